Background: an optimization exercise with open tools, aiming at small area. Do not read the settings as production practice. The RTL was checked by simulation tests, not by an equivalence proof against the original design. Runs are listed by start time; runs that overlapped did not see each other's results, and the first one shown may already differ from the original design. Not every run is shown, and edits may drop behaviour that the tests do not exercise.

File: design/flow/run.sh
#!/bin/bash
# synth_recipe.tcl (not shown) runs the flow's synth.tcl, then flattens the netlist and writes it again
# the make line also repeats each setting of config.mk as NAME=value (left out here)
make -C /OpenROAD-flow-scripts/flow DESIGN_CONFIG=/design/flow/config.mk WORK_HOME=/design/flow/orfs CLKGATE_MAP_FILE= SYNTH_SCRIPT=/design/flow/synth_recipe.tcl finish
File: design/flow/config.mk
export PLATFORM = sky130hd
export DESIGN_NAME = main
export DESIGN_NICKNAME = main
export VERILOG_FILES = /design/flow/design.v
export SDC_FILE = /design/flow/constraint.sdc
export NUM_CORES = 4
export LEC_CHECK = 0
export CAP_MARGIN = 20
export CORE_MARGIN = 2
export CORE_UTILIZATION = 40
export SLEW_MARGIN = 20
File: design/flow/constraint.sdc
create_clock -name core_clock -period 10.0 [get_ports {clk}]
set_input_delay 2.0000 -clock core_clock [delete_from_list [all_inputs] [get_ports {clk}]]
set_output_delay 2.0000 -clock core_clock [all_outputs]
set_load 0.01 [all_outputs]
File: design/flow/design.v
module  clkgen   
    #(parameter DIVWIDTH = 16) 
     (
    clk, rst, en, div, clkdiv, rise
);
input clk, rst, en;
input wire [DIVWIDTH-1:0] div;
output reg clkdiv;
output wire rise;
reg [DIVWIDTH-1:0] divct;
assign rise = en && (divct == div) && !clkdiv;
always @(posedge clk or negedge rst)
begin
    if(!rst)
    begin
       divct <= 1'b0;
       clkdiv <= 1'b0;
    end 
    else if(en) begin
       divct <= divct + 1'b1;
       if(divct == div) begin
           divct <= 1'b0;
           clkdiv <= !clkdiv;
       end 
    end    
end
endmodule
module siggen (
    clk, en, rst, npl, zero, runup, start, startRise
);
input clk, en, rst;
output wire startRise;
input wire [9:0] npl;
output reg runup;
output reg zero;
output reg start;
reg [9:0] nplDiv;
reg [2:0] status;
reg [4:0] tmpct;
parameter            IDLE   = 3'd0 ;
parameter            RUNUP   = 3'd1 ;
parameter            RUNDOWN  = 3'd2 ;
parameter            ZEROS  = 3'd3 ;
assign startRise = en && (status == IDLE) && !start;
always @(posedge clk or negedge rst)
begin
    if(!rst)
    begin
       zero <= 1'b0;
       runup <= 1'b0;
       status <= IDLE;
       tmpct <= 5'd0;
       start <= 1'b0;
    end 
    else if(en) begin
        case(status)
        IDLE:
            begin
                status <= RUNUP;
                tmpct <= 5'd0;
                nplDiv <= 10'b0;
                start <= 1'b1;
            end
        RUNUP:
            begin
                start <= 1'b0;
                tmpct <= tmpct + 5'd1;
                if(tmpct == 5'd19) 
                begin
                    tmpct <= 5'd0;
                    nplDiv <= nplDiv + 10'd1;
                end
                if(nplDiv == npl) begin
                    nplDiv <= 10'b0;
                    runup <= 1'd0;
                    status <= RUNDOWN;
                end
                else
                    runup <= 1'd1;
            end
        RUNDOWN:
            begin
                status <= ZEROS;
                zero <= 1'b1;
                tmpct <= 5'd0;
            end
        ZEROS:
            begin
                tmpct <= tmpct + 5'd1;
                if(tmpct == 5'd4) 
                begin
                    tmpct <= 5'd0;
                    status <= IDLE;
                    zero <= 1'b0;
                end
            end
        endcase
    end    
end
endmodule
module pwmgen 
#(parameter PERIOD = 10'd259) 
(
    clk, rst, start, reload, enable, mode, pwm, modeA, modeB
);
input clk,reload, enable, mode, rst, start;
output reg pwm;
output reg [31:0] modeA;
output reg [31:0] modeB;
reg [9:0] count;
reg [9:0] startct;
reg [9:0] finishct;
reg modest;
always @(posedge clk or negedge rst)
begin
	if(!rst) begin
		count <= 10'b0;
	end
	else begin
		if(enable) begin
			if(count == PERIOD) begin
				count <= 10'b0;
			end
			else begin
				count <= count + 10'd1;
			end
		end
		else begin
			count <= 10'b0;
		end
	 end
end
always @(posedge clk or negedge rst)
begin
	if(!rst) begin
		startct <= 10'b0;
		finishct <= 10'b0;
		modest <= 1'b0;
	end
	else begin
		if(count == 10'b0) begin
			modest <= mode;
			if(mode) begin
				startct <=  10'd2;
				finishct <= PERIOD-10'd2;
			end
			else begin
				startct <=  (PERIOD>>1) - 10'd2;
				finishct <= (PERIOD>>1) + 10'd2;
			end	
		end
		else begin
			startct <= startct;
			finishct <= finishct;
			modest <= modest;
		end
	 end
end
always @(posedge clk or negedge rst)
begin
	if(!rst) begin
		pwm <= 1'b0; 
	end
	else begin
		if(enable) begin
			if(count == startct) begin
				pwm <= 1'b1;
			end
			else if(count == finishct) begin
				pwm <= 1'b0;
			end	
		end
		else begin
			pwm <= pwm;
		end
	 end
end
always @(posedge clk or negedge rst)
begin
	 if(!rst) begin
		modeA <= 32'b0;
		modeB <= 32'b0;
	 end
	 else  begin
		if(start) begin
			modeA <= 32'b0;
			modeB <= 32'b0;
		 end
		 else if(count == 10'b1) begin
			if(modest) begin
				modeB <= modeB+32'b1;
			end
			else begin
				modeA <= modeA+32'b1;
			end
		 end
		 else begin
			 modeB <= modeB;
			 modeA <= modeA;
		 end
	 end
end
endmodule
module spi (
    stpwmNA,stpwmNB,stpwmPA,stpwmPB,strundown,stN64,stP8,stN1,sck,cs,miso,mosi,error,msclk,nplc,rst
);
    input wire [31:0] stpwmNA;
    input wire [31:0] stpwmNB;
    input wire [31:0] stpwmPA;
    input wire [31:0] stpwmPB;
    input wire [11:0] strundown;
    input wire [7:0]  stN64;
    input wire [7:0]  stP8;
    input wire [7:0]  stN1;
    input wire [2:0]  error;
    input wire sck;
    input wire cs;
    input wire msclk;
    input wire rst;
    output reg miso;
    output reg [9:0] nplc;
    input wire mosi;
    reg sck1,sck2, cs1, cs2;
    wire sckPosedge;
    wire csLow;
    wire csEdge;
    reg [2:0] status;
    reg [4:0] counter;
    reg [31:0] tmp;
    parameter            IDLE   = 3'd0 ;
    parameter            NA   = 3'd1 ;
    parameter            NB  = 3'd2 ;
    parameter            PA  = 3'd3 ;
    parameter            PB  = 3'd4 ;
    parameter            RD  = 3'd5 ;
    parameter            OTHER  = 3'd6 ;
    assign sckPosedge = ((sck1 == 1'b1)  && (sck2 == 1'b0));
    assign csEdge = ((cs1 == 1'b0) && (cs2 == 1'b1));
    always @(posedge msclk) begin
        sck1 <= sck;
        sck2 <= sck1;
        cs1 <= cs;
        cs2 <= cs1;
        if(!rst) begin
            nplc <= 10'd2;
            counter <= 5'b0;
            status <= IDLE;
            tmp <= stpwmNA;
            miso <= 1'b0;
        end
        else begin 
            if(cs) begin
                counter <= 5'b0;
                status <= IDLE;
                tmp <= stpwmNA;
                miso <= 1'b0;
            end
            else begin
                if(csEdge) begin
                    status <= NA;
                    tmp <= stpwmNA;
                    miso <= 1'b0;
                end
                else if (sckPosedge) begin
                    counter <= counter + 5'b1;
                    miso <= tmp[31];
                    case(status)
                        NA:
                        begin
                            if(counter == 5'd31) begin
                                status <= NB;
                                tmp <= stpwmNB;
                            end
                            else begin
                                tmp <= {tmp[30:0],mosi};
                                if((counter == 5'd16) && (tmp[15:10] == 6'b101010)) begin
                                    nplc <= tmp[9:0];
                                end
                            end
                        end
                        NB:
                        begin
                            if(counter == 5'd31) begin
                                status <= PA;
                                tmp <= stpwmPA;
                            end
                            else begin
                                tmp <= {tmp[30:0],1'b0};
                            end
                        end
                        PA:
                        begin
                            if(counter == 5'd31) begin
                                status <= PB;
                                tmp <= stpwmPB;
                            end
                            else begin
                                tmp <= {tmp[30:0],1'b0};
                            end
                        end
                        PB:
                        begin
                            if(counter == 5'd31) begin
                                status <= RD;
                                tmp <= {1'b0,error,strundown,stN64,stP8};
                            end
                            else begin
                                tmp <= {tmp[30:0],1'b0};
                            end
                        end
                        RD:
                        begin
                            if(counter == 5'd31) begin
                                status <= OTHER;
                                tmp <= {stN1,24'b0};
                            end
                            else begin
                                tmp <= {tmp[30:0],1'b0};
                            end
                        end
                        OTHER:
                        begin
                            if(counter == 5'd31) begin
                                status <= NA;
                                tmp <= stpwmNA;
                            end
                            else begin
                                tmp <= {tmp[30:0],1'b0};
                            end
                        end
                        default:
                        begin
                            counter <= 5'b0;
                            status <= NA;
                            tmp <= stpwmNA;
                            miso <= 1'b0;
                        end
                    endcase
                end
            end
        end
    end
endmodule
module main (clk, rst, zeroLevel, mediaLevel, highLevel ,sp512, sn512, sn64, sp8, sn1, sinput, szero,sck,cs,miso,mosi);
    input clk, rst, zeroLevel, mediaLevel, highLevel;
    output wire sp512, sn512, sinput, szero;
    output reg sn64,sp8, sn1;
    input wire sck;
    input wire cs;
    output wire miso;
    input wire mosi;
    parameter            IDLE   = 3'd0 ;
    parameter            RUNUP   = 3'd1 ;
    parameter            RUNDOWN  = 3'd2 ;
    parameter            N64  = 3'd3 ;
    parameter            P8  = 3'd4 ;
    parameter            N1  = 3'd5 ;
    parameter            ERROR  = 3'd6 ;
    wire ms;
    wire clk100k;
    reg [2:0] status;
    reg rundownreg;
    wire start;
    wire isrunup;
    wire modeN;
    wire modeP;
    wire runupw;
    reg preSinput;
    wire [31:0] wpwmNA;
    wire [31:0] wpwmNB;
    wire [31:0] wpwmPA;
    wire [31:0] wpwmPB;
    reg [31:0] stpwmNA;
    reg [31:0] stpwmNB;
    reg [31:0] stpwmPA;
    reg [31:0] stpwmPB;
    reg [11:0] strundown;
    reg [7:0]  stN64;
    reg [7:0]  stP8;
    reg [7:0]  stN1;
    reg [11:0] trundown;
    reg [7:0]  tN64;
    reg [7:0]  tP8;
    reg [7:0]  tN1;
    reg [2:0]  error;
    wire [9:0]  nplc;
    wire sgrundown;
    wire sgstart;
    wire rise100k;
    wire risems;
    wire startRise;
    assign modeN = mediaLevel ? 1'b0: 1'b1;
    assign modeP = highLevel ? 1'b1: 1'b0;
    assign isrunup = (status == RUNUP);
    assign sp512 = isrunup? runupw: rundownreg;
    assign sgrundown = (preSinput == 1'b1 && sinput == 1'b0);
    clkgen #(.DIVWIDTH(9)) c100k(clk,rst,1'b1,9'd124, clk100k, rise100k);
    clkgen #(.DIVWIDTH(9)) cms(clk,rst,rise100k,9'd49,ms,risems);
    siggen gen(.clk(clk),.en(risems),.rst(rst),.npl(nplc),.zero(szero),.runup(sinput),.start(start),.startRise(startRise));
    pwmgen #(.PERIOD(249)) pwmN(.clk(clk), .rst(rst),.start(start), .reload(clk100k), .enable(sinput), .mode(modeN), .pwm(sn512), .modeA(wpwmNA), .modeB(wpwmNB));
    pwmgen #(.PERIOD(249)) pwmP(.clk(clk), .rst(rst),.start(start), .reload(clk100k), .enable(sinput), .mode(modeP), .pwm(runupw), .modeA(wpwmPA), .modeB(wpwmPB)); 
    spi aaa(.stpwmNA(32'd1), .stpwmNB(stpwmNB), .stpwmPA(stpwmPA), .stpwmPB(stpwmPB), .strundown(strundown), 
            .stN64(stN64), .stP8(stP8), .stN1(stN1), .sck(sck), .cs(cs),.mosi(mosi), .miso(miso), .error(error), .nplc(nplc), .msclk(clk), .rst(rst));
    always @(posedge clk or negedge rst)
    begin
        if(!rst) begin
            strundown <= 12'b0;
            stN64 <= 8'b0;
            stP8 <= 8'b0;
            stN1 <= 8'b0;
            stpwmNA <= 32'b0;
            stpwmNB <= 32'b0;
            stpwmPA <= 32'b0;
            stpwmPB <= 32'b0;
        end
        else if(startRise) begin
            stpwmNA <= wpwmNA;
            stpwmNB <= wpwmNB;
            stpwmPA <= wpwmPA;
            stpwmPB <= wpwmPB;
            strundown <= trundown;
            stN64 <= tN64;
            stP8 <= tP8;
            stN1 <= tN1;
        end
	 end
    always @(posedge clk or negedge rst)
    begin
        if(!rst) begin
            status <= IDLE;
            sn64 <= 1'b0;
            rundownreg <= 1'b0;
            sp8 <= 1'b0;
            sn1 <= 1'b0;
            preSinput <= 1'b0;
            rundownreg  <= 1'b1;
            trundown <= 12'b0;
            tN64 <= 8'b0;
            tP8 <= 8'b0;
            tN1 <= 8'b0;
            error <= 3'b0;
        end
        else begin
            preSinput <= sinput;
            if(szero) begin
                sn1 <= 1'b0;
                sp8 <= 1'b0;
                sn64 <= 1'b0;
                rundownreg <= 1'b0;
                status <= IDLE;
            end
            else begin  
                case(status)
                    IDLE:
                    begin
                        if(start) begin
                            status <= RUNUP; 
                        end
                    end
                    RUNUP:
                    begin
                        if(sgrundown) begin
                            rundownreg  <= 1'b1;
                            trundown <= 12'b1;
                            tN64 <= 8'b0;
                            tP8 <= 8'b0;
                            tN1 <= 8'b0;
                            if(zeroLevel) begin
                                error <= 3'd0;
                                status <= RUNDOWN;
                            end
                            else begin
                                error <= 3'd1;
                                status <= IDLE;
                            end
                        end
                    end
                    RUNDOWN:
                        begin
                            if(zeroLevel) begin
                                if(trundown == 12'd4095) begin
                                    error <= 3'd2;
                                    status <= IDLE;
                                end
                                else begin
                                    trundown <= trundown + 12'b1;
                                end
                            end
                            else begin
                                rundownreg  <= 1'b0;
                                status <= N64;
                                sn64 <= 1'b1;
                                tN64 <= 8'b1;
                            end
                        end
                    N64:
                        begin
                            if(!zeroLevel) begin
                                if(trundown == 8'd255) begin
                                    error <= 3'd3;
                                    status <= IDLE;
                                end
                                else begin
                                    tN64 <= tN64 + 8'b1;
                                end
                            end
                            else begin
                                sn64  <= 1'b0;
                                status <= P8;
                                sp8 <= 1'b1;
                                tP8 <= 8'b1;
                            end
                        end
                    P8:
                        begin
                            if(zeroLevel) begin
                                if(trundown == 8'd255) begin
                                    error <= 3'd4;
                                    status <= IDLE;
                                end
                                else begin
                                    tP8 <= tP8 + 8'b1;
                                end
                            end
                            else begin
                                sp8  <= 1'b0;
                                status <= N1;
                                sn1 <= 1'b1;
                                tN1 <= 8'b1;
                            end 
                        end
                    N1:
                        begin
                            if(!zeroLevel) begin
                                if(trundown == 8'd255) begin
                                    error <= 3'd5;
                                    status <= IDLE;
                                end
                                else begin
                                    tN1 <= tN1 + 8'b1;
                                end
                            end
                            else begin
                                sn1  <= 1'b0;
                                status <= IDLE;
                            end 
                        end
                endcase
            end
        end
    end
endmodule
==> reports/metrics.yaml, run 1 <==
cp_top_family: "flip-flops"
synthDominantCellAreaShare: 0.427
final.setup_skew_ns: 0.0170
yosysSeqAreaShare: 0.500
dr_total_vias: 14619
hold_buffers: 0
rrSetupSlack_ns: 6.05
cts_root_buf: "clkbuf_16"
worstMarginPinSlew_ns: 1.08
synth.area.top_cells: "dfrtp_1, mux2_2, dfxtp_1"
critPathSlowestCell: "dfrtp_1"
dp.cells: 2455
reg2reg_to: "stpwmPB[23]"
synth.area.mux_share: 0.0834
setup_viol: 0
grt_antenna_before_repair: 0
cts_buffers: 45
crit_chain: "nand2b_1 > nor2_1 > mux2_2 > clkdlybuf4s50_1"
dr.pass1.iters: 7
synth_top_family_by_area: "simple AND/OR/NAND/NOR gates"
hold_viol_final: 0
syn-cell-area_um2: 19500
period_share: 0.449
maxCapViolCount: 0
synth-edff-count: 10
num_antenna_cells: 0
fmax_mhz: 223
routedWlPerCell_um: 18.9
cts.sinks: 398
synth_top_cells_by_count: "dfrtp_1, nor2_1, nand2_1, o21ai_0, mux2_2"
wl_mm: 47.8
async_flop_share: 0.837
path_clk_slew_ns: 0.06
cp_num_buf_inv: 1
max_stage_delay_ns: 0.75
nNetsFinal: 1923
status: "no timing/DRC/antenna violations"
rsz0062_at_grt: "false"
cts_tree: "built"
seqCellArea_um2: 9740
synthAdderAreaFrac: 0.0180
die_h_um: 225
reg2reg_depth: 7
core_region_area_um2: 47800
cts_setup_buffers: 0
pin_count: 16
layout_min_cycle_time_ns: 4.49
drt_iter0_markers: 1431
syn_inst: 1917
reg2reg_from: "cms.divct[3]"
hpwl_mm: 32.6
dieArea_um2: 50400
drc: 0
setup.worst_path.class: "flop to primary output"
start_kind: "flop"
finalSetupTns_ns: 0
yosys.cell_count.top_type: "dfrtp_1"
rows: 80
syn_area_per_cell_um2: 10.1
drive_gt1_frac: 0.119
initial_core_util: 0.407
finalNonFillerCells: 2535
grt_overflow: 0
clk_latency_ns: 0.57
synth_warnings: 5
maxSlewHeadroom: 0.278
ys_types: 76
hold_path.class: "flop to flop"
synth_fp_nets: 1953
cts_buffer_depth: 3
ys_seq_elements: 398
grt_usage: 0.192
htreeDepth: 2
worstSetupEndpointType: "primary output"
nFillCells: 4445
via_per_inst: 5.77
synth-compound-area-share: 0.126
synth-simple-area-share: 0.186
synth_top_flop_cell: "dfrtp_1"
gp_congestion: 0.824
path_max_fanout: 21
grt_pass1_vias: 14034
die_w_um: 225
required_ns: 8.00
grt_pass1_wl_mm: 77.9
synth_xor_area_frac: 0.0536
grt_start_max_net_pins: 151
hold_path_depth: 0
synth_largest_area_cell: "dfrtp_1"
io_buffers: 15
post_cts_resized: 0
multi_input_area_um2: 9120
whs_endpoint: "aaa.cs2"
worstPathArrival_ns: 2.49
syn2layout_area_growth_pct: 11.5
antenna_left: 0
worstHoldStart: "aaa.cs1"
slew_violations: 0
==> placed cells by master, fill, tap and decap left out, types with 24 or more instances in the layout <==
master / synthesis / layout
nor2_1: 180 / 179
nand4_1: 43 / 43
xor2_1: 37 / 37
a221oi_1: 26 / 26
xnor2_1: 82 / 82
dfxtp_1: 55 / 55
and3_1: 33 / 33
o21ai_0: 127 / 127
nand3_1: 73 / 73
nor4_1: 39 / 39
mux2_2: 105 / 105
nor3_1: 33 / 32
buf_4: 7 / 24
nand2_1: 136 / 136
a21oi_1: 64 / 64
mux2_1: 24 / 24
or3_1: 29 / 29
inv_1: 41 / 41
ha_1: 28 / 28
a222oi_1: 28 / 28
clkbuf_16: 0 / 45
nor2b_1: 24 / 24
dfrtp_1: 332 / 331
==> through the flow <==
stage          utilization  cell area [um^2]  setup slack, ns  hold slack (ns)
6_report             0.454             21700             5.51            0.355
5_1_grt              0.454             21700             5.37            0.363
4_1_cts              0.454             21700             5.47            0.359
3_5_place_dp         0.421             20100             5.57            0.349
3_3_place_gp         0.421             20100             5.63            0.340
2_1_floorplan            -             19500             6.60            0.331
==> kinds of logic (layout without fill, tap and decap cells) <==
kind of cell / Yosys count / after routing
AO/OA/AOI/OAI: 369 / 369
XOR/XNOR: 119 / 119
flip-flops: 398 / 398
buffers and inverters: 160 / 163
adder cells (fa/ha/maj): 28 / 28
AND/OR/NAND/NOR: 697 / 697
multiplexers: 146 / 146
==> sequential cells by signal (all words and copies together) (netlist names), 9 cells and up <==
name         flops
stpwmPB         32
pwmN.modeB      32
aaa.tmp         32
strundown       12
gen.nplDiv      10
pwmN.count      10
pwmP.count      10
c100k.divct      9
aaa.nplc        10
pwmP.modeA      32
stpwmNB         32
pwmP.modeB      32
stpwmPA         32
trundown        12
cms.divct        9
==> worst max path at each step <==
stage / end / start / slack (ns) / cells past startpoint
2_1_floorplan: trundown[9] / zeroLevel / 6.60 / 7
3_3_place_gp: trundown[11] / zeroLevel / 5.63 / 7
3_5_place_dp: trundown[11] / zeroLevel / 5.57 / 7
4_1_cts: sp512 / status[0] / 5.47 / 4
5_1_grt: sp512 / status[0] / 5.37 / 4
6_report: sp512 / status[0] / 5.51 / 4
==> worst reg2reg max path: stages, from the launching register on <==
cell and delay (ns):
dfrtp_1 0.44, or4_1 0.54, nor4b_2 0.78, nand4_1 0.17
buf_4 0.25, nand2b_4 0.53, buf_4 0.62, mux2_1 0.51
==> cell type report <==
type	count	share of cell area
clock buffer	60	0.0577
clock inverter	20	0.0140
inverter	42	0.00726
tap	615	0.0355
sequential	398	0.449
timing repair buffer	41	0.0166
multi-input combinational	1359	0.420
==> metal layers <==
metal / vias to the layer above / GRT usage / routed length [um]
met5: - / 0 / 0
met4: 0 / 0.0562 / 1080
met1: 7284 / 0.281 / 22500
met2: 346 / 0.297 / 21600
li1: 6911 / - / -
met3: 78 / 0.0251 / 2640
Power of run 1 is not shown: the default activity estimate is doubtful for this run.
==> run 2, diff against run 1 <==
==> design/flow/design.v (replaced) <==
module clkgen (clk, rst, ph, tick);
    input clk, rst;
    output reg [7:0] ph;
    output wire tick;
    reg [6:0] ms;
    wire r100k = (ph == 8'd249);
    assign tick = r100k && (ms == 7'd49);
    always @(posedge clk or negedge rst)
    begin
        if(!rst) begin
            ph <= 8'd125;
            ms <= 7'd0;
        end
        else begin
            ph <= r100k ? 8'd0 : ph + 8'd1;
            if(r100k)
                ms <= (ms == 7'd99) ? 7'd0 : ms + 7'd1;
        end
    end
endmodule
module siggen (clk, en, rst, npl, zero, runup, start, startRise);
    input clk, en, rst;
    input wire [2:0] npl;
    output reg zero;
    output reg runup;
    output reg start;
    output wire startRise;
    reg rd;
    reg [4:0] tmpct;
    reg [2:0] nplDiv;
    wire idle = !start && !runup && !rd && !zero;
    wire last = (nplDiv == npl);
    assign startRise = en && idle;
    always @(posedge clk or negedge rst)
    begin
        if(!rst) begin
            zero <= 1'b0;
            runup <= 1'b0;
            start <= 1'b0;
            rd <= 1'b0;
        end
        else if(en) begin
            start <= idle;
            runup <= (start || runup) && !last;
            rd <= (start || runup) && last;
            zero <= rd || (zero && tmpct != 5'd4);
        end
    end
    always @(posedge clk)
    begin
        if(en) begin
            if(idle || rd) begin
                tmpct <= 5'd0;
                nplDiv <= 3'd0;
            end
            else if(tmpct == 5'd19) begin
                tmpct <= 5'd0;
                nplDiv <= nplDiv + 3'd1;
            end
            else
                tmpct <= tmpct + 5'd1;
        end
    end
endmodule
module pwmgen (clk, rst, enable, mode, ph, pwm, modest);
    input clk, rst, enable, mode;
    input wire [7:0] ph;
    output reg pwm;
    output reg modest;
    always @(posedge clk or negedge rst)
    begin
        if(!rst) begin
            pwm <= 1'b0;
            modest <= 1'b0;
        end
        else begin
            if(!enable || ph == 8'd0)
                modest <= mode;
            if(enable) begin
                if(modest ? (ph == 8'd2) : (ph == 8'd122))
                    pwm <= 1'b1;
                else if(modest ? (ph == 8'd247) : (ph == 8'd126))
                    pwm <= 1'b0;
            end
        end
    end
endmodule
module spi (
    stpwmNB,stpwmPA,stpwmPB,strundown,stN64,stP8,stN1,sck,cs,miso,mosi,error,msclk,nplc,rst
);
    parameter W = 14;
    input wire [W-1:0] stpwmNB;
    input wire [W-1:0] stpwmPA;
    input wire [W-1:0] stpwmPB;
    input wire [11:0] strundown;
    input wire [7:0]  stN64;
    input wire [7:0]  stP8;
    input wire [7:0]  stN1;
    input wire [2:0]  error;
    input wire sck;
    input wire cs;
    input wire msclk;
    input wire rst;
    output reg miso;
    output reg [2:0] nplc;
    input wire mosi;
    reg sck1,sck2, cs1, cs2;
    wire sckPosedge;
    wire csEdge;
    reg [2:0] status;
    reg [4:0] counter;
    reg [31:0] tmp;
    parameter            IDLE   = 3'd0 ;
    parameter            NA   = 3'd1 ;
    parameter            NB  = 3'd2 ;
    parameter            PA  = 3'd3 ;
    parameter            PB  = 3'd4 ;
    parameter            RD  = 3'd5 ;
    parameter            OTHER  = 3'd6 ;
    assign sckPosedge = sck1 && !sck2;
    assign csEdge = !cs1 && cs2;
    always @(posedge msclk) begin
        sck1 <= sck;
        sck2 <= sck1;
        cs1 <= cs;
        cs2 <= cs1;
        if(!rst) begin
            nplc <= 3'd2;
            counter <= 5'b0;
            status <= IDLE;
            tmp <= 32'd1;
            miso <= 1'b0;
        end
        else begin
            if(cs) begin
                counter <= 5'b0;
                status <= IDLE;
                tmp <= 32'd1;
                miso <= 1'b0;
            end
            else begin
                if(csEdge) begin
                    status <= NA;
                    tmp <= 32'd1;
                    miso <= 1'b0;
                end
                else if (sckPosedge) begin
                    counter <= counter + 5'b1;
                    miso <= tmp[31];
                    tmp <= {tmp[30:0],mosi};
                    if((status == NA) && (counter == 5'd16) && tmp[15] && !tmp[10])
                        nplc <= tmp[2:0];
                    if(counter == 5'd31) begin
                        case(status)
                            NA: begin status <= NB; tmp <= stpwmNB; end
                            NB: begin status <= PA; tmp <= stpwmPA; end
                            PA: begin status <= PB; tmp <= stpwmPB; end
                            PB: begin status <= RD; tmp <= {1'b0,error,strundown,stN64,stP8}; end
                            RD: begin status <= OTHER; tmp <= {stN1,24'b0}; end
                            default: begin status <= NA; tmp <= 32'd1; end
                        endcase
                    end
                    if(status == IDLE) begin
                        counter <= 5'b0;
                        status <= NA;
                        tmp <= 32'd1;
                        miso <= 1'b0;
                    end
                end
            end
        end
    end
endmodule
module main (clk, rst, zeroLevel, mediaLevel, highLevel ,sp512, sn512, sn64, sp8, sn1, sinput, szero,sck,cs,miso,mosi);
    input clk, rst, zeroLevel, mediaLevel, highLevel;
    output wire sp512, sn512, sinput, szero;
    output reg sn64,sp8, sn1;
    input wire sck;
    input wire cs;
    output wire miso;
    input wire mosi;
    localparam W = 14;
    parameter            IDLE   = 3'd0 ;
    parameter            RUNUP   = 3'd1 ;
    parameter            RUNDOWN  = 3'd2 ;
    parameter            N64  = 3'd3 ;
    parameter            P8  = 3'd4 ;
    parameter            N1  = 3'd5 ;
    wire [7:0] ph;
    wire tick;
    reg [2:0] status;
    reg rundownreg;
    wire start;
    wire isrunup;
    wire runupw;
    wire modestN, modestP;
    reg preSinput;
    reg [W-1:0] pwmNB, pwmPA, pwmPB;
    reg [W-1:0] stpwmNB, stpwmPA, stpwmPB;
    reg [11:0] strundown;
    reg [7:0]  stN64;
    reg [7:0]  stP8;
    reg [7:0]  stN1;
    reg [11:0] trundown;
    reg [7:0]  tN64;
    reg [7:0]  tP8;
    reg [7:0]  tN1;
    reg [2:0]  error;
    wire [2:0] nplc;
    wire sgrundown;
    wire startRise;
    assign isrunup = (status == RUNUP);
    assign sp512 = isrunup? runupw: rundownreg;
    assign sgrundown = preSinput && !sinput;
    clkgen tb0(.clk(clk), .rst(rst), .ph(ph), .tick(tick));
    siggen gen(.clk(clk),.en(tick),.rst(rst),.npl(nplc),.zero(szero),.runup(sinput),.start(start),.startRise(startRise));
    pwmgen pwmN(.clk(clk), .rst(rst), .enable(sinput), .mode(!mediaLevel), .ph(ph), .pwm(sn512), .modest(modestN));
    pwmgen pwmP(.clk(clk), .rst(rst), .enable(sinput), .mode(highLevel), .ph(ph), .pwm(runupw), .modest(modestP));
    spi aaa(.stpwmNB(stpwmNB), .stpwmPA(stpwmPA), .stpwmPB(stpwmPB), .strundown(strundown),
            .stN64(stN64), .stP8(stP8), .stN1(stN1), .sck(sck), .cs(cs),.mosi(mosi), .miso(miso), .error(error), .nplc(nplc), .msclk(clk), .rst(rst));
    always @(posedge clk or negedge rst)
    begin
        if(!rst) begin
            pwmNB <= {W{1'b0}};
            pwmPA <= {W{1'b0}};
            pwmPB <= {W{1'b0}};
        end
        else if(start) begin
            pwmNB <= {W{1'b0}};
            pwmPA <= {W{1'b0}};
            pwmPB <= {W{1'b0}};
        end
        else if(sinput && ph == 8'd1) begin
            if(modestN)
                pwmNB <= pwmNB + 1'b1;
            if(modestP)
                pwmPB <= pwmPB + 1'b1;
            else
                pwmPA <= pwmPA + 1'b1;
        end
    end
    always @(posedge clk or negedge rst)
    begin
        if(!rst) begin
            strundown <= 12'b0;
            stN64 <= 8'b0;
            stP8 <= 8'b0;
            stN1 <= 8'b0;
            stpwmNB <= {W{1'b0}};
            stpwmPA <= {W{1'b0}};
            stpwmPB <= {W{1'b0}};
        end
        else if(startRise) begin
            stpwmNB <= pwmNB;
            stpwmPA <= pwmPA;
            stpwmPB <= pwmPB;
            strundown <= trundown;
            stN64 <= tN64;
            stP8 <= tP8;
            stN1 <= tN1;
        end
    end
    always @(posedge clk or negedge rst)
    begin
        if(!rst) begin
            status <= IDLE;
            sn64 <= 1'b0;
            sp8 <= 1'b0;
            sn1 <= 1'b0;
            preSinput <= 1'b0;
            rundownreg  <= 1'b1;
            trundown <= 12'b0;
            tN64 <= 8'b0;
            tP8 <= 8'b0;
            tN1 <= 8'b0;
            error <= 3'b0;
        end
        else begin
            preSinput <= sinput;
            if(szero) begin
                sn1 <= 1'b0;
                sp8 <= 1'b0;
                sn64 <= 1'b0;
                rundownreg <= 1'b0;
                status <= IDLE;
            end
            else begin
                case(status)
                    IDLE:
                        if(start)
                            status <= RUNUP;
                    RUNUP:
                        if(sgrundown) begin
                            rundownreg  <= 1'b1;
                            trundown <= 12'b1;
                            tN64 <= 8'b0;
                            tP8 <= 8'b0;
                            tN1 <= 8'b0;
                            if(zeroLevel) begin
                                error <= 3'd0;
                                status <= RUNDOWN;
                            end
                            else begin
                                error <= 3'd1;
                                status <= IDLE;
                            end
                        end
                    RUNDOWN:
                        if(zeroLevel) begin
                            if(trundown == 12'd4095) begin
                                error <= 3'd2;
                                status <= IDLE;
                            end
                            else
                                trundown <= trundown + 12'b1;
                        end
                        else begin
                            rundownreg  <= 1'b0;
                            status <= N64;
                            sn64 <= 1'b1;
                            tN64 <= 8'b1;
                        end
                    N64:
                        if(!zeroLevel) begin
                            if(trundown == 12'd255) begin
                                error <= 3'd3;
                                status <= IDLE;
                            end
                            else
                                tN64 <= tN64 + 8'b1;
                        end
                        else begin
                            sn64  <= 1'b0;
                            status <= P8;
                            sp8 <= 1'b1;
                            tP8 <= 8'b1;
                        end
                    P8:
                        if(zeroLevel) begin
                            if(trundown == 12'd255) begin
                                error <= 3'd4;
                                status <= IDLE;
                            end
                            else
                                tP8 <= tP8 + 8'b1;
                        end
                        else begin
                            sp8  <= 1'b0;
                            status <= N1;
                            sn1 <= 1'b1;
                            tN1 <= 8'b1;
                        end
                    N1:
                        if(!zeroLevel) begin
                            if(trundown == 12'd255) begin
                                error <= 3'd5;
                                status <= IDLE;
                            end
                            else
                                tN1 <= tN1 + 8'b1;
                        end
                        else begin
                            sn1  <= 1'b0;
                            status <= IDLE;
                        end
                    default: ;
                endcase
            end
        end
    end
endmodule
==> run 2 against run 1 <==
  * Flip-flop and latch count shrank 152
  * Largest cell class unchanged
  * Cell count shrank 39%
  * Critical path depth is the same
  * Synthesized cell count shrank 40%
  * Critical endpoint unchanged
  * Design area shrank 38%
  * Global-route usage shrank 2.0 points
  * Die area shrank 38%
  * Clock skew shrank 0.0069 ns
  * Hold slack lost 0.0086 ns
  * Register-to-register slack gained 0.85 ns
==> reports/metrics.yaml, run 2 <==
rows: 63
async_flop_share: 0.772
synth-edff-count: 8
core_region_area_um2: 29600
grt_usage: 0.172
io_buffers: 15
die_h_um: 177
dr_total_vias: 8610
synth_top_flop_cell: "dfrtp_1"
cts_buffer_depth: 3
yosysSeqAreaShare: 0.499
cts.sinks: 246
yosys.cell_count.top_type: "dfrtp_1"
synth_xor_area_frac: 0.0447
period_share: 0.461
dr.pass1.iters: 5
synth_fp_nets: 1177
worstHoldStart: "aaa.cs1"
synth-compound-area-share: 0.126
pin_count: 16
maxCapViolCount: 0
synth_largest_area_cell: "dfrtp_1"
syn-cell-area_um2: 12000
path_max_fanout: 23
cts_tree: "built"
ys_seq_elements: 246
max_stage_delay_ns: 0.85
gp_congestion: 0.812
syn_area_per_cell_um2: 10.4
rrSetupSlack_ns: 6.90
post_cts_resized: 0
path_clk_slew_ns: 0.06
cts_setup_buffers: 0
rsz0062_at_grt: "false"
nFillCells: 2783
reg2reg_from: "tb0.ph[0]"
final_cell_mix: "dfrtp_1, nor2_1, mux2_2"
synth_top_cells_by_count: "dfrtp_1, nor2_1, mux2_2, nand2_1, dfxtp_1"
synth.area.top_cells: "dfrtp_1, dfxtp_1, mux2_2"
grt_antenna_before_repair: 0
initial_core_util: 0.405
hpwl_mm: 17.4
num_antenna_cells: 0
grt_pass1_wl_mm: 44.0
synthAdderAreaFrac: 0.0199
dieArea_um2: 31300
drive_gt1_frac: 0.145
worstSetupEndpointType: "primary output"
slew_violations: 0
maxSlewHeadroom: 0.299
grt_overflow: 0
via_per_inst: 5.54
grt_pass1_vias: 8238
final.setup_skew_ns: 0.0100
fmax_mhz: 217
hold_viol_final: 0
critPathSlowestCell: "dfrtp_1"
top_register: "aaa.tmp"
syn_inst: 1150
clk_latency_ns: 0.54
synth.area.mux_share: 0.108
hold_path.class: "flop to flop"
cts_root_buf: "clkbuf_16"
final_common_cell: "dfrtp_1"
wl_mm: 26.4
setup_viol: 0
reg2reg_to: "strundown[10]"
synth_warnings: 5
drc: 0
nNetsFinal: 1168
hold_buffers: 0
syn2layout_area_growth_pct: 12.4
finalSetupTns_ns: 0
cp_top_family: "flip-flops"
synth-simple-area-share: 0.169
whs_endpoint: "aaa.cs2"
synthDominantCellAreaShare: 0.383
routedWlPerCell_um: 17.0
status: "no timing/DRC/antenna violations"
crit_chain: "nand2b_1 > nor2_1 > mux2_2 > clkdlybuf4s50_1"
ys_types: 72
cp_num_buf_inv: 1
worstPathArrival_ns: 2.61
htreeDepth: 1
start_kind: "flop"
setup.worst_path.class: "flop to primary output"
worstMarginPinSlew_ns: 1.05
grt_start_max_net_pins: 80
antenna_left: 0
drt_iter0_markers: 657
layout_min_cycle_time_ns: 4.61
largest_reg_flops: 32
cts_buffers: 28
seqCellArea_um2: 5960
die_w_um: 177
hold_path_depth: 0
required_ns: 8.00
synth_top_family_by_area: "simple AND/OR/NAND/NOR gates"
reg2reg_depth: 8
multi_input_area_um2: 5600
fin_worst_hold_slack_ns: 0.347
## run 2: cell count changes after synthesis, sizes merged, moves of 24 or more
cell    change
clkbuf     -52
nor2       -47
mux2       -42
nand2      -72
dfrtp     -149
o21ai      -94
xnor2      -48
nand3      -37
a221oi     -24
## run 2: final cells by class
cell class | instances | area share
clock inverter | 14 | 0.0169
multi-input combinational | 806 | 0.417
timing repair buffer | 25 | 0.0170
sequential | 246 | 0.444
inverter | 34 | 0.00959
clock buffer | 38 | 0.0595
tap | 390 | 0.0363
## run 2: worst max-delay path by stage
stage,slack (ns),cells after the start,endpoint,from
after floorplan,6.57,7,tN64[7],zeroLevel
after global placement,5.55,6,tN1[7],zeroLevel
after CTS,5.39,4,sp512,status[0]
after global routing,5.24,4,sp512,status[0]
after detailed placement,5.48,6,tN1[5],zeroLevel
final,5.39,4,sp512,status[0]
## run 2: per-stage QoR
step,util,setup WS (ns),cells,instance area (um^2)
floorplan,-,6.57,1150,12000
global placement,0.420,5.55,1501,12400
detailed placement,0.420,5.48,1501,12400
CTS,0.454,5.39,1553,13400
global route,0.455,5.24,1553,13400
finish,0.455,5.39,1553,13400
## run 2: routing by layer
| metal | track usage | routed length [um] | vias to the layer above |
|---|---|---|---|
| li1 | - | - | 4175 |
| met1 | 0.243 | 12500 | 4264 |
| met2 | 0.280 | 12400 | 132 |
| met3 | 0.0221 | 833 | 39 |
| met4 | 0.0417 | 595 | 0 |
| met5 | 0 | 0 | - |
## run 2: logic make-up after synthesis
kind of cell / after synthesis
DFF: 246
buffers and inverters: 98
adders and majority gates: 19
xor gates and xnor gates: 61
AOI/OAI and AO/OA: 216
and+or+nand+nor: 395
muxes: 115
Power of run 2 is not shown: the default activity estimate is doubtful for this run.
==> run 3, diff against run 2 <==
--- a/design/flow/design.v
+++ b/design/flow/design.v
@@ -20,3 +20,3 @@
 endmodule
-module siggen (clk, en, rst, npl, zero, runup, start, startRise);
+module siggen (clk, en, rst, npl, zero, runup, start, startRise, nrun);
     input clk, en, rst;
@@ -27,2 +27,3 @@
     output wire startRise;
+    output wire [2:0] nrun;
     reg rd;
@@ -33,2 +34,3 @@
     assign startRise = en && idle;
+    assign nrun = nplDiv;
     always @(posedge clk or negedge rst)
@@ -51,3 +53,3 @@
         if(en) begin
-            if(idle || rd) begin
+            if(idle) begin
                 tmpct <= 5'd0;
@@ -55,2 +57,4 @@
             end
+            else if(rd)
+                tmpct <= 5'd0;
             else if(tmpct == 5'd19) begin
@@ -71,20 +75,19 @@
     begin
-        if(!rst) begin
+        if(!rst)
             pwm <= 1'b0;
-            modest <= 1'b0;
-        end
-        else begin
-            if(!enable || ph == 8'd0)
-                modest <= mode;
-            if(enable) begin
-                if(modest ? (ph == 8'd2) : (ph == 8'd122))
-                    pwm <= 1'b1;
-                else if(modest ? (ph == 8'd247) : (ph == 8'd126))
-                    pwm <= 1'b0;
-            end
+        else if(enable) begin
+            if(modest ? (ph == 8'd2) : (ph == 8'd122))
+                pwm <= 1'b1;
+            else if(modest ? (ph == 8'd247) : (ph == 8'd126))
+                pwm <= 1'b0;
         end
     end
+    always @(posedge clk)
+    begin
+        if(!enable || ph == 8'd0)
+            modest <= mode;
+    end
 endmodule
 module spi (
-    stpwmNB,stpwmPA,stpwmPB,strundown,stN64,stP8,stN1,sck,cs,miso,mosi,error,msclk,nplc,rst
+    stpwmNB,stpwmPA,stpwmPB,strundown,stN64,stP8,stN1,valid,sck,cs,miso,mosi,error,msclk,nplc,rst
 );
@@ -98,2 +101,3 @@
     input wire [7:0]  stN1;
+    input wire valid;        
     input wire [2:0]  error;
@@ -121,2 +125,16 @@
     assign csEdge = !cs1 && cs2;
+    wire selNB = (status == NA) && valid;
+    wire selPA = (status == NB) && valid;
+    wire selPB = (status == PA) && valid;
+    wire selE  = (status == PB);
+    wire selRD = selE && valid;
+    wire selOT = (status == RD) && valid;
+    wire selNA = (status == OTHER) || (status == 3'd7);
+    wire [31:0] nextw = ({32{selNB}} & {{(32-W){1'b0}}, stpwmNB})
+                      | ({32{selPA}} & {{(32-W){1'b0}}, stpwmPA})
+                      | ({32{selPB}} & {{(32-W){1'b0}}, stpwmPB})
+                      | ({32{selE}}  & {1'b0, error, 28'b0})
+                      | ({32{selRD}} & {4'b0, strundown, stN64, stP8})
+                      | ({32{selOT}} & {stN1, 24'b0})
+                      | {31'b0, selNA};
     always @(posedge msclk) begin
@@ -153,10 +171,4 @@
                     if(counter == 5'd31) begin
-                        case(status)
-                            NA: begin status <= NB; tmp <= stpwmNB; end
-                            NB: begin status <= PA; tmp <= stpwmPA; end
-                            PA: begin status <= PB; tmp <= stpwmPB; end
-                            PB: begin status <= RD; tmp <= {1'b0,error,strundown,stN64,stP8}; end
-                            RD: begin status <= OTHER; tmp <= {stN1,24'b0}; end
-                            default: begin status <= NA; tmp <= 32'd1; end
-                        endcase
+                        status <= (status == OTHER) ? NA : status + 3'd1;
+                        tmp <= nextw;
                     end
@@ -197,4 +209,6 @@
     reg preSinput;
-    reg [W-1:0] pwmNB, pwmPA, pwmPB;
-    reg [W-1:0] stpwmNB, stpwmPA, stpwmPB;
+    reg [W-1:0] pwmNB, pwmPB;
+    wire [2:0] nrun;
+    reg [2:0] stNrun;
+    reg [W-1:0] stpwmNB, stpwmPB;
     reg [11:0] strundown;
@@ -211,2 +225,5 @@
     wire startRise;
+    reg [1:0] vcnt;
+    wire valid = vcnt[1];
+    wire [W-1:0] stpwmPA = stNrun * 14'd2000 - stpwmPB;
     assign isrunup = (status == RUNUP);
@@ -215,3 +232,3 @@
     clkgen tb0(.clk(clk), .rst(rst), .ph(ph), .tick(tick));
-    siggen gen(.clk(clk),.en(tick),.rst(rst),.npl(nplc),.zero(szero),.runup(sinput),.start(start),.startRise(startRise));
+    siggen gen(.clk(clk),.en(tick),.rst(rst),.npl(nplc),.zero(szero),.runup(sinput),.start(start),.startRise(startRise),.nrun(nrun));
     pwmgen pwmN(.clk(clk), .rst(rst), .enable(sinput), .mode(!mediaLevel), .ph(ph), .pwm(sn512), .modest(modestN));
@@ -219,13 +236,14 @@
     spi aaa(.stpwmNB(stpwmNB), .stpwmPA(stpwmPA), .stpwmPB(stpwmPB), .strundown(strundown),
-            .stN64(stN64), .stP8(stP8), .stN1(stN1), .sck(sck), .cs(cs),.mosi(mosi), .miso(miso), .error(error), .nplc(nplc), .msclk(clk), .rst(rst));
+            .stN64(stN64), .stP8(stP8), .stN1(stN1), .valid(valid), .sck(sck), .cs(cs),.mosi(mosi), .miso(miso), .error(error), .nplc(nplc), .msclk(clk), .rst(rst));
     always @(posedge clk or negedge rst)
     begin
-        if(!rst) begin
-            pwmNB <= {W{1'b0}};
-            pwmPA <= {W{1'b0}};
-            pwmPB <= {W{1'b0}};
-        end
-        else if(start) begin
+        if(!rst)
+            vcnt <= 2'b0;
+        else if(startRise)
+            vcnt <= {vcnt[1] | vcnt[0], 1'b1};
+    end
+    always @(posedge clk)
+    begin
+        if(start) begin
             pwmNB <= {W{1'b0}};
-            pwmPA <= {W{1'b0}};
             pwmPB <= {W{1'b0}};
@@ -237,21 +255,10 @@
                 pwmPB <= pwmPB + 1'b1;
-            else
-                pwmPA <= pwmPA + 1'b1;
         end
     end
-    always @(posedge clk or negedge rst)
+    always @(posedge clk)
     begin
-        if(!rst) begin
-            strundown <= 12'b0;
-            stN64 <= 8'b0;
-            stP8 <= 8'b0;
-            stN1 <= 8'b0;
-            stpwmNB <= {W{1'b0}};
-            stpwmPA <= {W{1'b0}};
-            stpwmPB <= {W{1'b0}};
-        end
-        else if(startRise) begin
+        if(startRise) begin
             stpwmNB <= pwmNB;
-            stpwmPA <= pwmPA;
             stpwmPB <= pwmPB;
+            stNrun <= nrun;
             strundown <= trundown;
@@ -262,2 +269,37 @@
     end
+    wire live = !szero;
+    wire goRD     = live && (status == RUNUP) && sgrundown;
+    wire rdCount  = live && (status == RUNDOWN) && zeroLevel && (trundown != 12'd4095);
+    wire n64Enter = live && (status == RUNDOWN) && !zeroLevel;
+    wire n64Count = live && (status == N64) && !zeroLevel && (trundown != 12'd255);
+    wire p8Enter  = live && (status == N64) && zeroLevel;
+    wire p8Count  = live && (status == P8) && zeroLevel && (trundown != 12'd255);
+    wire n1Enter  = live && (status == P8) && !zeroLevel;
+    wire n1Count  = live && (status == N1) && !zeroLevel && (trundown != 12'd255);
+    always @(posedge clk)
+    begin
+        preSinput <= sinput;
+        if(goRD) begin
+            trundown <= 12'b1;
+            tN64 <= 8'b0;
+            tP8 <= 8'b0;
+            tN1 <= 8'b0;
+        end
+        else begin
+            if(rdCount)
+                trundown <= trundown + 12'b1;
+            if(n64Enter)
+                tN64 <= 8'b1;
+            else if(n64Count)
+                tN64 <= tN64 + 8'b1;
+            if(p8Enter)
+                tP8 <= 8'b1;
+            else if(p8Count)
+                tP8 <= tP8 + 8'b1;
+            if(n1Enter)
+                tN1 <= 8'b1;
+            else if(n1Count)
+                tN1 <= tN1 + 8'b1;
+        end
+    end
     always @(posedge clk or negedge rst)
@@ -269,8 +311,3 @@
             sn1 <= 1'b0;
-            preSinput <= 1'b0;
             rundownreg  <= 1'b1;
-            trundown <= 12'b0;
-            tN64 <= 8'b0;
-            tP8 <= 8'b0;
-            tN1 <= 8'b0;
             error <= 3'b0;
@@ -278,3 +315,2 @@
         else begin
-            preSinput <= sinput;
             if(szero) begin
@@ -294,6 +330,2 @@
                             rundownreg  <= 1'b1;
-                            trundown <= 12'b1;
-                            tN64 <= 8'b0;
-                            tP8 <= 8'b0;
-                            tN1 <= 8'b0;
                             if(zeroLevel) begin
@@ -313,4 +345,2 @@
                             end
-                            else
-                                trundown <= trundown + 12'b1;
                         end
@@ -320,3 +350,2 @@
                             sn64 <= 1'b1;
-                            tN64 <= 8'b1;
                         end
@@ -328,4 +357,2 @@
                             end
-                            else
-                                tN64 <= tN64 + 8'b1;
                         end
@@ -335,3 +362,2 @@
                             sp8 <= 1'b1;
-                            tP8 <= 8'b1;
                         end
@@ -343,4 +369,2 @@
                             end
-                            else
-                                tP8 <= tP8 + 8'b1;
                         end
@@ -350,3 +374,2 @@
                             sn1 <= 1'b1;
-                            tN1 <= 8'b1;
                         end
@@ -358,4 +381,2 @@
                             end
-                            else
-                                tN1 <= tN1 + 8'b1;
                         end
==> run 3 against run 2 <==
  * Still clean
  * Wire length fell by 14%
  * Synthesized area fell by 11%
  * Design area fell by 11%
  * Critical path depth did not move
  * Non-clock buffer count fell by 1
  * Fmax rose by 9.4%
  * Utilization rose by 0.25 points
  * Worst setup slack improved by 0.40 ns
  * Clock skew barely moved
  * Flip-flop and latch count fell by 23
  * Critical endpoint unchanged
  * Hold slack improved by 0.017 ns
==> reports/metrics.yaml, run 3 <==
status: "no timing/DRC/antenna violations"
maxCapViolCount: 0
max_stage_delay_ns: 0.55
io_buffers: 15
syn_inst: 1096
die_w_um: 167
pin_count: 16
setup_slack_ns: 5.79
dr.pass1.iters: 15
rows: 59
final_common_cell: "nor2_1"
wl_met3_um: 999
worstPathArrival_ns: 2.21
synth_largest_area_cell: "edfxtp_1"
core_region_area_um2: 26100
cts_root_buf: "clkbuf_16"
gp_congestion: 0.820
ys_seq_elements: 223
top_register: "aaa.tmp"
grt_start_max_net_pins: 71
synth_fp_nets: 1146
hold_viol_final: 0
cp_num_buf_inv: 1
period_share: 0.421
dieArea_um2: 28000
synth_top_cells_by_count: "nor2_1, dfxtp_1, nand2_1, edfxtp_1"
slew_violations: 0
path_clk_slew_ns: 0.06
path_max_fanout: 12
worstSetupEndpointType: "primary output"
synth_top_flop_cell: "dfxtp_1"
setup.worst_path.class: "flop to primary output"
cts_buffers: 24
cts_buffer_depth: 3
htreeDepth: 1
ys_types: 66
syn-cell-area_um2: 10700
yosys.cell_count.top_type: "nor2_1"
maxSlewHeadroom: 0.416
finalNonFillerCells: 1454
num_antenna_cells: 0
fmax_mhz: 237
postLayoutCoreUtil: 0.457
wl_met2_mm: 9.87
dr_total_vias: 7690
largest_reg_flops: 32
clk_latency_ns: 0.51
rsz0062_at_grt: "false"
crit_chain: "nor2_1 > nand2_1 > mux2_2 > clkdlybuf4s50_1"
synthDominantCellAreaShare: 0.217
critPathSlowestCell: "clkdlybuf4s50_1"
via_per_inst: 5.29
hold_buffers: 0
cp_top_family: "buffers and inverters"
worstMarginPinSlew_ns: 0.876
yosysSeqAreaShare: 0.507
dp.cells: 1410
grt_pass1_wl_mm: 38.2
drive_gt1_frac: 0.0742
dp_slack_ns: 5.69
routedWlPerCell_um: 15.6
wl_mm: 22.7
die_h_um: 167
grt_usage: 0.165
hold_path.class: "flop to flop"
syn2layout_area_growth_pct: 12.0
grt_antenna_before_repair: 0
finalSetupTns_ns: 0
synth-edff-count: 77
routed.top_layer: "met4"
final.setup_skew_ns: 0.0103
synth.area.top_cells: "edfxtp_1, dfxtp_1, dfrtp_1"
antenna_left: 0
syn_area_per_cell_um2: 9.73
grt_pass1_vias: 7252
cts_setup_buffers: 0
synth_warnings: 5
hpwl_mm: 15.5
post_cts_resized: 0
final_cell_mix: "nor2_1, dfxtp_1, nand2_1"
required_ns: 8.00
m1WireLength_mm: 11.5
layout_min_cycle_time_ns: 4.21
drt_iter0_markers: 476
cts_tree: "built"
start_kind: "flop"
async_flop_share: 0.148
cts.sinks: 223
nNetsFinal: 1151
grt_overflow: 0
drc: 0
initial_core_util: 0.408
nFillCells: 2511
setup_viol: 0
[run 3: kinds of logic (layout without fill, tap and decap cells)]
logic type	Yosys count	count (layout)	share of synthesized area
and+or+nand+nor	435	435	0.203
adders and majority gates	42	42	0.0521
xor gates and xnor gates	80	80	0.0657
DFF	223	223	0.507
buffers and inverters	101	124	0.0358
AOI/OAI and AO/OA	199	199	0.120
muxes	16	16	0.0157
[run 3: worst paths after layout]
kind	startpoint	end	slack (ns)	cells after the start
min in group asynchronous	rst	sn64	1.54	2
max in group asynchronous	rst	rundownreg	8.09	2
max reg2reg	stNrun[0]	aaa.tmp[13]	6.25	12
min	aaa.cs1	aaa.cs2	0.36	0
max	status[1]	sp512	5.79	4
min reg2reg	aaa.cs1	aaa.cs2	0.36	0
[run 3: cell type report]
cell class,instances,area [um^2],area share
clock inverter,10,82.6,0.00691
multi-input combinational,772,4900,0.410
inverter,56,210,0.0176
clock buffer,34,709,0.0594
timing repair buffer,24,213,0.0178
tap,335,419,0.0351
sequential,223,5410,0.453
[run 3: through the flow]
| stage | hold WS [ns] | cell area [um^2] |
|---|---|---|
| 3_3_place_gp | 0.351 | 11200 |
| 6_report | 0.364 | 11900 |
| 3_5_place_dp | 0.358 | 11200 |
| 2_1_floorplan | 0.344 | 10700 |
| 4_1_cts | 0.364 | 11900 |
| 5_1_grt | 0.368 | 11900 |
[run 3: metal layers]
layer  up-vias  global-route usage
li1       3898                   -
met4         0              0.0378
met2       145               0.253
met1      3622               0.248
met3        25              0.0225
met5         -                   0
Power of run 3 is not shown: the default activity estimate is doubtful for this run.
==> run 4, diff against run 3 <==
--- a/design/flow/design.v
+++ b/design/flow/design.v
@@ -1,8 +1,25 @@
-module clkgen (clk, rst, ph, tick);
+module clkgen (clk, rst, tick, p0, p1, p2, p122, p126, p247);
     input clk, rst;
-    output reg [7:0] ph;
     output wire tick;
+    output wire p0, p1, p2, p122, p126, p247;
+    reg [7:0] ph;
     reg [6:0] ms;
-    wire r100k = (ph == 8'd249);
-    assign tick = r100k && (ms == 7'd49);
+    function [7:0] phnext;
+        input [7:0] s;
+        phnext = {s[6:0], s[7] ^ s[5] ^ s[4] ^ s[3]};
+    endfunction
+    function [6:0] msnext;
+        input [6:0] s;
+        msnext = {s[5:0], s[6] ^ s[5]};
+    endfunction
+    localparam [7:0] PH0 = 8'h01;
+    localparam [6:0] MS0 = 7'h01;
+    wire r100k = (ph == PH(249));
+    assign tick = r100k && (ms == MS(49));
+    assign p0 = (ph == PH(0));
+    assign p1 = (ph == PH(1));
+    assign p2 = (ph == PH(2));
+    assign p122 = (ph == PH(122));
+    assign p126 = (ph == PH(126));
+    assign p247 = (ph == PH(247));
     always @(posedge clk or negedge rst)
@@ -10,11 +27,29 @@
         if(!rst) begin
-            ph <= 8'd125;
-            ms <= 7'd0;
+            ph <= PH(125);
+            ms <= MS0;
         end
         else begin
-            ph <= r100k ? 8'd0 : ph + 8'd1;
+            ph <= r100k ? PH0 : phnext(ph);
             if(r100k)
-                ms <= (ms == 7'd99) ? 7'd0 : ms + 7'd1;
+                ms <= (ms == MS(99)) ? MS0 : msnext(ms);
         end
     end
+    function [7:0] PH;
+        input integer k;
+        integer i;
+        begin
+            PH = PH0;
+            for(i = 0; i < k; i = i + 1)
+                PH = phnext(PH);
+        end
+    endfunction
+    function [6:0] MS;
+        input integer k;
+        integer i;
+        begin
+            MS = MS0;
+            for(i = 0; i < k; i = i + 1)
+                MS = msnext(MS);
+        end
+    endfunction
 endmodule
@@ -29,3 +64,3 @@
     reg rd;
-    reg [4:0] tmpct;
+    reg [4:0] tmpct;      
     reg [2:0] nplDiv;
@@ -33,2 +68,16 @@
     wire last = (nplDiv == npl);
+    function [4:0] tnext;
+        input [4:0] s;
+        tnext = {s[3:0], s[4] ^ s[2]};
+    endfunction
+    localparam [4:0] T0 = 5'h01;
+    function [4:0] T;
+        input integer k;
+        integer i;
+        begin
+            T = T0;
+            for(i = 0; i < k; i = i + 1)
+                T = tnext(T);
+        end
+    endfunction
     assign startRise = en && idle;
@@ -47,3 +96,3 @@
             rd <= (start || runup) && last;
-            zero <= rd || (zero && tmpct != 5'd4);
+            zero <= rd || (zero && tmpct != T(4));
         end
@@ -54,3 +103,3 @@
             if(idle) begin
-                tmpct <= 5'd0;
+                tmpct <= T0;
                 nplDiv <= 3'd0;
@@ -58,5 +107,5 @@
             else if(rd)
-                tmpct <= 5'd0;
-            else if(tmpct == 5'd19) begin
-                tmpct <= 5'd0;
+                tmpct <= T0;
+            else if(tmpct == T(19)) begin
+                tmpct <= T0;
                 nplDiv <= nplDiv + 3'd1;
@@ -64,3 +113,3 @@
             else
-                tmpct <= tmpct + 5'd1;
+                tmpct <= tnext(tmpct);
         end
@@ -68,5 +117,5 @@
 endmodule
-module pwmgen (clk, rst, enable, mode, ph, pwm, modest);
+module pwmgen (clk, rst, enable, mode, p0, p2, p122, p126, p247, pwm, modest);
     input clk, rst, enable, mode;
-    input wire [7:0] ph;
+    input wire p0, p2, p122, p126, p247;   
     output reg pwm;
@@ -78,5 +127,5 @@
         else if(enable) begin
-            if(modest ? (ph == 8'd2) : (ph == 8'd122))
+            if(modest ? p2 : p122)
                 pwm <= 1'b1;
-            else if(modest ? (ph == 8'd247) : (ph == 8'd126))
+            else if(modest ? p247 : p126)
                 pwm <= 1'b0;
@@ -86,3 +135,3 @@
     begin
-        if(!enable || ph == 8'd0)
+        if(!enable || p0)
             modest <= mode;
@@ -115,3 +164,3 @@
     reg [4:0] counter;
-    reg [31:0] tmp;
+    reg [31:0] tmp;      
     parameter            IDLE   = 3'd0 ;
@@ -125,9 +174,10 @@
     assign csEdge = !cs1 && cs2;
-    wire selNB = (status == NA) && valid;
-    wire selPA = (status == NB) && valid;
-    wire selPB = (status == PA) && valid;
-    wire selE  = (status == PB);
+    wire isNA = (status == NA);
+    wire wend = (counter == 5'd31);
+    wire selNB = wend && isNA && valid;
+    wire selPA = wend && (status == NB) && valid;
+    wire selPB = wend && (status == PA) && valid;
+    wire selE  = wend && (status == PB);
     wire selRD = selE && valid;
-    wire selOT = (status == RD) && valid;
-    wire selNA = (status == OTHER) || (status == 3'd7);
+    wire selOT = wend && (status == RD) && valid;
     wire [31:0] nextw = ({32{selNB}} & {{(32-W){1'b0}}, stpwmNB})
@@ -137,4 +187,8 @@
                       | ({32{selRD}} & {4'b0, strundown, stN64, stP8})
-                      | ({32{selOT}} & {stN1, 24'b0})
-                      | {31'b0, selNA};
+                      | ({32{selOT}} & {stN1, 24'b0});
+    wire [31:0] shifted = {tmp[30:0], mosi && isNA} & {32{!(isNA && wend)}};
+    always @(posedge msclk) begin
+        if(sckPosedge)
+            tmp <= shifted | nextw;
+    end
     always @(posedge msclk) begin
@@ -148,3 +202,2 @@
             status <= IDLE;
-            tmp <= 32'd1;
             miso <= 1'b0;
@@ -155,3 +208,2 @@
                 status <= IDLE;
-                tmp <= 32'd1;
                 miso <= 1'b0;
@@ -161,3 +213,2 @@
                     status <= NA;
-                    tmp <= 32'd1;
                     miso <= 1'b0;
@@ -166,10 +217,7 @@
                     counter <= counter + 5'b1;
-                    miso <= tmp[31];
-                    tmp <= {tmp[30:0],mosi};
-                    if((status == NA) && (counter == 5'd16) && tmp[15] && !tmp[10])
+                    miso <= isNA ? wend : tmp[31];
+                    if(isNA && (counter == 5'd16) && tmp[15] && !tmp[10])
                         nplc <= tmp[2:0];
-                    if(counter == 5'd31) begin
+                    if(wend)
                         status <= (status == OTHER) ? NA : status + 3'd1;
-                        tmp <= nextw;
-                    end
                     if(status == IDLE) begin
@@ -177,3 +225,2 @@
                         status <= NA;
-                        tmp <= 32'd1;
                         miso <= 1'b0;
@@ -200,3 +247,3 @@
     parameter            N1  = 3'd5 ;
-    wire [7:0] ph;
+    wire p0, p1, p2, p122, p126, p247;
     wire tick;
@@ -231,6 +278,6 @@
     assign sgrundown = preSinput && !sinput;
-    clkgen tb0(.clk(clk), .rst(rst), .ph(ph), .tick(tick));
+    clkgen tb0(.clk(clk), .rst(rst), .tick(tick), .p0(p0), .p1(p1), .p2(p2), .p122(p122), .p126(p126), .p247(p247));
     siggen gen(.clk(clk),.en(tick),.rst(rst),.npl(nplc),.zero(szero),.runup(sinput),.start(start),.startRise(startRise),.nrun(nrun));
-    pwmgen pwmN(.clk(clk), .rst(rst), .enable(sinput), .mode(!mediaLevel), .ph(ph), .pwm(sn512), .modest(modestN));
-    pwmgen pwmP(.clk(clk), .rst(rst), .enable(sinput), .mode(highLevel), .ph(ph), .pwm(runupw), .modest(modestP));
+    pwmgen pwmN(.clk(clk), .rst(rst), .enable(sinput), .mode(!mediaLevel), .p0(p0), .p2(p2), .p122(p122), .p126(p126), .p247(p247), .pwm(sn512), .modest(modestN));
+    pwmgen pwmP(.clk(clk), .rst(rst), .enable(sinput), .mode(highLevel), .p0(p0), .p2(p2), .p122(p122), .p126(p126), .p247(p247), .pwm(runupw), .modest(modestP));
     spi aaa(.stpwmNB(stpwmNB), .stpwmPA(stpwmPA), .stpwmPB(stpwmPB), .strundown(strundown),
@@ -250,3 +297,3 @@
         end
-        else if(sinput && ph == 8'd1) begin
+        else if(sinput && p1) begin
             if(modestN)
--- a/design/flow/config.mk
+++ b/design/flow/config.mk
@@ -9,3 +9,6 @@
 export CORE_MARGIN = 2
-export CORE_UTILIZATION = 40
+export CORE_UTILIZATION = 60
+export CTS_BUF_LIST = sky130_fd_sc_hd__clkbuf_16
+export CTS_CLUSTER_DIAMETER = 100
+export CTS_CLUSTER_SIZE = 30
 export SLEW_MARGIN = 20
==> run 4 against run 3 <==
  * Global-route usage grew 6.6 points
  * Register-to-register slack got worse by 0.46 ns
  * Critical path type unchanged
  * Synthesized cell count down 16%
  * Largest cell class unchanged
  * Synthesized area decreased by 5.1%
  * Sequential share of layout area grew 8.0 points
  * Non-clock buffer count decreased by 3
  * First-iteration DRC count up 31%
  * Critical endpoint unchanged
  * Highest routed layer unchanged
==> reports/metrics.yaml, run 4 <==
status: "no timing/DRC/antenna violations"
worstSetupEndpointType: "primary output"
gp_congestion: 0.930
syn-cell-area_um2: 10100
cts_setup_buffers: 0
drt_iter0_markers: 625
hold_buffers: 0
synth_largest_area_cell: "edfxtp_1"
num_antenna_cells: 0
yosys.cell_count.top_type: "edfxtp_1"
dr_total_vias: 6815
via_per_inst: 6.02
rrSetupSlack_ns: 5.79
hold_path.class: "flop to flop"
startpoint: "status[1]"
clk_latency_ns: 0.47
post_cts_resized: 0
drive_gt1_frac: 0.0570
syn_inst: 916
yosysSeqAreaShare: 0.566
top_register: "aaa.tmp"
cts_tree: "built"
maxSlewHeadroom: 0.223
maxCapViolCount: 0
synth.area.mux_share: 0.0166
hold_viol_final: 0
synth-simple-area-share: 0.170
io_buffers: 15
wl_mm: 20.4
ys_seq_elements: 223
nNetsFinal: 949
initial_core_util: 0.612
synth_xor_area_frac: 0.0641
start_kind: "flop"
synth_top_family_by_area: "simple AND/OR/NAND/NOR gates"
synthDominantCellAreaShare: 0.323
dieArea_um2: 17900
pin_count: 16
routedWlPerCell_um: 18.0
largest_reg_flops: 32
cts_buffers: 11
worstPathArrival_ns: 2.23
drc: 0
synth_top_cells_by_count: "edfxtp_1, nor2_1, dfxtp_1, nand2_1, inv_1"
cts_root_buf: "clkbuf_16"
grt_pass1_wl_mm: 33.6
period_share: 0.423
synth.area.top_cells: "edfxtp_1, dfxtp_1, dfrtp_1"
setup_viol: 0
synth_warnings: 5
reg2reg_depth: 12
path_clk_slew_ns: 0.11
async_flop_share: 0.148
fmax_mhz: 237
synthAdderAreaFrac: 0.0448
rsz0062_at_grt: "false"
synth-edff-count: 109
htreeDepth: 1
hold_path_depth: 0
cts.sinks: 223
synth_fp_nets: 957
hpwl_mm: 14.4
final_cell_mix: "edfxtp_1, nor2_1, dfxtp_1"
reg2reg_from: "stNrun[0]"
synth_top_flop_cell: "edfxtp_1"
final_common_cell: "edfxtp_1"
dr.pass1.iters: 8
seqCellArea_um2: 5730
grt_pass1_vias: 6548
synth-compound-area-share: 0.103
grt_usage: 0.231
final.setup_skew_ns: 0.0141
grt_start_max_net_pins: 68
slew_violations: 0
worstHoldStart: "aaa.cs1"
core_region_area_um2: 16500
die_w_um: 134
ys_types: 66
reg2reg_to: "aaa.tmp[13]"
worstMarginPinSlew_ns: 1.15
layout_min_cycle_time_ns: 4.23
finalSetupTns_ns: 0
path_max_fanout: 15
setup.worst_path.class: "flop to primary output"
grt_overflow: 0
whs_endpoint: "aaa.cs2"
nFillCells: 1292
antenna_left: 0
multi_input_area_um2: 4050
cts_buffer_depth: 3
syn_area_per_cell_um2: 11.0
rows: 47
die_h_um: 134
syn2layout_area_growth_pct: 6.17
grt_antenna_before_repair: 0
required_ns: 8.00
-- run 4: cell types whose count changed in the layout (fill, tap and decap cells not counted), moves of 16 or more --
cell	before	now
a222oi_1	0	20
a22oi_1	28	2
dfxtp_1	113	81
edfxtp_1	77	109
nand2_1	101	64
nand3_1	46	30
nor2_1	135	93
o21ai_0	56	27
-- run 4: area by class of cell --
type / instances / area share
sequential: 223 / 0.533
multi-input combinational: 606 / 0.377
clock buffer: 11 / 0.0256
tap: 220 / 0.0256
timing repair buffer: 21 / 0.0177
inverter: 45 / 0.0157
clock inverter: 6 / 0.00536
-- run 4: worst max path at each step --
stage	cells after the start	endpoint
after global routing	12	aaa.tmp[13]
after floorplan	12	aaa.tmp[13]
after CTS	4	sp512
final	4	sp512
after global placement	6	tN64[3]
after detailed placement	6	tN64[3]
-- run 4: routing by layer --
metal | track usage | vias to the layer above | wire length, um
li1 | - | 3304 | -
met4 | 0.0674 | 0 | 473
met2 | 0.356 | 177 | 9180
met5 | 0 | - | 0
met1 | 0.345 | 3304 | 9790
met3 | 0.0317 | 30 | 952
-- run 4: cell families after synthesis --
| kind of cell | after synthesis |
|---|---|
| adder cells (fa/ha/maj) | 34 |
| flip-flops | 223 |
| XOR/XNOR | 74 |
| buffers and inverters | 87 |
| AND/OR/NAND/NOR | 331 |
| AO/OA/AOI/OAI | 151 |
| multiplexers | 16 |
-- run 4: critical path: stages (launching register included) --
cell	delay, ns
dfrtp_1	0.64
nor2_1	0.14
nand2_1	0.14
mux2_2	0.36
clkdlybuf4s50_1	0.48
-- run 4: per-stage QoR --
stage               cell area (um^2)  setup slack, ns  cells   util  hold WS [ns]
global route                   10700             5.62   1132  0.650         0.368
global placement               10400             5.82   1115  0.630         0.333
finish                         10700             5.77   1132  0.650         0.353
CTS                            10700             5.77   1132  0.650         0.357
detailed placement             10400             5.67   1115  0.630         0.336
floorplan                      10100             6.08    916      -         0.323
Power of run 4 is not shown: the default activity estimate is doubtful for this run.
==> run 5, diff against run 4 <==
--- a/design/flow/design.v
+++ b/design/flow/design.v
@@ -55,3 +55,3 @@
 endmodule
-module siggen (clk, en, rst, npl, zero, runup, start, startRise, nrun);
+module siggen (clk, en, rst, npl, zero, runup, start, startRise, nrun, rdown);
     input clk, en, rst;
@@ -63,2 +63,3 @@
     output wire [2:0] nrun;
+    output wire rdown;       
     reg rd;
@@ -84,2 +85,3 @@
     assign nrun = nplDiv;
+    assign rdown = rd;
     always @(posedge clk or negedge rst)
@@ -255,3 +257,3 @@
     wire modestN, modestP;
-    reg preSinput;
+    wire rdown;
     reg [W-1:0] pwmNB, pwmPB;
@@ -274,8 +276,18 @@
     wire valid = vcnt[1];
-    wire [W-1:0] stpwmPA = stNrun * 14'd2000 - stpwmPB;
+    wire [W-1:0] stpwmPA;
+    wire [W-1:0] nruns = stNrun * 14'd2000;
+    genvar gi;
+    wire [W:0] brw;
+    assign brw[0] = 1'b0;
+    generate
+        for(gi = 0; gi < W; gi = gi + 1) begin : sub
+            assign stpwmPA[gi] = nruns[gi] ^ stpwmPB[gi] ^ brw[gi];
+            assign brw[gi+1] = (!nruns[gi] && (stpwmPB[gi] || brw[gi])) || (stpwmPB[gi] && brw[gi]);
+        end
+    endgenerate
     assign isrunup = (status == RUNUP);
     assign sp512 = isrunup? runupw: rundownreg;
-    assign sgrundown = preSinput && !sinput;
+    assign sgrundown = rdown && (nrun != 3'd0);
     clkgen tb0(.clk(clk), .rst(rst), .tick(tick), .p0(p0), .p1(p1), .p2(p2), .p122(p122), .p126(p126), .p247(p247));
-    siggen gen(.clk(clk),.en(tick),.rst(rst),.npl(nplc),.zero(szero),.runup(sinput),.start(start),.startRise(startRise),.nrun(nrun));
+    siggen gen(.clk(clk),.en(tick),.rst(rst),.npl(nplc),.zero(szero),.runup(sinput),.start(start),.startRise(startRise),.nrun(nrun),.rdown(rdown));
     pwmgen pwmN(.clk(clk), .rst(rst), .enable(sinput), .mode(!mediaLevel), .p0(p0), .p2(p2), .p122(p122), .p126(p126), .p247(p247), .pwm(sn512), .modest(modestN));
@@ -327,3 +339,2 @@
     begin
-        preSinput <= sinput;
         if(goRD) begin
==> design/flow/flow/run.sh (new file) <==
#!/bin/bash
# Layout: the standard flow (standard.sh, standard synthesis unchanged)
# with two settings of its own, passed to ORFS through the environment:
#  - clock tree synthesis: no dummy loads, clkbuf_16 leaf buffers, small
#    root and tree buffers (the design has large timing slack)
#  - port buffering: every input and output port still gets a buffer, a buf_1
# The make output goes to standard.log here; ORFS keeps its per-step logs
# under orfs/logs.
set -euo pipefail
export CTS_ARGS="-sink_clustering_enable -repair_clock_nets -dont_use_dummy_load -sink_clustering_size 30 -sink_clustering_max_diameter 100 -buf_list sky130_fd_sc_hd__clkbuf_16 -root_buf sky130_fd_sc_hd__clkbuf_2 -tree_buf sky130_fd_sc_hd__clkbuf_2"
export BUFFER_PORTS_ARGS="-buffer_cell sky130_fd_sc_hd__buf_1"
bash standard.sh > standard.log 2>&1
==> design/flow/standard.sh (new file) <==
#!/bin/bash
# synth_recipe.tcl (not shown) runs the flow's synth.tcl, then flattens the netlist and writes it again
# the make line also repeats each setting of config.mk as NAME=value (left out here)
make -C /OpenROAD-flow-scripts/flow DESIGN_CONFIG=/design/flow/config.mk WORK_HOME=/design/flow/orfs CLKGATE_MAP_FILE= SYNTH_SCRIPT=/design/flow/synth_recipe.tcl "${@:-finish}"
--- a/design/flow/config.mk
+++ b/design/flow/config.mk
@@ -10,5 +10,2 @@
 export CORE_UTILIZATION = 60
-export CTS_BUF_LIST = sky130_fd_sc_hd__clkbuf_16
-export CTS_CLUSTER_DIAMETER = 100
-export CTS_CLUSTER_SIZE = 30
 export SLEW_MARGIN = 20
removed: design/flow/run.sh
==> run 5 against run 4 <==
  * Hold slack gained 0.0085 ns
  * Synthesized cell count shrank 4.8%
  * Critical path type is now flop to flop
  * Largest cell class unchanged
  * Critical path depth grew 15
  * Die area shrank 2.3%
  * Worst setup slack lost 0.69 ns
  * Via count shrank 6.7%
  * Fmax shrank 14%
  * Global-route usage shrank 1.4 points
  * Wire length shrank 8.9%
==> reports/metrics.yaml, run 5 <==
hpwl_mm: 13.2
final.setup_skew_ns: 0.0564
synthDominantCellAreaShare: 0.332
start_kind: "flop"
worstSetupEndpointType: "flop"
die_w_um: 132
yosysSeqAreaShare: 0.578
nNetsFinal: 915
yosys.cell_count.top_type: "edfxtp_1"
largest_reg_flops: 32
drt_iter0_markers: 429
gp_congestion: 0.847
ys_seq_elements: 222
setup_slack_ns: 5.08
cts_buffer_depth: 3
dr.pass1.iters: 5
cts.sinks: 222
synth_top_cells_by_count: "edfxtp_1, nor2_1, dfxtp_1, nand2_1, inv_1"
drc: 0
fmax_mhz: 203
drive_gt1_frac: 0.0518
syn_area_per_cell_um2: 11.3
setup.worst_path.class: "flop to flop"
synth-edff-count: 109
grt_pass1_vias: 6240
die_h_um: 132
async_flop_share: 0.149
synth_warnings: 5
grt_usage: 0.217
slew_violations: 0
routedWlPerCell_um: 17.1
finalSetupTns_ns: 0
synth_fp_nets: 916
post_cts_resized: 0
status: "no timing/DRC/antenna violations"
required_ns: 10.41
clk_latency_ns: 0.66
path_max_fanout: 2
postLayoutCoreUtil: 0.646
final_cell_mix: "edfxtp_1, nor2_1, dfxtp_1"
maxCapViolCount: 0
worstMarginPinSlew_ns: 1.08
cts_buffers: 11
dr_total_vias: 6355
grt_pass1_wl_mm: 31.2
antenna_left: 0
io_buffers: 15
grt_start_max_net_pins: 60
hold_path.class: "flop to flop"
maxSlewHeadroom: 0.271
cts_setup_buffers: 0
rsz0062_at_grt: "false"
grt_antenna_before_repair: 1
synth_largest_area_cell: "edfxtp_1"
syn2layout_area_growth_pct: 4.61
worstPathArrival_ns: 5.32
dieArea_um2: 17500
grt_overflow: 0
nFillCells: 1320
synth.area.top_cells: "edfxtp_1, dfxtp_1, dfrtp_1"
syn_inst: 872
initial_core_util: 0.617
setup_viol: 0
ys_types: 63
path_clk_slew_ns: 0.11
syn-cell-area_um2: 9870
hold_viol_final: 0
top_register: "aaa.tmp"
wl_mm: 18.6
hold_buffers: 0
synth_top_flop_cell: "edfxtp_1"
layout_min_cycle_time_ns: 4.92
core_region_area_um2: 16000
period_share: 0.492
dp_slack_ns: 5.07
cts_root_buf: "clkbuf_2"
rows: 46
pin_count: 16
cts_tree: "built"
htreeDepth: 1
via_per_inst: 5.85
final_common_cell: "edfxtp_1"
==> run 5: changes by cell type after synthesis, moves of 5 or more <==
cell      delta
a21oi_1      -8
a222oi_1     -5
a22oi_1     +19
a31oi_1      -5
clkbuf_1     -7
fa_1         +9
ha_1         -6
inv_1        +6
nand2_1      +6
nand4_1     -11
nor3_1       -7
o211ai_1    -10
xnor2_1     -11
==> run 5: worst paths after layout <==
path | cells past startpoint | slack (ns) | end | start
setup reg to reg | 19 | 5.08 | aaa.tmp[12] | stpwmPB[0]
max in group asynchronous | 2 | 8.22 | gen.start | rst
hold reg to reg | 0 | 0.36 | aaa.cs2 | aaa.cs1
setup / recovery | 19 | 5.08 | aaa.tmp[12] | stpwmPB[0]
hold / removal | 0 | 0.36 | aaa.cs2 | aaa.cs1
min in group asynchronous | 2 | 1.38 | error[0] | rst
==> run 5: cell type report <==
cell class	count	area [um^2]	share of cell area
Sequential cell	222	5710	0.553
Multi-Input combinational cell	565	3840	0.372
Tap cell	216	270	0.0262
Clock buffer	11	215	0.0208
Inverter	50	188	0.0182
Timing Repair Buffer	21	103	0.00993
Antenna cell	1	2.50	0.000242
==> run 5: worst max-delay path, cell delays in order (launching register included) <==
cell and delay (ns):
edfxtp_1 0.41, inv_1 0.07, ha_1 0.13, ha_1 0.13, ha_1 0.13, inv_1 0.05
fa_1 0.35, inv_1 0.08, fa_1 0.16, inv_1 0.05, fa_1 0.38, fa_1 0.40
fa_1 0.39, fa_1 0.39, fa_1 0.39, fa_1 0.37, inv_1 0.08, fa_1 0.41
a222oi_1 0.23, nand2_1 0.08
==> run 5: through the flow <==
step / instance area [um^2] / std cells / hold slack (ns)
after floorplan: 9870 / 872 / 0.323
after global placement: 10100 / 1074 / 0.334
after detailed placement: 10100 / 1074 / 0.342
after CTS: 10300 / 1085 / 0.362
after global routing: 10300 / 1086 / 0.367
final: 10300 / 1086 / 0.362
==> run 5: cells by family (layout without fill, tap and decap cells) <==
logic type,Yosys count,after routing,synth area share
AOI/OAI and AO/OA,139,139,0.0977
buffers and inverters,85,82,0.0341
other,0,1,0
muxes,15,15,0.0157
xor gates and xnor gates,61,61,0.0541
DFF,222,222,0.578
adders and majority gates,36,36,0.0555
and+or+nand+nor,314,314,0.165
==> run 5: metal layers <==
metal / part of all wire / track usage / wire length [um] / vias up
met3: 0.036 / 0.0208 / 674 / 18
met2: 0.49 / 0.364 / 9140 / 112
met5: 0 / 0 / 0 / -
li1: - / - / - / 3112
met1: 0.46 / 0.311 / 8490 / 3113
met4: 0.014 / 0.0484 / 257 / 0
Power of run 5 is not shown: the default activity estimate is doubtful for this run.
==> run 6, diff against run 5 <==
--- a/design/flow/design.v
+++ b/design/flow/design.v
@@ -303,2 +303,3 @@
     end
+    wire pev = sinput && p1;
     always @(posedge clk)
@@ -309,7 +310,5 @@
         end
-        else if(sinput && p1) begin
-            if(modestN)
-                pwmNB <= pwmNB + 1'b1;
-            if(modestP)
-                pwmPB <= pwmPB + 1'b1;
+        else begin
+            pwmNB <= pwmNB + (pev && modestN);
+            pwmPB <= pwmPB + (pev && modestP);
         end
@@ -346,16 +345,6 @@
         else begin
-            if(rdCount)
-                trundown <= trundown + 12'b1;
-            if(n64Enter)
-                tN64 <= 8'b1;
-            else if(n64Count)
-                tN64 <= tN64 + 8'b1;
-            if(p8Enter)
-                tP8 <= 8'b1;
-            else if(p8Count)
-                tP8 <= tP8 + 8'b1;
-            if(n1Enter)
-                tN1 <= 8'b1;
-            else if(n1Count)
-                tN1 <= tN1 + 8'b1;
+            trundown <= trundown + rdCount;
+            tN64 <= tN64 + (n64Enter || n64Count);
+            tP8 <= tP8 + (p8Enter || p8Count);
+            tN1 <= tN1 + (n1Enter || n1Count);
         end
==> run 6 against run 5 <==
  * Non-clock buffer count unchanged
  * Register-to-register slack lost 0.098 ns
  * Still clean
  * Largest cell class unchanged
  * Hold slack got worse by 0.0097 ns
==> reports/metrics.yaml, run 6 <==
required_ns: 10.46
setup_viol: 0
syn_inst: 820
maxSlewHeadroom: 0.357
largest_reg_flops: 32
dp.cells: 1022
path_clk_slew_ns: 0.11
reg2reg_from: "stpwmPB[0]"
period_share: 0.502
grt_pass1_wl_mm: 29.1
initial_core_util: 0.608
via_per_inst: 5.81
setup.worst_path.class: "flop to flop"
htreeDepth: 1
layout_min_cycle_time_ns: 5.02
synth.area.top_cells: "edfxtp_1, dfxtp_1, dfrtp_1"
cts.sinks: 222
rrSetupSlack_ns: 4.98
routedWlPerCell_um: 17.0
synth_top_cells_by_count: "edfxtp_1, dfxtp_1, nor2_1, nand2_1, inv_1"
cp_num_buf_inv: 5
finalSetupTns_ns: 0
final_cell_mix: "edfxtp_1, dfxtp_1, nor2_1"
worstSetupEndpointType: "flop"
synthDominantCellAreaShare: 0.341
grt_overflow: 0
status: "no timing/DRC/antenna violations"
start_kind: "flop"
whs_endpoint: "aaa.cs2"
synth_largest_area_cell: "edfxtp_1"
ys_seq_elements: 222
syn2layout_area_growth_pct: 4.92
syn-cell-area_um2: 9590
hold_viol_final: 0
cpMostUsedCell: "fa_1"
die_h_um: 130
maxCapViolCount: 0
cts_buffer_depth: 3
grt_usage: 0.217
slew_violations: 0
drive_gt1_frac: 0.0453
grt_pass1_vias: 5812
worstPathArrival_ns: 5.47
drc: 0
rows: 46
yosysSeqAreaShare: 0.595
hpwl_mm: 12.2
cts_buffers: 11
rsz0062_at_grt: "false"
wl_mm: 17.6
nNetsFinal: 869
syn_area_per_cell_um2: 11.7
synth_fp_nets: 870
path_max_fanout: 2
dr_total_vias: 6008
ys_types: 58
worstMarginPinSlew_ns: 0.965
async_flop_share: 0.149
io_buffers: 15
reg2reg_depth: 19
drt_iter0_markers: 537
antenna_left: 0
synth_warnings: 5
gp_congestion: 0.867
synth-edff-count: 109
synth_top_flop_cell: "edfxtp_1"
post_cts_resized: 0
yosys.cell_count.top_type: "edfxtp_1"
cts_setup_buffers: 0
crit_chain: "inv_1 > ha_1 > ha_1 > ha_1 > inv_1 > fa_1 > inv_1 > fa_1 > inv_1 > fa_1 > fa_1 > fa_1 > fa_1 > fa_1 > fa_1 > inv_1 > fa_1 > a222oi_1 > nand2_1"
cts_root_buf: "clkbuf_2"
critPathSlowestCell: "fa_1"
dr.pass1.iters: 6
grt_antenna_before_repair: 1
reg2reg_to: "aaa.tmp[12]"
worstHoldStart: "aaa.cs1"
finalNonFillerCells: 1034
hold_path.class: "flop to flop"
final.setup_skew_ns: 0.0740
cp_top_family: "adder cells"
hold_path_depth: 0
top_register: "aaa.tmp"
hold_buffers: 0
die_w_um: 130
core_region_area_um2: 15800
pin_count: 16
grt_start_max_net_pins: 61
clk_latency_ns: 0.71
dieArea_um2: 17000
fmax_mhz: 199
max_stage_delay_ns: 0.43
final_common_cell: "edfxtp_1"
cts_tree: "built"
## run 6: changes by cell type after synthesis, sizes merged, moves of 6 or more
cell | before | now
a221o | 0 | 7
a222oi | 15 | 8
ha | 23 | 29
inv | 50 | 40
mux2i | 11 | 5
nand2 | 70 | 48
nand4 | 17 | 11
nor2 | 91 | 78
nor2b | 9 | 19
or3 | 10 | 4
## run 6: cells by family after synthesis
| group | share of synthesized area |
|---|---|
| and+or+nand+nor | 0.146 |
| DFF | 0.595 |
| AOI/OAI and AO/OA | 0.0994 |
| buffers and inverters | 0.0303 |
| xor gates and xnor gates | 0.0566 |
| adders and majority gates | 0.0650 |
| muxes | 0.00757 |
## run 6: worst max path at each step
stage | startpoint | to | cells after the start
final | stpwmPB[0] | aaa.tmp[12] | 19
after global routing | stpwmPB[0] | aaa.tmp[12] | 19
after CTS | stpwmPB[0] | aaa.tmp[12] | 19
after detailed placement | stpwmPB[0] | aaa.tmp[12] | 19
after global placement | stpwmPB[1] | aaa.tmp[12] | 19
after floorplan | stpwmPB[1] | aaa.tmp[12] | 19
## run 6: final cells by class
class | count | area (um^2)
Sequential cell | 222 | 5710
Tap cell | 216 | 270
Inverter | 40 | 150
Antenna cell | 1 | 2.50
Clock buffer | 11 | 215
Multi-Input combinational cell | 523 | 3610
Fill cell | 1279 | 5710
Timing Repair Buffer | 21 | 103
## run 6: metrics by stage
step	hold slack [ns]	setup WS (ns)	util	instance area, um^2
6_report	0.352	4.98	0.638	10100
5_1_grt	0.363	4.74	0.638	10100
4_1_cts	0.355	4.97	0.638	10100
3_5_place_dp	0.333	4.98	0.624	9840
3_3_place_gp	0.327	5.07	0.624	9840
2_1_floorplan	0.323	5.23	-	9590
## run 6: layer usage
layer,global-route usage,share of wire,up-vias
li1,-,-,2927
met4,0.0532,0.021,0
met2,0.364,0.48,112
met1,0.304,0.46,2940
met5,0,0,-
met3,0.0285,0.036,29
Power of run 6 is not shown: the default activity estimate is doubtful for this run.
==> run 7, diff against run 6 <==
--- a/design/flow/flow/run.sh
+++ b/design/flow/flow/run.sh
@@ -6,2 +6,4 @@
 #  - port buffering: every input and output port still gets a buffer, a buf_1
+#  - power recovery after global routing (ORFS's RECOVER_POWER): gates off
+#    the critical paths are downsized
 # The make output goes to standard.log here; ORFS keeps its per-step logs
@@ -11,2 +13,3 @@
 export BUFFER_PORTS_ARGS="-buffer_cell sky130_fd_sc_hd__buf_1"
+export RECOVER_POWER=100
 bash standard.sh > standard.log 2>&1
==> run 7 against run 6 <==
  * The layout now fails its checks (capacitance limit, slew limit)
  * Register-to-register slack worse by 1.6 ns
  * Clock-buffer cell count stayed put
  * Cell count stayed put
  * Synthesized cell count stayed put
  * Flip-flop and latch count stayed put
  * First-iteration DRC count is 3.0% lower
  * Fmax is 24% lower
  * Design area is 0.35% lower
  * Die area stayed put
  * Sequential share of layout area is 0.19 points higher
  * Critical path depth is 13 lower
  * Largest cell class unchanged
==> reports/metrics.yaml, run 7 <==
hold_buffers: 0
yosysSeqAreaShare: 0.595
reg2reg_to: "stpwmNB[5]"
synth_top_flop_cell: "edfxtp_1"
core_region_area_um2: 15800
final_common_cell: "edfxtp_1"
io_buffers: 15
ys_types: 58
die_w_um: 130
dr.pass1.iters: 5
htreeDepth: 1
required_ns: 10.17
grt_pass1_vias: 5812
yosys.cell_count.top_type: "edfxtp_1"
slew_violations: 152
setup.worst_path.class: "flop to flop"
nFillCells: 1287
synth_fp_nets: 870
worstPathArrival_ns: 6.74
syn_inst: 820
rrSetupSlack_ns: 3.43
syn_area_per_cell_um2: 11.7
dieArea_um2: 17000
die_h_um: 130
final.setup_skew_ns: 0.0731
rsz0062_at_grt: "false"
grt_start_max_net_pins: 61
path_clk_slew_ns: 0.10
synth_top_cells_by_count: "edfxtp_1, dfxtp_1, nor2_1, nand2_1, inv_1"
hold_path_depth: 0
worstHoldStart: "aaa.cs1"
via_per_inst: 5.81
dp_slack_ns: 4.98
rows: 46
gp_congestion: 0.867
whs_endpoint: "aaa.cs2"
setup_viol: 0
layout_min_cycle_time_ns: 6.57
top_register: "aaa.tmp"
finalSetupTns_ns: 0
cts_buffer_depth: 3
drive_gt1_frac: 0.0330
synth_warnings: 5
drt_iter0_markers: 521
cts_tree: "built"
setup_slack_ns: 3.43
grt_antenna_before_repair: 1
hold_viol_final: 0
synth.area.top_cells: "edfxtp_1, dfxtp_1, dfrtp_1"
fin_worst_hold_slack_ns: 0.352
final_cell_mix: "edfxtp_1, dfxtp_1, nor2_1"
syn2layout_area_growth_pct: 4.55
fmax_mhz: 152
drc: 0
maxSlewHeadroom: -1.23
largest_reg_flops: 32
hpwl_mm: 12.2
cts_buffers: 11
reg2reg_from: "tb0.ph[7]"
routedWlPerCell_um: 17.0
grt_usage: 0.217
period_share: 0.657
reg2reg_depth: 6
worstMarginPinSlew_ns: 3.35
post_cts_resized: 0
status: "failed layout checks"
path_max_fanout: 60
async_flop_share: 0.149
synth-edff-count: 109
start_kind: "flop"
wl_mm: 17.6
initial_core_util: 0.608
synthDominantCellAreaShare: 0.341
ys_seq_elements: 222
worstSetupEndpointType: "flop"
cts_setup_buffers: 0
dr_total_vias: 6010
antenna_left: 0
clk_latency_ns: 0.70
hold_path.class: "flop to flop"
syn-cell-area_um2: 9590
nNetsFinal: 869
synth_largest_area_cell: "edfxtp_1"
grt_overflow: 0
cts.sinks: 222
pin_count: 16
maxCapViolCount: 4
violations: "capacitance limit, slew limit"
grt_pass1_wl_mm: 29.1
cts_root_buf: "clkbuf_2"
run 7: cell counts after synthesis:
No cell type changed its count.
run 7: through the flow:
stage | instances | instance area (um^2) | util
global placement | 1022 | 9840 | 0.624
CTS | 1033 | 10100 | 0.638
floorplan | 820 | 9590 | -
global route | 1034 | 10000 | 0.636
finish | 1034 | 10000 | 0.636
detailed placement | 1022 | 9840 | 0.624
run 7: kinds of logic after synthesis:
group | share of synthesized area
simple gates | 0.146
flops | 0.595
compound gates | 0.0994
buf+inv | 0.0303
xor+xnor | 0.0566
fa+ha+maj | 0.0650
mux | 0.00757
run 7: critical path: stages (launching register included):
cell      delay, ns
dfrtp_1        0.44
or4b_1         0.52
or4b_1         0.72
nor3b_1        1.33
nand2_1        0.24
inv_1          0.39
clkbuf_1       2.40
run 7: routing by layer:
| metal | wire length [um] | GRT usage | vias to the layer above |
|---|---|---|---|
| li1 | - | - | 2927 |
| met3 | 716 | 0.0285 | 28 |
| met1 | 8110 | 0.304 | 2939 |
| met4 | 367 | 0.0532 | 0 |
| met5 | 0 | 0 | - |
| met2 | 8390 | 0.364 | 116 |
run 7: layout make-up:
cell class / count / area [um^2] / share of cell area
clock buffer: 11 / 215 / 0.0215
antenna: 1 / 2.50 / 0.000250
inverter: 40 / 150 / 0.0150
multi-input combinational: 523 / 3590 / 0.358
sequential: 222 / 5710 / 0.569
timing repair buffer: 21 / 90.1 / 0.00899
tap: 216 / 270 / 0.0270
run 7: how the worst max path moves through the flow:
stage | from | end | depth (start not counted)
finish | tb0.ph[7] | stpwmNB[5] | 6
global route | tb0.ph[7] | stpwmNB[5] | 6
CTS | stpwmPB[0] | aaa.tmp[12] | 19
detailed placement | stpwmPB[0] | aaa.tmp[12] | 19
global placement | stpwmPB[1] | aaa.tmp[12] | 19
floorplan | stpwmPB[1] | aaa.tmp[12] | 19
Power of run 7 is not shown: the default activity estimate is doubtful for this run.
==> run 8, diff against run 7 <==
--- a/design/flow/design.v
+++ b/design/flow/design.v
@@ -277,3 +277,18 @@
     wire [W-1:0] stpwmPA;
-    wire [W-1:0] nruns = stNrun * 14'd2000;
+    function [W-1:0] tfun;
+        input [2:0] n;
+        integer i, j;
+        reg [W-1:0] t;
+        begin
+            for(i = 0; i < W; i = i + 1) begin
+                tfun[i] = 1'b0;
+                for(j = 0; j < 8; j = j + 1) begin
+                    t = j * 2000;
+                    if(t[i] && n == j)
+                        tfun[i] = 1'b1;
+                end
+            end
+        end
+    endfunction
+    wire [W-1:0] nruns = tfun(stNrun);
     genvar gi;
--- a/design/flow/flow/run.sh
+++ b/design/flow/flow/run.sh
@@ -2,3 +2,3 @@
 # Layout: the standard flow (standard.sh, standard synthesis unchanged)
-# with two settings of its own, passed to ORFS through the environment:
+# with settings of its own, passed to ORFS through the environment:
 #  - clock tree synthesis: no dummy loads, clkbuf_16 leaf buffers, small
==> run 8 against run 7 <==
  * Critical path depth is 1 higher
  * Synthesized cell count down 0.24%
  * Cell count decreased by 0.19%
  * Still fails the layout checks on capacitance limit, slew limit
  * Die area down 0.80%
  * Wire length down 0.84%
  * Highest routed layer unchanged
  * Utilization fell by 0.54 points
==> reports/metrics.yaml, run 8 <==
path_max_fanout: 67
whs_endpoint: "aaa.cs2"
cp_top_family: "buffers and inverters"
final.setup_skew_ns: 0.0471
initial_core_util: 0.605
drive_gt1_frac: 0.0380
crit_chain: "or4b_1 > nor4_1 > nand3_4 > clkinvlp_2 > nand2_1 > clkinv_1 > clkbuf_1"
nNetsFinal: 856
dr.pass1.iters: 6
top_register: "aaa.tmp"
synthDominantCellAreaShare: 0.344
fin_worst_hold_slack_ns: 0.355
reg2reg_from: "tb0.ph[1]"
grt_overflow: 0
cts_setup_buffers: 0
ys_types: 67
hold_path_depth: 0
worstHoldStart: "aaa.cs1"
wl_mm: 17.4
drc: 0
rows: 46
yosys.cell_count.top_type: "edfxtp_1"
cts_tree: "built"
pin_count: 16
status: "failed layout checks"
fmax_mhz: 170
hold_path.class: "flop to flop"
hold_viol_final: 0
setup.worst_path.class: "flop to flop"
synth-edff-count: 109
cts_buffers: 11
rrSetupSlack_ns: 4.12
start_kind: "flop"
yosysSeqAreaShare: 0.600
worstMarginPinSlew_ns: 3.78
htreeDepth: 1
hpwl_mm: 11.8
finalSetupTns_ns: 0
rsz0062_at_grt: "false"
io_buffers: 15
via_per_inst: 5.81
dr_total_vias: 5991
setup_viol: 0
grt_usage: 0.210
dieArea_um2: 16900
async_flop_share: 0.149
worstSetupEndpointType: "flop"
cts.sinks: 222
synth_fp_nets: 856
syn2layout_area_growth_pct: 4.14
critPathSlowestCell: "clkbuf_1"
synth.area.top_cells: "edfxtp_1, dfxtp_1, dfrtp_1"
num_antenna_cells: 0
grt_antenna_before_repair: 0
max_stage_delay_ns: 2.65
routed.top_layer: "met4"
wl_met2_mm: 7.99
synth_top_flop_cell: "edfxtp_1"
layout_min_cycle_time_ns: 5.88
maxCapViolCount: 2
grt_start_max_net_pins: 68
syn-cell-area_um2: 9510
antenna_left: 0
wl_met3_um: 624
slew_violations: 88
drt_iter0_markers: 566
ys_seq_elements: 222
clk_latency_ns: 0.70
hold_buffers: 0
worstPathArrival_ns: 6.06
synth_warnings: 5
gp_congestion: 0.844
violations: "capacitance limit, slew limit"
cp_num_buf_inv: 3
die_w_um: 130
die_h_um: 130
final_cell_mix: "edfxtp_1, nor2_1, dfxtp_1"
cts_buffer_depth: 3
required_ns: 10.18
syn_area_per_cell_um2: 11.6
reg2reg_to: "strundown[11]"
path_clk_slew_ns: 0.11
largest_reg_flops: 32
routedWlPerCell_um: 16.9
cts_root_buf: "clkbuf_2"
period_share: 0.588
synth_top_cells_by_count: "edfxtp_1, nor2_1, dfxtp_1, nand2_1, inv_1"
synth_largest_area_cell: "edfxtp_1"
syn_inst: 818
grt_pass1_wl_mm: 28.0
final_common_cell: "edfxtp_1"
grt_pass1_vias: 5436
m1WireLength_mm: 8.47
post_cts_resized: 0
maxSlewHeadroom: -1.52
reg2reg_depth: 7
core_region_area_um2: 15700
-- run 8: cell types whose count changed after synthesis, sizes merged, moves of 8 or more --
| cell | before | now |
|---|---|---|
| nor2 | 78 | 86 |
| o21ai | 31 | 22 |
| a21oi | 29 | 20 |
| a222oi | 8 | 20 |
| nand2 | 48 | 64 |
| ha | 29 | 21 |
| a22oi | 20 | 11 |
-- run 8: routing by layer --
layer | global-route usage | vias up
met5 | 0 | -
met4 | 0.0531 | 0
met3 | 0.0221 | 19
met2 | 0.328 | 130
met1 | 0.317 | 2926
li1 | - | 2916
-- run 8: worst reg2reg max path, delay by kind of cell (launching register included) --
| kind | cells | cell delay, ns |
|---|---|---|
| buffers and inverters | 3 | 3.09 |
| AND/OR/NAND/NOR | 4 | 1.83 |
| flip-flops | 1 | 0.44 |
-- run 8: cell type report --
cell class / instances / area (um^2)
Clock buffer: 11 / 215
Fill cell: 1278 / 5810
Inverter: 42 / 159
Multi-Input combinational cell: 519 / 3460
Sequential cell: 222 / 5710
Tap cell: 216 / 270
Timing Repair Buffer: 22 / 90.1
-- run 8: cell families after synthesis --
family          count (synthesis)  synth area share
simple gates                  300             0.162
xor+xnor                       64            0.0589
fa+ha+maj                      31            0.0476
buf+inv                        77            0.0332
mux                            10            0.0113
compound gates                114            0.0866
flops                         222             0.600
-- run 8: worst max path at each step --
stage,depth (start not counted),start,to
final,7,tb0.ph[1],strundown[11]
after global routing,7,tb0.ph[1],strundown[10]
after CTS,23,stpwmPB[1],aaa.tmp[12]
after detailed placement,23,stpwmPB[1],aaa.tmp[12]
after global placement,23,stpwmPB[1],aaa.tmp[12]
after floorplan,23,stpwmPB[1],aaa.tmp[12]
-- run 8: metrics by stage --
stage,std cells,instance area [um^2],utilization,setup slack (ns)
after floorplan,818,9510,-,5.44
after global placement,1018,9730,0.619,5.27
after detailed placement,1018,9730,0.619,5.22
after CTS,1029,9950,0.633,5.23
after global routing,1032,9900,0.630,3.54
final,1032,9900,0.630,4.12
Power of run 8 is not shown: the default activity estimate is doubtful for this run.
==> run 9, diff against run 8 <==
--- a/design/flow/flow/run.sh
+++ b/design/flow/flow/run.sh
@@ -6,4 +6,2 @@
 #  - port buffering: every input and output port still gets a buffer, a buf_1
-#  - power recovery after global routing (ORFS's RECOVER_POWER): gates off
-#    the critical paths are downsized
 # The make output goes to standard.log here; ORFS keeps its per-step logs
@@ -13,3 +11,2 @@
 export BUFFER_PORTS_ARGS="-buffer_cell sky130_fd_sc_hd__buf_1"
-export RECOVER_POWER=100
 bash standard.sh > standard.log 2>&1
==> run 9 against run 8 <==
  * First-iteration DRC count is 1.2% lower
  * Via count is 0.22% higher
  * Flip-flop and latch count stayed put
  * Critical path depth is 16 higher
  * Critical endpoint is now aaa.tmp[12]
  * The run now finishes clean
  * Synthesized area stayed put
  * Die area stayed put
  * Largest cell class unchanged
==> reports/metrics.yaml, run 9 <==
status: "no timing/DRC/antenna violations"
dr_total_vias: 6004
cts_root_buf: "clkbuf_2"
synthDominantCellAreaShare: 0.344
antenna_left: 0
largest_reg_flops: 32
via_per_inst: 5.82
cts_buffer_depth: 3
yosysSeqAreaShare: 0.600
crit_chain: "inv_1 > ha_1 > ha_1 > ha_1 > inv_1 > fa_1 > inv_1 > fa_1 > inv_1 > fa_1 > inv_1 > fa_1 > inv_1 > fa_1 > inv_1 > fa_1 > inv_1 > fa_1 > fa_1 > inv_1 > fa_1 > a22oi_1 > nand2_1"
async_flop_share: 0.149
worstMarginPinSlew_ns: 1.04
design_area_um2: 10000
grt_pass1_vias: 5436
synth-compound-area-share: 0.0866
syn_area_per_cell_um2: 11.6
hpwl_mm: 11.8
synth.area.mux_share: 0.0113
required_ns: 10.45
start_kind: "flop"
cts_buffers: 11
synth_xor_area_frac: 0.0589
nNetsFinal: 856
syn2layout_area_growth_pct: 5.26
dieArea_um2: 16900
finalSetupTns_ns: 0
clk_latency_ns: 0.69
grt_antenna_before_repair: 0
routedWlPerCell_um: 16.8
top_register: "aaa.tmp"
maxSlewHeadroom: 0.301
multi_input_area_um2: 3500
path_max_fanout: 2
post_cts_resized: 0
synth_warnings: 5
critPathSlowestCell: "fa_1"
rsz0062_at_grt: "false"
maxCapViolCount: 0
ys_seq_elements: 222
num_antenna_cells: 0
rrSetupSlack_ns: 5.27
synthAdderAreaFrac: 0.0476
synth-edff-count: 109
layout_min_cycle_time_ns: 4.73
slew_violations: 0
synth_largest_area_cell: "edfxtp_1"
grt_overflow: 0
syn-cell-area_um2: 9510
cts_tree: "built"
final.setup_skew_ns: 0.0481
final_common_cell: "edfxtp_1"
hold_path.class: "flop to flop"
drive_gt1_frac: 0.0588
grt_usage: 0.210
setup.worst_path.class: "flop to flop"
die_h_um: 130
htreeDepth: 1
gp_congestion: 0.844
detailed_place.area_um2: 9730
cts_setup_buffers: 0
grt_pass1_wl_mm: 28.0
synth-simple-area-share: 0.162
wl_mm: 17.4
syn_inst: 818
worstPathArrival_ns: 5.18
synth_top_flop_cell: "edfxtp_1"
period_share: 0.473
cts.sinks: 222
drc: 0
hold_buffers: 0
pin_count: 16
io_buffers: 15
rows: 46
ys_types: 67
final_cell_mix: "edfxtp_1, nor2_1, dfxtp_1"
nFillCells: 1263
synth_top_cells_by_count: "edfxtp_1, nor2_1, dfxtp_1, nand2_1, inv_1"
drt_iter0_markers: 559
yosys.cell_count.top_type: "edfxtp_1"
path_clk_slew_ns: 0.11
synth_fp_nets: 856
fmax_mhz: 211
dr.pass1.iters: 5
core_region_area_um2: 15700
max_stage_delay_ns: 0.41
seqCellArea_um2: 5710
grt_start_max_net_pins: 68
setup_viol: 0
synth.area.top_cells: "edfxtp_1, dfxtp_1, dfrtp_1"
hold_viol_final: 0
die_w_um: 130
worstSetupEndpointType: "flop"
initial_core_util: 0.605
synth_top_family_by_area: "simple AND/OR/NAND/NOR gates"
fin_worst_hold_slack_ns: 0.355
run 9: final timing paths:
path / startpoint / to / cells after the start
worst max-delay path: stpwmPB[1] / aaa.tmp[12] / 23
worst min-delay path: aaa.cs1 / aaa.cs2 / 0
worst max register to register: stpwmPB[1] / aaa.tmp[12] / 23
worst min register to register: aaa.cs1 / aaa.cs2 / 0
max in group asynchronous: rst / tb0.ms[0] / 2
min in group asynchronous: rst / vcnt[0] / 1
run 9: cell families after synthesis:
| kind of cell | after synthesis |
|---|---|
| AND/OR/NAND/NOR | 300 |
| flip-flops | 222 |
| AO/OA/AOI/OAI | 114 |
| buffers and inverters | 77 |
| XOR/XNOR | 64 |
| adder cells (fa/ha/maj) | 31 |
| multiplexers | 10 |
run 9: final cells by class:
type	instances	area share
timing repair buffer	22	0.0150
inverter	42	0.0163
clock buffer	11	0.0215
sequential	222	0.570
tap	216	0.0270
multi-input combinational	519	0.350
run 9: stage by stage:
stage	setup slack, ns	utilization	std cells
6_report	5.27	0.637	1032
2_1_floorplan	5.44	-	818
3_5_place_dp	5.22	0.619	1018
3_3_place_gp	5.27	0.619	1018
4_1_cts	5.23	0.633	1029
5_1_grt	4.93	0.637	1032
run 9: worst max-delay path: cells and delay by family (launching register included):
kind                       cells  cell delay (ns)
AOI/OAI and AO/OA              1             0.16
DFF                            1             0.40
buffers and inverters          9             0.59
adders and majority gates     12             3.30
and+or+nand+nor                1             0.07
run 9: metal layers:
metal	vias up	track usage	share of wire
li1	2916	-	-
met2	156	0.328	0.46
met1	2913	0.317	0.48
met3	19	0.0221	0.042
met4	0	0.0531	0.020
met5	-	0	0
Power of run 9 is not shown: the default activity estimate is doubtful for this run.
==> run 10, diff against run 9 <==
--- a/design/flow/design.v
+++ b/design/flow/design.v
@@ -223,3 +223,10 @@
                     if(wend)
-                        status <= (status == OTHER) ? NA : status + 3'd1;
+                        case(status)
+                            NA: status <= NB;
+                            NB: status <= PA;
+                            PA: status <= PB;
+                            PB: status <= RD;
+                            RD: status <= OTHER;
+                            default: status <= NA;
+                        endcase
                     if(status == IDLE) begin
==> run 10 against run 9 <==
  * Worst setup slack got worse by 0.011 ns
  * Global-route usage is 0.27 points higher
  * Register-to-register slack about the same
  * Die area shrank 0.28%
  * Design area shrank 0.70%
==> reports/metrics.yaml, run 10 <==
slew_violations: 0
drt_iter0_markers: 427
routedWlPerCell_um: 16.7
initial_core_util: 0.619
dr.pass1.iters: 5
die_w_um: 130
crit_chain: "inv_1 > ha_1 > ha_1 > ha_1 > inv_1 > fa_1 > inv_1 > fa_1 > inv_1 > fa_1 > fa_1 > fa_1 > inv_1 > fa_1 > fa_1 > fa_1 > inv_1 > fa_1 > xor2_1 > nor2_1 > xnor2_1 > o21ai_0"
fmax_mhz: 211
maxSlewHeadroom: 0.295
synth_top_flop_cell: "edfxtp_1"
hold_path.class: "flop to flop"
synthDominantCellAreaShare: 0.345
synth.area.top_cells: "edfxtp_1, dfxtp_1, dfrtp_1"
ys_seq_elements: 222
layout_min_cycle_time_ns: 4.74
hold_buffers: 0
nNetsFinal: 853
worstMarginPinSlew_ns: 1.06
rsz0062_at_grt: "false"
largest_reg_flops: 32
top_register: "aaa.tmp"
pin_count: 16
drc: 0
post_cts_resized: 0
htreeDepth: 1
wl_mm: 17.1
cpMostUsedCell: "fa_1"
path_clk_slew_ns: 0.11
async_flop_share: 0.149
synth-edff-count: 109
grt_pass1_vias: 5646
via_per_inst: 5.83
final.setup_skew_ns: 0.0443
seqCellArea_um2: 5710
gp_congestion: 0.852
rrSetupSlack_ns: 5.26
worstSetupEndpointType: "flop"
die_h_um: 130
cts_setup_buffers: 0
dr_total_vias: 5980
reg2reg_depth: 22
core_region_area_um2: 15300
final_common_cell: "edfxtp_1"
cts_buffers: 11
grt_pass1_wl_mm: 28.5
critPathSlowestCell: "fa_1"
period_share: 0.474
hold_viol_final: 0
cts_buffer_depth: 3
setup_viol: 0
syn_inst: 816
multi_input_area_um2: 3490
synth_fp_nets: 853
status: "no timing/DRC/antenna violations"
hold_path_depth: 0
cts_root_buf: "clkbuf_2"
grt_antenna_before_repair: 1
cts_tree: "built"
finalSetupTns_ns: 0
maxCapViolCount: 0
grt_usage: 0.212
path_max_fanout: 2
required_ns: 10.41
cts.sinks: 222
hpwl_mm: 11.8
grt_start_max_net_pins: 68
yosysSeqAreaShare: 0.602
syn_area_per_cell_um2: 11.6
ys_types: 57
synth_largest_area_cell: "edfxtp_1"
start_kind: "flop"
synth_warnings: 5
rows: 45
yosys.cell_count.top_type: "edfxtp_1"
final_cell_mix: "edfxtp_1, dfxtp_1, nor2_1"
grt_overflow: 0
setup.worst_path.class: "flop to flop"
worstPathArrival_ns: 5.15
nFillCells: 1216
drive_gt1_frac: 0.0627
syn-cell-area_um2: 9480
synth_top_cells_by_count: "edfxtp_1, dfxtp_1, nor2_1, nand2_1, inv_1"
clk_latency_ns: 0.67
dieArea_um2: 16800
max_stage_delay_ns: 0.45
syn2layout_area_growth_pct: 4.83
io_buffers: 15
antenna_left: 0
run 10: worst paths after layout:
check / startpoint / to
worst min-delay path: aaa.cs1 / aaa.cs2
worst max register to register: stpwmPB[1] / aaa.tmp[13]
worst max-delay path: stpwmPB[1] / aaa.tmp[13]
worst min register to register: aaa.cs1 / aaa.cs2
min in group asynchronous: rst / pwmN.pwm
max in group asynchronous: rst / tb0.ms[0]
run 10: layout make-up:
| cell class | instances | area share |
|---|---|---|
| diodes | 1 | 0.000252 |
| clock buffers | 11 | 0.0217 |
| inverters | 37 | 0.0140 |
| multi-input cells | 520 | 0.351 |
| flip-flops and latches | 222 | 0.574 |
| well taps | 211 | 0.0266 |
| repair buffers | 24 | 0.0126 |
run 10: cell families (layout without fill, tap and decap cells):
kind of cell,after synthesis,in the layout,share of synthesized area
compound gates,124,124,0.0885
xor+xnor,60,60,0.0554
fa+ha+maj,29,29,0.0454
buf+inv,74,72,0.0319
flops,222,222,0.602
mux,20,20,0.0228
other cells,0,1,0
simple gates,287,287,0.154
run 10: per-layer routing:
layer,track usage,up-vias,part of all wire
met2,0.344,107,0.47
met3,0.0254,21,0.039
met1,0.315,2955,0.48
met4,0.0417,0,0.013
li1,-,2897,-
met5,0,-,0
run 10: through the flow:
step	utilization	setup WS, ns	cells	area [um^2]	hold slack, ns
after floorplan	-	5.49	816	9480	0.323
after global placement	0.634	5.30	1013	9710	0.328
after detailed placement	0.634	5.26	1013	9710	0.333
after CTS	0.648	5.22	1024	9930	0.356
after global routing	0.649	4.87	1026	9940	0.362
final	0.649	5.26	1026	9940	0.354
run 10: worst max-delay path, delay by kind of cell (launching register included):
kind	cells	cell delay, ns
buffers and inverters	6	0.39
adders and majority gates	12	3.19
and+or+nand+nor	1	0.11
AOI/OAI and AO/OA	1	0.08
DFF	1	0.41
xor gates and xnor gates	2	0.29
Power of run 10 is not shown: the default activity estimate is doubtful for this run.
==> run 11, diff against run 10 <==
==> design/flow/run.sh (new file) <==
#!/bin/bash
# synth_recipe.tcl (not shown) runs the flow's synth.tcl, then flattens the netlist and writes it again
# the make line also repeats each setting of config.mk as NAME=value (left out here)
make -C /OpenROAD-flow-scripts/flow DESIGN_CONFIG=/design/flow/config.mk WORK_HOME=/design/flow/orfs CLKGATE_MAP_FILE= SYNTH_SCRIPT=/design/flow/synth_recipe.tcl finish
--- a/design/flow/config.mk
+++ b/design/flow/config.mk
@@ -10,2 +10,5 @@
 export CORE_UTILIZATION = 60
+export CTS_BUF_LIST = sky130_fd_sc_hd__clkbuf_16
+export CTS_CLUSTER_DIAMETER = 100
+export CTS_CLUSTER_SIZE = 30
 export SLEW_MARGIN = 20
removed: design/flow/flow/run.sh
removed: design/flow/standard.sh
==> run 11 against run 10 <==
  * Worst setup slack got worse by 0.054 ns
  * Critical path depth did not move
  * First-iteration DRC count rose by 13%
  * Synthesized cell count did not move
  * Clock-buffer cell count did not move
  * Sequential share of layout area fell by 0.91 points
  * Non-clock buffer count fell by 3
  * Cell count rose by 0.19%
  * Largest cell class unchanged
  * Register-to-register slack got worse by 0.05 ns
==> reports/metrics.yaml, run 11 <==
cts_buffers: 11
synth-edff-count: 109
routedWlPerCell_um: 17.1
synth_top_cells_by_count: "edfxtp_1, dfxtp_1, nor2_1, nand2_1, inv_1"
final_cell_mix: "edfxtp_1, dfxtp_1, nor2_1"
setup.worst_path.class: "flop to flop"
grt_start_max_net_pins: 68
via_per_inst: 5.76
layout_min_cycle_time_ns: 4.80
nNetsFinal: 850
dr_total_vias: 5923
grt_antenna_before_repair: 0
busiest_layer: "met2"
drt_iter0_markers: 483
synth_fp_nets: 853
max_stage_delay_ns: 0.44
nFillCells: 1187
core_region_area_um2: 15300
start_kind: "flop"
cts_tree: "built"
crit_chain: "inv_1 > ha_1 > ha_1 > ha_1 > inv_1 > fa_1 > inv_1 > fa_1 > inv_1 > fa_1 > fa_1 > fa_1 > inv_1 > fa_1 > fa_1 > fa_1 > inv_1 > fa_1 > xor2_1 > nor2_1 > xnor2_1 > o21ai_0"
final_common_cell: "edfxtp_1"
cp_top_family: "adder cells"
finalSetupTns_ns: 0
synth_xor_area_frac: 0.0554
hpwl_mm: 12.0
synth-compound-area-share: 0.0885
ys_seq_elements: 222
final.setup_skew_ns: 0.0243
worstPathArrival_ns: 5.01
cts_setup_buffers: 0
maxCapViolCount: 0
pin_count: 16
slew_violations: 0
setup_slack_ns: 5.20
synth-simple-area-share: 0.154
rsz0062_at_grt: "false"
worstSetupEndpointType: "flop"
hold_buffers: 0
dieArea_um2: 16800
clk_latency_ns: 0.47
drive_gt1_frac: 0.0624
synth_warnings: 5
grt_usage: 0.215
syn_inst: 816
fmax_mhz: 209
dp.cells: 1011
setup_viol: 0
status: "no timing/DRC/antenna violations"
grt_overflow: 0
hold_path.class: "flop to flop"
required_ns: 10.22
io_buffers: 15
synth_largest_area_cell: "edfxtp_1"
worstMarginPinSlew_ns: 1.14
drc: 0
cts_root_buf: "clkbuf_16"
initial_core_util: 0.619
die_h_um: 130
dr.pass1.iters: 5
hold_viol_final: 0
maxSlewHeadroom: 0.239
cp_num_buf_inv: 6
cts_buffer_depth: 3
rows: 45
syn2layout_area_growth_pct: 6.55
critPathSlowestCell: "fa_1"
wl_mm: 17.5
path_max_fanout: 2
post_cts_resized: 0
finalNonFillerCells: 1028
num_antenna_cells: 0
synth_top_flop_cell: "edfxtp_1"
cpMostUsedCell: "fa_1"
ys_types: 57
grt_pass1_wl_mm: 28.8
syn-cell-area_um2: 9480
async_flop_share: 0.149
synthAdderAreaFrac: 0.0454
use_met3: 0.0299
die_w_um: 130
antenna_left: 0
cts.sinks: 222
synthDominantCellAreaShare: 0.345
synth.area.mux_share: 0.0228
synth_top_family_by_area: "simple AND/OR/NAND/NOR gates"
gp_congestion: 0.852
grt_use_met2: 0.353
fin_worst_hold_slack_ns: 0.359
largest_reg_flops: 32
path_clk_slew_ns: 0.11
period_share: 0.480
htreeDepth: 1
yosysSeqAreaShare: 0.602
top_register: "aaa.tmp"
grt_pass1_vias: 5690
dp_slack_ns: 5.19
yosys.cell_count.top_type: "edfxtp_1"
syn_area_per_cell_um2: 11.6
synth.area.top_cells: "edfxtp_1, dfxtp_1, dfrtp_1"
gr-usage-met1: 0.307
[run 11: changes by cell type in the layout (fill, tap and decap cells not counted), moves of 3 or more]
| cell | change |
|---|---|
| clkbuf_16 | +3 |
| buf_4 | -3 |
| inv_1 | +4 |
| buf_1 | -14 |
| clkbuf_2 | -4 |
| clkdlybuf4s50_1 | +14 |
[run 11: final timing paths]
kind	startpoint	endpoint	slack, ns	cells past startpoint
worst min register to register	aaa.cs1	aaa.cs2	0.36	0
min in group asynchronous	rst	pwmN.pwm	1.57	2
worst max-delay path	stpwmPB[0]	aaa.tmp[13]	5.20	22
worst max register to register	stpwmPB[0]	aaa.tmp[13]	5.20	22
max in group asynchronous	rst	tb0.ms[0]	8.05	2
worst min-delay path	aaa.cs1	aaa.cs2	0.36	0
[run 11: worst register-to-register path, cell delays in order, from the launching register on]
cell      delay [ns]
edfxtp_1        0.42
inv_1           0.08
ha_1            0.14
ha_1            0.15
ha_1            0.14
inv_1           0.05
fa_1            0.38
inv_1           0.09
fa_1            0.17
inv_1           0.06
fa_1            0.41
fa_1            0.44
fa_1            0.41
inv_1           0.09
fa_1            0.19
fa_1            0.20
fa_1            0.17
inv_1           0.05
fa_1            0.39
xor2_1          0.17
nor2_1          0.13
xnor2_1         0.13
o21ai_0         0.08
[run 11: logic make-up after synthesis]
| group | after synthesis |
|---|---|
| buffers and inverters | 74 |
| muxes | 20 |
| and+or+nand+nor | 287 |
| xor gates and xnor gates | 60 |
| adders and majority gates | 29 |
| AOI/OAI and AO/OA | 124 |
| DFF | 222 |
[run 11: final cells by class]
type	count	area, um^2	share of cell area
flip-flops and latches	222	5710	0.565
repair buffers	21	190	0.0188
clock buffers	11	275	0.0272
inverters	37	139	0.0137
clock inverters	6	38.8	0.00384
well taps	211	264	0.0261
multi-input cells	520	3490	0.345
[run 11: stage by stage]
step / utilization / instance area [um^2]
after floorplan: - / 9480
after global placement: 0.639 / 9790
after detailed placement: 0.639 / 9790
after CTS: 0.660 / 10100
after global routing: 0.660 / 10100
final: 0.660 / 10100
[run 11: per-layer routing]
layer | part of all wire | up-vias
met4 | 0.014 | 0
met3 | 0.049 | 20
met2 | 0.47 | 130
met1 | 0.46 | 2881
met5 | 0 | -
li1 | - | 2892
Power of run 11 is not shown: the default activity estimate is doubtful for this run.
==> run 12, diff against run 11 <==
--- a/design/flow/design.v
+++ b/design/flow/design.v
@@ -250,11 +250,9 @@
     localparam W = 14;
-    parameter            IDLE   = 3'd0 ;
-    parameter            RUNUP   = 3'd1 ;
-    parameter            RUNDOWN  = 3'd2 ;
-    parameter            N64  = 3'd3 ;
-    parameter            P8  = 3'd4 ;
-    parameter            N1  = 3'd5 ;
     wire p0, p1, p2, p122, p126, p247;
     wire tick;
-    reg [2:0] status;
+    reg ru, act;
+    wire sRD  = act && rundownreg;
+    wire sN64 = act && sn64;
+    wire sP8  = act && sp8;
+    wire sN1  = act && sn1;
     reg rundownreg;
@@ -309,3 +307,3 @@
     endgenerate
-    assign isrunup = (status == RUNUP);
+    assign isrunup = ru;
     assign sp512 = isrunup? runupw: rundownreg;
@@ -350,10 +348,10 @@
     wire live = !szero;
-    wire goRD     = live && (status == RUNUP) && sgrundown;
-    wire rdCount  = live && (status == RUNDOWN) && zeroLevel && (trundown != 12'd4095);
-    wire n64Enter = live && (status == RUNDOWN) && !zeroLevel;
-    wire n64Count = live && (status == N64) && !zeroLevel && (trundown != 12'd255);
-    wire p8Enter  = live && (status == N64) && zeroLevel;
-    wire p8Count  = live && (status == P8) && zeroLevel && (trundown != 12'd255);
-    wire n1Enter  = live && (status == P8) && !zeroLevel;
-    wire n1Count  = live && (status == N1) && !zeroLevel && (trundown != 12'd255);
+    wire goRD     = live && ru && sgrundown;
+    wire rdCount  = live && sRD && zeroLevel && (trundown != 12'd4095);
+    wire n64Enter = live && sRD && !zeroLevel;
+    wire n64Count = live && sN64 && !zeroLevel && (trundown != 12'd255);
+    wire p8Enter  = live && sN64 && zeroLevel;
+    wire p8Count  = live && sP8 && zeroLevel && (trundown != 12'd255);
+    wire n1Enter  = live && sP8 && !zeroLevel;
+    wire n1Count  = live && sN1 && !zeroLevel && (trundown != 12'd255);
     always @(posedge clk)
@@ -376,3 +374,4 @@
         if(!rst) begin
-            status <= IDLE;
+            ru <= 1'b0;
+            act <= 1'b0;
             sn64 <= 1'b0;
@@ -383,76 +382,66 @@
         end
+        else if(szero) begin
+            sn1 <= 1'b0;
+            sp8 <= 1'b0;
+            sn64 <= 1'b0;
+            rundownreg <= 1'b0;
+            ru <= 1'b0;
+            act <= 1'b0;
+        end
         else begin
-            if(szero) begin
-                sn1 <= 1'b0;
-                sp8 <= 1'b0;
-                sn64 <= 1'b0;
-                rundownreg <= 1'b0;
-                status <= IDLE;
-            end
-            else begin
-                case(status)
-                    IDLE:
-                        if(start)
-                            status <= RUNUP;
-                    RUNUP:
-                        if(sgrundown) begin
-                            rundownreg  <= 1'b1;
-                            if(zeroLevel) begin
-                                error <= 3'd0;
-                                status <= RUNDOWN;
-                            end
-                            else begin
-                                error <= 3'd1;
-                                status <= IDLE;
-                            end
-                        end
-                    RUNDOWN:
-                        if(zeroLevel) begin
-                            if(trundown == 12'd4095) begin
-                                error <= 3'd2;
-                                status <= IDLE;
-                            end
-                        end
-                        else begin
-                            rundownreg  <= 1'b0;
-                            status <= N64;
-                            sn64 <= 1'b1;
-                        end
-                    N64:
-                        if(!zeroLevel) begin
-                            if(trundown == 12'd255) begin
-                                error <= 3'd3;
-                                status <= IDLE;
-                            end
-                        end
-                        else begin
-                            sn64  <= 1'b0;
-                            status <= P8;
-                            sp8 <= 1'b1;
-                        end
-                    P8:
-                        if(zeroLevel) begin
-                            if(trundown == 12'd255) begin
-                                error <= 3'd4;
-                                status <= IDLE;
-                            end
-                        end
-                        else begin
-                            sp8  <= 1'b0;
-                            status <= N1;
-                            sn1 <= 1'b1;
-                        end
-                    N1:
-                        if(!zeroLevel) begin
-                            if(trundown == 12'd255) begin
-                                error <= 3'd5;
-                                status <= IDLE;
-                            end
-                        end
-                        else begin
-                            sn1  <= 1'b0;
-                            status <= IDLE;
-                        end
-                    default: ;
-                endcase
+            if(!ru && !act && start)
+                ru <= 1'b1;
+            if(ru && sgrundown) begin
+                ru <= 1'b0;
+                rundownreg  <= 1'b1;
+                act <= zeroLevel;
+                error <= zeroLevel ? 3'd0 : 3'd1;
+            end
+            if(sRD) begin
+                if(zeroLevel) begin
+                    if(trundown == 12'd4095) begin
+                        error <= 3'd2;
+                        act <= 1'b0;
+                    end
+                end
+                else begin
+                    rundownreg  <= 1'b0;
+                    sn64 <= 1'b1;
+                end
+            end
+            if(sN64) begin
+                if(!zeroLevel) begin
+                    if(trundown == 12'd255) begin
+                        error <= 3'd3;
+                        act <= 1'b0;
+                    end
+                end
+                else begin
+                    sn64  <= 1'b0;
+                    sp8 <= 1'b1;
+                end
+            end
+            if(sP8) begin
+                if(zeroLevel) begin
+                    if(trundown == 12'd255) begin
+                        error <= 3'd4;
+                        act <= 1'b0;
+                    end
+                end
+                else begin
+                    sp8  <= 1'b0;
+                    sn1 <= 1'b1;
+                end
+            end
+            if(sN1) begin
+                if(!zeroLevel) begin
+                    if(trundown == 12'd255) begin
+                        error <= 3'd5;
+                        act <= 1'b0;
+                    end
+                end
+                else begin
+                    sn1  <= 1'b0;
+                    act <= 1'b0;
+                end
             end
==> design/flow/flow/run.sh (new file) <==
#!/bin/bash
# Layout: the standard flow (standard.sh, standard synthesis unchanged)
# with settings of its own, passed to ORFS through the environment:
#  - clock tree synthesis: no dummy loads, clkbuf_16 leaf buffers, small
#    root and tree buffers (the design has large timing slack)
#  - port buffering: every input and output port still gets a buffer, a buf_1
# The make output goes to standard.log here; ORFS keeps its per-step logs
# under orfs/logs.
set -euo pipefail
export CTS_ARGS="-sink_clustering_enable -repair_clock_nets -dont_use_dummy_load -sink_clustering_size 30 -sink_clustering_max_diameter 100 -buf_list sky130_fd_sc_hd__clkbuf_16 -root_buf sky130_fd_sc_hd__clkbuf_2 -tree_buf sky130_fd_sc_hd__clkbuf_2"
export BUFFER_PORTS_ARGS="-buffer_cell sky130_fd_sc_hd__buf_1"
bash standard.sh > standard.log 2>&1
==> design/flow/standard.sh (new file) <==
#!/bin/bash
# synth_recipe.tcl (not shown) runs the flow's synth.tcl, then flattens the netlist and writes it again
# the make line also repeats each setting of config.mk as NAME=value (left out here)
make -C /OpenROAD-flow-scripts/flow DESIGN_CONFIG=/design/flow/config.mk WORK_HOME=/design/flow/orfs CLKGATE_MAP_FILE= SYNTH_SCRIPT=/design/flow/synth_recipe.tcl "${@:-finish}"
--- a/design/flow/config.mk
+++ b/design/flow/config.mk
@@ -10,5 +10,2 @@
 export CORE_UTILIZATION = 60
-export CTS_BUF_LIST = sky130_fd_sc_hd__clkbuf_16
-export CTS_CLUSTER_DIAMETER = 100
-export CTS_CLUSTER_SIZE = 30
 export SLEW_MARGIN = 20
removed: design/flow/run.sh
==> run 12 against run 11 <==
  * First-iteration DRC count up 1.9%
  * Die area down 0.39%
  * Largest cell class unchanged
  * Still clean
  * Critical path type unchanged
  * Fmax shrank 7.9%
  * Non-clock buffer count grew 1
==> reports/metrics.yaml, run 12 <==
status: "no timing/DRC/antenna violations"
path_max_fanout: 2
layout_min_cycle_time_ns: 5.21
worstMarginPinSlew_ns: 0.903
syn_inst: 808
design_area_um2: 9890
synth_largest_area_cell: "edfxtp_1"
grt_pass1_wl_mm: 29.1
gp_congestion: 0.855
required_ns: 10.41
dr_total_vias: 6070
final_common_cell: "edfxtp_1"
synthDominantCellAreaShare: 0.347
multi_input_area_um2: 3480
nNetsFinal: 840
top_register: "aaa.tmp"
worstPathArrival_ns: 5.61
largest_reg_flops: 32
cts_buffer_depth: 3
routedWlPerCell_um: 17.7
synth_top_flop_cell: "edfxtp_1"
synth_fp_nets: 845
ys_types: 69
period_share: 0.521
fin_worst_hold_slack_ns: 0.336
path_clk_slew_ns: 0.12
synth_warnings: 5
via_per_inst: 5.99
cts_root_buf: "clkbuf_2"
syn2layout_area_growth_pct: 4.74
hold_path.class: "flop to flop"
detailed_place.area_um2: 9670
cts_tree: "built"
maxSlewHeadroom: 0.398
rsz0062_at_grt: "false"
finalSetupTns_ns: 0
cts.sinks: 221
hpwl_mm: 12.3
startpoint: "stpwmPB[1]"
final.setup_skew_ns: 0.0386
pin_count: 16
slew_violations: 0
antenna_left: 0
hold_buffers: 0
dieArea_um2: 16800
synth-edff-count: 109
cts_buffers: 11
yosysSeqAreaShare: 0.602
initial_core_util: 0.617
wl_mm: 17.9
yosys.cell_count.top_type: "edfxtp_1"
io_buffers: 15
synth.area.top_cells: "edfxtp_1, dfxtp_1, dfrtp_1"
setup_viol: 0
die_w_um: 129
clk_latency_ns: 0.65
post_cts_resized: 0
drive_gt1_frac: 0.0549
grt_start_max_net_pins: 68
rows: 45
start_kind: "flop"
nFillCells: 1248
dr.pass1.iters: 6
setup.worst_path.class: "flop to flop"
async_flop_share: 0.145
grt_overflow: 0
grt_usage: 0.220
maxCapViolCount: 0
hold_viol_final: 0
cts_setup_buffers: 0
seqCellArea_um2: 5680
synth_top_cells_by_count: "edfxtp_1, dfxtp_1, nor2_1, nand2_1, nand3_1"
grt_pass1_vias: 5640
core_region_area_um2: 15300
grt_antenna_before_repair: 1
final_cell_mix: "edfxtp_1, dfxtp_1, nor2_1"
fmax_mhz: 192
worstHoldStart: "aaa.sck1"
die_h_um: 129
drc: 0
ys_seq_elements: 221
syn_area_per_cell_um2: 11.7
syn-cell-area_um2: 9440
drt_iter0_markers: 492
reg2reg_from: "stpwmPB[1]"
worstSetupEndpointType: "flop"
htreeDepth: 1
[run 12: through the flow]
stage | instances | setup slack, ns | util
floorplan | 808 | 5.04 | -
global placement | 1001 | 4.90 | 0.632
detailed placement | 1001 | 4.80 | 0.632
CTS | 1012 | 4.78 | 0.646
global route | 1013 | 4.47 | 0.646
finish | 1013 | 4.79 | 0.646
[run 12: per-layer routing]
metal / GRT usage / wire, um / up-vias
met1: 0.334 / 8460 / 2994
li1: - / - / 2907
met4: 0.0462 / 285 / 0
met5: 0 / 0 / -
met2: 0.349 / 8330 / 148
met3: 0.0231 / 824 / 21
[run 12: kinds of logic after synthesis]
group	synth area share
buffers and inverters	0.0322
multiplexers	0.00927
AND/OR/NAND/NOR	0.161
AO/OA/AOI/OAI	0.100
XOR/XNOR	0.0501
flip-flops	0.602
adder cells (fa/ha/maj)	0.0456
[run 12: cell type report]
type,count,share of cell area
flip-flops and latches,221,0.574
multi-input cells,510,0.352
well taps,211,0.0267
clock buffers,11,0.0218
inverters,37,0.0140
repair buffers,22,0.0111
diodes,1,0.000253
[run 12: path summary, 6_finish.rpt]
kind / to / slack, ns / cells past startpoint
worst min-delay path: aaa.sck2 / 0.34 / 0
max in group asynchronous: tb0.ph[0] / 8.25 / 2
worst min register to register: aaa.sck2 / 0.34 / 0
worst max register to register: aaa.tmp[12] / 4.79 / 19
min in group asynchronous: sn64 / 1.38 / 2
worst max-delay path: aaa.tmp[12] / 4.79 / 19
[run 12: critical path, stage by stage (launching register included)]
cell	delay, ns
edfxtp_1	0.40
inv_1	0.08
ha_1	0.15
ha_1	0.17
ha_1	0.16
inv_1	0.05
fa_1	0.38
inv_1	0.08
fa_1	0.16
inv_1	0.05
fa_1	0.41
fa_1	0.42
fa_1	0.43
fa_1	0.43
fa_1	0.42
fa_1	0.39
inv_1	0.08
fa_1	0.41
a22oi_1	0.17
nand3_1	0.12
Power of run 12 is not shown: the default activity estimate is doubtful for this run.
==> run 13, diff against run 12 <==
--- a/design/flow/design.v
+++ b/design/flow/design.v
@@ -1,4 +1,5 @@
-module clkgen (clk, rst, tick, p0, p1, p2, p122, p126, p247);
+module clkgen (clk, rst, tick, ft, p0, p1, p2, p122, p126, p247);
     input clk, rst;
     output wire tick;
+    output wire ft;      
     output wire p0, p1, p2, p122, p126, p247;
@@ -19,2 +20,3 @@
     assign p0 = (ph == PH(0));
+    assign ft = p0 && (ms == MS(50));
     assign p1 = (ph == PH(1));
@@ -252,3 +254,5 @@
     wire tick;
-    reg ru, act;
+    wire ft;
+    wire ru;
+    reg act;
     wire sRD  = act && rundownreg;
@@ -307,2 +311,4 @@
     endgenerate
+    assign ru = (start && !ft) || sinput || (rdown && (ft || nrun == 3'd0))
+              || (szero && ft && nrun == 3'd0);
     assign isrunup = ru;
@@ -310,3 +316,3 @@
     assign sgrundown = rdown && (nrun != 3'd0);
-    clkgen tb0(.clk(clk), .rst(rst), .tick(tick), .p0(p0), .p1(p1), .p2(p2), .p122(p122), .p126(p126), .p247(p247));
+    clkgen tb0(.clk(clk), .rst(rst), .tick(tick), .ft(ft), .p0(p0), .p1(p1), .p2(p2), .p122(p122), .p126(p126), .p247(p247));
     siggen gen(.clk(clk),.en(tick),.rst(rst),.npl(nplc),.zero(szero),.runup(sinput),.start(start),.startRise(startRise),.nrun(nrun),.rdown(rdown));
@@ -374,3 +380,2 @@
         if(!rst) begin
-            ru <= 1'b0;
             act <= 1'b0;
@@ -387,3 +392,2 @@
             rundownreg <= 1'b0;
-            ru <= 1'b0;
             act <= 1'b0;
@@ -391,6 +395,3 @@
         else begin
-            if(!ru && !act && start)
-                ru <= 1'b1;
             if(ru && sgrundown) begin
-                ru <= 1'b0;
                 rundownreg  <= 1'b1;
==> run 13 against run 12 <==
  * Sequential share of layout area rose by 0.63 points
  * Fmax shrank 2.4%
  * Clock skew is 0.036 ns higher
  * Synthesized cell count decreased by 3.1%
  * Non-clock buffer count shrank 2
  * Critical path type unchanged
  * Critical endpoint unchanged
==> reports/metrics.yaml, run 13 <==
htreeDepth: 1
dieArea_um2: 16500
grt_usage: 0.218
hold_buffers: 0
period_share: 0.534
hold_path.class: "flop to flop"
multi_input_area_um2: 3410
async_flop_share: 0.141
cts_root_buf: "clkbuf_2"
cts_buffers: 11
io_buffers: 15
die_w_um: 128
finalNonFillerCells: 968
finalSetupTns_ns: 0
grt_start_max_net_pins: 51
top_register: "aaa.tmp"
dr.pass1.iters: 7
gp_congestion: 0.820
setup_viol: 0
final_common_cell: "edfxtp_1"
wl_mm: 17.3
seqCellArea_um2: 5660
grt_pass1_wl_mm: 29.0
nFillCells: 1176
worstSetupEndpointType: "flop"
dp_slack_ns: 4.64
yosys.cell_count.top_type: "edfxtp_1"
drt_iter0_markers: 457
grt_pass1_vias: 5714
synth_fp_nets: 820
post_cts_resized: 0
layout_min_cycle_time_ns: 5.34
status: "no timing/DRC/antenna violations"
drc: 0
syn2layout_area_growth_pct: 4.90
syn_area_per_cell_um2: 11.9
nNetsFinal: 818
final_cell_mix: "edfxtp_1, dfxtp_1, nor2_1"
syn_inst: 783
dp.cells: 955
core_region_area_um2: 15100
synth.area.top_cells: "edfxtp_1, dfxtp_1, dfrtp_1"
synth-edff-count: 109
synthDominantCellAreaShare: 0.352
ys_types: 59
synth_largest_area_cell: "edfxtp_1"
maxSlewHeadroom: 0.325
dr_total_vias: 5830
syn-cell-area_um2: 9290
grt_antenna_before_repair: 1
via_per_inst: 6.02
required_ns: 10.37
grt_overflow: 0
maxCapViolCount: 0
cts_tree: "built"
yosysSeqAreaShare: 0.609
path_clk_slew_ns: 0.11
worstMarginPinSlew_ns: 1.01
largest_reg_flops: 32
die_h_um: 128
cts_buffer_depth: 3
antenna_left: 0
clk_latency_ns: 0.66
final.setup_skew_ns: 0.0748
setup.worst_path.class: "flop to flop"
routedWlPerCell_um: 17.8
fmax_mhz: 187
drive_gt1_frac: 0.0539
slew_violations: 0
synth_warnings: 5
synth_top_cells_by_count: "edfxtp_1, dfxtp_1, nor2_1, nand2_1, xor2_1"
synth_top_flop_cell: "edfxtp_1"
hpwl_mm: 11.9
postLayoutCoreUtil: 0.643
pin_count: 16
cts_setup_buffers: 0
path_max_fanout: 2
setup_slack_ns: 4.66
rsz0062_at_grt: "false"
initial_core_util: 0.613
cts.sinks: 220
rows: 45
ys_seq_elements: 220
hold_viol_final: 0
worstPathArrival_ns: 5.71
start_kind: "flop"
[run 13: changes by cell type after synthesis, sizes merged, moves of 4 or more]
cell	delta
nand3	-18
xor2	+11
a22oi	-10
o211ai	-9
nand2b	+8
nor2	+8
a221o	+6
inv	-6
mux2i	+6
nor3	-6
or3	-6
nor2b	+5
a222oi	+4
buf	-4
[run 13: cell families after synthesis]
kind of cell | count (synthesis) | share of synthesized area
AO/OA/AOI/OAI | 116 | 0.0900
buffers and inverters | 66 | 0.0275
adder cells (fa/ha/maj) | 29 | 0.0463
multiplexers | 13 | 0.0147
XOR/XNOR | 62 | 0.0585
flip-flops | 220 | 0.609
AND/OR/NAND/NOR | 277 | 0.154
[run 13: final timing paths]
path                       startpoint          end  slack (ns)  depth (start not counted)
max in group asynchronous         rst      vcnt[0]        8.03                          1
min reg2reg                   aaa.cs1      aaa.cs2        0.36                          0
min in group asynchronous         rst     error[1]        1.41                          1
max                        stpwmPB[0]  aaa.tmp[12]        4.66                         19
max reg2reg                stpwmPB[0]  aaa.tmp[12]        4.66                         19
min                           aaa.cs1      aaa.cs2        0.36                          0
[run 13: area by class of cell]
class / instances / area share
flip-flops and latches: 220 / 0.581
multi-input cells: 497 / 0.350
well taps: 188 / 0.0241
clock buffers: 11 / 0.0221
inverters: 31 / 0.0119
repair buffers: 20 / 0.0105
diodes: 1 / 0.000257
[run 13: routing by layer]
metal | global-route usage | part of all wire | vias to the layer above
met5 | 0 | 0 | -
met4 | 0.0511 | 0.018 | 0
met3 | 0.0254 | 0.036 | 24
met2 | 0.364 | 0.48 | 111
met1 | 0.310 | 0.46 | 2900
li1 | - | - | 2795
[run 13: critical path: stages (launching register included)]
cell and delay, ns:
edfxtp_1 0.42, inv_1 0.07, ha_1 0.14, ha_1 0.15, ha_1 0.14, inv_1 0.05
fa_1 0.38, inv_1 0.09, fa_1 0.17, inv_1 0.05, fa_1 0.41, fa_1 0.43
fa_1 0.43, fa_1 0.43, fa_1 0.43, fa_1 0.40, inv_1 0.08, fa_1 0.42
a222oi_1 0.32, nand2_1 0.09
[run 13: stage by stage]
| step | hold slack (ns) | cell area [um^2] |
|---|---|---|
| 2_1_floorplan | 0.323 | 9290 |
| 3_3_place_gp | 0.326 | 9500 |
| 3_5_place_dp | 0.337 | 9500 |
| 4_1_cts | 0.359 | 9720 |
| 5_1_grt | 0.362 | 9740 |
| 6_report | 0.357 | 9740 |
Power of run 13 is not shown: the default activity estimate is doubtful for this run.
==> run 14, diff against run 13 <==
--- a/design/flow/design.v
+++ b/design/flow/design.v
@@ -257,2 +257,3 @@
     reg act;
+    reg rundownreg;
     wire sRD  = act && rundownreg;
@@ -261,3 +262,2 @@
     wire sN1  = act && sn1;
-    reg rundownreg;
     wire start;
==> run 14 against run 13 <==
  * Utilization unchanged
  * Wire length unchanged
  * Die area unchanged
  * Sequential share of layout area unchanged
  * Clock skew unchanged
  * Highest routed layer unchanged
  * Synthesized area unchanged
  * Critical path type unchanged
  * Critical path depth unchanged
  * Synthesized cell count unchanged
  * Flip-flop and latch count unchanged
  * Worst setup slack unchanged
==> reports/metrics.yaml, run 14 <==
syn_area_per_cell_um2: 11.9
gp_congestion: 0.820
crit_chain: "inv_1 > ha_1 > ha_1 > ha_1 > inv_1 > fa_1 > inv_1 > fa_1 > inv_1 > fa_1 > fa_1 > fa_1 > fa_1 > fa_1 > fa_1 > inv_1 > fa_1 > a222oi_1 > nand2_1"
grt_start_max_net_pins: 51
htreeDepth: 1
slew_violations: 0
drive_gt1_frac: 0.0539
final_cell_mix: "edfxtp_1, dfxtp_1, nor2_1"
maxCapViolCount: 0
setup_viol: 0
core_region_area_um2: 15100
wl_mm: 17.3
synth.area.top_cells: "edfxtp_1, dfxtp_1, dfrtp_1"
reg2reg_depth: 19
largest_reg_flops: 32
clk_latency_ns: 0.66
cts_root_buf: "clkbuf_2"
io_buffers: 15
nNetsFinal: 818
yosys.cell_count.top_type: "edfxtp_1"
yosysSeqAreaShare: 0.609
setup.worst_path.class: "flop to flop"
initial_core_util: 0.613
routedWlPerCell_um: 17.8
pin_count: 16
synth_warnings: 5
grt_overflow: 0
maxSlewHeadroom: 0.325
final.setup_skew_ns: 0.0748
dr.pass1.iters: 7
cts_buffers: 11
reg2reg_from: "stpwmPB[0]"
syn2layout_area_growth_pct: 4.90
required_ns: 10.37
synth_top_flop_cell: "edfxtp_1"
drc: 0
cpMostUsedCell: "fa_1"
setup_slack_ns: 4.66
layout_min_cycle_time_ns: 5.34
post_cts_resized: 0
nFillCells: 1176
rsz0062_at_grt: "false"
cts_tree: "built"
status: "no timing/DRC/antenna violations"
dp_slack_ns: 4.64
period_share: 0.534
hold_viol_final: 0
rrSetupSlack_ns: 4.66
cts_setup_buffers: 0
syn-cell-area_um2: 9290
die_h_um: 128
synth_top_cells_by_count: "edfxtp_1, dfxtp_1, nor2_1, nand2_1, xor2_1"
async_flop_share: 0.141
hold_path.class: "flop to flop"
worstSetupEndpointType: "flop"
die_w_um: 128
path_max_fanout: 2
worstMarginPinSlew_ns: 1.01
ys_seq_elements: 220
rows: 45
max_stage_delay_ns: 0.43
hpwl_mm: 11.9
dieArea_um2: 16500
dr_total_vias: 5830
hold_buffers: 0
drt_iter0_markers: 457
grt_antenna_before_repair: 1
synth_largest_area_cell: "edfxtp_1"
path_clk_slew_ns: 0.11
fmax_mhz: 187
final_common_cell: "edfxtp_1"
whs_endpoint: "aaa.cs2"
ys_types: 59
grt_pass1_wl_mm: 29.0
top_register: "aaa.tmp"
start_kind: "flop"
syn_inst: 783
synthDominantCellAreaShare: 0.352
grt_usage: 0.218
hold_path_depth: 0
worstPathArrival_ns: 5.71
synth_fp_nets: 820
worstHoldStart: "aaa.cs1"
reg2reg_to: "aaa.tmp[12]"
finalSetupTns_ns: 0
grt_pass1_vias: 5714
cts_buffer_depth: 3
cts.sinks: 220
synth-edff-count: 109
antenna_left: 0
critPathSlowestCell: "fa_1"
via_per_inst: 6.02
[run 14: cell counts after synthesis]
No cell type changed its count.
[run 14: final cells by class]
class                   instances  area (um^2)  area share
well taps                     188          235      0.0241
multi-input cells             497         3410       0.350
inverters                      31          116      0.0119
clock buffers                  11          215      0.0221
flip-flops and latches        220         5660       0.581
diodes                          1         2.50    0.000257
repair buffers                 20          103      0.0105
[run 14: worst max-delay path, delay by kind of cell (launching register included)]
family                     cells  cell delay [ns]
AOI/OAI and AO/OA              1             0.32
DFF                            1             0.42
buffers and inverters          5             0.34
and+or+nand+nor                1             0.09
adders and majority gates     12             3.93
[run 14: layer usage]
layer,wire [um],vias to the layer above,global-route usage
met4,309,0,0.0511
met2,8300,111,0.364
li1,-,2795,-
met3,626,24,0.0254
met1,8020,2900,0.310
met5,0,-,0
[run 14: logic make-up (layout without fill, tap and decap cells)]
| group | Yosys count | in the layout | synth area share |
|---|---|---|---|
| other | 0 | 1 | 0 |
| buffers and inverters | 66 | 62 | 0.0275 |
| adders and majority gates | 29 | 29 | 0.0463 |
| and+or+nand+nor | 277 | 277 | 0.154 |
| xor gates and xnor gates | 62 | 62 | 0.0585 |
| DFF | 220 | 220 | 0.609 |
| muxes | 13 | 13 | 0.0147 |
| AOI/OAI and AO/OA | 116 | 116 | 0.0900 |
[run 14: stage by stage]
stage	cells	instance area (um^2)	util	hold WS [ns]
after detailed placement	955	9500	0.627	0.337
after CTS	966	9720	0.641	0.359
after global routing	968	9740	0.643	0.362
after global placement	955	9500	0.627	0.326
after floorplan	783	9290	-	0.323
final	968	9740	0.643	0.357
[run 14: how the worst max path moves through the flow]
stage                     startpoint           to  slack [ns]
after detailed placement  stpwmPB[0]  aaa.tmp[12]        4.64
after CTS                 stpwmPB[0]  aaa.tmp[12]        4.64
final                     stpwmPB[0]  aaa.tmp[12]        4.66
after global placement    stpwmPB[0]  aaa.tmp[12]        4.75
after global routing      stpwmPB[0]  aaa.tmp[12]        4.37
after floorplan           stpwmPB[1]  aaa.tmp[12]        4.91
Power of run 14 is not shown: the default activity estimate is doubtful for this run.

==> what the ideal ports hide <==
The flow's constraints put no driver on any port. The routed layouts listed below were extracted and timed again, unchanged, in two steps.
Step 1, drivers: a clkbuf_16 drives clk and a buf_2 each remaining input, both assumed.
Step 2, shift: input delay + t, output delay - t, t = (earliest + latest rising clock arrival at the registers) / 2. This alone moves slack from input paths to output paths.
Slacks: ideal ports / drivers / drivers and shift; pairs: ideal ports / drivers.
run | t (ns) | slack for setup (ns) | worst hold slack (ns) | slew at the worst register clock pin (ns) | cell pins on the clock port's net
run 1 | 0.611 | 5.509 / 5.456 / 5.564 | 0.355 / 0.355 / 0.355 | 0.06 / 0.06 | 1
run 2 | 0.581 | 5.390 / 5.341 / 5.442 | 0.347 / 0.347 / 0.347 | 0.06 / 0.06 | 1
run 3 | 0.556 | 5.788 / 5.740 / 5.674 | 0.364 / 0.364 / 0.364 | 0.06 / 0.06 | 1
run 4 | 0.504 | 5.774 / 5.732 / 5.574 | 0.353 / 0.353 / 0.353 | 0.11 / 0.11 | 1
run 5 | 0.672 | 5.083 / 5.083 / 5.083 | 0.362 / 0.362 / 0.362 | 0.11 / 0.11 | 1
run 6 | 0.713 | 4.985 / 4.985 / 4.985 | 0.352 / 0.352 / 0.352 | 0.12 / 0.12 | 1
run 7 | 0.709 | 3.428 / 3.428 / 3.428 | 0.352 / 0.352 / 0.352 | 0.12 / 0.12 | 1
run 8 | 0.714 | 4.120 / 4.120 / 4.120 | 0.355 / 0.355 / 0.355 | 0.11 / 0.11 | 1
run 9 | 0.703 | 5.269 / 5.269 / 5.269 | 0.355 / 0.355 / 0.355 | 0.11 / 0.11 | 1
run 10 | 0.680 | 5.258 / 5.258 / 5.258 | 0.354 / 0.354 / 0.354 | 0.11 / 0.11 | 1
run 11 | 0.495 | 5.204 / 5.204 / 5.204 | 0.359 / 0.359 / 0.359 | 0.12 / 0.12 | 1
run 12 | 0.663 | 4.791 / 4.791 / 4.791 | 0.336 / 0.336 / 0.336 | 0.12 / 0.12 | 1
run 13 | 0.663 | 4.661 / 4.661 / 4.661 | 0.357 / 0.357 / 0.357 | 0.12 / 0.12 | 1
run 14 | 0.663 | 4.661 / 4.661 / 4.661 | 0.357 / 0.357 / 0.357 | 0.12 / 0.12 | 1
For run 4, which loses most, drivers alone change the setup slack by -0.042 ns; drivers and shift together by -0.200 ns.
